Background: an optimization exercise with open tools, aiming at small area. Do not read the settings as production practice.
At most, simulation tests tie the RTL to the original design; equivalence was not proved.
Runs are listed by start time; runs that overlapped did not see each other's results, and the first one shown may already differ from the original design.
Not every run is shown, and edits may drop behaviour that the tests do not exercise.
Only the layout flow was run in run 1; the RTL was not checked for function there.
Power figures rest on the tool's default switching activity, not on a simulated workload.

===== flow/config.mk =====
export PLATFORM = sky130hd
export DESIGN_NAME = fan_top
export DESIGN_NICKNAME = fan_top
export VERILOG_FILES = /design/flow/design.v
export SDC_FILE = /design/flow/constraint.sdc
export NUM_CORES = 8
export LEC_CHECK = 0
export CAP_MARGIN = 20
export CORE_MARGIN = 2
export CORE_UTILIZATION = 45
export PLACE_DENSITY = 0.6
export SLEW_MARGIN = 20

===== flow/constraint.sdc =====
create_clock -name core_clock -period 7.0 [get_ports {clk}]
set_input_delay 1.4000 -clock core_clock [delete_from_list [all_inputs] [get_ports {clk}]]
set_output_delay 1.4000 -clock core_clock [all_outputs]
set_load 0.01 [all_outputs]

===== flow/design.v =====
`timescale 100ps / 100ps
module adder32(clk, rst_n, A, B, O);
    input [31:0] A, B;
    input clk;
    input rst_n;
    output reg [31:0] O;
    always@(posedge clk or negedge rst_n)begin
        if(rst_n == 1'b0) begin
            O <= 'd0;
        end 
        else begin
            O <= A + B;
        end
    end
endmodule
`timescale 100ps / 100ps
module reduction_mux # (
	parameter W = 32, 
	parameter NUM_IN = 4,  
	parameter SEL_IN = 2,  
	parameter NUM_OUT = 2) (  
	i_data,
	i_sel,
	o_data
);
	parameter SEL_IN_LEFT_END = SEL_IN/2 -1;
	parameter SEL_IN_RIGHT_START = SEL_IN/2;
	input [(NUM_IN * W)-1:0] i_data;  
	input [SEL_IN-1:0] i_sel;  
	output reg [(NUM_OUT * W)-1:0] o_data;  
	wire [(NUM_IN/2 * W )-1:0] w_data_left;
	wire [(NUM_IN/2 * W )-1:0] w_data_right;
	wire [SEL_IN/2 -1:0] w_sel_in_left;
	wire [SEL_IN/2 -1:0] w_sel_in_right;
	assign w_data_left = i_data[NUM_IN/2 * W -1:0];
	assign w_data_right = i_data[NUM_IN * W - 1: NUM_IN/2 * W];
	assign w_sel_in_left = i_sel[SEL_IN_LEFT_END:0];
	assign w_sel_in_right = i_sel[SEL_IN-1:SEL_IN_RIGHT_START];
	always @ (*) begin
		if (w_sel_in_left <= NUM_IN/2) begin
			o_data[0*W+:W] <= w_data_left[w_sel_in_left*W +: W];
		end else begin
			o_data[0*W+:W] <= 'b0;
		end
	end
	always @ (*) begin
		if (w_sel_in_right <= NUM_IN/2) begin
			o_data[1*W+:W] <= w_data_right[w_sel_in_right*W +: W];
		end else begin
			o_data[1*W+:W] <= 'b0;
		end
	end
endmodule
`timescale 100ps / 100ps
module adder_switch # (
	parameter DATA_WIDTH = 32,
	parameter NUM_IN = 4,
	parameter SEL_IN = 2) (
	clk,
	rst_n,
	i_valid,  
	i_data_bus,  
	i_add_en,  
	i_cmd,  
	i_sel,  
	o_vn,  
	o_vn_valid,  
	o_adder  
);
	parameter NUM_OUT =2;
	input clk;
	input rst_n;
	input i_valid;  
	input [(DATA_WIDTH*NUM_IN)-1:0] i_data_bus;  
	input i_add_en;
	input [2:0] i_cmd;  
	input [SEL_IN-1:0] i_sel;  
	output reg [(2*DATA_WIDTH)-1:0] o_vn;  
	output reg [1:0] o_vn_valid;  
	output reg [(DATA_WIDTH*NUM_OUT)-1:0] o_adder;  
	wire [(2 * DATA_WIDTH)-1:0] w_sel_data;  
	wire [DATA_WIDTH-1:0] w_O;  
	reg [(DATA_WIDTH*NUM_OUT)-1:0] r_adder;
	reg r_add_en;
	reg [(2*DATA_WIDTH)-1:0] r_vn;
	reg [1:0] r_vn_valid; 
	reduction_mux # (
		.W(DATA_WIDTH),
		.NUM_IN(NUM_IN),
		.SEL_IN(SEL_IN),
		.NUM_OUT(NUM_OUT)) my_reduction_mux (
		.i_data(i_data_bus),
		.i_sel(i_sel),
		.o_data(w_sel_data)
	);
	always @ (posedge clk or negedge rst_n) begin
		if (rst_n == 1'b0) begin
			r_adder <= 'b0;
			r_vn <= 'b0;
			r_vn_valid <= 'b0;
		end else begin
			if (i_valid == 1'b1) begin
				case (i_cmd)
					3'b000 : begin
						r_vn_valid <= 2'b00;
					end
					3'b001 : begin
						r_adder <= w_sel_data;
						r_vn_valid <= 2'b00;
					end
					3'b010 : begin
						r_vn_valid <= 2'b00;
					end
					3'b011 : begin
						r_adder[2*DATA_WIDTH-1:DATA_WIDTH] <= w_sel_data[2*DATA_WIDTH-1:DATA_WIDTH];
						r_vn[DATA_WIDTH-1:0] <= i_data_bus[DATA_WIDTH-1:0];
						r_vn_valid <= 2'b01;
					end
					3'b100 : begin 
						r_adder[DATA_WIDTH-1:0] <= w_sel_data[DATA_WIDTH-1:0];
						r_vn[2*DATA_WIDTH-1:DATA_WIDTH] <= i_data_bus[(DATA_WIDTH*NUM_IN)-1:DATA_WIDTH*(NUM_IN-1)];
						r_vn_valid <= 2'b10;
					end
					3'b101: begin
						r_vn[2*DATA_WIDTH-1:DATA_WIDTH] <= i_data_bus[(DATA_WIDTH*NUM_IN)-1:DATA_WIDTH*(NUM_IN-1)];
						r_vn[DATA_WIDTH-1:0] <= i_data_bus[DATA_WIDTH-1:0];
						r_vn_valid <= 2'b11;					
					end
					default: begin
						r_vn_valid <= 2'b00;
					end
				endcase
			end
		end
	end
	always @ (posedge clk or negedge rst_n) begin
		if (rst_n == 1'b0) begin
			r_add_en <= 'b0;
		end else begin
			r_add_en <= i_add_en;
		end
	end
	always @ (*) begin
		if (rst_n == 1'b0) begin
			o_adder <= 'd0;
			o_vn <= 'd0;
			o_vn_valid <= 'd0;
		end else begin
			if (r_add_en == 1'b0) begin
				o_adder <= r_adder;
			end else begin
				o_adder <= {w_O,w_O};
			end
			o_vn <= r_vn;
			o_vn_valid <= r_vn_valid;
		end
	end
	adder32 my_adder (
		.clk(clk),
		.rst_n(rst_n),
		.A(w_sel_data[DATA_WIDTH+:DATA_WIDTH]),
		.B(w_sel_data[0+:DATA_WIDTH]),
		.O(w_O)
	);
endmodule
`timescale 100ps / 100ps
module edge_adder_switch # (
	parameter DATA_WIDTH = 32,
	parameter NUM_IN = 4,
	parameter SEL_IN = 2) (
	clk,
	rst_n,
	i_valid,  
	i_data_bus,  
	i_add_en,  
	i_cmd,  
	i_sel,  
	o_vn,  
	o_vn_valid,  
	o_adder  
);
	parameter NUM_OUT =1;
	input clk;
	input rst_n;
	input i_valid;  
	input [(DATA_WIDTH*NUM_IN)-1:0] i_data_bus;  
	input i_add_en;
	input [2:0] i_cmd;  
	input [SEL_IN-1:0] i_sel;  
	output reg [(2*DATA_WIDTH)-1:0] o_vn;  
	output reg [1:0] o_vn_valid;  
	output reg [DATA_WIDTH-1:0] o_adder;  
	wire [(2 * DATA_WIDTH)-1:0] w_sel_data;  
	wire [DATA_WIDTH-1:0] w_O;  
	reg [DATA_WIDTH-1:0] r_adder;
	reg r_add_en;
	reg [(2*DATA_WIDTH)-1:0] r_vn;
	reg [1:0] r_vn_valid;
	reduction_mux # (
		.W(DATA_WIDTH),
		.NUM_IN(NUM_IN),
		.SEL_IN(SEL_IN),
		.NUM_OUT(2)
	) my_reduction_mux (
		.i_data(i_data_bus),
		.i_sel(i_sel),
		.o_data(w_sel_data)
	);
	always @ (posedge clk or negedge rst_n) begin
		if (rst_n == 1'b0) begin
			r_adder <= 'b0;
			r_vn <= 'b0;
			r_vn_valid <= 'b0;
		end else begin
			if (i_valid == 1'b1) begin
				case (i_cmd)
					3'b000 : begin
						r_vn_valid <= 2'b00;
					end
					3'b001 : begin
						r_vn_valid <= 2'b00;
					end
					3'b010 : begin
						r_vn_valid <= 2'b00;
					end
					3'b011 : begin
						r_adder <= w_sel_data[2*DATA_WIDTH-1:DATA_WIDTH];
						r_vn[DATA_WIDTH-1:0] <= i_data_bus[DATA_WIDTH-1:0];
						r_vn_valid <= 2'b01;
					end
					3'b100 : begin 
						r_adder <= w_sel_data[DATA_WIDTH-1:0];
						r_vn[2*DATA_WIDTH-1:DATA_WIDTH] <= i_data_bus[(DATA_WIDTH*NUM_IN)-1:DATA_WIDTH*(NUM_IN-1)];
						r_vn_valid <= 2'b10;
					end
					3'b101: begin
						r_vn[2*DATA_WIDTH-1:DATA_WIDTH] <= i_data_bus[(DATA_WIDTH*NUM_IN)-1:DATA_WIDTH*(NUM_IN-1)];
						r_vn[DATA_WIDTH-1:0] <= i_data_bus[DATA_WIDTH-1:0];
						r_vn_valid <= 2'b11;					
					end
					default: begin
						r_vn_valid <= 2'b00;
					end
				endcase
			end
		end
	end
	always @ (posedge clk or negedge rst_n) begin
		if (rst_n == 1'b0) begin
			r_add_en <= 'b0;
		end else begin
			r_add_en <= i_add_en;
		end
	end
	always @ (*) begin
		if (rst_n == 1'b0) begin
			o_adder <= 'd0;
			o_vn <= 'd0;
			o_vn_valid <= 'd0;
		end else begin
			if (r_add_en == 1'b0) begin
				o_adder <= r_adder;
			end else begin
				o_adder <= w_O;
			end
			o_vn <= r_vn;
			o_vn_valid <= r_vn_valid;
		end
	end
	adder32 my_adder (
		.clk(clk),
		.rst_n(rst_n),
		.A(w_sel_data[DATA_WIDTH+:DATA_WIDTH]),
		.B(w_sel_data[0+:DATA_WIDTH]),
		.O(w_O)
	);
endmodule
`timescale 100ps / 100ps
module fan_network # (
	parameter DATA_WIDTH =  32 ,
	parameter NUM_PES =  32 ,
	parameter LOG2_PES =  5 ) (
	clk,
	rst_n,
	i_valid,
	i_data_bus,
	i_add_en_bus,
	i_cmd_bus,
	i_sel_bus,
	o_valid,
	o_valid_bus,
	o_data_bus
);
	input clk;
	input rst_n;
	input i_valid;  
	input [NUM_PES*DATA_WIDTH-1 : 0] i_data_bus;  
	input [(NUM_PES-1)-1 : 0] i_add_en_bus;  
	input [3*(NUM_PES-1)-1 : 0] i_cmd_bus;  
	input [19 : 0] i_sel_bus;  
	output reg o_valid;
	output reg [NUM_PES-1 : 0] o_valid_bus;  
	output reg [NUM_PES*DATA_WIDTH-1 : 0] o_data_bus;  
	wire [ 959  : 0] w_fan_lvl_0;
	wire [ 447  : 0] w_fan_lvl_1;
	wire [ 191  : 0] w_fan_lvl_2;
	wire [ 63  : 0] w_fan_lvl_3;
	wire [ 31  : 0] w_fan_lvl_4;
	reg [63 : 0] r_fan_ff_lvl_0_to_4;
	reg [191 : 0] r_fan_ff_lvl_0_to_3;
	reg [447 : 0] r_fan_ff_lvl_0_to_2;
	reg [63 : 0] r_fan_ff_lvl_1_to_4;
	reg [191 : 0] r_fan_ff_lvl_1_to_3;
	reg [63 : 0] r_fan_ff_lvl_2_to_4;
	wire [1023 : 0] w_vn_lvl_0;
	wire [31 : 0] w_vn_lvl_0_valid;
	wire [511 : 0] w_vn_lvl_1;
	wire [15 : 0] w_vn_lvl_1_valid;
	wire [255 : 0] w_vn_lvl_2;
	wire [7 : 0] w_vn_lvl_2_valid;
	wire [127 : 0] w_vn_lvl_3;
	wire [3 : 0] w_vn_lvl_3_valid;
	wire [63 : 0] w_vn_lvl_4;
	wire [1 : 0] w_vn_lvl_4_valid;
	reg [5119 : 0] r_lvl_output_ff;
	reg [159 : 0] r_lvl_output_ff_valid;
	reg [6 : 0] r_valid;
	reg [DATA_WIDTH-1:0] r_final_sum;
	reg r_final_add;
	reg r_final_add2;
	always @ (posedge clk or negedge rst_n) begin
		if (rst_n == 1'b0) begin
			r_fan_ff_lvl_0_to_4 <= 'd0;
			r_fan_ff_lvl_0_to_3 <= 'd0;
			r_fan_ff_lvl_0_to_2 <= 'd0;
			r_fan_ff_lvl_1_to_4 <= 'd0;
			r_fan_ff_lvl_1_to_3 <= 'd0;
			r_fan_ff_lvl_2_to_4 <= 'd0;
		end else begin
			r_fan_ff_lvl_0_to_4[31:0] <= r_fan_ff_lvl_0_to_3[95:64];
			r_fan_ff_lvl_0_to_4[63:32] <= r_fan_ff_lvl_0_to_3[127:96];
			r_fan_ff_lvl_0_to_3[31:0] <= r_fan_ff_lvl_0_to_2[95:64];
			r_fan_ff_lvl_0_to_3[63:32] <= r_fan_ff_lvl_0_to_2[127:96];
			r_fan_ff_lvl_0_to_3[95:64] <= r_fan_ff_lvl_0_to_2[223:192];
			r_fan_ff_lvl_0_to_3[127:96] <= r_fan_ff_lvl_0_to_2[255:224];
			r_fan_ff_lvl_0_to_3[159:128] <= r_fan_ff_lvl_0_to_2[351:320];
			r_fan_ff_lvl_0_to_3[191:160] <= r_fan_ff_lvl_0_to_2[383:352];
			r_fan_ff_lvl_0_to_2[31:0] <= w_fan_lvl_0[95:64];
			r_fan_ff_lvl_0_to_2[63:32] <= w_fan_lvl_0[127:96];
			r_fan_ff_lvl_0_to_2[95:64] <= w_fan_lvl_0[223:192];
			r_fan_ff_lvl_0_to_2[127:96] <= w_fan_lvl_0[255:224];
			r_fan_ff_lvl_0_to_2[159:128] <= w_fan_lvl_0[351:320];
			r_fan_ff_lvl_0_to_2[191:160] <= w_fan_lvl_0[383:352];
			r_fan_ff_lvl_0_to_2[223:192] <= w_fan_lvl_0[479:448];
			r_fan_ff_lvl_0_to_2[255:224] <= w_fan_lvl_0[511:480];
			r_fan_ff_lvl_0_to_2[287:256] <= w_fan_lvl_0[607:576];
			r_fan_ff_lvl_0_to_2[319:288] <= w_fan_lvl_0[639:608];
			r_fan_ff_lvl_0_to_2[351:320] <= w_fan_lvl_0[735:704];
			r_fan_ff_lvl_0_to_2[383:352] <= w_fan_lvl_0[767:736];
			r_fan_ff_lvl_0_to_2[415:384] <= w_fan_lvl_0[863:832];
			r_fan_ff_lvl_0_to_2[447:416] <= w_fan_lvl_0[895:864];
			r_fan_ff_lvl_1_to_4[31:0] <= r_fan_ff_lvl_1_to_3[95:64];
			r_fan_ff_lvl_1_to_4[63:32] <= r_fan_ff_lvl_1_to_3[127:96];
			r_fan_ff_lvl_1_to_3[31:0] <= w_fan_lvl_1[95:64];
			r_fan_ff_lvl_1_to_3[63:32] <= w_fan_lvl_1[127:96];
			r_fan_ff_lvl_1_to_3[95:64] <= w_fan_lvl_1[223:192];
			r_fan_ff_lvl_1_to_3[127:96] <= w_fan_lvl_1[255:224];
			r_fan_ff_lvl_1_to_3[159:128] <= w_fan_lvl_1[351:320];
			r_fan_ff_lvl_1_to_3[191:160] <= w_fan_lvl_1[383:352];
			r_fan_ff_lvl_2_to_4[31:0] <= w_fan_lvl_2[95:64];
			r_fan_ff_lvl_2_to_4[63:32] <= w_fan_lvl_2[127:96];
		end
	end
	always @ (posedge clk or negedge rst_n) begin
		if (rst_n == 1'b0) begin
			r_lvl_output_ff[1023:0] <= 'd0;
			r_lvl_output_ff_valid[31:0] <= 'd0;
		end else begin
			if (w_vn_lvl_0_valid[1:0] == 2'b11) begin  
				r_lvl_output_ff[63:0] <= w_vn_lvl_0[63:0];
				r_lvl_output_ff_valid[1:0] <= 2'b11;
			end else if (w_vn_lvl_0_valid[1:0] == 2'b10) begin  
				r_lvl_output_ff[63:32] <= w_vn_lvl_0[63:32];
				r_lvl_output_ff[31:0] <= 'd0;
				r_lvl_output_ff_valid[1:0] <= 2'b10;
			end else if (w_vn_lvl_0_valid[1:0] == 2'b01) begin  
				r_lvl_output_ff[63:0] <= 'd0;
				r_lvl_output_ff[31:0] <= w_vn_lvl_0[31:0];
				r_lvl_output_ff_valid[1:0] <= 2'b01;
			end else begin  
				r_lvl_output_ff[63:0] <= 'd0; 
				r_lvl_output_ff_valid[1:0] <= 2'b00;
			end
			if (w_vn_lvl_0_valid[3:2] == 2'b11) begin  
				r_lvl_output_ff[127:64] <= w_vn_lvl_0[127:64];
				r_lvl_output_ff_valid[3:2] <= 2'b11;
			end else if (w_vn_lvl_0_valid[3:2] == 2'b10) begin  
				r_lvl_output_ff[127:96] <= w_vn_lvl_0[127:96];
				r_lvl_output_ff[95:64] <= 'd0;
				r_lvl_output_ff_valid[3:2] <= 2'b10;
			end else if (w_vn_lvl_0_valid[3:2] == 2'b01) begin  
				r_lvl_output_ff[127:64] <= 'd0;
				r_lvl_output_ff[95:64] <= w_vn_lvl_0[95:64];
				r_lvl_output_ff_valid[3:2] <= 2'b01;
			end else begin  
				r_lvl_output_ff[127:64] <= 'd0; 
				r_lvl_output_ff_valid[3:2] <= 2'b00;
			end
			if (w_vn_lvl_0_valid[5:4] == 2'b11) begin  
				r_lvl_output_ff[191:128] <= w_vn_lvl_0[191:128];
				r_lvl_output_ff_valid[5:4] <= 2'b11;
			end else if (w_vn_lvl_0_valid[5:4] == 2'b10) begin  
				r_lvl_output_ff[191:160] <= w_vn_lvl_0[191:160];
				r_lvl_output_ff[159:128] <= 'd0;
				r_lvl_output_ff_valid[5:4] <= 2'b10;
			end else if (w_vn_lvl_0_valid[5:4] == 2'b01) begin  
				r_lvl_output_ff[191:128] <= 'd0;
				r_lvl_output_ff[159:128] <= w_vn_lvl_0[159:128];
				r_lvl_output_ff_valid[5:4] <= 2'b01;
			end else begin  
				r_lvl_output_ff[191:128] <= 'd0; 
				r_lvl_output_ff_valid[5:4] <= 2'b00;
			end
			if (w_vn_lvl_0_valid[7:6] == 2'b11) begin  
				r_lvl_output_ff[255:192] <= w_vn_lvl_0[255:192];
				r_lvl_output_ff_valid[7:6] <= 2'b11;
			end else if (w_vn_lvl_0_valid[7:6] == 2'b10) begin  
				r_lvl_output_ff[255:224] <= w_vn_lvl_0[255:224];
				r_lvl_output_ff[223:192] <= 'd0;
				r_lvl_output_ff_valid[7:6] <= 2'b10;
			end else if (w_vn_lvl_0_valid[7:6] == 2'b01) begin  
				r_lvl_output_ff[255:192] <= 'd0;
				r_lvl_output_ff[223:192] <= w_vn_lvl_0[223:192];
				r_lvl_output_ff_valid[7:6] <= 2'b01;
			end else begin  
				r_lvl_output_ff[255:192] <= 'd0; 
				r_lvl_output_ff_valid[7:6] <= 2'b00;
			end
			if (w_vn_lvl_0_valid[9:8] == 2'b11) begin  
				r_lvl_output_ff[319:256] <= w_vn_lvl_0[319:256];
				r_lvl_output_ff_valid[9:8] <= 2'b11;
			end else if (w_vn_lvl_0_valid[9:8] == 2'b10) begin  
				r_lvl_output_ff[319:288] <= w_vn_lvl_0[319:288];
				r_lvl_output_ff[287:256] <= 'd0;
				r_lvl_output_ff_valid[9:8] <= 2'b10;
			end else if (w_vn_lvl_0_valid[9:8] == 2'b01) begin  
				r_lvl_output_ff[319:256] <= 'd0;
				r_lvl_output_ff[287:256] <= w_vn_lvl_0[287:256];
				r_lvl_output_ff_valid[9:8] <= 2'b01;
			end else begin  
				r_lvl_output_ff[319:256] <= 'd0; 
				r_lvl_output_ff_valid[9:8] <= 2'b00;
			end
			if (w_vn_lvl_0_valid[11:10] == 2'b11) begin  
				r_lvl_output_ff[383:320] <= w_vn_lvl_0[383:320];
				r_lvl_output_ff_valid[11:10] <= 2'b11;
			end else if (w_vn_lvl_0_valid[11:10] == 2'b10) begin  
				r_lvl_output_ff[383:352] <= w_vn_lvl_0[383:352];
				r_lvl_output_ff[351:320] <= 'd0;
				r_lvl_output_ff_valid[11:10] <= 2'b10;
			end else if (w_vn_lvl_0_valid[11:10] == 2'b01) begin  
				r_lvl_output_ff[383:320] <= 'd0;
				r_lvl_output_ff[351:320] <= w_vn_lvl_0[351:320];
				r_lvl_output_ff_valid[11:10] <= 2'b01;
			end else begin  
				r_lvl_output_ff[383:320] <= 'd0; 
				r_lvl_output_ff_valid[11:10] <= 2'b00;
			end
			if (w_vn_lvl_0_valid[13:12] == 2'b11) begin  
				r_lvl_output_ff[447:384] <= w_vn_lvl_0[447:384];
				r_lvl_output_ff_valid[13:12] <= 2'b11;
			end else if (w_vn_lvl_0_valid[13:12] == 2'b10) begin  
				r_lvl_output_ff[447:416] <= w_vn_lvl_0[447:416];
				r_lvl_output_ff[415:384] <= 'd0;
				r_lvl_output_ff_valid[13:12] <= 2'b10;
			end else if (w_vn_lvl_0_valid[13:12] == 2'b01) begin  
				r_lvl_output_ff[447:384] <= 'd0;
				r_lvl_output_ff[415:384] <= w_vn_lvl_0[415:384];
				r_lvl_output_ff_valid[13:12] <= 2'b01;
			end else begin  
				r_lvl_output_ff[447:384] <= 'd0; 
				r_lvl_output_ff_valid[13:12] <= 2'b00;
			end
			if (w_vn_lvl_0_valid[15:14] == 2'b11) begin  
				r_lvl_output_ff[511:448] <= w_vn_lvl_0[511:448];
				r_lvl_output_ff_valid[15:14] <= 2'b11;
			end else if (w_vn_lvl_0_valid[15:14] == 2'b10) begin  
				r_lvl_output_ff[511:480] <= w_vn_lvl_0[511:480];
				r_lvl_output_ff[479:448] <= 'd0;
				r_lvl_output_ff_valid[15:14] <= 2'b10;
			end else if (w_vn_lvl_0_valid[15:14] == 2'b01) begin  
				r_lvl_output_ff[511:448] <= 'd0;
				r_lvl_output_ff[479:448] <= w_vn_lvl_0[479:448];
				r_lvl_output_ff_valid[15:14] <= 2'b01;
			end else begin  
				r_lvl_output_ff[511:448] <= 'd0; 
				r_lvl_output_ff_valid[15:14] <= 2'b00;
			end
			if (w_vn_lvl_0_valid[17:16] == 2'b11) begin  
				r_lvl_output_ff[575:512] <= w_vn_lvl_0[575:512];
				r_lvl_output_ff_valid[17:16] <= 2'b11;
			end else if (w_vn_lvl_0_valid[17:16] == 2'b10) begin  
				r_lvl_output_ff[575:544] <= w_vn_lvl_0[575:544];
				r_lvl_output_ff[543:512] <= 'd0;
				r_lvl_output_ff_valid[17:16] <= 2'b10;
			end else if (w_vn_lvl_0_valid[17:16] == 2'b01) begin  
				r_lvl_output_ff[575:512] <= 'd0;
				r_lvl_output_ff[543:512] <= w_vn_lvl_0[543:512];
				r_lvl_output_ff_valid[17:16] <= 2'b01;
			end else begin  
				r_lvl_output_ff[575:512] <= 'd0; 
				r_lvl_output_ff_valid[17:16] <= 2'b00;
			end
			if (w_vn_lvl_0_valid[19:18] == 2'b11) begin  
				r_lvl_output_ff[639:576] <= w_vn_lvl_0[639:576];
				r_lvl_output_ff_valid[19:18] <= 2'b11;
			end else if (w_vn_lvl_0_valid[19:18] == 2'b10) begin  
				r_lvl_output_ff[639:608] <= w_vn_lvl_0[639:608];
				r_lvl_output_ff[607:576] <= 'd0;
				r_lvl_output_ff_valid[19:18] <= 2'b10;
			end else if (w_vn_lvl_0_valid[19:18] == 2'b01) begin  
				r_lvl_output_ff[639:576] <= 'd0;
				r_lvl_output_ff[607:576] <= w_vn_lvl_0[607:576];
				r_lvl_output_ff_valid[19:18] <= 2'b01;
			end else begin  
				r_lvl_output_ff[639:576] <= 'd0; 
				r_lvl_output_ff_valid[19:18] <= 2'b00;
			end
			if (w_vn_lvl_0_valid[21:20] == 2'b11) begin  
				r_lvl_output_ff[703:640] <= w_vn_lvl_0[703:640];
				r_lvl_output_ff_valid[21:20] <= 2'b11;
			end else if (w_vn_lvl_0_valid[21:20] == 2'b10) begin  
				r_lvl_output_ff[703:672] <= w_vn_lvl_0[703:672];
				r_lvl_output_ff[671:640] <= 'd0;
				r_lvl_output_ff_valid[21:20] <= 2'b10;
			end else if (w_vn_lvl_0_valid[21:20] == 2'b01) begin  
				r_lvl_output_ff[703:640] <= 'd0;
				r_lvl_output_ff[671:640] <= w_vn_lvl_0[671:640];
				r_lvl_output_ff_valid[21:20] <= 2'b01;
			end else begin  
				r_lvl_output_ff[703:640] <= 'd0; 
				r_lvl_output_ff_valid[21:20] <= 2'b00;
			end
			if (w_vn_lvl_0_valid[23:22] == 2'b11) begin  
				r_lvl_output_ff[767:704] <= w_vn_lvl_0[767:704];
				r_lvl_output_ff_valid[23:22] <= 2'b11;
			end else if (w_vn_lvl_0_valid[23:22] == 2'b10) begin  
				r_lvl_output_ff[767:736] <= w_vn_lvl_0[767:736];
				r_lvl_output_ff[735:704] <= 'd0;
				r_lvl_output_ff_valid[23:22] <= 2'b10;
			end else if (w_vn_lvl_0_valid[23:22] == 2'b01) begin  
				r_lvl_output_ff[767:704] <= 'd0;
				r_lvl_output_ff[735:704] <= w_vn_lvl_0[735:704];
				r_lvl_output_ff_valid[23:22] <= 2'b01;
			end else begin  
				r_lvl_output_ff[767:704] <= 'd0; 
				r_lvl_output_ff_valid[23:22] <= 2'b00;
			end
			if (w_vn_lvl_0_valid[25:24] == 2'b11) begin  
				r_lvl_output_ff[831:768] <= w_vn_lvl_0[831:768];
				r_lvl_output_ff_valid[25:24] <= 2'b11;
			end else if (w_vn_lvl_0_valid[25:24] == 2'b10) begin  
				r_lvl_output_ff[831:800] <= w_vn_lvl_0[831:800];
				r_lvl_output_ff[799:768] <= 'd0;
				r_lvl_output_ff_valid[25:24] <= 2'b10;
			end else if (w_vn_lvl_0_valid[25:24] == 2'b01) begin  
				r_lvl_output_ff[831:768] <= 'd0;
				r_lvl_output_ff[799:768] <= w_vn_lvl_0[799:768];
				r_lvl_output_ff_valid[25:24] <= 2'b01;
			end else begin  
				r_lvl_output_ff[831:768] <= 'd0; 
				r_lvl_output_ff_valid[25:24] <= 2'b00;
			end
			if (w_vn_lvl_0_valid[27:26] == 2'b11) begin  
				r_lvl_output_ff[895:832] <= w_vn_lvl_0[895:832];
				r_lvl_output_ff_valid[27:26] <= 2'b11;
			end else if (w_vn_lvl_0_valid[27:26] == 2'b10) begin  
				r_lvl_output_ff[895:864] <= w_vn_lvl_0[895:864];
				r_lvl_output_ff[863:832] <= 'd0;
				r_lvl_output_ff_valid[27:26] <= 2'b10;
			end else if (w_vn_lvl_0_valid[27:26] == 2'b01) begin  
				r_lvl_output_ff[895:832] <= 'd0;
				r_lvl_output_ff[863:832] <= w_vn_lvl_0[863:832];
				r_lvl_output_ff_valid[27:26] <= 2'b01;
			end else begin  
				r_lvl_output_ff[895:832] <= 'd0; 
				r_lvl_output_ff_valid[27:26] <= 2'b00;
			end
			if (w_vn_lvl_0_valid[29:28] == 2'b11) begin  
				r_lvl_output_ff[959:896] <= w_vn_lvl_0[959:896];
				r_lvl_output_ff_valid[29:28] <= 2'b11;
			end else if (w_vn_lvl_0_valid[29:28] == 2'b10) begin  
				r_lvl_output_ff[959:928] <= w_vn_lvl_0[959:928];
				r_lvl_output_ff[927:896] <= 'd0;
				r_lvl_output_ff_valid[29:28] <= 2'b10;
			end else if (w_vn_lvl_0_valid[29:28] == 2'b01) begin  
				r_lvl_output_ff[959:896] <= 'd0;
				r_lvl_output_ff[927:896] <= w_vn_lvl_0[927:896];
				r_lvl_output_ff_valid[29:28] <= 2'b01;
			end else begin  
				r_lvl_output_ff[959:896] <= 'd0; 
				r_lvl_output_ff_valid[29:28] <= 2'b00;
			end
			if (w_vn_lvl_0_valid[31:30] == 2'b11) begin  
				r_lvl_output_ff[1023:960] <= w_vn_lvl_0[1023:960];
				r_lvl_output_ff_valid[31:30] <= 2'b11;
			end else if (w_vn_lvl_0_valid[31:30] == 2'b10) begin  
				r_lvl_output_ff[1023:992] <= w_vn_lvl_0[1023:992];
				r_lvl_output_ff[991:960] <= 'd0;
				r_lvl_output_ff_valid[31:30] <= 2'b10;
			end else if (w_vn_lvl_0_valid[31:30] == 2'b01) begin  
				r_lvl_output_ff[1023:960] <= 'd0;
				r_lvl_output_ff[991:960] <= w_vn_lvl_0[991:960];
				r_lvl_output_ff_valid[31:30] <= 2'b01;
			end else begin  
				r_lvl_output_ff[1023:960] <= 'd0; 
				r_lvl_output_ff_valid[31:30] <= 2'b00;
			end
		end
	end
	always @ (posedge clk) begin
		if (rst_n == 1'b0) begin
			r_lvl_output_ff[2047:1024] <= 'd0;
			r_lvl_output_ff_valid[63:32] <= 'd0;
		end else begin
			if (w_vn_lvl_1_valid[0] == 1'b1) begin
				r_lvl_output_ff[1055:1024] <= w_vn_lvl_1[31:0];
				r_lvl_output_ff_valid[32] <= 1'b1;
			end else begin
				r_lvl_output_ff[1055:1024] <= r_lvl_output_ff[31:0];
			    r_lvl_output_ff_valid[32] <= r_lvl_output_ff_valid[0];
			end
            r_lvl_output_ff[1087:1056] <= r_lvl_output_ff[63:32];
			r_lvl_output_ff_valid[33] <= r_lvl_output_ff_valid[1];
			if (w_vn_lvl_1_valid[1] == 1'b1) begin
				r_lvl_output_ff[1119:1088] <= w_vn_lvl_1[63:32];
				r_lvl_output_ff_valid[34] <= 1'b1;
			end else begin
				r_lvl_output_ff[1119:1088] <= r_lvl_output_ff[95:64];
				r_lvl_output_ff_valid[34] <= r_lvl_output_ff_valid[2];
			end
			r_lvl_output_ff[1151:1120] <= r_lvl_output_ff[127:96];
			r_lvl_output_ff_valid[35] <= r_lvl_output_ff_valid[3];
			if (w_vn_lvl_1_valid[2] == 1'b1) begin
				r_lvl_output_ff[1183:1152] <= w_vn_lvl_1[95:64];
				r_lvl_output_ff_valid[36] <= 1'b1;
			end else begin
				r_lvl_output_ff[1183:1152] <= r_lvl_output_ff[159:128];
			    r_lvl_output_ff_valid[36] <= r_lvl_output_ff_valid[4];
			end
            r_lvl_output_ff[1215:1184] <= r_lvl_output_ff[191:160];
			r_lvl_output_ff_valid[37] <= r_lvl_output_ff_valid[5];
			if (w_vn_lvl_1_valid[3] == 1'b1) begin
				r_lvl_output_ff[1247:1216] <= w_vn_lvl_1[127:96];
				r_lvl_output_ff_valid[38] <= 1'b1;
			end else begin
				r_lvl_output_ff[1247:1216] <= r_lvl_output_ff[223:192];
				r_lvl_output_ff_valid[38] <= r_lvl_output_ff_valid[6];
			end
			r_lvl_output_ff[1279:1248] <= r_lvl_output_ff[255:224];
			r_lvl_output_ff_valid[39] <= r_lvl_output_ff_valid[7];
			if (w_vn_lvl_1_valid[4] == 1'b1) begin
				r_lvl_output_ff[1311:1280] <= w_vn_lvl_1[159:128];
				r_lvl_output_ff_valid[40] <= 1'b1;
			end else begin
				r_lvl_output_ff[1311:1280] <= r_lvl_output_ff[287:256];
			    r_lvl_output_ff_valid[40] <= r_lvl_output_ff_valid[8];
			end
            r_lvl_output_ff[1343:1312] <= r_lvl_output_ff[319:288];
			r_lvl_output_ff_valid[41] <= r_lvl_output_ff_valid[9];
			if (w_vn_lvl_1_valid[5] == 1'b1) begin
				r_lvl_output_ff[1375:1344] <= w_vn_lvl_1[191:160];
				r_lvl_output_ff_valid[42] <= 1'b1;
			end else begin
				r_lvl_output_ff[1375:1344] <= r_lvl_output_ff[351:320];
				r_lvl_output_ff_valid[42] <= r_lvl_output_ff_valid[10];
			end
			r_lvl_output_ff[1407:1376] <= r_lvl_output_ff[383:352];
			r_lvl_output_ff_valid[43] <= r_lvl_output_ff_valid[11];
			if (w_vn_lvl_1_valid[6] == 1'b1) begin
				r_lvl_output_ff[1439:1408] <= w_vn_lvl_1[223:192];
				r_lvl_output_ff_valid[44] <= 1'b1;
			end else begin
				r_lvl_output_ff[1439:1408] <= r_lvl_output_ff[415:384];
			    r_lvl_output_ff_valid[44] <= r_lvl_output_ff_valid[12];
			end
            r_lvl_output_ff[1471:1440] <= r_lvl_output_ff[447:416];
	    	r_lvl_output_ff_valid[45] <= r_lvl_output_ff_valid[13];
			if (w_vn_lvl_1_valid[7] == 1'b1) begin
				r_lvl_output_ff[1503:1472] <= w_vn_lvl_1[255:224];
				r_lvl_output_ff_valid[46] <= 1'b1;
			end else begin
				r_lvl_output_ff[1503:1472] <= r_lvl_output_ff[479:448];
				r_lvl_output_ff_valid[46] <= r_lvl_output_ff_valid[14];
			end
			r_lvl_output_ff[1535:1504] <= r_lvl_output_ff[511:480];
			r_lvl_output_ff_valid[47] <= r_lvl_output_ff_valid[15];
			if (w_vn_lvl_1_valid[8] == 1'b1) begin
				r_lvl_output_ff[1567:1536] <= w_vn_lvl_1[287:256];
				r_lvl_output_ff_valid[48] <= 1'b1;
			end else begin
				r_lvl_output_ff[1567:1536] <= r_lvl_output_ff[543:512];
			    r_lvl_output_ff_valid[48] <= r_lvl_output_ff_valid[16];
			end
            r_lvl_output_ff[1599:1568] <= r_lvl_output_ff[575:544];
			r_lvl_output_ff_valid[49] <= r_lvl_output_ff_valid[17];
			if (w_vn_lvl_1_valid[9] == 1'b1) begin
				r_lvl_output_ff[1631:1600] <= w_vn_lvl_1[319:288];
				r_lvl_output_ff_valid[50] <= 1'b1;
			end else begin
				r_lvl_output_ff[1631:1600] <= r_lvl_output_ff[607:576];
				r_lvl_output_ff_valid[50] <= r_lvl_output_ff_valid[18];
			end
			r_lvl_output_ff[1663:1632] <= r_lvl_output_ff[639:608];
			r_lvl_output_ff_valid[51] <= r_lvl_output_ff_valid[19];
			if (w_vn_lvl_1_valid[10] == 1'b1) begin
				r_lvl_output_ff[1695:1664] <= w_vn_lvl_1[351:320];
				r_lvl_output_ff_valid[52] <= 1'b1;
			end else begin
				r_lvl_output_ff[1695:1664] <= r_lvl_output_ff[671:640];
			    r_lvl_output_ff_valid[52] <= r_lvl_output_ff_valid[20];
			end
            r_lvl_output_ff[1727:1696] <= r_lvl_output_ff[703:672];
			r_lvl_output_ff_valid[53] <= r_lvl_output_ff_valid[21];
			if (w_vn_lvl_1_valid[11] == 1'b1) begin
				r_lvl_output_ff[1759:1728] <= w_vn_lvl_1[383:352];
				r_lvl_output_ff_valid[54] <= 1'b1;
			end else begin
				r_lvl_output_ff[1759:1728] <= r_lvl_output_ff[735:704];
				r_lvl_output_ff_valid[54] <= r_lvl_output_ff_valid[22];
			end
			r_lvl_output_ff[1791:1760] <= r_lvl_output_ff[767:736];
			r_lvl_output_ff_valid[55] <= r_lvl_output_ff_valid[23];
			if (w_vn_lvl_1_valid[12] == 1'b1) begin
				r_lvl_output_ff[1823:1792] <= w_vn_lvl_1[415:384];
				r_lvl_output_ff_valid[56] <= 1'b1;
			end else begin
				r_lvl_output_ff[1823:1792] <= r_lvl_output_ff[799:768];
			    r_lvl_output_ff_valid[56] <= r_lvl_output_ff_valid[24];
			end
            r_lvl_output_ff[1855:1824] <= r_lvl_output_ff[831:800];
			r_lvl_output_ff_valid[57] <= r_lvl_output_ff_valid[25];
			if (w_vn_lvl_1_valid[13] == 1'b1) begin
				r_lvl_output_ff[1887:1856] <= w_vn_lvl_1[447:416];
				r_lvl_output_ff_valid[58] <= 1'b1;
			end else begin
				r_lvl_output_ff[1887:1856] <= r_lvl_output_ff[863:832];
				r_lvl_output_ff_valid[58] <= r_lvl_output_ff_valid[26];
			end
			r_lvl_output_ff[1919:1888] <= r_lvl_output_ff[895:864];
			r_lvl_output_ff_valid[59] <= r_lvl_output_ff_valid[27];
			if (w_vn_lvl_1_valid[14] == 1'b1) begin
				r_lvl_output_ff[1951:1920] <= w_vn_lvl_1[479:448];
				r_lvl_output_ff_valid[60] <= 1'b1;
			end else begin
				r_lvl_output_ff[1951:1920] <= r_lvl_output_ff[927:896];
			    r_lvl_output_ff_valid[60] <= r_lvl_output_ff_valid[28];
			end
            r_lvl_output_ff[1983:1952] <= r_lvl_output_ff[959:928];
			r_lvl_output_ff_valid[61] <= r_lvl_output_ff_valid[29];
			if (w_vn_lvl_1_valid[15] == 1'b1) begin
				r_lvl_output_ff[2015:1984] <= w_vn_lvl_1[511:480];
				r_lvl_output_ff_valid[62] <= 1'b1;
			end else begin
				r_lvl_output_ff[2015:1984] <= r_lvl_output_ff[991:960];
				r_lvl_output_ff_valid[62] <= r_lvl_output_ff_valid[30];
			end
			r_lvl_output_ff[2047:2016] <= r_lvl_output_ff[1023:992];
			r_lvl_output_ff_valid[63] <= r_lvl_output_ff_valid[31];
		end
	end
	always @ (posedge clk) begin
		if (rst_n == 1'b0) begin
			r_lvl_output_ff[3071:2048] <= 'd0;
			r_lvl_output_ff_valid[95:64] <= 'd0;
		end else begin
			r_lvl_output_ff[2079:2048] <= r_lvl_output_ff[1055:1024];
			r_lvl_output_ff_valid[64] <= r_lvl_output_ff_valid[32];
			if (w_vn_lvl_2_valid[0] == 1'b1) begin
				r_lvl_output_ff[2111:2080] <= w_vn_lvl_2[31:0];
				r_lvl_output_ff_valid[65] <= 1'b1;
			end else begin
				r_lvl_output_ff[2111:2080] <= r_lvl_output_ff[1087:1056];
			    r_lvl_output_ff_valid[65] <= r_lvl_output_ff_valid[33];
			end
			r_lvl_output_ff[2143:2112] <= r_lvl_output_ff[1119:1088];
			r_lvl_output_ff_valid[66] <= r_lvl_output_ff_valid[34];
            r_lvl_output_ff[2175:2144] <= r_lvl_output_ff[1151:1120];
			r_lvl_output_ff_valid[67] <= r_lvl_output_ff_valid[35];
            r_lvl_output_ff[2207:2176] <= r_lvl_output_ff[1183:1152];
			r_lvl_output_ff_valid[68] <= r_lvl_output_ff_valid[36];
            if (w_vn_lvl_2_valid[1] == 1'b1) begin
				r_lvl_output_ff[2239:2208] <= w_vn_lvl_2[63:32];
				r_lvl_output_ff_valid[69] <= 1'b1;
			end else begin
				r_lvl_output_ff[2239:2208] <= r_lvl_output_ff[1215:1184];
			    r_lvl_output_ff_valid[69] <= r_lvl_output_ff_valid[37];
			end
			r_lvl_output_ff[2271:2240] <= r_lvl_output_ff[1247:1216];
			r_lvl_output_ff_valid[70] <= r_lvl_output_ff_valid[38];
			r_lvl_output_ff[2303:2272] <= r_lvl_output_ff[1279:1248];
			r_lvl_output_ff_valid[71] <= r_lvl_output_ff_valid[39];
			r_lvl_output_ff[2335:2304] <= r_lvl_output_ff[1311:1280];
			r_lvl_output_ff_valid[72] <= r_lvl_output_ff_valid[40];
			if (w_vn_lvl_2_valid[2] == 1'b1) begin
				r_lvl_output_ff[2367:2336] <= w_vn_lvl_2[95:64];
				r_lvl_output_ff_valid[73] <= 1'b1;
			end else begin
				r_lvl_output_ff[2367:2336] <= r_lvl_output_ff[1343:1312];
			    r_lvl_output_ff_valid[73] <= r_lvl_output_ff_valid[41];
			end
			r_lvl_output_ff[2399:2368] <= r_lvl_output_ff[1375:1344];
			r_lvl_output_ff_valid[74] <= r_lvl_output_ff_valid[42];
            r_lvl_output_ff[2431:2400] <= r_lvl_output_ff[1407:1376];
			r_lvl_output_ff_valid[75] <= r_lvl_output_ff_valid[43];
            r_lvl_output_ff[2463:2432] <= r_lvl_output_ff[1439:1408];
			r_lvl_output_ff_valid[76] <= r_lvl_output_ff_valid[44];
			if (w_vn_lvl_2_valid[3] == 1'b1) begin
				r_lvl_output_ff[2495:2464] <= w_vn_lvl_2[127:96];
				r_lvl_output_ff_valid[77] <= 1'b1;
			end else begin
				r_lvl_output_ff[2495:2464] <= r_lvl_output_ff[1471:1440];
			    r_lvl_output_ff_valid[77] <= r_lvl_output_ff_valid[45];
			end
			r_lvl_output_ff[2527:2496] <= r_lvl_output_ff[1503:1472];
			r_lvl_output_ff_valid[78] <= r_lvl_output_ff_valid[46];
			r_lvl_output_ff[2559:2528] <= r_lvl_output_ff[1535:1504];
			r_lvl_output_ff_valid[79] <= r_lvl_output_ff_valid[47];
			r_lvl_output_ff[2591:2560] <= r_lvl_output_ff[1567:1536];
			r_lvl_output_ff_valid[80] <= r_lvl_output_ff_valid[48];
			if (w_vn_lvl_2_valid[4] == 1'b1) begin
				r_lvl_output_ff[2623:2592] <= w_vn_lvl_2[159:128];
				r_lvl_output_ff_valid[81] <= 1'b1;
			end else begin
				r_lvl_output_ff[2623:2592] <= r_lvl_output_ff[1599:1568];
			    r_lvl_output_ff_valid[81] <= r_lvl_output_ff_valid[49];
			end
			r_lvl_output_ff[2655:2624] <= r_lvl_output_ff[1631:1600];
			r_lvl_output_ff_valid[82] <= r_lvl_output_ff_valid[50];
            r_lvl_output_ff[2687:2656] <= r_lvl_output_ff[1663:1632];
			r_lvl_output_ff_valid[83] <= r_lvl_output_ff_valid[51];
            r_lvl_output_ff[2719:2688] <= r_lvl_output_ff[1695:1664];
			r_lvl_output_ff_valid[84] <= r_lvl_output_ff_valid[52];
			if (w_vn_lvl_2_valid[5] == 1'b1) begin
				r_lvl_output_ff[2751:2720] <= w_vn_lvl_2[191:160];
				r_lvl_output_ff_valid[85] <= 1'b1;
			end else begin
				r_lvl_output_ff[2751:2720] <= r_lvl_output_ff[1727:1696];
			    r_lvl_output_ff_valid[85] <= r_lvl_output_ff_valid[53];
			end
			r_lvl_output_ff[2783:2752] <= r_lvl_output_ff[1759:1728];
			r_lvl_output_ff_valid[86] <= r_lvl_output_ff_valid[54];
			r_lvl_output_ff[2815:2784] <= r_lvl_output_ff[1791:1760];
			r_lvl_output_ff_valid[87] <= r_lvl_output_ff_valid[55];
			r_lvl_output_ff[2847:2816] <= r_lvl_output_ff[1823:1792];
			r_lvl_output_ff_valid[88] <= r_lvl_output_ff_valid[56];
			if (w_vn_lvl_2_valid[6] == 1'b1) begin
				r_lvl_output_ff[2879:2848] <= w_vn_lvl_2[223:192];
				r_lvl_output_ff_valid[89] <= 1'b1;
			end else begin
				r_lvl_output_ff[2879:2848] <= r_lvl_output_ff[1855:1824];
			    r_lvl_output_ff_valid[89] <= r_lvl_output_ff_valid[57];
			end
			r_lvl_output_ff[2911:2880] <= r_lvl_output_ff[1887:1856];
			r_lvl_output_ff_valid[90] <= r_lvl_output_ff_valid[58];
            r_lvl_output_ff[2943:2912] <= r_lvl_output_ff[1919:1888];
			r_lvl_output_ff_valid[91] <= r_lvl_output_ff_valid[59];
            r_lvl_output_ff[2975:2944] <= r_lvl_output_ff[1951:1920];
			r_lvl_output_ff_valid[92] <= r_lvl_output_ff_valid[60];
			if (w_vn_lvl_2_valid[7] == 1'b1) begin
				r_lvl_output_ff[3007:2976] <= w_vn_lvl_2[255:224];
				r_lvl_output_ff_valid[93] <= 1'b1;
			end else begin
				r_lvl_output_ff[3007:2976] <= r_lvl_output_ff[1983:1952];
			    r_lvl_output_ff_valid[93] <= r_lvl_output_ff_valid[61];
			end
			r_lvl_output_ff[3039:3008] <= r_lvl_output_ff[2015:1984];
			r_lvl_output_ff_valid[94] <= r_lvl_output_ff_valid[62];
			r_lvl_output_ff[3071:3040] <= r_lvl_output_ff[2047:2016];
			r_lvl_output_ff_valid[95] <= r_lvl_output_ff_valid[63];
		end
	end
	always @ (posedge clk) begin
		if (rst_n == 1'b0) begin
			r_lvl_output_ff[4095:3072] <= 'd0;
			r_lvl_output_ff_valid[127:96] <= 'd0;
		end else begin
			r_lvl_output_ff[3103:3072] <= r_lvl_output_ff[2079:2048];
			r_lvl_output_ff_valid[96] <= r_lvl_output_ff_valid[64];
			r_lvl_output_ff[3135:3104] <= r_lvl_output_ff[2111:2080];
			r_lvl_output_ff_valid[97] <= r_lvl_output_ff_valid[65];
			r_lvl_output_ff[3167:3136] <= r_lvl_output_ff[2143:2112];
			r_lvl_output_ff_valid[98] <= r_lvl_output_ff_valid[66];
			if (w_vn_lvl_3_valid[0] == 1'b1) begin
				r_lvl_output_ff[3199:3168] <= w_vn_lvl_3[31:0];
				r_lvl_output_ff_valid[99] <= 1'b1;
			end else begin
				r_lvl_output_ff[3199:3168] <= r_lvl_output_ff[2175:2144];
			    r_lvl_output_ff_valid[99] <= r_lvl_output_ff_valid[67];
			end
			r_lvl_output_ff[3231:3200] <= r_lvl_output_ff[2207:2176];
			r_lvl_output_ff_valid[100] <= r_lvl_output_ff_valid[68];
			r_lvl_output_ff[3263:3232] <= r_lvl_output_ff[2239:2208];
			r_lvl_output_ff_valid[101] <= r_lvl_output_ff_valid[69];
			r_lvl_output_ff[3295:3264] <= r_lvl_output_ff[2271:2240];
			r_lvl_output_ff_valid[102] <= r_lvl_output_ff_valid[70];
            r_lvl_output_ff[3327:3296] <= r_lvl_output_ff[2303:2272];
			r_lvl_output_ff_valid[103] <= r_lvl_output_ff_valid[71];
            r_lvl_output_ff[3359:3328] <= r_lvl_output_ff[2335:2304];
			r_lvl_output_ff_valid[104] <= r_lvl_output_ff_valid[72];
			r_lvl_output_ff[3391:3360] <= r_lvl_output_ff[2367:2336];
			r_lvl_output_ff_valid[105] <= r_lvl_output_ff_valid[73];
			r_lvl_output_ff[3423:3392] <= r_lvl_output_ff[2399:2368];
			r_lvl_output_ff_valid[106] <= r_lvl_output_ff_valid[74];
			if (w_vn_lvl_3_valid[1] == 1'b1) begin
				r_lvl_output_ff[3455:3424] <= w_vn_lvl_3[63:32];
				r_lvl_output_ff_valid[107] <= 1'b1;
			end else begin
				r_lvl_output_ff[3455:3424] <= r_lvl_output_ff[2431:2400];
			    r_lvl_output_ff_valid[107] <= r_lvl_output_ff_valid[75];
			end
			r_lvl_output_ff[3487:3456] <= r_lvl_output_ff[2463:2432];
			r_lvl_output_ff_valid[108] <= r_lvl_output_ff_valid[76];
			r_lvl_output_ff[3519:3488] <= r_lvl_output_ff[2495:2464];
			r_lvl_output_ff_valid[109] <= r_lvl_output_ff_valid[77];
			r_lvl_output_ff[3551:3520] <= r_lvl_output_ff[2527:2496];
			r_lvl_output_ff_valid[110] <= r_lvl_output_ff_valid[78];
			r_lvl_output_ff[3583:3552] <= r_lvl_output_ff[2559:2528];
			r_lvl_output_ff_valid[111] <= r_lvl_output_ff_valid[79];
			r_lvl_output_ff[3615:3584] <= r_lvl_output_ff[2591:2560];
			r_lvl_output_ff_valid[112] <= r_lvl_output_ff_valid[80];
			r_lvl_output_ff[3647:3616] <= r_lvl_output_ff[2623:2592];
			r_lvl_output_ff_valid[113] <= r_lvl_output_ff_valid[81];
			r_lvl_output_ff[3679:3648] <= r_lvl_output_ff[2655:2624];
			r_lvl_output_ff_valid[114] <= r_lvl_output_ff_valid[82];
            if (w_vn_lvl_3_valid[2] == 1'b1) begin
				r_lvl_output_ff[3711:3680] <= w_vn_lvl_3[95:64];
				r_lvl_output_ff_valid[115] <= 1'b1;
			end else begin
				r_lvl_output_ff[3711:3680] <= r_lvl_output_ff[2687:2656];
			    r_lvl_output_ff_valid[115] <= r_lvl_output_ff_valid[83];
			end
			r_lvl_output_ff[3743:3712] <= r_lvl_output_ff[2719:2688];
			r_lvl_output_ff_valid[116] <= r_lvl_output_ff_valid[84];
			r_lvl_output_ff[3775:3744] <= r_lvl_output_ff[2751:2720];
			r_lvl_output_ff_valid[117] <= r_lvl_output_ff_valid[85];
			r_lvl_output_ff[3807:3776] <= r_lvl_output_ff[2783:2752];
			r_lvl_output_ff_valid[118] <= r_lvl_output_ff_valid[86];
            r_lvl_output_ff[3839:3808] <= r_lvl_output_ff[2815:2784];
			r_lvl_output_ff_valid[119] <= r_lvl_output_ff_valid[87];
            r_lvl_output_ff[3871:3840] <= r_lvl_output_ff[2847:2816];
			r_lvl_output_ff_valid[120] <= r_lvl_output_ff_valid[88];
			r_lvl_output_ff[3903:3872] <= r_lvl_output_ff[2879:2848];
			r_lvl_output_ff_valid[121] <= r_lvl_output_ff_valid[89];
			r_lvl_output_ff[3935:3904] <= r_lvl_output_ff[2911:2880];
			r_lvl_output_ff_valid[122] <= r_lvl_output_ff_valid[90];
            if (w_vn_lvl_3_valid[3] == 1'b1) begin
				r_lvl_output_ff[3967:3936] <= w_vn_lvl_3[127:96];
				r_lvl_output_ff_valid[123] <= 1'b1;
			end else begin
				r_lvl_output_ff[3967:3936] <= r_lvl_output_ff[2943:2912];
			    r_lvl_output_ff_valid[123] <= r_lvl_output_ff_valid[91];
			end
			r_lvl_output_ff[3999:3968] <= r_lvl_output_ff[2975:2944];
			r_lvl_output_ff_valid[124] <= r_lvl_output_ff_valid[92];
			r_lvl_output_ff[4031:4000] <= r_lvl_output_ff[3007:2976];
			r_lvl_output_ff_valid[125] <= r_lvl_output_ff_valid[93];
			r_lvl_output_ff[4063:4032] <= r_lvl_output_ff[3039:3008];
			r_lvl_output_ff_valid[126] <= r_lvl_output_ff_valid[94];
			r_lvl_output_ff[4095:4064] <= r_lvl_output_ff[3071:3040];
			r_lvl_output_ff_valid[127] <= r_lvl_output_ff_valid[95];
		end
	end
	always @ (posedge clk) begin
		if (rst_n == 1'b0) begin
			r_lvl_output_ff[5119:4096] <= 'd0;
			r_lvl_output_ff_valid[159:128] <= 'd0;
		end else begin
			r_lvl_output_ff[4127:4096] <= r_lvl_output_ff[3103:3072];
			r_lvl_output_ff_valid[128] <= r_lvl_output_ff_valid[96];
			r_lvl_output_ff[4159:4128] <= r_lvl_output_ff[3135:3104];
			r_lvl_output_ff_valid[129] <= r_lvl_output_ff_valid[97];
			r_lvl_output_ff[4191:4160] <= r_lvl_output_ff[3167:3136];
			r_lvl_output_ff_valid[130] <= r_lvl_output_ff_valid[98];
			r_lvl_output_ff[4223:4192] <= r_lvl_output_ff[3199:3168];
			r_lvl_output_ff_valid[131] <= r_lvl_output_ff_valid[99];
			r_lvl_output_ff[4255:4224] <= r_lvl_output_ff[3231:3200];
			r_lvl_output_ff_valid[132] <= r_lvl_output_ff_valid[100];
			r_lvl_output_ff[4287:4256] <= r_lvl_output_ff[3263:3232];
			r_lvl_output_ff_valid[133] <= r_lvl_output_ff_valid[101];
			r_lvl_output_ff[4319:4288] <= r_lvl_output_ff[3295:3264];
			r_lvl_output_ff_valid[134] <= r_lvl_output_ff_valid[102];
			if (w_vn_lvl_4_valid[0] == 1'b1) begin
				r_lvl_output_ff[4351:4320] <= w_vn_lvl_4[31:0];
				r_lvl_output_ff_valid[135] <= 1'b1;
			end else begin
				r_lvl_output_ff[4351:4320] <= r_lvl_output_ff[3327:3296];
			    r_lvl_output_ff_valid[135] <= r_lvl_output_ff_valid[103];
			end
			r_lvl_output_ff[4383:4352] <= r_lvl_output_ff[3359:3328];
			r_lvl_output_ff_valid[136] <= r_lvl_output_ff_valid[104];
			r_lvl_output_ff[4415:4384] <= r_lvl_output_ff[3391:3360];
			r_lvl_output_ff_valid[137] <= r_lvl_output_ff_valid[105];
			r_lvl_output_ff[4447:4416] <= r_lvl_output_ff[3423:3392];
			r_lvl_output_ff_valid[138] <= r_lvl_output_ff_valid[106];
			r_lvl_output_ff[4479:4448] <= r_lvl_output_ff[3455:3424];
			r_lvl_output_ff_valid[139] <= r_lvl_output_ff_valid[107];
			r_lvl_output_ff[4511:4480] <= r_lvl_output_ff[3487:3456];
			r_lvl_output_ff_valid[140] <= r_lvl_output_ff_valid[108];
			r_lvl_output_ff[4543:4512] <= r_lvl_output_ff[3519:3488];
			r_lvl_output_ff_valid[141] <= r_lvl_output_ff_valid[109];
			r_lvl_output_ff[4575:4544] <= r_lvl_output_ff[3551:3520];
			r_lvl_output_ff_valid[142] <= r_lvl_output_ff_valid[110];
            r_lvl_output_ff[4607:4576] <= r_lvl_output_ff[3583:3552];
			r_lvl_output_ff_valid[143] <= r_lvl_output_ff_valid[111];
            r_lvl_output_ff[4639:4608] <= r_lvl_output_ff[3615:3584];
			r_lvl_output_ff_valid[144] <= r_lvl_output_ff_valid[112];
			r_lvl_output_ff[4671:4640] <= r_lvl_output_ff[3647:3616];
			r_lvl_output_ff_valid[145] <= r_lvl_output_ff_valid[113];
			r_lvl_output_ff[4703:4672] <= r_lvl_output_ff[3679:3648];
			r_lvl_output_ff_valid[146] <= r_lvl_output_ff_valid[114];
			r_lvl_output_ff[4735:4704] <= r_lvl_output_ff[3711:3680];
			r_lvl_output_ff_valid[147] <= r_lvl_output_ff_valid[115];
			r_lvl_output_ff[4767:4736] <= r_lvl_output_ff[3743:3712];
			r_lvl_output_ff_valid[148] <= r_lvl_output_ff_valid[116];
			r_lvl_output_ff[4799:4768] <= r_lvl_output_ff[3775:3744];
			r_lvl_output_ff_valid[149] <= r_lvl_output_ff_valid[117];
			r_lvl_output_ff[4831:4800] <= r_lvl_output_ff[3807:3776];
			r_lvl_output_ff_valid[150] <= r_lvl_output_ff_valid[118];
            if (w_vn_lvl_4_valid[1] == 1'b1) begin
				r_lvl_output_ff[4863:4832] <= w_vn_lvl_4[63:32];
				r_lvl_output_ff_valid[151] <= 1'b1;
			end else begin
				r_lvl_output_ff[4863:4832] <= r_lvl_output_ff[3839:3808];
			    r_lvl_output_ff_valid[151] <= r_lvl_output_ff_valid[119];
			end
			r_lvl_output_ff[4895:4864] <= r_lvl_output_ff[3871:3840];
			r_lvl_output_ff_valid[152] <= r_lvl_output_ff_valid[120];
			r_lvl_output_ff[4927:4896] <= r_lvl_output_ff[3903:3872];
			r_lvl_output_ff_valid[153] <= r_lvl_output_ff_valid[121];
			r_lvl_output_ff[4959:4928] <= r_lvl_output_ff[3935:3904];
			r_lvl_output_ff_valid[154] <= r_lvl_output_ff_valid[122];
			r_lvl_output_ff[4991:4960] <= r_lvl_output_ff[3967:3936];
			r_lvl_output_ff_valid[155] <= r_lvl_output_ff_valid[123];
			r_lvl_output_ff[5023:4992] <= r_lvl_output_ff[3999:3968];
			r_lvl_output_ff_valid[156] <= r_lvl_output_ff_valid[124];
			r_lvl_output_ff[5055:5024] <= r_lvl_output_ff[4031:4000];
			r_lvl_output_ff_valid[157] <= r_lvl_output_ff_valid[125];
			r_lvl_output_ff[5087:5056] <= r_lvl_output_ff[4063:4032];
			r_lvl_output_ff_valid[158] <= r_lvl_output_ff_valid[126];
			r_lvl_output_ff[5119:5088] <= r_lvl_output_ff[4095:4064];
			r_lvl_output_ff_valid[159] <= r_lvl_output_ff_valid[127];
		end
	end
	always @ (*) begin
		if (i_valid == 1'b1) begin
			r_valid[0] <= 1'b1;
		end else begin
			r_valid[0] <= 1'b0;
		end
	end
	genvar i;
	generate
		for (i=0; i < 6; i=i+1) begin
			always @ (posedge clk or negedge rst_n) begin
				if (rst_n == 1'b0) begin
					r_valid[i+1] <= 1'b0;
				end else begin
					r_valid[i+1] <= r_valid[i];
				end
			end
		end
	endgenerate
	edge_adder_switch #(
		.DATA_WIDTH( 32 ),
		.NUM_IN( 2 ),
		.SEL_IN( 2 )) my_adder_0 (
		.clk(clk),
		.rst_n(rst_n),
		.i_valid(r_valid[0]),
		.i_data_bus(i_data_bus[63 : 0]),
		.i_add_en(i_add_en_bus[0]),
		.i_cmd(i_cmd_bus[2:0]),
		.i_sel(2'b00),
		.o_vn(w_vn_lvl_0[63 : 0]),
		.o_vn_valid(w_vn_lvl_0_valid[1 : 0]),
		.o_adder(w_fan_lvl_0[31 : 0])
	);
	edge_adder_switch #(
		.DATA_WIDTH( 32 ),
		.NUM_IN( 2 ),
		.SEL_IN( 2 )) my_adder_1 (
		.clk(clk),
		.rst_n(rst_n),
		.i_valid(r_valid[1]),
		.i_data_bus({ w_fan_lvl_0[63:32], w_fan_lvl_0[31:0]}),
		.i_add_en(i_add_en_bus[16]),
		.i_cmd(i_cmd_bus[50:48]),
		.i_sel(2'b00),
		.o_vn(w_vn_lvl_1[63 : 0]),
		.o_vn_valid(w_vn_lvl_1_valid[1 : 0]),
		.o_adder(w_fan_lvl_1[31 : 0])
	);
	adder_switch #(
		.DATA_WIDTH( 32 ),
		.NUM_IN( 2 ),
		.SEL_IN( 2 )) my_adder_2 (
		.clk(clk),
		.rst_n(rst_n),
		.i_valid(r_valid[0]),
		.i_data_bus(i_data_bus[127 : 64]),
		.i_add_en(i_add_en_bus[1]),
		.i_cmd(i_cmd_bus[5:3]),
		.i_sel(2'b00),
		.o_vn(w_vn_lvl_0[127 : 64]),
		.o_vn_valid(w_vn_lvl_0_valid[3 : 2]),
		.o_adder(w_fan_lvl_0[95 : 32])
	);
	edge_adder_switch #(
		.DATA_WIDTH( 32 ),
		.NUM_IN( 4 ),
		.SEL_IN( 2 )) my_adder_3 (
		.clk(clk),
		.rst_n(rst_n),
		.i_valid(r_valid[2]),
		.i_data_bus({ w_fan_lvl_1[63:32], r_fan_ff_lvl_0_to_2[63:32], r_fan_ff_lvl_0_to_2[31:0], w_fan_lvl_1[31:0]}),
		.i_add_en(i_add_en_bus[24]),
		.i_cmd(i_cmd_bus[74:72]),
		.i_sel(i_sel_bus[1:0]),
		.o_vn(w_vn_lvl_2[63 : 0]),
		.o_vn_valid(w_vn_lvl_2_valid[1 : 0]),
		.o_adder(w_fan_lvl_2[31 : 0])
	);
	adder_switch #(
		.DATA_WIDTH( 32 ),
		.NUM_IN( 2 ),
		.SEL_IN( 2 )) my_adder_4 (
		.clk(clk),
		.rst_n(rst_n),
		.i_valid(r_valid[0]),
		.i_data_bus(i_data_bus[191 : 128]),
		.i_add_en(i_add_en_bus[2]),
		.i_cmd(i_cmd_bus[8:6]),
		.i_sel(2'b00),
		.o_vn(w_vn_lvl_0[191 : 128]),
		.o_vn_valid(w_vn_lvl_0_valid[5 : 4]),
		.o_adder(w_fan_lvl_0[159 : 96])
	);
	adder_switch #(
		.DATA_WIDTH( 32 ),
		.NUM_IN( 2 ),
		.SEL_IN( 2 )) my_adder_5 (
		.clk(clk),
		.rst_n(rst_n),
		.i_valid(r_valid[1]),
		.i_data_bus({ w_fan_lvl_0[191:160], w_fan_lvl_0[159:128]}),
		.i_add_en(i_add_en_bus[17]),
		.i_cmd(i_cmd_bus[53:51]),
		.i_sel(2'b00),
		.o_vn(w_vn_lvl_1[127 : 64]),
		.o_vn_valid(w_vn_lvl_1_valid[3 : 2]),
		.o_adder(w_fan_lvl_1[95 : 32])
	);
	adder_switch #(
		.DATA_WIDTH( 32 ),
		.NUM_IN( 2 ),
		.SEL_IN( 2 )) my_adder_6 (
		.clk(clk),
		.rst_n(rst_n),
		.i_valid(r_valid[0]),
		.i_data_bus(i_data_bus[255 : 192]),
		.i_add_en(i_add_en_bus[3]),
		.i_cmd(i_cmd_bus[11:9]),
		.i_sel(2'b00),
		.o_vn(w_vn_lvl_0[255 : 192]),
		.o_vn_valid(w_vn_lvl_0_valid[7 : 6]),
		.o_adder(w_fan_lvl_0[223 : 160])
	);
	edge_adder_switch #(
		.DATA_WIDTH( 32 ),
		.NUM_IN( 6 ),
		.SEL_IN( 4 )) my_adder_7 (
		.clk(clk),
		.rst_n(rst_n),
		.i_valid(r_valid[3]),
		.i_data_bus({ w_fan_lvl_2[63:32], r_fan_ff_lvl_1_to_3[63:32], r_fan_ff_lvl_0_to_3[63:32], r_fan_ff_lvl_0_to_3[31:0], r_fan_ff_lvl_1_to_3[31:0], w_fan_lvl_2[31:0]}),
		.i_add_en(i_add_en_bus[28]),
		.i_cmd(i_cmd_bus[86:84]),
		.i_sel(i_sel_bus[11:8]),
		.o_vn(w_vn_lvl_3[63 : 0]),
		.o_vn_valid(w_vn_lvl_3_valid[1 : 0]),
		.o_adder(w_fan_lvl_3[31 : 0])
	);
	adder_switch #(
		.DATA_WIDTH( 32 ),
		.NUM_IN( 2 ),
		.SEL_IN( 2 )) my_adder_8 (
		.clk(clk),
		.rst_n(rst_n),
		.i_valid(r_valid[0]),
		.i_data_bus(i_data_bus[319 : 256]),
		.i_add_en(i_add_en_bus[4]),
		.i_cmd(i_cmd_bus[14:12]),
		.i_sel(2'b00),
		.o_vn(w_vn_lvl_0[319 : 256]),
		.o_vn_valid(w_vn_lvl_0_valid[9 : 8]),
		.o_adder(w_fan_lvl_0[287 : 224])
	);
	adder_switch #(
		.DATA_WIDTH( 32 ),
		.NUM_IN( 2 ),
		.SEL_IN( 2 )) my_adder_9 (
		.clk(clk),
		.rst_n(rst_n),
		.i_valid(r_valid[1]),
		.i_data_bus({ w_fan_lvl_0[319:288], w_fan_lvl_0[287:256]}),
		.i_add_en(i_add_en_bus[18]),
		.i_cmd(i_cmd_bus[56:54]),
		.i_sel(2'b00),
		.o_vn(w_vn_lvl_1[191 : 128]),
		.o_vn_valid(w_vn_lvl_1_valid[5 : 4]),
		.o_adder(w_fan_lvl_1[159 : 96])
	);
	adder_switch #(
		.DATA_WIDTH( 32 ),
		.NUM_IN( 2 ),
		.SEL_IN( 2 )) my_adder_10 (
		.clk(clk),
		.rst_n(rst_n),
		.i_valid(r_valid[0]),
		.i_data_bus(i_data_bus[383 : 320]),
		.i_add_en(i_add_en_bus[5]),
		.i_cmd(i_cmd_bus[17:15]),
		.i_sel(2'b00),
		.o_vn(w_vn_lvl_0[383 : 320]),
		.o_vn_valid(w_vn_lvl_0_valid[11 : 10]),
		.o_adder(w_fan_lvl_0[351 : 288])
	);
	adder_switch #(
		.DATA_WIDTH( 32 ),
		.NUM_IN( 4 ),
		.SEL_IN( 2 )) my_adder_11 (
		.clk(clk),
		.rst_n(rst_n),
		.i_valid(r_valid[2]),
		.i_data_bus({ w_fan_lvl_1[191:160], r_fan_ff_lvl_0_to_2[191:160], r_fan_ff_lvl_0_to_2[159:128], w_fan_lvl_1[159:128]}),
		.i_add_en(i_add_en_bus[25]),
		.i_cmd(i_cmd_bus[77:75]),
		.i_sel(i_sel_bus[3:2]),
		.o_vn(w_vn_lvl_2[127 : 64]),
		.o_vn_valid(w_vn_lvl_2_valid[3 : 2]),
		.o_adder(w_fan_lvl_2[95 : 32])
	);
	adder_switch #(
		.DATA_WIDTH( 32 ),
		.NUM_IN( 2 ),
		.SEL_IN( 2 )) my_adder_12 (
		.clk(clk),
		.rst_n(rst_n),
		.i_valid(r_valid[0]),
		.i_data_bus(i_data_bus[447 : 384]),
		.i_add_en(i_add_en_bus[6]),
		.i_cmd(i_cmd_bus[20:18]),
		.i_sel(2'b00),
		.o_vn(w_vn_lvl_0[447 : 384]),
		.o_vn_valid(w_vn_lvl_0_valid[13 : 12]),
		.o_adder(w_fan_lvl_0[415 : 352])
	);
	adder_switch #(
		.DATA_WIDTH( 32 ),
		.NUM_IN( 2 ),
		.SEL_IN( 2 )) my_adder_13 (
		.clk(clk),
		.rst_n(rst_n),
		.i_valid(r_valid[1]),
		.i_data_bus({ w_fan_lvl_0[447:416], w_fan_lvl_0[415:384]}),
		.i_add_en(i_add_en_bus[19]),
		.i_cmd(i_cmd_bus[59:57]),
		.i_sel(2'b00),
		.o_vn(w_vn_lvl_1[255 : 192]),
		.o_vn_valid(w_vn_lvl_1_valid[7 : 6]),
		.o_adder(w_fan_lvl_1[223 : 160])
	);
	adder_switch #(
		.DATA_WIDTH( 32 ),
		.NUM_IN( 2 ),
		.SEL_IN( 2 )) my_adder_14 (
		.clk(clk),
		.rst_n(rst_n),
		.i_valid(r_valid[0]),
		.i_data_bus(i_data_bus[511 : 448]),
		.i_add_en(i_add_en_bus[7]),
		.i_cmd(i_cmd_bus[23:21]),
		.i_sel(2'b00),
		.o_vn(w_vn_lvl_0[511 : 448]),
		.o_vn_valid(w_vn_lvl_0_valid[15 : 14]),
		.o_adder(w_fan_lvl_0[479 : 416])
	);
	edge_adder_switch #(
		.DATA_WIDTH( 32 ),
		.NUM_IN( 8 ),
		.SEL_IN( 4 )) my_adder_15 (
		.clk(clk),
		.rst_n(rst_n),
		.i_valid(r_valid[4]),
		.i_data_bus({ w_fan_lvl_3[63:32], r_fan_ff_lvl_2_to_4[63:32], r_fan_ff_lvl_1_to_4[63:32], r_fan_ff_lvl_0_to_4[63:32], r_fan_ff_lvl_0_to_4[31:0], r_fan_ff_lvl_1_to_4[31:0], r_fan_ff_lvl_2_to_4[31:0], w_fan_lvl_3[31:0]}),
		.i_add_en(i_add_en_bus[30]),
		.i_cmd(i_cmd_bus[92:90]),
		.i_sel(i_sel_bus[19:16]),
		.o_vn(w_vn_lvl_4[63 : 0]),
		.o_vn_valid(w_vn_lvl_4_valid[1 : 0]),
		.o_adder(w_fan_lvl_4[31 : 0])
	);
	adder_switch #(
		.DATA_WIDTH( 32 ),
		.NUM_IN( 2 ),
		.SEL_IN( 2 )) my_adder_16 (
		.clk(clk),
		.rst_n(rst_n),
		.i_valid(r_valid[0]),
		.i_data_bus(i_data_bus[575 : 512]),
		.i_add_en(i_add_en_bus[8]),
		.i_cmd(i_cmd_bus[26:24]),
		.i_sel(2'b00),
		.o_vn(w_vn_lvl_0[575 : 512]),
		.o_vn_valid(w_vn_lvl_0_valid[17 : 16]),
		.o_adder(w_fan_lvl_0[543 : 480])
	);
	adder_switch #(
		.DATA_WIDTH( 32 ),
		.NUM_IN( 2 ),
		.SEL_IN( 2 )) my_adder_17 (
		.clk(clk),
		.rst_n(rst_n),
		.i_valid(r_valid[1]),
		.i_data_bus({ w_fan_lvl_0[575:544], w_fan_lvl_0[543:512]}),
		.i_add_en(i_add_en_bus[20]),
		.i_cmd(i_cmd_bus[62:60]),
		.i_sel(2'b00),
		.o_vn(w_vn_lvl_1[319 : 256]),
		.o_vn_valid(w_vn_lvl_1_valid[9 : 8]),
		.o_adder(w_fan_lvl_1[287 : 224])
	);
	adder_switch #(
		.DATA_WIDTH( 32 ),
		.NUM_IN( 2 ),
		.SEL_IN( 2 )) my_adder_18 (
		.clk(clk),
		.rst_n(rst_n),
		.i_valid(r_valid[0]),
		.i_data_bus(i_data_bus[639 : 576]),
		.i_add_en(i_add_en_bus[9]),
		.i_cmd(i_cmd_bus[29:27]),
		.i_sel(2'b00),
		.o_vn(w_vn_lvl_0[639 : 576]),
		.o_vn_valid(w_vn_lvl_0_valid[19 : 18]),
		.o_adder(w_fan_lvl_0[607 : 544])
	);
	adder_switch #(
		.DATA_WIDTH( 32 ),
		.NUM_IN( 4 ),
		.SEL_IN( 2 )) my_adder_19 (
		.clk(clk),
		.rst_n(rst_n),
		.i_valid(r_valid[2]),
		.i_data_bus({ w_fan_lvl_1[319:288], r_fan_ff_lvl_0_to_2[319:288], r_fan_ff_lvl_0_to_2[287:256], w_fan_lvl_1[287:256]}),
		.i_add_en(i_add_en_bus[26]),
		.i_cmd(i_cmd_bus[80:78]),
		.i_sel(i_sel_bus[5:4]),
		.o_vn(w_vn_lvl_2[191 : 128]),
		.o_vn_valid(w_vn_lvl_2_valid[5 : 4]),
		.o_adder(w_fan_lvl_2[159 : 96])
	);
	adder_switch #(
		.DATA_WIDTH( 32 ),
		.NUM_IN( 2 ),
		.SEL_IN( 2 )) my_adder_20 (
		.clk(clk),
		.rst_n(rst_n),
		.i_valid(r_valid[0]),
		.i_data_bus(i_data_bus[703 : 640]),
		.i_add_en(i_add_en_bus[10]),
		.i_cmd(i_cmd_bus[32:30]),
		.i_sel(2'b00),
		.o_vn(w_vn_lvl_0[703 : 640]),
		.o_vn_valid(w_vn_lvl_0_valid[21 : 20]),
		.o_adder(w_fan_lvl_0[671 : 608])
	);
	adder_switch #(
		.DATA_WIDTH( 32 ),
		.NUM_IN( 2 ),
		.SEL_IN( 2 )) my_adder_21 (
		.clk(clk),
		.rst_n(rst_n),
		.i_valid(r_valid[1]),
		.i_data_bus({ w_fan_lvl_0[703:672], w_fan_lvl_0[671:640]}),
		.i_add_en(i_add_en_bus[21]),
		.i_cmd(i_cmd_bus[65:63]),
		.i_sel(2'b00),
		.o_vn(w_vn_lvl_1[383 : 320]),
		.o_vn_valid(w_vn_lvl_1_valid[11 : 10]),
		.o_adder(w_fan_lvl_1[351 : 288])
	);
	adder_switch #(
		.DATA_WIDTH( 32 ),
		.NUM_IN( 2 ),
		.SEL_IN( 2 )) my_adder_22 (
		.clk(clk),
		.rst_n(rst_n),
		.i_valid(r_valid[0]),
		.i_data_bus(i_data_bus[767 : 704]),
		.i_add_en(i_add_en_bus[11]),
		.i_cmd(i_cmd_bus[35:33]),
		.i_sel(2'b00),
		.o_vn(w_vn_lvl_0[767 : 704]),
		.o_vn_valid(w_vn_lvl_0_valid[23 : 22]),
		.o_adder(w_fan_lvl_0[735 : 672])
	);
	edge_adder_switch #(
		.DATA_WIDTH( 32 ),
		.NUM_IN( 6 ),
		.SEL_IN( 4 )) my_adder_23 (
		.clk(clk),
		.rst_n(rst_n),
		.i_valid(r_valid[3]),
		.i_data_bus({ w_fan_lvl_2[191:160], r_fan_ff_lvl_1_to_3[191:160], r_fan_ff_lvl_0_to_3[191:160], r_fan_ff_lvl_0_to_3[159:128], r_fan_ff_lvl_1_to_3[159:128], w_fan_lvl_2[159:128]}),
		.i_add_en(i_add_en_bus[29]),
		.i_cmd(i_cmd_bus[89:87]),
		.i_sel(i_sel_bus[15:12]),
		.o_vn(w_vn_lvl_3[127 : 64]),
		.o_vn_valid(w_vn_lvl_3_valid[3 : 2]),
		.o_adder(w_fan_lvl_3[63 : 32])
	);
	adder_switch #(
		.DATA_WIDTH( 32 ),
		.NUM_IN( 2 ),
		.SEL_IN( 2 )) my_adder_24 (
		.clk(clk),
		.rst_n(rst_n),
		.i_valid(r_valid[0]),
		.i_data_bus(i_data_bus[831 : 768]),
		.i_add_en(i_add_en_bus[12]),
		.i_cmd(i_cmd_bus[38:36]),
		.i_sel(2'b00),
		.o_vn(w_vn_lvl_0[831 : 768]),
		.o_vn_valid(w_vn_lvl_0_valid[25 : 24]),
		.o_adder(w_fan_lvl_0[799 : 736])
	);
	adder_switch #(
		.DATA_WIDTH( 32 ),
		.NUM_IN( 2 ),
		.SEL_IN( 2 )) my_adder_25 (
		.clk(clk),
		.rst_n(rst_n),
		.i_valid(r_valid[1]),
		.i_data_bus({ w_fan_lvl_0[831:800], w_fan_lvl_0[799:768]}),
		.i_add_en(i_add_en_bus[22]),
		.i_cmd(i_cmd_bus[68:66]),
		.i_sel(2'b00),
		.o_vn(w_vn_lvl_1[447 : 384]),
		.o_vn_valid(w_vn_lvl_1_valid[13 : 12]),
		.o_adder(w_fan_lvl_1[415 : 352])
	);
	adder_switch #(
		.DATA_WIDTH( 32 ),
		.NUM_IN( 2 ),
		.SEL_IN( 2 )) my_adder_26 (
		.clk(clk),
		.rst_n(rst_n),
		.i_valid(r_valid[0]),
		.i_data_bus(i_data_bus[895 : 832]),
		.i_add_en(i_add_en_bus[13]),
		.i_cmd(i_cmd_bus[41:39]),
		.i_sel(2'b00),
		.o_vn(w_vn_lvl_0[895 : 832]),
		.o_vn_valid(w_vn_lvl_0_valid[27 : 26]),
		.o_adder(w_fan_lvl_0[863 : 800])
	);
	edge_adder_switch #(
		.DATA_WIDTH( 32 ),
		.NUM_IN( 4 ),
		.SEL_IN( 2 )) my_adder_27 (
		.clk(clk),
		.rst_n(rst_n),
		.i_valid(r_valid[2]),
		.i_data_bus({ w_fan_lvl_1[447:416], r_fan_ff_lvl_0_to_2[447:416], r_fan_ff_lvl_0_to_2[415:384], w_fan_lvl_1[415:384]}),
		.i_add_en(i_add_en_bus[27]),
		.i_cmd(i_cmd_bus[83:81]),
		.i_sel(i_sel_bus[7:6]),
		.o_vn(w_vn_lvl_2[255 : 192]),
		.o_vn_valid(w_vn_lvl_2_valid[7 : 6]),
		.o_adder(w_fan_lvl_2[191 : 160])
	);
	adder_switch #(
		.DATA_WIDTH( 32 ),
		.NUM_IN( 2 ),
		.SEL_IN( 2 )) my_adder_28 (
		.clk(clk),
		.rst_n(rst_n),
		.i_valid(r_valid[0]),
		.i_data_bus(i_data_bus[959 : 896]),
		.i_add_en(i_add_en_bus[14]),
		.i_cmd(i_cmd_bus[44:42]),
		.i_sel(2'b00),
		.o_vn(w_vn_lvl_0[959 : 896]),
		.o_vn_valid(w_vn_lvl_0_valid[29 : 28]),
		.o_adder(w_fan_lvl_0[927 : 864])
	);
	edge_adder_switch #(
		.DATA_WIDTH( 32 ),
		.NUM_IN( 2 ),
		.SEL_IN( 2 )) my_adder_29 (
		.clk(clk),
		.rst_n(rst_n),
		.i_valid(r_valid[1]),
		.i_data_bus({ w_fan_lvl_0[959:928], w_fan_lvl_0[927:896]}),
		.i_add_en(i_add_en_bus[23]),
		.i_cmd(i_cmd_bus[71:69]),
		.i_sel(2'b00),
		.o_vn(w_vn_lvl_1[511 : 448]),
		.o_vn_valid(w_vn_lvl_1_valid[15 : 14]),
		.o_adder(w_fan_lvl_1[447 : 416])
	);
	edge_adder_switch #(
		.DATA_WIDTH( 32 ),
		.NUM_IN( 2 ),
		.SEL_IN( 2 )) my_adder_30 (
		.clk(clk),
		.rst_n(rst_n),
		.i_valid(r_valid[0]),
		.i_data_bus(i_data_bus[1023 : 960]),
		.i_add_en(i_add_en_bus[15]),
		.i_cmd(i_cmd_bus[47:45]),
		.i_sel(2'b00),
		.o_vn(w_vn_lvl_0[1023 : 960]),
		.o_vn_valid(w_vn_lvl_0_valid[31 : 30]),
		.o_adder(w_fan_lvl_0[959 : 928])
	);
	always @ (posedge clk or negedge rst_n) begin
		if (rst_n == 1'b0) begin
			r_final_add <= 'd0;
			r_final_add2 <= 'd0;
			r_final_sum <= 'd0;
		end else begin
			r_final_add <= i_add_en_bus[30];
			r_final_add2 <= r_final_add;
			r_final_sum <= w_fan_lvl_4;
			end
	end
	always @ (*) begin
		if (rst_n == 1'b0) begin
			o_data_bus <= 'd0;
		end else begin
			o_data_bus[479:0] <= r_lvl_output_ff[4575:4096];
			if (r_final_add2 == 1'b1) begin
				o_data_bus[511:480] <= r_final_sum;
			end else begin
				o_data_bus[511:480] <= r_lvl_output_ff[4607:4576];
			end
			o_data_bus[1023:512] <= r_lvl_output_ff[5119:4608];
		end
	end
	always @ (*) begin
		if (rst_n == 1'b0 || r_valid[6] == 1'b0) begin
			o_valid_bus <= 'd0;
			o_valid <= 1'b0;
		end else begin
			o_valid_bus[14:0] <= r_lvl_output_ff_valid[143:128];
			if (r_final_add2 == 1'b1) begin
				o_valid_bus[15] <= 1'b1 ;
			end else begin
				o_valid_bus[15] <= r_lvl_output_ff_valid[143];
			end
			o_valid_bus[31:16] <= r_lvl_output_ff_valid[159:144];
			o_valid <= 1'b1;
		end
	end
endmodule
`timescale 100ps / 100ps
module fan_ctrl # (
	parameter DATA_WIDTH =  32 ,
	parameter NUM_PES =  32 ,
	parameter LOG2_PES =  5 ) (
	clk,
	rst_n,
	i_vn,
	i_data_valid,
	o_reduction_add,
	o_reduction_cmd,
	o_reduction_sel,
	o_reduction_valid
);
	input clk;
	input rst_n;
	input [NUM_PES*LOG2_PES-1: 0] i_vn;  
	input i_data_valid;  
	output reg [(NUM_PES-1)-1:0] o_reduction_add;  
	output reg [3*(NUM_PES-1)-1:0] o_reduction_cmd;  
	output reg [19 : 0] o_reduction_sel;  
	output reg o_reduction_valid;  
	reg [(NUM_PES-1)-1:0] r_reduction_add;
	reg [3*(NUM_PES-1)-1:0] r_reduction_cmd;
	reg [19 : 0] r_reduction_sel;
	reg [15 : 0] r_add_lvl_0;
	reg [15 : 0] r_add_lvl_1;
	reg [11 : 0] r_add_lvl_2;
	reg [7 : 0] r_add_lvl_3;
	reg [4 : 0] r_add_lvl_4;
	reg [47 : 0] r_cmd_lvl_0;
	reg [47 : 0] r_cmd_lvl_1;
	reg [35 : 0] r_cmd_lvl_2;
	reg [23 : 0] r_cmd_lvl_3;
	reg [14 : 0] r_cmd_lvl_4;
	reg [23 : 0] r_sel_lvl_2;
	reg [31 : 0] r_sel_lvl_3;
	reg [19 : 0] r_sel_lvl_4;
	reg [2*NUM_PES*LOG2_PES-1:0] r_vn;
	reg [NUM_PES*LOG2_PES-1:0] w_vn;
	reg [4 : 0 ] r_valid;
	genvar i, x;
	always @(*) begin
		w_vn <= i_vn;  
	end
	generate
		for (x=0; x < 16; x=x+1) begin: adders_lvl_0
			if (x == 0) begin: l_edge_case
				always @ (*) begin
					if (rst_n == 1'b0) begin
						r_reduction_add[0+x] = 'd0;
						r_reduction_cmd[3*0+3*x+:3] = 'd0;
					end else begin
						if (r_valid[0] == 1'b1) begin
							if (w_vn[(2*x+0)*LOG2_PES+:LOG2_PES] == w_vn[(2*x+1)*LOG2_PES+:LOG2_PES]) begin
								r_reduction_add[0+x] = 1'b1;  
							end else begin
								r_reduction_add[0+x] = 1'b0;
							end
							if (w_vn[(2*x+1)*LOG2_PES+:LOG2_PES] != w_vn[(2*x+2)*LOG2_PES+:LOG2_PES] && w_vn[(2*x+0)*LOG2_PES+:LOG2_PES] != w_vn[(2*x+1)*LOG2_PES+:LOG2_PES]) begin
								r_reduction_cmd[3*0+3*x+:3] = 3'b101;  
							end else if (w_vn[(2*x+1)*LOG2_PES+:LOG2_PES] == w_vn[(2*x+2)*LOG2_PES+:LOG2_PES] && w_vn[(2*x+0)*LOG2_PES+:LOG2_PES] != w_vn[(2*x+1)*LOG2_PES+:LOG2_PES]) begin
								r_reduction_cmd[3*0+3*x+:3] = 3'b011;  
							end else begin
								r_reduction_cmd[3*0+3*x+:3] = 3'b000;  
							end
						end else begin
							r_reduction_add[0+x] = 1'b0;
							r_reduction_cmd[3*0+3*x+:3] = 3'b000;  
						end
					end
				end
			end else if (x == 15) begin: r_edge_case
				always @ (*) begin
					if (rst_n == 1'b0) begin
						r_reduction_add[0+x] = 'd0;
						r_reduction_cmd[3*0+3*x+:3] = 'd0;
					end else begin
						if (r_valid[0] == 1'b1) begin
							if (w_vn[(2*x+0)*LOG2_PES+:LOG2_PES] == w_vn[(2*x+1)*LOG2_PES+:LOG2_PES]) begin
								r_reduction_add[0+x] = 1'b1;  
							end else begin
								r_reduction_add[0+x] = 1'b0;
							end
							if (w_vn[(2*x+0)*LOG2_PES+:LOG2_PES] != w_vn[(2*x+-1)*LOG2_PES+:LOG2_PES] && w_vn[(2*x+0)*LOG2_PES+:LOG2_PES] != w_vn[(2*x+1)*LOG2_PES+:LOG2_PES]) begin
								r_reduction_cmd[3*0+3*x+:3] = 3'b101;  
							end else if (w_vn[(2*x+0)*LOG2_PES+:LOG2_PES] == w_vn[(2*x+-1)*LOG2_PES+:LOG2_PES] && w_vn[(2*x+0)*LOG2_PES+:LOG2_PES] != w_vn[(2*x+1)*LOG2_PES+:LOG2_PES]) begin
								r_reduction_cmd[3*0+3*x+:3] = 3'b100;  
							end else begin
								r_reduction_cmd[3*0+3*x+:3] = 3'b000;  
							end
						end else begin
							r_reduction_add[0+x] = 1'b0;
							r_reduction_cmd[3*0+3*x+:3] = 3'b000;  
						end
					end
				end
			end else begin: normal
				always @ (*) begin
					if (rst_n == 1'b0) begin
						r_reduction_add[0+x] = 'd0;
						r_reduction_cmd[3*0+3*x+:3] = 'd0;
					end else begin
						if (r_valid[0] == 1'b1) begin
							if (w_vn[(2*x+0)*LOG2_PES+:LOG2_PES] == w_vn[(2*x+1)*LOG2_PES+:LOG2_PES]) begin
								r_reduction_add[0+x] = 1'b1;  
							end else begin
								r_reduction_add[0+x] = 1'b0;
							end
							if ((w_vn[(2*x+0)*LOG2_PES+:LOG2_PES] != w_vn[(2*x+-1)*LOG2_PES+:LOG2_PES]) && (w_vn[(2*x+1)*LOG2_PES+:LOG2_PES] != w_vn[(2*x+2)*LOG2_PES+:LOG2_PES]) && w_vn[(2*x+0)*LOG2_PES+:LOG2_PES] != w_vn[(2*x+1)*LOG2_PES+:LOG2_PES]) begin
								r_reduction_cmd[3*0+3*x+:3] = 3'b101;  
							end else if ((w_vn[(2*x+0)*LOG2_PES+:LOG2_PES] == w_vn[(2*x+-1)*LOG2_PES+:LOG2_PES]) && (w_vn[(2*x+1)*LOG2_PES+:LOG2_PES] != w_vn[(2*x+2)*LOG2_PES+:LOG2_PES]) && w_vn[(2*x+0)*LOG2_PES+:LOG2_PES] != w_vn[(2*x+1)*LOG2_PES+:LOG2_PES]) begin
								r_reduction_cmd[3*0+3*x+:3] = 3'b100;  
							end else if ((w_vn[(2*x+0)*LOG2_PES+:LOG2_PES] != w_vn[(2*x+-1)*LOG2_PES+:LOG2_PES]) && (w_vn[(2*x+1)*LOG2_PES+:LOG2_PES] == w_vn[(2*x+2)*LOG2_PES+:LOG2_PES]) && w_vn[(2*x+0)*LOG2_PES+:LOG2_PES] != w_vn[(2*x+1)*LOG2_PES+:LOG2_PES]) begin
								r_reduction_cmd[3*0+3*x+:3] = 3'b011;  
							end else begin
								r_reduction_cmd[3*0+3*x+:3] = 3'b001;  
							end
						end else begin
							r_reduction_add[0+x] = 1'b0;
					r_reduction_cmd[3*0+3*x+:3] = 3'b000;  
						end
					end
				end
			end
		end
	endgenerate
	generate
		for (x=0; x < 8; x=x+1) begin: adders_lvl_1
			if (x == 0) begin: l_edge_case
				always @ (*) begin
					if (rst_n == 1'b0) begin
						r_reduction_add[16+x] = 'd0;
						r_reduction_cmd[3*16+3*x+:3] = 'd0;
					end else begin
						if (r_valid[0] == 1'b1) begin
							if (w_vn[(4*x+1)*LOG2_PES+:LOG2_PES] == w_vn[(4*x+2)*LOG2_PES+:LOG2_PES]) begin
								r_reduction_add[16+x] = 1'b1;  
							end else begin
								r_reduction_add[16+x] = 1'b0;
							end
							if ((w_vn[(4*x+0)*LOG2_PES+:LOG2_PES] == w_vn[(4*x+1)*LOG2_PES+:LOG2_PES]) && (w_vn[(4*x+2)*LOG2_PES+:LOG2_PES] == w_vn[(4*x+3)*LOG2_PES+:LOG2_PES]) && (w_vn[(4*x+4)*LOG2_PES+:LOG2_PES] != w_vn[(4*x+3)*LOG2_PES+:LOG2_PES]) && w_vn[(4*x+1)*LOG2_PES+:LOG2_PES] != w_vn[(4*x+2)*LOG2_PES+:LOG2_PES]) begin
								r_reduction_cmd[3*16+3*x+:3] = 3'b101;  
							end else if ((w_vn[(4*x+2)*LOG2_PES+:LOG2_PES] == w_vn[(4*x+3)*LOG2_PES+:LOG2_PES]) && (w_vn[(4*x+4)*LOG2_PES+:LOG2_PES] != w_vn[(4*x+3)*LOG2_PES+:LOG2_PES]) && w_vn[(4*x+1)*LOG2_PES+:LOG2_PES] != w_vn[(4*x+2)*LOG2_PES+:LOG2_PES]) begin
								r_reduction_cmd[3*16+3*x+:3] = 3'b100;  
							end else if ((w_vn[(4*x+0)*LOG2_PES+:LOG2_PES] == w_vn[(4*x+1)*LOG2_PES+:LOG2_PES]) && w_vn[(4*x+1)*LOG2_PES+:LOG2_PES] != w_vn[(4*x+2)*LOG2_PES+:LOG2_PES]) begin
								r_reduction_cmd[3*16+3*x+:3] = 3'b011;  
							end else begin
								r_reduction_cmd[3*16+3*x+:3] = 3'b000;  
							end
						end else begin
							r_reduction_add[16+x] = 1'b0;
							r_reduction_cmd[3*16+3*x+:3] = 3'b000;  
						end
					end
				end
			end else if (x == 7) begin: r_edge_case
				always @ (*) begin
					if (rst_n == 1'b0) begin
						r_reduction_add[16+x] = 'd0;
						r_reduction_cmd[3*16+3*x+:3] = 'd0;
					end else begin
						if (r_valid[0] == 1'b1) begin
							if (w_vn[(4*x+1)*LOG2_PES+:LOG2_PES] == w_vn[(4*x+2)*LOG2_PES+:LOG2_PES]) begin
								r_reduction_add[16+x] = 1'b1;  
							end else begin
								r_reduction_add[16+x] = 1'b0;
							end
							if ((w_vn[(4*x+0)*LOG2_PES+:LOG2_PES] == w_vn[(4*x+1)*LOG2_PES+:LOG2_PES]) && (w_vn[(4*x+2)*LOG2_PES+:LOG2_PES] == w_vn[(4*x+3)*LOG2_PES+:LOG2_PES]) && (w_vn[(4*x+0)*LOG2_PES+:LOG2_PES] != w_vn[(4*x+-1)*LOG2_PES+:LOG2_PES]) && w_vn[(4*x+1)*LOG2_PES+:LOG2_PES] != w_vn[(4*x+2)*LOG2_PES+:LOG2_PES]) begin
								r_reduction_cmd[3*16+3*x+:3] = 3'b101;  
							end else if ((w_vn[(4*x+0)*LOG2_PES+:LOG2_PES] == w_vn[(4*x+1)*LOG2_PES+:LOG2_PES]) && (w_vn[(4*x+0)*LOG2_PES+:LOG2_PES] != w_vn[(4*x+-1)*LOG2_PES+:LOG2_PES]) && w_vn[(4*x+1)*LOG2_PES+:LOG2_PES] != w_vn[(4*x+2)*LOG2_PES+:LOG2_PES]) begin
								r_reduction_cmd[3*16+3*x+:3] = 3'b011;  
							end else if ((w_vn[(4*x+2)*LOG2_PES+:LOG2_PES] == w_vn[(4*x+3)*LOG2_PES+:LOG2_PES]) && w_vn[(4*x+1)*LOG2_PES+:LOG2_PES] != w_vn[(4*x+2)*LOG2_PES+:LOG2_PES]) begin
								r_reduction_cmd[3*16+3*x+:3] = 3'b100;  
							end else begin
								r_reduction_cmd[3*16+3*x+:3] = 3'b000;  
							end
						end else begin
							r_reduction_add[16+x] = 1'b0;
							r_reduction_cmd[3*16+3*x+:3] = 3'b000;  
						end
					end
				end
			end else begin: normal
				always @ (*) begin
					if (rst_n == 1'b0) begin
						r_reduction_add[16+x] = 'd0;
						r_reduction_cmd[3*16+3*x+:3] = 'd0;
					end else begin
						if (r_valid[0] == 1'b1) begin
							if (w_vn[(4*x+1)*LOG2_PES+:LOG2_PES] == w_vn[(4*x+2)*LOG2_PES+:LOG2_PES]) begin
								r_reduction_add[16+x] = 1'b1;  
							end else begin
								r_reduction_add[16+x] = 1'b0;
							end
							if ((w_vn[(4*x+0)*LOG2_PES+:LOG2_PES] == w_vn[(4*x+1)*LOG2_PES+:LOG2_PES]) && (w_vn[(4*x+2)*LOG2_PES+:LOG2_PES] == w_vn[(4*x+3)*LOG2_PES+:LOG2_PES]) && (w_vn[(4*x+0)*LOG2_PES+:LOG2_PES] != w_vn[(4*x+-1)*LOG2_PES+:LOG2_PES]) && (w_vn[(4*x+4)*LOG2_PES+:LOG2_PES] != w_vn[(4*x+3)*LOG2_PES+:LOG2_PES]) && w_vn[(4*x+1)*LOG2_PES+:LOG2_PES] != w_vn[(4*x+2)*LOG2_PES+:LOG2_PES]) begin
								r_reduction_cmd[3*16+3*x+:3] = 3'b101;  
							end else if ((w_vn[(4*x+2)*LOG2_PES+:LOG2_PES] == w_vn[(4*x+3)*LOG2_PES+:LOG2_PES]) && (w_vn[(4*x+4)*LOG2_PES+:LOG2_PES] != w_vn[(4*x+3)*LOG2_PES+:LOG2_PES]) && w_vn[(4*x+1)*LOG2_PES+:LOG2_PES] != w_vn[(4*x+2)*LOG2_PES+:LOG2_PES]) begin
								r_reduction_cmd[3*16+3*x+:3] = 3'b100;  
							end else if ((w_vn[(4*x+0)*LOG2_PES+:LOG2_PES] == w_vn[(4*x+1)*LOG2_PES+:LOG2_PES]) && (w_vn[(4*x+0)*LOG2_PES+:LOG2_PES] != w_vn[(4*x+-1)*LOG2_PES+:LOG2_PES]) && w_vn[(4*x+1)*LOG2_PES+:LOG2_PES] != w_vn[(4*x+2)*LOG2_PES+:LOG2_PES]) begin
								r_reduction_cmd[3*16+3*x+:3] = 3'b011;  
							end else begin
								r_reduction_cmd[3*16+3*x+:3] = 3'b000;  
							end
						end else begin
							r_reduction_add[16+x] = 1'b0;
					r_reduction_cmd[3*16+3*x+:3] = 3'b000;  
						end
					end
				end
			end
		end
	endgenerate
	generate
		for (x=0; x < 4; x=x+1) begin: adders_lvl_2
			if (x == 0) begin: l_edge_case
				always @ (*) begin
					if (rst_n == 1'b0) begin
						r_reduction_add[24+x] = 'd0;
						r_reduction_cmd[3*24+3*x+:3] = 'd0;
						r_reduction_sel[(x*2)+0+:2] = 'd0;
					end else begin
						if (r_valid[0] == 1'b1) begin
							if (w_vn[(8*x+3)*LOG2_PES+:LOG2_PES] == w_vn[(8*x+4)*LOG2_PES+:LOG2_PES]) begin
								r_reduction_add[24+x] = 1'b1;  
							end else begin
								r_reduction_add[24+x] = 1'b0;
							end
							if ((w_vn[(8*x+1)*LOG2_PES+:LOG2_PES] == w_vn[(8*x+2)*LOG2_PES+:LOG2_PES]) && (w_vn[(8*x+5)*LOG2_PES+:LOG2_PES] == w_vn[(8*x+6)*LOG2_PES+:LOG2_PES]) && (w_vn[(8*x+8)*LOG2_PES+:LOG2_PES] != w_vn[(8*x+6)*LOG2_PES+:LOG2_PES]) && (w_vn[(8*x+2)*LOG2_PES+:LOG2_PES] != w_vn[(8*x+4)*LOG2_PES+:LOG2_PES]) && (w_vn[(8*x+5)*LOG2_PES+:LOG2_PES] != w_vn[(8*x+3)*LOG2_PES+:LOG2_PES])) begin
								r_reduction_cmd[3*24+3*x+:3] = 3'b101;  
							end else if ((w_vn[(8*x+5)*LOG2_PES+:LOG2_PES] == w_vn[(8*x+6)*LOG2_PES+:LOG2_PES]) && (w_vn[(8*x+8)*LOG2_PES+:LOG2_PES] != w_vn[(8*x+6)*LOG2_PES+:LOG2_PES])  && (w_vn[(8*x+5)*LOG2_PES+:LOG2_PES] != w_vn[(8*x+3)*LOG2_PES+:LOG2_PES])) begin
								r_reduction_cmd[3*24+3*x+:3] = 3'b100;  
							end else if ((w_vn[(8*x+1)*LOG2_PES+:LOG2_PES] == w_vn[(8*x+2)*LOG2_PES+:LOG2_PES]) && (w_vn[(8*x+2)*LOG2_PES+:LOG2_PES] != w_vn[(8*x+4)*LOG2_PES+:LOG2_PES])) begin
								r_reduction_cmd[3*24+3*x+:3] = 3'b011;  
							end else begin
								r_reduction_cmd[3*24+3*x+:3] = 3'b000;  
							end
						end else begin
							r_reduction_add[24+x] = 1'b0;
							r_reduction_cmd[3*24+3*x+:3] = 3'b000;  
						end
						if (r_valid[0] == 1'b1) begin
							if (w_vn[(8*x+3)*LOG2_PES+:LOG2_PES] == w_vn[(8*x+1)*LOG2_PES+:LOG2_PES]) begin
								r_reduction_sel[(x*2)+0+:1] = 'd0;
							end else begin
								r_reduction_sel[(x*2)+0+:1] = 'd1;
							end
						end else begin
							r_reduction_sel[(x*2)+0+:2] = 'd0;
						end
						if (r_valid[0] == 1'b1) begin
							if (w_vn[(8*x+4)*LOG2_PES+:LOG2_PES] == w_vn[(8*x+6)*LOG2_PES+:LOG2_PES]) begin
								r_reduction_sel[(x*2)+1+:1] = 'd1;
							end else begin
								r_reduction_sel[(x*2)+1+:1] = 'd0;
							end
						end else begin
							r_reduction_sel[(x*2)+0+:2] = 'd0;
						end
					end
				end
			end else if (x == 3) begin: r_edge_case
				always @ (*) begin
					if (rst_n == 1'b0) begin
						r_reduction_add[24+x] = 'd0;
						r_reduction_cmd[3*24+3*x+:3] = 'd0;
						r_reduction_sel[(x*2)+0+:2] = 'd0;
					end else begin
						if (r_valid[0] == 1'b1) begin
							if (w_vn[(8*x+3)*LOG2_PES+:LOG2_PES] == w_vn[(8*x+4)*LOG2_PES+:LOG2_PES]) begin
								r_reduction_add[24+x] = 1'b1;  
							end else begin
								r_reduction_add[24+x] = 1'b0;
							end
							if ((w_vn[(8*x+1)*LOG2_PES+:LOG2_PES] == w_vn[(8*x+2)*LOG2_PES+:LOG2_PES]) && (w_vn[(8*x+5)*LOG2_PES+:LOG2_PES] == w_vn[(8*x+6)*LOG2_PES+:LOG2_PES]) && (w_vn[(8*x+1)*LOG2_PES+:LOG2_PES] != w_vn[(8*x+-1)*LOG2_PES+:LOG2_PES]) && (w_vn[(8*x+2)*LOG2_PES+:LOG2_PES] != w_vn[(8*x+4)*LOG2_PES+:LOG2_PES]) && (w_vn[(8*x+5)*LOG2_PES+:LOG2_PES] != w_vn[(8*x+3)*LOG2_PES+:LOG2_PES])) begin
								r_reduction_cmd[3*24+3*x+:3] = 3'b101;  
							end else if ((w_vn[(8*x+1)*LOG2_PES+:LOG2_PES] == w_vn[(8*x+2)*LOG2_PES+:LOG2_PES]) && (w_vn[(8*x+1)*LOG2_PES+:LOG2_PES] != w_vn[(8*x+-1)*LOG2_PES+:LOG2_PES]) && (w_vn[(8*x+4)*LOG2_PES+:LOG2_PES] != w_vn[(8*x+2)*LOG2_PES+:LOG2_PES])) begin
								r_reduction_cmd[3*24+3*x+:3] = 3'b011;  
							end else if ((w_vn[(8*x+5)*LOG2_PES+:LOG2_PES] == w_vn[(8*x+6)*LOG2_PES+:LOG2_PES]) && (w_vn[(8*x+5)*LOG2_PES+:LOG2_PES] != w_vn[(8*x+3)*LOG2_PES+:LOG2_PES])) begin
								r_reduction_cmd[3*24+3*x+:3] = 3'b100;  
							end else begin
								r_reduction_cmd[3*24+3*x+:3] = 3'b000;  
							end
						end else begin
							r_reduction_add[24+x] = 1'b0;
							r_reduction_cmd[3*24+3*x+:3] = 3'b000;  
						end
						if (r_valid[0] == 1'b1) begin
							if (w_vn[(8*x+3)*LOG2_PES+:LOG2_PES] == w_vn[(8*x+1)*LOG2_PES+:LOG2_PES]) begin
								r_reduction_sel[(x*2)+0+:1] = 'd0;
							end else begin
								r_reduction_sel[(x*2)+0+:1] = 'd1;
							end
						end else begin
							r_reduction_sel[(x*2)+0+:2] = 'd0;
						end
						if (r_valid[0] == 1'b1) begin
							if (w_vn[(8*x+4)*LOG2_PES+:LOG2_PES] == w_vn[(8*x+6)*LOG2_PES+:LOG2_PES]) begin
								r_reduction_sel[(x*2)+1+:1] = 'd1;
							end else begin
								r_reduction_sel[(x*2)+1+:1] = 'd0;
							end
						end else begin
							r_reduction_sel[(x*2)+0+:2] = 'd0;
						end
					end
				end
			end else begin: normal
				always @ (*) begin
					if (rst_n == 1'b0) begin
						r_reduction_add[24+x] = 'd0;
						r_reduction_cmd[3*24+3*x+:3] = 'd0;
						r_reduction_sel[(x*2)+0+:2] = 'd0;
					end else begin
						if (r_valid[0] == 1'b1) begin
							if (w_vn[(8*x+3)*LOG2_PES+:LOG2_PES] == w_vn[(8*x+4)*LOG2_PES+:LOG2_PES]) begin
								r_reduction_add[24+x] = 1'b1;  
							end else begin
								r_reduction_add[24+x] = 1'b0;
							end
							if ((w_vn[(8*x+1)*LOG2_PES+:LOG2_PES] == w_vn[(8*x+2)*LOG2_PES+:LOG2_PES]) && (w_vn[(8*x+5)*LOG2_PES+:LOG2_PES] == w_vn[(8*x+6)*LOG2_PES+:LOG2_PES]) && (w_vn[(8*x+1)*LOG2_PES+:LOG2_PES] != w_vn[(8*x+-1)*LOG2_PES+:LOG2_PES]) && (w_vn[(8*x+8)*LOG2_PES+:LOG2_PES] != w_vn[(8*x+6)*LOG2_PES+:LOG2_PES])  && (w_vn[(8*x+2)*LOG2_PES+:LOG2_PES] != w_vn[(8*x+4)*LOG2_PES+:LOG2_PES]) && (w_vn[(8*x+5)*LOG2_PES+:LOG2_PES] != w_vn[(8*x+3)*LOG2_PES+:LOG2_PES])) begin
								r_reduction_cmd[3*24+3*x+:3] = 3'b101;  
							end else if ((w_vn[(8*x+5)*LOG2_PES+:LOG2_PES] == w_vn[(8*x+6)*LOG2_PES+:LOG2_PES]) && (w_vn[(8*x+8)*LOG2_PES+:LOG2_PES] != w_vn[(8*x+6)*LOG2_PES+:LOG2_PES])  && (w_vn[(8*x+5)*LOG2_PES+:LOG2_PES] != w_vn[(8*x+3)*LOG2_PES+:LOG2_PES])) begin
								r_reduction_cmd[3*24+3*x+:3] = 3'b100;  
							end else if ((w_vn[(8*x+1)*LOG2_PES+:LOG2_PES] == w_vn[(8*x+2)*LOG2_PES+:LOG2_PES]) && (w_vn[(8*x+1)*LOG2_PES+:LOG2_PES] != w_vn[(8*x+-1)*LOG2_PES+:LOG2_PES]) && (w_vn[(8*x+4)*LOG2_PES+:LOG2_PES] != w_vn[(8*x+2)*LOG2_PES+:LOG2_PES])) begin
								r_reduction_cmd[3*24+3*x+:3] = 3'b011;  
							end else begin
								r_reduction_cmd[3*24+3*x+:3] = 3'b000;  
							end
						end else begin
							r_reduction_add[24+x] = 1'b0;
					r_reduction_cmd[3*24+3*x+:3] = 3'b000;  
						end
						if (r_valid[0] == 1'b1) begin
							if (w_vn[(8*x+3)*LOG2_PES+:LOG2_PES] == w_vn[(8*x+1)*LOG2_PES+:LOG2_PES]) begin
								r_reduction_sel[(x*2)+0+:1] = 'd0;
							end else begin
								r_reduction_sel[(x*2)+0+:1] = 'd1;
							end
						end else begin
							r_reduction_sel[(x*2)+0+:2] = 'd0;
						end
						if (r_valid[0] == 1'b1) begin
							if (w_vn[(8*x+4)*LOG2_PES+:LOG2_PES] == w_vn[(8*x+6)*LOG2_PES+:LOG2_PES]) begin
								r_reduction_sel[(x*2)+1+:1] = 'd1;
							end else begin
								r_reduction_sel[(x*2)+1+:1] = 'd0;
							end
						end else begin
							r_reduction_sel[(x*2)+0+:2] = 'd0;
						end
					end
				end
			end
		end
	endgenerate
	generate
		for (x=0; x < 2; x=x+1) begin: adders_lvl_3
			if (x == 0) begin: l_edge_case
				always @ (*) begin
					if (rst_n == 1'b0) begin
						r_reduction_add[28+x] = 'd0;
						r_reduction_cmd[3*28+3*x+:3] = 'd0;
						r_reduction_sel[(x*4)+8+:4] = 'd0;
					end else begin
						if (r_valid[0] == 1'b1) begin
							if (w_vn[(16*x+7)*LOG2_PES+:LOG2_PES] == w_vn[(16*x+8)*LOG2_PES+:LOG2_PES]) begin
								r_reduction_add[28+x] = 1'b1;  
							end else begin
								r_reduction_add[28+x] = 1'b0;
							end
							if ((w_vn[(16*x+3)*LOG2_PES+:LOG2_PES] == w_vn[(16*x+4)*LOG2_PES+:LOG2_PES]) && (w_vn[(16*x+11)*LOG2_PES+:LOG2_PES] == w_vn[(16*x+12)*LOG2_PES+:LOG2_PES]) && (w_vn[(16*x+16)*LOG2_PES+:LOG2_PES] != w_vn[(16*x+12)*LOG2_PES+:LOG2_PES]) && (w_vn[(16*x+4)*LOG2_PES+:LOG2_PES] != w_vn[(16*x+8)*LOG2_PES+:LOG2_PES]) && (w_vn[(16*x+11)*LOG2_PES+:LOG2_PES] != w_vn[(16*x+7)*LOG2_PES+:LOG2_PES])) begin
								r_reduction_cmd[3*28+3*x+:3] = 3'b101;  
							end else if ((w_vn[(16*x+11)*LOG2_PES+:LOG2_PES] == w_vn[(16*x+12)*LOG2_PES+:LOG2_PES]) && (w_vn[(16*x+16)*LOG2_PES+:LOG2_PES] != w_vn[(16*x+12)*LOG2_PES+:LOG2_PES])  && (w_vn[(16*x+11)*LOG2_PES+:LOG2_PES] != w_vn[(16*x+7)*LOG2_PES+:LOG2_PES])) begin
								r_reduction_cmd[3*28+3*x+:3] = 3'b100;  
							end else if ((w_vn[(16*x+3)*LOG2_PES+:LOG2_PES] == w_vn[(16*x+4)*LOG2_PES+:LOG2_PES]) && (w_vn[(16*x+4)*LOG2_PES+:LOG2_PES] != w_vn[(16*x+8)*LOG2_PES+:LOG2_PES])) begin
								r_reduction_cmd[3*28+3*x+:3] = 3'b011;  
							end else begin
								r_reduction_cmd[3*28+3*x+:3] = 3'b000;  
							end
						end else begin
							r_reduction_add[28+x] = 1'b0;
							r_reduction_cmd[3*28+3*x+:3] = 3'b000;  
						end
						if (r_valid[0] == 1'b1) begin
							if (w_vn[(16*x+7)*LOG2_PES+:LOG2_PES] == w_vn[(16*x+3)*LOG2_PES+:LOG2_PES]) begin
								r_reduction_sel[(x*4)+8+:2] = 'd0;
							end else if (w_vn[(16*x+7)*LOG2_PES+:LOG2_PES] == w_vn[(16*x+5)*LOG2_PES+:LOG2_PES]) begin
								r_reduction_sel[(x*4)+8+:2] = 'd1;
							end else begin
								r_reduction_sel[(x*4)+8+:2] = 'd2;
							end
						end else begin
							r_reduction_sel[(x*4)+8+:4] = 'd0;
						end
						if (r_valid[0] == 1'b1) begin
							if (w_vn[(16*x+8)*LOG2_PES+:LOG2_PES] == w_vn[(16*x+12)*LOG2_PES+:LOG2_PES]) begin
								r_reduction_sel[(x*4)+10+:2] = 'd2;
							end else if (w_vn[(16*x+8)*LOG2_PES+:LOG2_PES] == w_vn[(16*x+10)*LOG2_PES+:LOG2_PES]) begin
								r_reduction_sel[(x*4)+10+:2] = 'd1;
							end else begin
								r_reduction_sel[(x*4)+10+:2] = 'd0;
							end
						end else begin
							r_reduction_sel[(x*4)+8+:4] = 'd0;
						end
					end
				end
			end else if (x == 1) begin: r_edge_case
				always @ (*) begin
					if (rst_n == 1'b0) begin
						r_reduction_add[28+x] = 'd0;
						r_reduction_cmd[3*28+3*x+:3] = 'd0;
						r_reduction_sel[(x*4)+8+:4] = 'd0;
					end else begin
						if (r_valid[0] == 1'b1) begin
							if (w_vn[(16*x+7)*LOG2_PES+:LOG2_PES] == w_vn[(16*x+8)*LOG2_PES+:LOG2_PES]) begin
								r_reduction_add[28+x] = 1'b1;  
							end else begin
								r_reduction_add[28+x] = 1'b0;
							end
							if ((w_vn[(16*x+3)*LOG2_PES+:LOG2_PES] == w_vn[(16*x+4)*LOG2_PES+:LOG2_PES]) && (w_vn[(16*x+11)*LOG2_PES+:LOG2_PES] == w_vn[(16*x+12)*LOG2_PES+:LOG2_PES]) && (w_vn[(16*x+3)*LOG2_PES+:LOG2_PES] != w_vn[(16*x+-1)*LOG2_PES+:LOG2_PES]) && (w_vn[(16*x+4)*LOG2_PES+:LOG2_PES] != w_vn[(16*x+8)*LOG2_PES+:LOG2_PES]) && (w_vn[(16*x+11)*LOG2_PES+:LOG2_PES] != w_vn[(16*x+7)*LOG2_PES+:LOG2_PES])) begin
								r_reduction_cmd[3*28+3*x+:3] = 3'b101;  
							end else if ((w_vn[(16*x+3)*LOG2_PES+:LOG2_PES] == w_vn[(16*x+4)*LOG2_PES+:LOG2_PES]) && (w_vn[(16*x+3)*LOG2_PES+:LOG2_PES] != w_vn[(16*x+-1)*LOG2_PES+:LOG2_PES]) && (w_vn[(16*x+8)*LOG2_PES+:LOG2_PES] != w_vn[(16*x+4)*LOG2_PES+:LOG2_PES])) begin
								r_reduction_cmd[3*28+3*x+:3] = 3'b011;  
							end else if ((w_vn[(16*x+11)*LOG2_PES+:LOG2_PES] == w_vn[(16*x+12)*LOG2_PES+:LOG2_PES]) && (w_vn[(16*x+11)*LOG2_PES+:LOG2_PES] != w_vn[(16*x+7)*LOG2_PES+:LOG2_PES])) begin
								r_reduction_cmd[3*28+3*x+:3] = 3'b100;  
							end else begin
								r_reduction_cmd[3*28+3*x+:3] = 3'b000;  
							end
						end else begin
							r_reduction_add[28+x] = 1'b0;
							r_reduction_cmd[3*28+3*x+:3] = 3'b000;  
						end
						if (r_valid[0] == 1'b1) begin
							if (w_vn[(16*x+7)*LOG2_PES+:LOG2_PES] == w_vn[(16*x+3)*LOG2_PES+:LOG2_PES]) begin
								r_reduction_sel[(x*4)+8+:2] = 'd0;
							end else if (w_vn[(16*x+7)*LOG2_PES+:LOG2_PES] == w_vn[(16*x+5)*LOG2_PES+:LOG2_PES]) begin
								r_reduction_sel[(x*4)+8+:2] = 'd1;
							end else begin
								r_reduction_sel[(x*4)+8+:2] = 'd2;
							end
						end else begin
							r_reduction_sel[(x*4)+8+:4] = 'd0;
						end
						if (r_valid[0] == 1'b1) begin
							if (w_vn[(16*x+8)*LOG2_PES+:LOG2_PES] == w_vn[(16*x+12)*LOG2_PES+:LOG2_PES]) begin
								r_reduction_sel[(x*4)+10+:2] = 'd2;
							end else if (w_vn[(16*x+8)*LOG2_PES+:LOG2_PES] == w_vn[(16*x+10)*LOG2_PES+:LOG2_PES]) begin
								r_reduction_sel[(x*4)+10+:2] = 'd1;
							end else begin
								r_reduction_sel[(x*4)+10+:2] = 'd0;
							end
						end else begin
							r_reduction_sel[(x*4)+8+:4] = 'd0;
						end
					end
				end
			end else begin: normal
				always @ (*) begin
					if (rst_n == 1'b0) begin
						r_reduction_add[28+x] = 'd0;
						r_reduction_cmd[3*28+3*x+:3] = 'd0;
						r_reduction_sel[(x*4)+8+:4] = 'd0;
					end else begin
						if (r_valid[0] == 1'b1) begin
							if (w_vn[(16*x+7)*LOG2_PES+:LOG2_PES] == w_vn[(16*x+8)*LOG2_PES+:LOG2_PES]) begin
								r_reduction_add[28+x] = 1'b1;  
							end else begin
								r_reduction_add[28+x] = 1'b0;
							end
							if ((w_vn[(16*x+3)*LOG2_PES+:LOG2_PES] == w_vn[(16*x+4)*LOG2_PES+:LOG2_PES]) && (w_vn[(16*x+11)*LOG2_PES+:LOG2_PES] == w_vn[(16*x+12)*LOG2_PES+:LOG2_PES]) && (w_vn[(16*x+3)*LOG2_PES+:LOG2_PES] != w_vn[(16*x+-1)*LOG2_PES+:LOG2_PES]) && (w_vn[(16*x+16)*LOG2_PES+:LOG2_PES] != w_vn[(16*x+12)*LOG2_PES+:LOG2_PES])  && (w_vn[(16*x+4)*LOG2_PES+:LOG2_PES] != w_vn[(16*x+8)*LOG2_PES+:LOG2_PES]) && (w_vn[(16*x+11)*LOG2_PES+:LOG2_PES] != w_vn[(16*x+7)*LOG2_PES+:LOG2_PES])) begin
								r_reduction_cmd[3*28+3*x+:3] = 3'b101;  
							end else if ((w_vn[(16*x+11)*LOG2_PES+:LOG2_PES] == w_vn[(16*x+12)*LOG2_PES+:LOG2_PES]) && (w_vn[(16*x+16)*LOG2_PES+:LOG2_PES] != w_vn[(16*x+12)*LOG2_PES+:LOG2_PES])  && (w_vn[(16*x+11)*LOG2_PES+:LOG2_PES] != w_vn[(16*x+7)*LOG2_PES+:LOG2_PES])) begin
								r_reduction_cmd[3*28+3*x+:3] = 3'b100;  
							end else if ((w_vn[(16*x+3)*LOG2_PES+:LOG2_PES] == w_vn[(16*x+4)*LOG2_PES+:LOG2_PES]) && (w_vn[(16*x+3)*LOG2_PES+:LOG2_PES] != w_vn[(16*x+-1)*LOG2_PES+:LOG2_PES]) && (w_vn[(16*x+8)*LOG2_PES+:LOG2_PES] != w_vn[(16*x+4)*LOG2_PES+:LOG2_PES])) begin
								r_reduction_cmd[3*28+3*x+:3] = 3'b011;  
							end else begin
								r_reduction_cmd[3*28+3*x+:3] = 3'b000;  
							end
						end else begin
							r_reduction_add[28+x] = 1'b0;
					r_reduction_cmd[3*28+3*x+:3] = 3'b000;  
						end
						if (r_valid[0] == 1'b1) begin
							if (w_vn[(16*x+7)*LOG2_PES+:LOG2_PES] == w_vn[(16*x+3)*LOG2_PES+:LOG2_PES]) begin
								r_reduction_sel[(x*4)+8+:2] = 'd0;
							end else if (w_vn[(16*x+7)*LOG2_PES+:LOG2_PES] == w_vn[(16*x+5)*LOG2_PES+:LOG2_PES]) begin
								r_reduction_sel[(x*4)+8+:2] = 'd1;
							end else begin
								r_reduction_sel[(x*4)+8+:2] = 'd2;
							end
						end else begin
							r_reduction_sel[(x*4)+8+:4] = 'd0;
						end
						if (r_valid[0] == 1'b1) begin
							if (w_vn[(16*x+8)*LOG2_PES+:LOG2_PES] == w_vn[(16*x+12)*LOG2_PES+:LOG2_PES]) begin
								r_reduction_sel[(x*4)+10+:2] = 'd2;
							end else if (w_vn[(16*x+8)*LOG2_PES+:LOG2_PES] == w_vn[(16*x+10)*LOG2_PES+:LOG2_PES]) begin
								r_reduction_sel[(x*4)+10+:2] = 'd1;
							end else begin
								r_reduction_sel[(x*4)+10+:2] = 'd0;
							end
						end else begin
							r_reduction_sel[(x*4)+8+:4] = 'd0;
						end
					end
				end
			end
		end
	endgenerate
	generate
		for (x=0; x < 1; x=x+1) begin: adders_lvl_4
			if (x == 0) begin: middle_case
				always @ (*) begin
					if (rst_n == 1'b0) begin
						r_reduction_add[30+x] = 'd0;
						r_reduction_cmd[3*30+3*x+:3] = 'd0;
						r_reduction_sel[(x*4)+16+:4] = 'd0;
					end else begin
						if (r_valid[0] == 1'b1) begin
							if (w_vn[(32*x+15)*LOG2_PES+:LOG2_PES] == w_vn[(32*x+16)*LOG2_PES+:LOG2_PES]) begin
								r_reduction_add[30+x] = 1'b1;  
							end else begin
								r_reduction_add[30+x] = 1'b0;
							end
							if ((w_vn[(32*x+7)*LOG2_PES+:LOG2_PES] == w_vn[(32*x+8)*LOG2_PES+:LOG2_PES]) && (w_vn[(32*x+23)*LOG2_PES+:LOG2_PES] == w_vn[(32*x+24)*LOG2_PES+:LOG2_PES]) && (w_vn[(32*x+8)*LOG2_PES+:LOG2_PES] != w_vn[(32*x+16)*LOG2_PES+:LOG2_PES]) && (w_vn[(32*x+23)*LOG2_PES+:LOG2_PES] != w_vn[(32*x+15)*LOG2_PES+:LOG2_PES])) begin
								r_reduction_cmd[3*30+3*x+:3] = 3'b101;  
							end else if ((w_vn[(32*x+23)*LOG2_PES+:LOG2_PES] == w_vn[(32*x+24)*LOG2_PES+:LOG2_PES]) && (w_vn[(32*x+23)*LOG2_PES+:LOG2_PES] != w_vn[(32*x+15)*LOG2_PES+:LOG2_PES])) begin
								r_reduction_cmd[3*30+3*x+:3] = 3'b100;  
							end else if ((w_vn[(32*x+7)*LOG2_PES+:LOG2_PES] == w_vn[(32*x+8)*LOG2_PES+:LOG2_PES]) && (w_vn[(32*x+16)*LOG2_PES+:LOG2_PES] != w_vn[(32*x+8)*LOG2_PES+:LOG2_PES])) begin
								r_reduction_cmd[3*30+3*x+:3] = 3'b011;  
							end else begin
								r_reduction_cmd[3*30+3*x+:3] = 3'b000;  
							end
						end else begin
							r_reduction_add[30+x] = 1'b0;
							r_reduction_cmd[3*30+3*x+:3] = 3'b000;  
						end
						if (r_valid[0] == 1'b1) begin
							if (w_vn[(32*x+15)*LOG2_PES+:LOG2_PES] == w_vn[(32*x+7)*LOG2_PES+:LOG2_PES]) begin
								r_reduction_sel[(x*4)+16+:2] = 'd0;
							end else if (w_vn[(32*x+15)*LOG2_PES+:LOG2_PES] == w_vn[(32*x+11)*LOG2_PES+:LOG2_PES]) begin
								r_reduction_sel[(x*4)+16+:2] = 'd1;
							end else if (w_vn[(32*x+15)*LOG2_PES+:LOG2_PES] == w_vn[(32*x+13)*LOG2_PES+:LOG2_PES]) begin
								r_reduction_sel[(x*4)+16+:2] = 'd2;
							end else begin
								r_reduction_sel[(x*4)+16+:2] = 'd3;
							end
						end else begin
							r_reduction_sel[(x*4)+16+:4] = 'd0;
						end
						if (r_valid[0] == 1'b1) begin
							if (w_vn[(32*x+16)*LOG2_PES+:LOG2_PES] == w_vn[(32*x+24)*LOG2_PES+:LOG2_PES]) begin
								r_reduction_sel[(x*4)+18+:2] = 'd3;
							end else if (w_vn[(32*x+16)*LOG2_PES+:LOG2_PES] == w_vn[(32*x+20)*LOG2_PES+:LOG2_PES]) begin
								r_reduction_sel[(x*4)+18+:2] = 'd2;
							end else if (w_vn[(32*x+16)*LOG2_PES+:LOG2_PES] == w_vn[(32*x+18)*LOG2_PES+:LOG2_PES]) begin
								r_reduction_sel[(x*4)+18+:2] = 'd1;
							end else begin
								r_reduction_sel[(x*4)+18+:2] = 'd0;
							end
						end else begin
							r_reduction_sel[(x*4)+16+:4] = 'd0;
						end
					end
				end
			end
		end
	endgenerate
	always @ (posedge clk or negedge rst_n) begin
		if (rst_n == 1'b0) begin
			r_add_lvl_0 <= 'd0;
			r_add_lvl_1 <= 'd0;
			r_add_lvl_2 <= 'd0;
			r_add_lvl_3 <= 'd0;
			r_add_lvl_4 <= 'd0;
			r_cmd_lvl_0 <= 'd0;
			r_cmd_lvl_1 <= 'd0;
			r_cmd_lvl_2 <= 'd0;
			r_cmd_lvl_3 <= 'd0;
			r_cmd_lvl_4 <= 'd0;
			r_sel_lvl_2 <= 'd0;
			r_sel_lvl_3 <= 'd0;
			r_sel_lvl_4 <= 'd0;
		end else begin
			r_add_lvl_0[15:0] <= r_reduction_add[15:0];
			r_add_lvl_1[7:0] <= r_reduction_add[23:16];
			r_add_lvl_1[15:8] <= r_add_lvl_1[7:0];
			r_add_lvl_2[3:0] <= r_reduction_add[27:24];
			r_add_lvl_2[7:4] <= r_add_lvl_2[3:0];
			r_add_lvl_2[11:8] <= r_add_lvl_2[7:4];
			r_add_lvl_3[1:0] <= r_reduction_add[29:28];
			r_add_lvl_3[3:2] <= r_add_lvl_3[1:0];
			r_add_lvl_3[5:4] <= r_add_lvl_3[3:2];
			r_add_lvl_3[7:6] <= r_add_lvl_3[5:4];
			r_add_lvl_4[0:0] <= r_reduction_add[30:30];
			r_add_lvl_4[1:1] <= r_add_lvl_4[0:0];
			r_add_lvl_4[2:2] <= r_add_lvl_4[1:1];
			r_add_lvl_4[3:3] <= r_add_lvl_4[2:2];
			r_add_lvl_4[4:4] <= r_add_lvl_4[3:3];
			r_cmd_lvl_0[47:0] <= r_reduction_cmd[47:0];
			r_cmd_lvl_1[23:0] <= r_reduction_cmd[71:48];
			r_cmd_lvl_1[47:24] <= r_cmd_lvl_1[23:0];
			r_cmd_lvl_2[11:0] <= r_reduction_cmd[83:72];
			r_cmd_lvl_2[23:12] <= r_cmd_lvl_2[11:0];
			r_cmd_lvl_2[35:24] <= r_cmd_lvl_2[23:12];
			r_cmd_lvl_3[5:0] <= r_reduction_cmd[89:84];
			r_cmd_lvl_3[11:6] <= r_cmd_lvl_3[5:0];
			r_cmd_lvl_3[17:12] <= r_cmd_lvl_3[11:6];
			r_cmd_lvl_3[23:18] <= r_cmd_lvl_3[17:12];
			r_cmd_lvl_4[2:0] <= r_reduction_cmd[92:90];
			r_cmd_lvl_4[5:3] <= r_cmd_lvl_4[2:0];
			r_cmd_lvl_4[8:6] <= r_cmd_lvl_4[5:3];
			r_cmd_lvl_4[11:9] <= r_cmd_lvl_4[8:6];
			r_cmd_lvl_4[14:12] <= r_cmd_lvl_4[11:9];
			r_sel_lvl_2[7:0] <= r_reduction_sel[7:0];
			r_sel_lvl_2[15:8] <= r_sel_lvl_2[7:0];
			r_sel_lvl_2[23:16] <= r_sel_lvl_2[15:8];
			r_sel_lvl_3[7:0] <= r_reduction_sel[15:8];
			r_sel_lvl_3[15:8] <= r_sel_lvl_3[7:0];
			r_sel_lvl_3[23:16] <= r_sel_lvl_3[15:8];
			r_sel_lvl_3[31:24] <= r_sel_lvl_3[23:16];
			r_sel_lvl_4[3:0] <= r_reduction_sel[19:16];
			r_sel_lvl_4[7:4] <= r_sel_lvl_4[3:0];
			r_sel_lvl_4[11:8] <= r_sel_lvl_4[7:4];
			r_sel_lvl_4[15:12] <= r_sel_lvl_4[11:8];
			r_sel_lvl_4[19:16] <= r_sel_lvl_4[15:12];
		end
	end
	always @ (*) begin
		r_valid[0] <= i_data_valid;
	end
	generate
		for (i=0; i < 4; i=i+1) begin
			always @ (posedge clk or negedge rst_n) begin
				if (rst_n == 1'b0) begin
					r_valid[i+1] <= 1'b0;
				end else begin
					r_valid[i+1] <= r_valid[i];
				end
			end
		end
	endgenerate
	always @ (*) begin
		if (rst_n == 1'b0) begin
			o_reduction_valid <= 1'b0;
		end else begin
			o_reduction_valid <= r_valid[2];
		end
	end
	always @ (posedge clk or negedge rst_n) begin
		if (rst_n == 1'b0) begin
			o_reduction_add <= 'd0;
			o_reduction_cmd <= 'd0;
			o_reduction_sel <= 'd0;
		end else begin
			o_reduction_add <= {r_add_lvl_4[4:4],r_add_lvl_3[7:6],r_add_lvl_2[11:8],r_add_lvl_1[15:8],r_add_lvl_0[15:0]};
			o_reduction_cmd <= {r_cmd_lvl_4[14:12],r_cmd_lvl_3[23:18],r_cmd_lvl_2[35:24],r_cmd_lvl_1[47:24],r_cmd_lvl_0[47:0]};
			o_reduction_sel <= {r_sel_lvl_4[19:16],r_sel_lvl_3[31:24],r_sel_lvl_2[23:16]};
		end
	end
endmodule
`timescale 100ps / 100ps
module fan_top (
    input clk,
    input rst_n,
    input i_valid,
    input [127:0] i_vn,
    input [1023:0] i_data,
    output o_valid,
    output [31:0] o_valid_bus,
    output [1023:0] o_data
);
    wire [30:0] w_add;
    wire [92:0] w_cmd;
    wire [19:0] w_sel;
    wire w_rvalid;
    fan_ctrl #(.DATA_WIDTH(32), .NUM_PES(32), .LOG2_PES(4)) u_fan_ctrl (
        .clk(clk), .rst_n(rst_n), .i_vn(i_vn), .i_data_valid(i_valid),
        .o_reduction_add(w_add), .o_reduction_cmd(w_cmd),
        .o_reduction_sel(w_sel), .o_reduction_valid(w_rvalid));
    fan_network #(.DATA_WIDTH(32), .NUM_PES(32), .LOG2_PES(5)) u_fan_network (
        .clk(clk), .rst_n(rst_n), .i_valid(w_rvalid), .i_data_bus(i_data),
        .i_add_en_bus(w_add), .i_cmd_bus(w_cmd), .i_sel_bus(w_sel),
        .o_valid(o_valid), .o_valid_bus(o_valid_bus), .o_data_bus(o_data));
endmodule

===== flow/run.sh =====
#!/bin/bash
# synth_recipe.tcl (not shown) runs the flow's synth.tcl, then flattens the netlist and writes it again
# the make line also repeats each setting of config.mk as NAME=value (left out here)
make -C /OpenROAD-flow-scripts/flow DESIGN_CONFIG=/design/flow/config.mk WORK_HOME=/design/flow/orfs CLKGATE_MAP_FILE= SYNTH_SCRIPT=/design/flow/synth_recipe.tcl finish

==> results of run 1 <==
[area by class of cell]
type,instances,area [µm²]
sequential,11560,268200
multi-input combinational,24030,170800
fill,86400,464600
timing repair buffer,3183,30260
clock buffer,1860,36760
tap,13280,16620
clock inverter,429,5839
antenna,471,1179
inverter,932,3506
[synth_stat cells (all sizes together) (31+ instances only)]
master,number
xnor2,819
dfrtp,7332
nand2,2950
or3,41
o21a,203
fa,31
nand3b,45
xor2,402
nand3,164
o31ai,33
buf,87
nor3,131
mux2,2713
a21boi,1064
inv,932
and3,1165
a211oi,76
o21bai,118
nor2,616
ha,960
clkbuf,2045
o211ai,56
nor2b,1388
o31a,31
mux2i,1458
and2,4304
dfxtp,4224
a21o,443
mux4,56
a31oi,127
o21ai,2128
nor4,58
a21oi,830
nand2b,1155
nand4,71
[report_power, final]
| part | internal [µW] | switching (µW) | total [µW] |
|---|---|---|---|
| sequential | 73900 | 3830 | 77700 |
| combinational | 8990 | 13400 | 22400 |
| clock | 39800 | 28200 | 68000 |
| total | 123000 | 45400 | 168000 |
[per-stage QoR]
stage          setup slack [ns]  cells  instance area [µm²]
6_report                 0.7393  55740               533200
3_3_place_gp             0.5120  52970               489200
4_1_cts                  0.7962  55270               532000
3_5_place_dp             0.5683  52980               489400
2_1_floorplan             1.238  38650               450000
5_1_grt                  0.5957  55610               532900
[path summary, 6_finish.rpt]
path	slack, ns	startpoint	to	cells past startpoint
max	0.74	rst_n	o_data[542]	7
min	0.32	u_fan_network.r_fan_ff_lvl_0_to_2[69]	u_fan_network.r_fan_ff_lvl_0_to_3[5]	0
max reg2reg	1.51	u_fan_network.my_adder_9.r_add_en	u_fan_network.my_adder_11.my_adder.O[30]	17
min reg2reg	0.32	u_fan_network.r_fan_ff_lvl_0_to_2[69]	u_fan_network.r_fan_ff_lvl_0_to_3[5]	0
max in group asynchronous	3.45	rst_n	u_fan_network.my_adder_0.r_adder[15]	7
min in group asynchronous	0.36	rst_n	u_fan_network.my_adder_19.r_adder[18]	1
[routing by layer]
metal  GRT usage (%)  vias up  routed length (µm)
met4           16.97      126               97400
met1           41.31   149900              679900
li1                -   134000                   -
met2           49.62     8840              745000
met5               0        -                 849
met3           5.590     2557               94540
[sequential cells by signal (all words and copies together), names as in the netlist, 92 cells and up]
signal,cells
u_fan_network.r_fan_ff_lvl_0_to_2,448
u_fan_network.r_fan_ff_lvl_0_to_3,192
u_fan_network.r_fan_ff_lvl_1_to_3,192
u_fan_ctrl.o_reduction_cmd,92
u_fan_network.r_lvl_output_ff,5120
u_fan_network.r_lvl_output_ff_valid,160
[cells by family (layout without fill, tap and decap cells)]
logic type / Yosys count / after routing
DFF: 11560 / 11560
xor gates and xnor gates: 1221 / 1221
buffers and inverters: 3064 / 6404
adders and majority gates: 991 / 991
muxes: 4227 / 4227
other: 0 / 471
and+or+nand+nor: 12200 / 12200
AOI/OAI and AO/OA: 5386 / 5386
[critical path: stages]
cell	delay, ns
buf_16	0.20
buf_12	0.31
buf_4	0.39
buf_12	0.49
buf_4	0.69
and2_1	0.23
clkdlybuf4s50_1	0.54
[layout by cell type (no fill, tap or decap), types with 118 or more instances in the layout]
cell type and count:
buf_4 896, and2_1 4303, o21a_1 203, nor2_1 615
o21bai_1 118, clkdlybuf4s50_1 2194, mux2i_1 1457, xor2_1 402
nand2b_1 1155, xnor2_1 818, a21boi_0 1050, inv_1 930
dfxtp_1 4224, dfrtp_1 7250, and3_1 1154, nand3_1 158
a31oi_1 127, nor2b_1 1384, a21o_1 441, ha_1 960
clkinv_2 172, diode_2 471, mux2_2 2709, clkbuf_8 251
a21oi_1 829, nand2_1 2947, o21ai_0 2074, clkbuf_1 327
clkbuf_16 1282
==> qor.txt, run 1 <==
Final #Nets = 43.08k
max-cap viol count = 0
initial core utilization = 45.10%
#FFs+latches synth = 11.56k
hold_ws = 0.3156 ns
Post-DP HPWL = 1,239,000 µm
CP Launch Type = input pin
Clk Latency, worst-skew pair = 1.17 ns
Post-synth EDFFs = 0
CTS tree = done
period utilization = 89.44%
Synth Net Count = 40.79k
status = finished clean
largest net degree at the start of global routing = 255
worst endpoint required time = 5.60 ns
synthesized area = 450,000 µm²
Netlist cell types = 97
critical path arrival = 4.86 ns
Synth Area in Simple Gates = 14.95%
most used flip-flop cell after synthesis = dfrtp_1
Routed WL = 1,618,000 µm
Iter 0 DRT Violations = 24.40k
Chip Width = 1004 µm
combinational family with the most area after synthesis = simple AND/OR/NAND/NOR gates
Hold Buf Count CTS = 0
ys async rst share = 63.45%
Synth-to-Final Area Change = 18.49%
htree depth = 7
Slew Limit Fails = 0
ANT nets after route = 0
DR DRC count = 0
Syn Inst Count = 38.65k
CP max FO = 161
clk buf depth = 5
Hold Path Class = reg -> reg
FMAX = 159.7 MHz
Core Footprint = 997,800 µm²
worst vdd ir = 0.0002122 V
static leakage = 0.2400 µW
CTS Buf Count = 1,235
GRT Util Overall = 31.40%
# clock sinks = 11.56k
Tot Pwr = 168,100 µW
Setup crit end kind = output pin
die height = 1004 µm
power per cell area = 315.3 nW/µm²
Setup TNS Final = 0 ns
complex-gate fraction of the synthesized area = 7.422%
post-synthesis xor/xnor area fraction = 2.378%
min cycle time layout = 6.261 ns
Setup Fix Bufs, Post-CTS = 0
worst rel slew slack = 9.003%
Vias = 295.4k
CTS root buffer = clkbuf_16
Setup violations, final = 0
Clock Pin Slew Worst Setup and Hold Paths = 0.06 ns
share of cells above drive strength 1 = 14.15%
cts repair resizes = 0
initial antenna violation count = 467
Layout Utilization = 53.43%
I/O Pins = 2,212
Synth Area in Adders = 2.807%
top cell type's share of synthesized area = 40.77%
register area share after synthesis = 59.57%
First-pass DRT Iterations = 6
Final Skew = 0.08881 ns
global-route wire length before repair = 2,251,000 µm
Synth area leaders = dfrtp_1 41%, dfxtp_1 19%, mux2_2 6.8%, and2_1 6.0%, mux2i_1 3.2%
average wire per standard cell = 29.02 µm
Hold Fails Final Rpt = 0
syn_area_per_cell = 11.64 µm²
routability cong. = 0.9612
DR vias/cell = 5.300
# port buffers = 2,211
Worst Tran Pin Value = 1.353 ns
leading area contributor after synthesis = dfrtp_1
RSZ-0062 raised after global routing = no
vias in the first global route = 293.0k
post-synthesis mux area share = 10.31%
Synth warnings = 13
die area = 1,008,000 µm²
critical path class = in -> out
Row Count = 367
total gr overflow = 0
--- run 2: outline of the changes from run 1 ---
flow/design.v: 2265 -> 1736 lines; modules unchanged: 0
  fan_top: edited, 23 -> 1735 lines, shown in part
  removed: adder32, reduction_mux, adder_switch, edge_adder_switch, fan_network, fan_ctrl
  code outside the modules changed too, not shown
==> module fan_top, changes in run 2, first 35 of 1741 lines <==
@@ -8,16 +8,1728 @@
     output [31:0] o_valid_bus,
     output [1023:0] o_data
 );
-    wire [30:0] w_add;
-    wire [92:0] w_cmd;
-    wire [19:0] w_sel;
-    wire w_rvalid;
-    fan_ctrl #(.DATA_WIDTH(32), .NUM_PES(32), .LOG2_PES(4)) u_fan_ctrl (
-        .clk(clk), .rst_n(rst_n), .i_vn(i_vn), .i_data_valid(i_valid),
-        .o_reduction_add(w_add), .o_reduction_cmd(w_cmd),
-        .o_reduction_sel(w_sel), .o_reduction_valid(w_rvalid));
-    fan_network #(.DATA_WIDTH(32), .NUM_PES(32), .LOG2_PES(5)) u_fan_network (
-        .clk(clk), .rst_n(rst_n), .i_valid(w_rvalid), .i_data_bus(i_data),
-        .i_add_en_bus(w_add), .i_cmd_bus(w_cmd), .i_sel_bus(w_sel),
-        .o_valid(o_valid), .o_valid_bus(o_valid_bus), .o_data_bus(o_data));
+    wire [30:0] w_eq;
+    assign w_eq[0] = (i_vn[0 +: 4] == i_vn[4 +: 4]);
+    assign w_eq[1] = (i_vn[4 +: 4] == i_vn[8 +: 4]);
+    assign w_eq[2] = (i_vn[8 +: 4] == i_vn[12 +: 4]);
+    assign w_eq[3] = (i_vn[12 +: 4] == i_vn[16 +: 4]);
+    assign w_eq[4] = (i_vn[16 +: 4] == i_vn[20 +: 4]);
+    assign w_eq[5] = (i_vn[20 +: 4] == i_vn[24 +: 4]);
+    assign w_eq[6] = (i_vn[24 +: 4] == i_vn[28 +: 4]);
+    assign w_eq[7] = (i_vn[28 +: 4] == i_vn[32 +: 4]);
+    assign w_eq[8] = (i_vn[32 +: 4] == i_vn[36 +: 4]);
+    assign w_eq[9] = (i_vn[36 +: 4] == i_vn[40 +: 4]);
+    assign w_eq[10] = (i_vn[40 +: 4] == i_vn[44 +: 4]);
+    assign w_eq[11] = (i_vn[44 +: 4] == i_vn[48 +: 4]);
+    assign w_eq[12] = (i_vn[48 +: 4] == i_vn[52 +: 4]);
+    assign w_eq[13] = (i_vn[52 +: 4] == i_vn[56 +: 4]);
+    assign w_eq[14] = (i_vn[56 +: 4] == i_vn[60 +: 4]);
+    assign w_eq[15] = (i_vn[60 +: 4] == i_vn[64 +: 4]);
+    assign w_eq[16] = (i_vn[64 +: 4] == i_vn[68 +: 4]);
+    assign w_eq[17] = (i_vn[68 +: 4] == i_vn[72 +: 4]);
==> qor.txt, run 2 <==
status = finished clean
top cell type's share of synthesized area = 75.57%
min cycle time layout = 6.529 ns
total gr overflow = 0
htree depth = 6
hold_ws = 0.2749 ns
worst endpoint required time = 7.87 ns
CTS root buffer = clkbuf_16
Hold Path Class = reg -> reg
Worst Tran Pin Value = 1.166 ns
# port buffers = 2,211
CP Cell Sequence = and2_1, nand2_1, nand2_1, nand2_1, fa_1, fa_1, o21ai_0, a221oi_1, fa_1, fa_1, fa_1, fa_1, fa_1, fa_1, fa_1, inv_1, fa_1
register area share after synthesis = 75.68%
initial antenna violation count = 290
FMAX = 153.2 MHz
Chip Width = 621.1 µm
RR Endpoint = r4_23[13]
syn_area_per_cell = 14.85 µm²
most used flip-flop cell after synthesis = dfxtp_1
Worst R2R Path Depth = 17
WP buf/inv = 1
Synth area leaders = dfxtp_1 76%, fa_1 11%, inv_1 2.5%, nand2_1 1.7%, mux2i_1 1.3%
Setup Fix Bufs, Post-CTS = 0
Routed WL = 644,000 µm
critical path's largest stage delay = 0.53 ns
initial core utilization = 45.22%
CP Launch Type = flip-flop
Synth warnings = 1
period utilization = 93.27%
critical path class = reg -> reg
Final Skew = 0.06161 ns
critical path arrival = 7.40 ns
ys async rst share = 0.1235%
CTS Buf Count = 622
power per cell area = 380.5 nW/µm²
vias in the first global route = 96.54k
share of cells above drive strength 1 = 9.229%
Final #Nets = 16.39k
leading area contributor after synthesis = dfxtp_1
Syn Inst Count = 11.54k
max-cap viol count = 0
ANT nets after route = 0
Cell Area, Placed = 200,000 µm²
average wire per standard cell = 32.32 µm
Worst path top cell family by delay = adder cells
die area = 385,700 µm²
Synth-to-Final Area Change = 29.51%
DR DRC count = 0
DR vias/cell = 4.657
Layout Utilization = 58.56%
most frequent CP cell = fa_1
Hold Buf Count CTS = 0
Slew Limit Fails = 0
Vias = 92.80k
count leader, synth = dfxtp_1
Core Footprint = 378,900 µm²
most frequent cells in the layout = 6,468 x dfxtp_1, 2,211 x clkdlybuf4s50_1, 1,151 x inv_1, 930 x fa_1, 780 x nand2_1
CP max-delay cell = fa_1
Synth Net Count = 13.66k
cts repair resizes = 0
Setup TNS Final = 0 ns
commonest non-fill, non-tap cell in the layout = dfxtp_1
routability cong. = 0.9821
synthesized area = 171,300 µm²
largest net degree at the start of global routing = 33
I/O Pins = 2,212
static leakage = 0.09362 µW
Post-synth top cells = 6,468 x dfxtp_1, 1,152 x inv_1, 930 x fa_1
# clock sinks = 6,476
worst rel slew slack = 21.44%
Post-synth EDFFs = 0
Hold EP = r5_22[4]
Hold Path Cell Cnt = 0
#FFs+latches synth = 6,476
CTS tree = done
Reg area = 129,700 µm²
Setup violations, final = 0
RSZ-0062 raised after global routing = no
fillcell total = 29.87k
Row Count = 226
Clock Pin Slew Worst Setup and Hold Paths = 0.06 ns
RR Startpoint = q3[20]
die height = 621.1 µm
Netlist cell types = 52
Setup crit end kind = flip-flop
Hold Path Origin = r4_22[4]
worst vdd ir = 0.0002469 V
global-route wire length before repair = 849,400 µm
Clk Latency, worst-skew pair = 1.04 ns
multi-input logic area = 36,400 µm²
First-pass DRT Iterations = 13
design area = 221,900 µm²
Iter 0 DRT Violations = 7,607
clk buf depth = 4
Hold Fails Final Rpt = 0
R2R Setup Slk = 0.47 ns
Post-DP HPWL = 542,000 µm
CP max FO = 10
GRT Util Overall = 32.95%
worst setup path start = q3[20]
run 2: changes by cell type after synthesis, sizes merged, moves of 899 or more:
cell,previous run,this run
o21ai,2128,132
nand2,2950,780
fa,31,930
ha,960,31
nand2b,1155,15
mux2,2713,188
dfxtp,4224,6468
and3,1165,26
and2,4304,318
nor2b,1388,93
a21boi,1064,57
mux2i,1458,230
dfrtp,7332,8
clkbuf,2045,231
run 2: cell families (layout without fill, tap and decap cells):
family,after synthesis,count (layout),share of synthesized area (%)
and+or+nand+nor,1456,1456,3.970
muxes,418,418,2.579
AOI/OAI and AO/OA,638,638,2.622
DFF,6476,6476,75.68
other,0,131,0
adders and majority gates,961,961,11.09
xor gates and xnor gates,181,181,0.9661
buffers and inverters,1409,4650,3.087
run 2: worst max path at each step:
stage / cells after the start / end / slack, ns
6_report: 17 / r4_23[13] / 0.47
2_1_floorplan: 19 / r5_23[24] / 0.71
3_3_place_gp: 15 / r5_15[21] / 0.20
3_5_place_dp: 15 / r5_15[21] / 0.28
4_1_cts: 15 / r5_15[21] / 0.24
5_1_grt: 17 / r4_23[13] / 0.16
run 2: area by class of cell:
| class | instances | area share, % |
|---|---|---|
| well taps | 5016 | 2.828 |
| diodes | 131 | 0.1477 |
| multi-input cells | 3654 | 16.41 |
| inverters | 1152 | 1.949 |
| clock buffers | 869 | 8.025 |
| repair buffers | 2370 | 10.51 |
| flip-flops and latches | 6476 | 58.44 |
| clock inverters | 259 | 1.698 |
run 2: through the flow:
step | setup slack, ns | power (µW) | std cells
detailed placement | 0.2806 | 50430 | 18670
global route | 0.1619 | 86810 | 19880
CTS | 0.2448 | 84830 | 19790
floorplan | 0.7095 | 44390 | 11540
global placement | 0.1996 | 50420 | 18660
finish | 0.4712 | 84450 | 19930
run 2: layer usage:
metal / routed length (µm) / global-route usage, % / up-vias
met3: 43360 / 7.605 / 1096
li1: - / - / 41500
met5: 452 / 0 / -
met1: 256900 / 40.61 / 46360
met4: 36120 / 17.50 / 72
met2: 307200 / 53.86 / 3773
run 2: power breakdown:
part	internal, µW	total (µW)	switching, µW
clock network	20200	34700	14500
registers	40700	43500	2740
logic	2890	6260	3370
## Run 3: large edit since run 2, in outline
flow/design.v: 1736 -> 2609 lines; modules unchanged: 0
  fan_top: edited, 1735 -> 2589 lines, shown in part
  hadd: new, 9 lines
  fadd: new, 10 lines
==> module fan_top, changes in run 3, first 31 of 2078 lines <==
@@ -322,9 +322,18 @@
     wire sr2_0_0 = q2[0];
     wire [10:0] m2_0 = ({11{sr2_0_0}} & r2_1[10:0]);
     wire [11:0] y2_0;
-    assign y2_0[0] = 1'b0;
-    wire [10:0] n2_0 = l2_0 ^ m2_0 ^ y2_0[10:0];
-    assign y2_0[11:1] = (l2_0 & m2_0) | (l2_0 & y2_0[10:0]) | (m2_0 & y2_0[10:0]);
+    wire [10:0] n2_0;
+    hadd u_ha2_0_0 (.a(l2_0[0]), .b(m2_0[0]), .s(n2_0[0]), .co(y2_0[1]));
+    fadd u_fa2_0_1 (.a(l2_0[1]), .b(m2_0[1]), .ci(y2_0[1]), .s(n2_0[1]), .co(y2_0[2]));
+    fadd u_fa2_0_2 (.a(l2_0[2]), .b(m2_0[2]), .ci(y2_0[2]), .s(n2_0[2]), .co(y2_0[3]));
+    fadd u_fa2_0_3 (.a(l2_0[3]), .b(m2_0[3]), .ci(y2_0[3]), .s(n2_0[3]), .co(y2_0[4]));
+    fadd u_fa2_0_4 (.a(l2_0[4]), .b(m2_0[4]), .ci(y2_0[4]), .s(n2_0[4]), .co(y2_0[5]));
+    fadd u_fa2_0_5 (.a(l2_0[5]), .b(m2_0[5]), .ci(y2_0[5]), .s(n2_0[5]), .co(y2_0[6]));
+    fadd u_fa2_0_6 (.a(l2_0[6]), .b(m2_0[6]), .ci(y2_0[6]), .s(n2_0[6]), .co(y2_0[7]));
+    fadd u_fa2_0_7 (.a(l2_0[7]), .b(m2_0[7]), .ci(y2_0[7]), .s(n2_0[7]), .co(y2_0[8]));
+    fadd u_fa2_0_8 (.a(l2_0[8]), .b(m2_0[8]), .ci(y2_0[8]), .s(n2_0[8]), .co(y2_0[9]));
+    fadd u_fa2_0_9 (.a(l2_0[9]), .b(m2_0[9]), .ci(y2_0[9]), .s(n2_0[9]), .co(y2_0[10]));
+    fadd u_fa2_0_10 (.a(l2_0[10]), .b(m2_0[10]), .ci(y2_0[10]), .s(n2_0[10]), .co(y2_0[11]));
     reg k3_0;
     always @(posedge clk) k3_0 <= y2_0[11];
     wire sl2_1_0 = ~q2[0];
@@ -333,18 +342,33 @@
     wire sr2_1_0 = q2[1];
     wire [7:0] m2_1 = ({8{sr2_1_0}} & c2_2[7:0]);
     wire [8:0] y2_1;
-    assign y2_1[0] = 1'b0;
-    wire [7:0] n2_1 = l2_1 ^ m2_1 ^ y2_1[7:0];
-    assign y2_1[8:1] = (l2_1 & m2_1) | (l2_1 & y2_1[7:0]) | (m2_1 & y2_1[7:0]);
+    wire [7:0] n2_1;
+    hadd u_ha2_1_0 (.a(l2_1[0]), .b(m2_1[0]), .s(n2_1[0]), .co(y2_1[1]));
==> module hadd as of run 3 <==
module hadd (
    input a,
    input b,
    output s,
    output co
);
    assign s = a ^ b;
    assign co = a & b;
endmodule
==> module fadd as of run 3 <==
module fadd (
    input a,
    input b,
    input ci,
    output s,
    output co
);
    assign s = a ^ b ^ ci;
    assign co = (a & b) | (a & ci) | (b & ci);
endmodule
removed: flow/run.sh
==> flow/flow/run.sh (new file) <==
#!/bin/bash
# The standard layout (standard.sh: standard synthesis, floorplan, power grid,
# placement, CTS, routing), with two settings changed:
#  - each port gets a buf_1 as its port buffer (BUFFER_PORTS_ARGS);
#  - clock tree: clkbuf_16 buffers, sinks clustered up to 30 within 60 um,
#    no dummy loads (CTS_ARGS).
# The make output goes to standard.log; each step's own log is in orfs/logs.
set -euo pipefail
bash standard.sh \
  "BUFFER_PORTS_ARGS=-buffer_cell sky130_fd_sc_hd__buf_1" \
  "CTS_ARGS=-sink_clustering_enable -repair_clock_nets -dont_use_dummy_load -sink_clustering_size 30 -sink_clustering_max_diameter 60 -buf_list sky130_fd_sc_hd__clkbuf_16" \
  finish > standard.log 2>&1
==> flow/standard.sh (new file) <==
#!/bin/bash
# synth_recipe.tcl (not shown) runs the flow's synth.tcl, then flattens the netlist and writes it again
# the make line also repeats each setting of config.mk as NAME=value (left out here)
make -C /OpenROAD-flow-scripts/flow DESIGN_CONFIG=/design/flow/config.mk WORK_HOME=/design/flow/orfs CLKGATE_MAP_FILE= SYNTH_SCRIPT=/design/flow/synth_recipe.tcl "${@:-finish}"
--- a/flow/config.mk
+++ b/flow/config.mk
@@ -10,3 +10,4 @@
 export CORE_UTILIZATION = 45
 export PLACE_DENSITY = 0.6
 export SLEW_MARGIN = 20
+export SYNTH_HIERARCHICAL = 1
==> qor.txt, run 3 <==
status = finished clean
Hold Fails Final Rpt = 0
initial antenna violation count = 258
DR DRC count = 0
largest net degree at the start of global routing = 34
placed instance count = 17.59k
CP Cell Sequence = buf_4, and2_1, nand2_1, a21boi_0, fa_1, a221o_1, fa_1, fa_1, fa_1, fa_1, fa_1, fa_1, fa_1, fa_1, fa_1
Iter 0 DRT Violations = 6,816
CTS Buf Count = 404
Setup violations, final = 0
RSZ-0062 raised after global routing = no
Hold Path Cell Cnt = 0
share of cells above drive strength 1 = 5.979%
RR Endpoint = r5_23[24]
htree depth = 5
leading area contributor after synthesis = dfxtp_1
CP max-delay cell = fa_1
critical path class = reg -> reg
Post-DP HPWL = 513,200 µm
worst endpoint required time = 7.84 ns
Vias = 86.32k
Setup crit end kind = flip-flop
Clk Latency, worst-skew pair = 1.00 ns
period utilization = 91.20%
Synth area leaders = dfxtp_1 76%, fa_1 11%, and2_1 3.1%, mux2_2 1.7%, mux2i_1 1.0%
Hold Buf Count CTS = 0
RR Startpoint = q4[29]
static leakage = 0.08006 µW
Synth Net Count = 12.69k
Hold Path Class = reg -> reg
GRT Util Overall = 31.13%
critical path arrival = 7.23 ns
CTS root buffer = clkbuf_16
CTS tree = done
Synth warnings = 7
initial core utilization = 45.14%
I/O Pins = 2,212
max-cap viol count = 0
Row Count = 225
top cell type's share of synthesized area = 76.43%
Setup TNS Final = 0 ns
Worst Tran Pin Value = 1.141 ns
DR vias/cell = 4.768
cts repair resizes = 0
total gr overflow = 0
count leader, synth = dfxtp_1
Clock Pin Slew Worst Setup and Hold Paths = 0.09 ns
average wire per standard cell = 33.35 µm
min cycle time layout = 6.384 ns
Netlist cell types = 42
vias in the first global route = 89.53k
First-pass DRT Iterations = 5
Cell Area, Placed = 183,500 µm²
multi-input logic area = 38,370 µm²
Core Footprint = 375,300 µm²
Synth-to-Final Area Change = 14.48%
die area = 381,400 µm²
worst vdd ir = 0.0002325 V
Setup Fix Bufs, Post-CTS = 0
Hold Path Origin = r5_18[22]
Final Non-Filler Cells = 18.10k
# clock sinks = 6,476
fillcell total = 31.74k
Slew Limit Fails = 0
R2R Setup Slk = 0.62 ns
Chip Width = 617.6 µm
die height = 617.6 µm
critical path's largest stage delay = 0.54 ns
worst setup path start = q4[29]
CP Launch Type = flip-flop
FMAX = 156.7 MHz
worst rel slew slack = 23.75%
Syn Inst Count = 10.54k
synthesized area = 169,400 µm²
clk buf depth = 4
most frequent cells in the layout = 6,467 x dfxtp_1, 2,207 x buf_1, 961 x fa_1, 831 x and2_1, 404 x clkbuf_16
commonest non-fill, non-tap cell in the layout = dfxtp_1
ANT nets after route = 0
register area share after synthesis = 76.55%
syn_area_per_cell = 16.07 µm²
# port buffers = 2,211
most used flip-flop cell after synthesis = dfxtp_1
routability cong. = 0.9879
power per cell area = 359.7 nW/µm²
most frequent CP cell = fa_1
design area = 193,900 µm²
Worst R2R Path Depth = 15
Reg area = 129,700 µm²
Final #Nets = 15.14k
Post-synth top cells = 6,468 x dfxtp_1, 961 x fa_1, 831 x and2_1
#FFs+latches synth = 6,476
Routed WL = 603,700 µm
Final Skew = 0.1413 ns
CP max FO = 13
Hold EP = r6_18[22]
Post-synth EDFFs = 0
global-route wire length before repair = 788,100 µm
ys async rst share = 0.1235%
==> run 3: cell count changes in the layout (fill, tap and decap cells not counted), moves of 97 or more <==
cell	previous run	this run
a221o_1	21	122
a222oi_1	97	0
and2_1	318	831
buf_1	0	2207
clkbuf_1	120	0
clkbuf_16	626	404
clkbuf_8	123	0
clkdlybuf4s50_1	2211	0
clkinv_2	105	0
inv_1	1151	42
nand2_1	780	308
o21ai_0	131	14
==> run 3: cells by family after synthesis <==
| kind of cell | Yosys count | share of synthesized area (%) |
|---|---|---|
| buf+inv | 304 | 0.8110 |
| mux | 433 | 2.747 |
| fa+ha+maj | 992 | 11.59 |
| xor+xnor | 124 | 0.6411 |
| compound gates | 616 | 2.581 |
| simple gates | 1595 | 5.082 |
| flops | 6476 | 76.55 |
==> run 3: worst max-delay path by stage <==
| stage | end | slack [ns] | cells after the start |
|---|---|---|---|
| after CTS | r5_23[24] | 0.64 | 15 |
| after global routing | r5_23[24] | 0.45 | 15 |
| after global placement | r5_15[21] | 0.64 | 15 |
| final | r5_23[24] | 0.62 | 15 |
| after detailed placement | r5_23[24] | 0.60 | 15 |
| after floorplan | r5_3[27] | 1.40 | 15 |
==> run 3: through the flow <==
step / power (µW) / util [%] / hold slack [ns] / setup slack [ns]
3_3_place_gp: 48830 / 48.90 / 0.3096 / 0.6415
3_5_place_dp: 48830 / 48.91 / 0.3121 / 0.5978
6_report: 69760 / 51.68 / 0.2376 / 0.6163
4_1_cts: 70090 / 51.60 / 0.2302 / 0.6359
2_1_floorplan: 44280 / - / 0.3096 / 1.398
5_1_grt: 71840 / 51.64 / 0.2357 / 0.4496
==> run 3: routing by layer <==
metal,part of all wire (%),track usage (%),vias up
met1,41,39.70,43530
li1,-,-,38320
met4,6.5,17.67,20
met2,46,49.87,3428
met3,6.2,5.871,1018
met5,0.023,0,-
==> run 3: modules after synthesis, one instance, submodules excluded <==
module	area [µm²]	flip-flops and latches	cells
hadd	12.51	0	1
fadd	20.02	0	1
fan_top	149800	6476	9548
==> run 3: worst max-delay path: cells and delay by family, from the launching register on <==
family                   cells  cell delay [ns]
adder cells (fa/ha/maj)     10             4.27
AO/OA/AOI/OAI                2             0.98
AND/OR/NAND/NOR              2             0.52
flip-flops                   1             0.33
buffers and inverters        1             0.18
==> run 3: report_power, final <==
part	switching (µW)	internal, µW	total (µW)
clock	11500	10200	21700
sequential	2970	40700	43700
combinational	2960	1450	4410
==> run 3: area by class of cell <==
type	count	area share (%)
Timing Repair Buffer	2313	4.679
Inverter	42	0.08129
Tap cell	4994	3.222
Clock buffer	404	5.213
Multi-Input combinational cell	3760	19.79
Sequential cell	6476	66.87
Antenna cell	114	0.1471
==> run 4: changes to the inputs <==
==> flow/flow/run.sh (replaced) <==
#!/bin/bash
# The standard layout (standard.sh: standard synthesis, floorplan, power grid,
# placement, CTS, routing), with two settings changed:
#  - each port gets a buf_1 as its port buffer (BUFFER_PORTS_ARGS);
#  - clock tree: clkbuf_8 buffers, sinks clustered up to 16 within 60 um,
#    no dummy loads (CTS_ARGS).
# The make output goes to standard.log; each step's own log is in orfs/logs.
set -euo pipefail
bash standard.sh \
  "BUFFER_PORTS_ARGS=-buffer_cell sky130_fd_sc_hd__buf_1" \
  "CTS_ARGS=-sink_clustering_enable -repair_clock_nets -dont_use_dummy_load -sink_clustering_size 16 -sink_clustering_max_diameter 60 -buf_list sky130_fd_sc_hd__clkbuf_8" \
  finish > standard.log 2>&1
==> qor.txt, run 4 <==
GRT Util Overall = 31.18%
CTS Buf Count = 478
Iter 0 DRT Violations = 6,514
cts repair resizes = 0
Chip Width = 617.6 µm
# port buffers = 2,211
Row Count = 225
#FFs+latches synth = 6,476
global-route wire length before repair = 790,200 µm
combinational share of power = 6.8%
Tot Pwr = 65,190 µW
power per cell area = 342.4 nW/µm²
Setup Fix Bufs, Post-CTS = 0
average wire per standard cell = 33.27 µm
count leader, synth = dfxtp_1
initial antenna violation count = 258
Synth area leaders = dfxtp_1 76%, fa_1 11%, and2_1 3.1%, mux2_2 1.7%, mux2i_1 1.0%
status = finished clean
top cell type's share of synthesized area = 76.43%
Synth warnings = 7
largest net degree at the start of global routing = 34
die height = 617.6 µm
Post-synth EDFFs = 0
period utilization = 92.99%
setup ws final = 0.4910 ns
Setup violations, final = 0
critical path arrival = 7.50 ns
static leakage = 0.07852 µW
syn_area_per_cell = 16.07 µm²
Routed WL = 604,700 µm
Synth Net Count = 12.69k
max-cap viol count = 0
Clk Latency, worst-skew pair = 1.17 ns
Clock Pin Slew Worst Setup and Hold Paths = 0.10 ns
P_sw = 16,980 µW
initial core utilization = 45.14%
Worst R2R Path Depth = 15
FMAX = 153.6 MHz
worst rel slew slack = 21.88%
DR vias/cell = 4.767
Setup crit end kind = flip-flop
clock group share of total power = 26.3%
htree depth = 5
CP max FO = 13
Hold Fails Final Rpt = 0
Final Non-Filler Cells = 18.18k
ys async rst share = 0.1235%
clk buf depth = 4
commonest non-fill, non-tap cell in the layout = dfxtp_1
Hold Buf Count CTS = 0
RR Endpoint = r5_23[24]
Final #Nets = 15.22k
leading area contributor after synthesis = dfxtp_1
Syn Inst Count = 10.54k
worst vdd ir = 0.0002449 V
worst endpoint required time = 7.99 ns
worst setup path start = q4[29]
register area share after synthesis = 76.55%
Post-synth top cells = 6,468 x dfxtp_1, 961 x fa_1, 831 x and2_1
total gr overflow = 0
fillcell total = 32.16k
Reg power frac = 67.0%
Worst Tran Pin Value = 1.169 ns
CP endpoint = r5_23[24]
pre-CTS WS = 0.5978 ns
Core Footprint = 375,300 µm²
I/O Pins = 2,212
Post-DP HPWL = 513,200 µm
Vias = 86.66k
DR DRC count = 0
ANT nets after route = 0
most used flip-flop cell after synthesis = dfxtp_1
Synth-to-Final Area Change = 12.39%
critical path class = reg -> reg
min cycle time layout = 6.509 ns
die area = 381,400 µm²
Final Skew = 0.1576 ns
P_int = 48,210 µW
CTS tree = done
Netlist cell types = 42
# clock sinks = 6,476
CTS root buffer = clkbuf_8
RR Startpoint = q4[29]
routability cong. = 0.9879
placed instance count = 17.59k
most frequent cells in the layout = 6,467 x dfxtp_1, 2,207 x buf_1, 961 x fa_1, 831 x and2_1, 478 x clkbuf_8
sw frac = 26.04%
R2R Setup Slk = 0.49 ns
Setup TNS Final = 0 ns
vias in the first global route = 90.19k
RSZ-0062 raised after global routing = no
synthesized area = 169,400 µm²
First-pass DRT Iterations = 7
CP Launch Type = flip-flop
share of cells above drive strength 1 = 6.512%
Slew Limit Fails = 0
Hold Path Class = in -> async
## run 4: per-stage QoR
step | hold WS, ns | instance area, µm² | util, %
floorplan | 0.3096 | 169400 | -
global placement | 0.3096 | 183500 | 48.90
detailed placement | 0.3121 | 183500 | 48.91
CTS | 0.04400 | 190100 | 50.66
global route | 0.1501 | 190300 | 50.70
finish | 0.1964 | 190400 | 50.74
## run 4: cell families (layout without fill, tap and decap cells)
kind of cell | count (synthesis) | in the layout | synth area share, %
DFF | 6476 | 6476 | 76.55
and+or+nand+nor | 1595 | 1595 | 5.082
adders and majority gates | 992 | 992 | 11.59
AOI/OAI and AO/OA | 616 | 616 | 2.581
muxes | 433 | 433 | 2.747
buffers and inverters | 304 | 2833 | 0.8110
xor gates and xnor gates | 124 | 124 | 0.6411
other | 0 | 115 | 0
## run 4: critical path, cell delays in order, from the launching register on
cell	delay [ns]
dfxtp_1	0.34
buf_4	0.18
and2_1	0.41
nand2_1	0.11
a21boi_0	0.49
fa_1	0.54
a221o_1	0.48
fa_1	0.47
fa_1	0.39
fa_1	0.41
fa_1	0.41
fa_1	0.41
fa_1	0.40
fa_1	0.41
fa_1	0.41
fa_1	0.44
## run 4: cell type report
cell class              count  area, µm²  share of cell area [%]
well taps                4994       6248                   3.282
flip-flops and latches   6476     129700                   68.11
repair buffers           2313       9075                   4.766
inverters                  42      157.7                 0.08280
clock buffers             478       6579                   3.455
diodes                    115      287.8                  0.1511
multi-input cells        3760      38370                   20.15
## run 4: Yosys stat by module (local to each module, per instance)
module | area [µm²] | times used | flip-flops and latches | cells inside
fan_top | 149800 | 1 | 6476 | 9548
fadd | 20.02 | 961 | 0 | 1
hadd | 12.51 | 31 | 0 | 1
## run 4: layer usage
metal	track usage, %	up-vias	part of all wire, %
met1	39.62	43700	41
met2	49.97	3454	46
met3	5.776	1108	6.1
li1	-	38370	-
met4	18.25	26	6.8
met5	0	-	0.027
## run 4: worst min-delay path by stage
stage             start  slack, ns       end  cells after the start
6_report          rst_n       0.20    r_v[7]                      1
4_1_cts           rst_n       0.04    r_v[0]                      1
3_5_place_dp   r3_6[25]       0.31  r4_6[25]                      0
2_1_floorplan     q0[0]       0.31     q1[0]                      0
3_3_place_gp   r5_31[8]       0.31  r6_31[8]                      0
5_1_grt           rst_n       0.15    r_v[7]                      1
## run 4: power by group through the flow
stage,Clock (µW),Sequential [µW],Combinational (µW)
final,17100,43700,4400
after detailed placement,0,44400,4410
after floorplan,0,42700,1560
after global placement,0,44500,4370
after global routing,18700,43800,4700
after CTS,17400,43600,4440
## Run 5: large edit since run 4, in outline
flow/design.v: 2609 -> 2673 lines; modules unchanged: 2
  fan_top: edited, 2589 -> 2653 lines, shown in part
==> module fan_top as of run 5, first 39 of 2653 lines <==
module fan_top (
    input clk,
    input rst_n,
    input i_valid,
    input [127:0] i_vn,
    input [1023:0] i_data,
    output o_valid,
    output [31:0] o_valid_bus,
    output [1023:0] o_data
);
    wire [30:0] w_eq;
    assign w_eq[0] = (i_vn[0 +: 4] == i_vn[4 +: 4]);
    assign w_eq[1] = (i_vn[4 +: 4] == i_vn[8 +: 4]);
    assign w_eq[2] = (i_vn[8 +: 4] == i_vn[12 +: 4]);
    assign w_eq[3] = (i_vn[12 +: 4] == i_vn[16 +: 4]);
    assign w_eq[4] = (i_vn[16 +: 4] == i_vn[20 +: 4]);
    assign w_eq[5] = (i_vn[20 +: 4] == i_vn[24 +: 4]);
    assign w_eq[6] = (i_vn[24 +: 4] == i_vn[28 +: 4]);
    assign w_eq[7] = (i_vn[28 +: 4] == i_vn[32 +: 4]);
    assign w_eq[8] = (i_vn[32 +: 4] == i_vn[36 +: 4]);
    assign w_eq[9] = (i_vn[36 +: 4] == i_vn[40 +: 4]);
    assign w_eq[10] = (i_vn[40 +: 4] == i_vn[44 +: 4]);
    assign w_eq[11] = (i_vn[44 +: 4] == i_vn[48 +: 4]);
    assign w_eq[12] = (i_vn[48 +: 4] == i_vn[52 +: 4]);
    assign w_eq[13] = (i_vn[52 +: 4] == i_vn[56 +: 4]);
    assign w_eq[14] = (i_vn[56 +: 4] == i_vn[60 +: 4]);
    assign w_eq[15] = (i_vn[60 +: 4] == i_vn[64 +: 4]);
    assign w_eq[16] = (i_vn[64 +: 4] == i_vn[68 +: 4]);
    assign w_eq[17] = (i_vn[68 +: 4] == i_vn[72 +: 4]);
    assign w_eq[18] = (i_vn[72 +: 4] == i_vn[76 +: 4]);
    assign w_eq[19] = (i_vn[76 +: 4] == i_vn[80 +: 4]);
    assign w_eq[20] = (i_vn[80 +: 4] == i_vn[84 +: 4]);
    assign w_eq[21] = (i_vn[84 +: 4] == i_vn[88 +: 4]);
    assign w_eq[22] = (i_vn[88 +: 4] == i_vn[92 +: 4]);
    assign w_eq[23] = (i_vn[92 +: 4] == i_vn[96 +: 4]);
    assign w_eq[24] = (i_vn[96 +: 4] == i_vn[100 +: 4]);
    assign w_eq[25] = (i_vn[100 +: 4] == i_vn[104 +: 4]);
    assign w_eq[26] = (i_vn[104 +: 4] == i_vn[108 +: 4]);
    assign w_eq[27] = (i_vn[108 +: 4] == i_vn[112 +: 4]);
==> qor.txt, run 5 <==
CP Launch Type = flip-flop
Post-DP HPWL = 523,900 µm
critical path class = reg -> reg
FMAX = 161.6 MHz
routability cong. = 1.029
Chip Width = 616.4 µm
initial core utilization = 45.28%
die area = 380,000 µm²
synthesized area = 168,800 µm²
max-cap viol count = 0
Slew Limit Fails = 0
Clock Pin Slew Worst Setup and Hold Paths = 0.10 ns
Worst path top cell family by delay = adder cells
# clock sinks = 6,480
power per cell area = 342.4 nW/µm²
average wire per standard cell = 33.95 µm
Synth-to-Final Area Change = 12.57%
CTS root buffer = clkbuf_8
critical path's largest stage delay = 1.00 ns
DR vias/cell = 4.854
WP buf/inv = 4
cts repair resizes = 0
Final Skew = 0.1405 ns
min cycle time layout = 6.189 ns
count leader, synth = dfxtp_1
most frequent CP cell = fa_1
CP max-delay cell = a222oi_1
Hold Path Class = in -> async
static leakage = 0.07832 µW
status = finished clean
# port buffers = 2,211
share of cells above drive strength 1 = 6.473%
Clk Latency, worst-skew pair = 1.15 ns
Routed WL = 617,900 µm
Setup TNS Final = 0 ns
largest net degree at the start of global routing = 34
Setup violations, final = 0
First-pass DRT Iterations = 8
Hold Buf Count CTS = 0
initial antenna violation count = 233
commonest non-fill, non-tap cell in the layout = dfxtp_1
worst vdd ir = 0.0002177 V
clk buf depth = 4
Hold Fails Final Rpt = 0
register area share after synthesis = 76.89%
most used flip-flop cell after synthesis = dfxtp_1
CTS tree = done
Core Footprint = 372,800 µm²
Post-synth top cells = 6,472 x dfxtp_1, 930 x fa_1, 755 x and2_1
period utilization = 88.41%
Setup crit end kind = flip-flop
RSZ-0062 raised after global routing = no
fillcell total = 31.71k
global-route wire length before repair = 805,100 µm
Synth Net Count = 12.68k
Syn Inst Count = 10.57k
Final #Nets = 15.23k
Iter 0 DRT Violations = 8,584
Row Count = 224
critical path arrival = 7.15 ns
Post-synth EDFFs = 0
I/O Pins = 2,212
Synth warnings = 7
worst endpoint required time = 7.96 ns
worst rel slew slack = 19.04%
DR DRC count = 0
CTS Buf Count = 473
vias in the first global route = 90.87k
#FFs+latches synth = 6,480
Setup Fix Bufs, Post-CTS = 0
placed instance count = 17.62k
CP max FO = 25
total gr overflow = 0
Netlist cell types = 54
Synth area leaders = dfxtp_1 77%, fa_1 11%, and2_1 2.8%, mux2_2 1.7%, mux2i_1 1.0%
syn_area_per_cell = 15.97 µm²
Final Non-Filler Cells = 18.20k
leading area contributor after synthesis = dfxtp_1
htree depth = 5
CP Cell Sequence = buf_4, mux2_2, fa_1, nand3_1, a21boi_0, fa_1, a222oi_1, buf_4, inv_1, fa_1, fa_1, mux2i_1, o21ai_0, buf_4, fa_1
top cell type's share of synthesized area = 76.77%
ANT nets after route = 0
most frequent cells in the layout = 6,472 x dfxtp_1, 2,199 x buf_1, 930 x fa_1, 755 x and2_1, 473 x clkbuf_8
Vias = 88.35k
die height = 616.4 µm
Worst Tran Pin Value = 1.214 ns
ys async rst share = 0.1235%
GRT Util Overall = 31.85%
==> run 5: per-stage QoR <==
| stage | area [µm²] | setup WS (ns) | hold slack [ns] | utilization, % | total power (µW) |
|---|---|---|---|---|---|
| global placement | 183200 | 0.9678 | 0.3100 | 49.14 | 48750 |
| CTS | 189700 | 0.8791 | 0.03355 | 50.89 | 65290 |
| finish | 190000 | 0.8113 | 0.1626 | 50.97 | 65050 |
| floorplan | 168800 | 1.425 | 0.3096 | - | 44240 |
| detailed placement | 183200 | 0.9598 | 0.3121 | 49.15 | 48790 |
| global route | 189800 | 0.6696 | 0.1109 | 50.93 | 67090 |
==> run 5: power breakdown <==
part           switching (µW)  internal [µW]  total [µW]
Combinational            2940           1430        4360
Sequential               2980          40700       43700
Clock                   11000           6010       17000
Total                   16900          48100       65000
==> run 5: layout make-up <==
class	count	area [µm²]	share of cell area [%]
diodes	113	282.8	0.1488
clock buffers	473	6510	3.426
inverters	139	521.8	0.2746
multi-input cells	3720	37630	19.81
flip-flops and latches	6480	129800	68.30
well taps	4972	6221	3.274
repair buffers	2304	9062	4.770
==> run 5: cells by family (layout without fill, tap and decap cells) <==
group           after synthesis  in the layout  synth area share (%)
buf+inv                     366           2916                0.8281
fa+ha+maj                   961            961                 11.26
mux                         423            423                 2.696
flops                      6480           6480                 76.89
other cells                   0            113                     0
xor+xnor                    185            185                0.9645
compound gates              717            717                 2.855
simple gates               1434           1434                 4.509
==> run 5: worst reg2reg max path, delay by kind of cell (launching register included) <==
| kind | cells | cell delay, ns |
|---|---|---|
| adder cells (fa/ha/maj) | 5 | 2.56 |
| AND/OR/NAND/NOR | 1 | 0.08 |
| flip-flops | 1 | 0.38 |
| multiplexers | 2 | 0.55 |
| buffers and inverters | 4 | 0.84 |
| AO/OA/AOI/OAI | 3 | 1.64 |
==> run 5: metal layers <==
metal | part of all wire (%) | vias up | GRT usage, %
met5 | 0.044 | - | 0
met4 | 6.2 | 44 | 17.81
met3 | 7.2 | 1115 | 7.151
met2 | 45 | 4103 | 49.48
met1 | 41 | 44500 | 41.29
li1 | - | 38600 | -
==> run 5: final timing paths <==
| check | start | to | slack [ns] | depth (start not counted) |
|---|---|---|---|---|
| worst min register to register | r6_23[19] | r7_23[19] | 0.23 | 0 |
| max in group asynchronous | rst_n | r_v[7] | 6.50 | 1 |
| worst max register to register | q4[28] | r5_15[19] | 0.81 | 15 |
| worst min-delay path | rst_n | r_v[3] | 0.16 | 1 |
| worst max-delay path | q4[28] | r5_15[19] | 0.81 | 15 |
| min in group core_clock | r6_23[19] | r7_23[19] | 0.23 | 0 |
==> run 5: per-module statistics from Yosys (local to each module, per instance) <==
module   cells  copies in the design  flip-flops and latches  cell area, µm²
hadd         1                    31                       0           12.51
fadd         1                   930                       0           20.02
fan_top   9605                     1                    6480          149800
--- run 6: outline of the changes from run 5 ---
flow/design.v: 2673 -> 2555 lines; modules unchanged: 2
  fan_top: edited, 2653 -> 2535 lines, shown in part
==> module fan_top, changes in run 6, first 36 of 1718 lines <==
@@ -289,35 +289,35 @@
         r2_31 <= i_data[992 +: 32];
     end
     wire [31:0] c2_0 = {r2_0[31:12], n2_0[11:0]};
-    wire [31:0] c2_1 = {r2_1[31:9], n2_1[8:0]};
+    wire [31:0] c2_1 = {r2_1[31:10], n2_1[9:0]};
     wire [31:0] c2_2 = {r2_2[31:12], n2_2[11:0]};
     wire [31:0] c2_3 = {r2_3[31:7], n2_3[6:0]};
     wire [31:0] c2_4 = {r2_4[31:12], n2_4[11:0]};
-    wire [31:0] c2_5 = {r2_5[31:9], n2_5[8:0]};
+    wire [31:0] c2_5 = {r2_5[31:10], n2_5[9:0]};
     wire [31:0] c2_6 = {r2_6[31:12], n2_6[11:0]};
-    wire [31:0] c2_7 = {r2_7[31:4], n2_7[3:0]};
+    wire [31:0] c2_7 = {r2_7[31:5], n2_7[4:0]};
     wire [31:0] c2_8 = {r2_8[31:12], n2_8[11:0]};
-    wire [31:0] c2_9 = {r2_9[31:9], n2_9[8:0]};
+    wire [31:0] c2_9 = {r2_9[31:10], n2_9[9:0]};
     wire [31:0] c2_10 = {r2_10[31:12], n2_10[11:0]};
     wire [31:0] c2_11 = {r2_11[31:7], n2_11[6:0]};
     wire [31:0] c2_12 = {r2_12[31:12], n2_12[11:0]};
-    wire [31:0] c2_13 = {r2_13[31:9], n2_13[8:0]};
+    wire [31:0] c2_13 = {r2_13[31:10], n2_13[9:0]};
     wire [31:0] c2_14 = {r2_14[31:12], n2_14[11:0]};
     wire [31:0] c2_15 = {r2_15[31:2], n2_15[1:0]};
     wire [31:0] c2_16 = {r2_16[31:12], n2_16[11:0]};
-    wire [31:0] c2_17 = {r2_17[31:9], n2_17[8:0]};
+    wire [31:0] c2_17 = {r2_17[31:10], n2_17[9:0]};
     wire [31:0] c2_18 = {r2_18[31:12], n2_18[11:0]};
     wire [31:0] c2_19 = {r2_19[31:7], n2_19[6:0]};
     wire [31:0] c2_20 = {r2_20[31:12], n2_20[11:0]};
-    wire [31:0] c2_21 = {r2_21[31:9], n2_21[8:0]};
+    wire [31:0] c2_21 = {r2_21[31:10], n2_21[9:0]};
     wire [31:0] c2_22 = {r2_22[31:12], n2_22[11:0]};
-    wire [31:0] c2_23 = {r2_23[31:4], n2_23[3:0]};
+    wire [31:0] c2_23 = {r2_23[31:5], n2_23[4:0]};
     wire [31:0] c2_24 = {r2_24[31:12], n2_24[11:0]};
==> qor.txt, run 6 <==
cts repair resizes = 0
CP Launch Type = flip-flop
ANT nets after route = 0
syn_area_per_cell = 15.99 µm²
Hold Buf Count CTS = 0
Synth warnings = 7
multi-input logic area = 37,400 µm²
top cell type's share of synthesized area = 76.82%
# clock sinks = 6,470
sw frac = 26.01%
Post-synth top cells = 6,462 x dfxtp_1, 930 x fa_1, 754 x and2_1
DR DRC count = 0
Reg power frac = 67.0%
Iter 0 DRT Violations = 7,685
I/O Pins = 2,212
share of cells above drive strength 1 = 6.590%
initial antenna violation count = 295
P_int = 48,220 µW
vias in the first global route = 90.79k
Worst Tran Pin Value = 1.342 ns
Setup TNS Final = 0 ns
die area = 379,100 µm²
initial core utilization = 45.21%
global-route wire length before repair = 797,800 µm
Netlist cell types = 51
Synth-to-Final Area Change = 12.81%
Syn Inst Count = 10.54k
synthesized area = 168,400 µm²
RR Endpoint = r5_23[22]
R2R Setup Slk = 0.40 ns
leading area contributor after synthesis = dfxtp_1
GRT Util Overall = 31.67%
htree depth = 5
Final Skew = 0.1589 ns
worst vdd ir = 0.0002159 V
commonest non-fill, non-tap cell in the layout = dfxtp_1
Setup violations, final = 0
critical path arrival = 7.61 ns
status = finished clean
Worst R2R Path Depth = 13
pre-CTS WS = 0.6519 ns
period utilization = 94.23%
most used flip-flop cell after synthesis = dfxtp_1
#FFs+latches synth = 6,470
Synth Net Count = 12.65k
RSZ-0062 raised after global routing = no
Hold Path Class = in -> async
clk buf depth = 4
Post-synth EDFFs = 0
routability cong. = 0.9960
CTS Buf Count = 480
Clock Pin Slew Worst Setup and Hold Paths = 0.10 ns
max-cap viol count = 0
Row Count = 224
P_sw = 16,950 µW
design area = 190,000 µm²
die height = 615.7 µm
Setup crit end kind = flip-flop
Slew Limit Fails = 0
min cycle time layout = 6.596 ns
CP max FO = 13
ys async rst share = 0.1236%
hold_ws = 0.1700 ns
register area share after synthesis = 76.94%
Reg area = 129,600 µm²
Hold Fails Final Rpt = 0
Core Footprint = 372,500 µm²
average wire per standard cell = 33.50 µm
FMAX = 151.6 MHz
Layout Utilization = 51.01%
fillcell total = 31.85k
# port buffers = 2,211
clock group share of total power = 26.4%
Setup Fix Bufs, Post-CTS = 0
CTS root buffer = clkbuf_8
Cell Area, Placed = 182,900 µm²
Synth area leaders = dfxtp_1 77%, fa_1 11%, and2_1 2.8%, mux2_2 1.7%, mux2i_1 0.87%
largest net degree at the start of global routing = 34
setup ws final = 0.4038 ns
power per cell area = 343.0 nW/µm²
Final #Nets = 15.21k
combinational share of power = 6.6%
total gr overflow = 0
worst endpoint required time = 8.01 ns
Vias = 87.82k
CTS tree = done
First-pass DRT Iterations = 9
Routed WL = 612,000 µm
count leader, synth = dfxtp_1
RR Startpoint = q4[27]
Post-DP HPWL = 518,900 µm
static leakage = 0.07835 µW
most frequent cells in the layout = 6,461 x dfxtp_1, 2,183 x buf_1, 930 x fa_1, 754 x and2_1, 480 x clkbuf_8
DR vias/cell = 4.808
critical path class = reg -> reg
Chip Width = 615.7 µm
worst rel slew slack = 10.37%
Clk Latency, worst-skew pair = 1.16 ns
## run 6: changes by cell type in the layout (fill, tap and decap cells not counted), sizes merged, moves of 14 or more
cell	previous run	this run
mux2i	171	148
inv	138	164
nand2	362	378
nand3	91	58
a222oi	88	119
a22oi	118	82
clkbuf	473	487
diode	113	199
## run 6: routing by layer
layer | track usage, % | up-vias | share of wire, %
li1 | - | 38590 | -
met1 | 38.86 | 44110 | 39
met2 | 52.17 | 3892 | 47
met3 | 5.626 | 1180 | 6.2
met4 | 19.29 | 46 | 7.4
met5 | 0 | - | 0.051
## run 6: power by group through the flow
stage / clock, µW / sequential [µW] / combinational, µW
floorplan: 0 / 42800 / 1490
global placement: 0 / 44500 / 4270
detailed placement: 0 / 44500 / 4310
CTS: 17400 / 43700 / 4330
global route: 18800 / 43900 / 4560
finish: 17200 / 43700 / 4300
## run 6: logic make-up (layout without fill, tap and decap cells)
logic type      Yosys count  in the layout  share of synthesized area (%)
flops                  6470           6470                          76.94
other cells               0            199                              0
compound gates          712            712                          2.855
fa+ha+maj               961            961                          11.29
simple gates           1416           1416                          4.434
mux                     400            400                          2.569
xor+xnor                191            191                          1.054
buf+inv                 385           2945                         0.8656
## run 6: worst max-delay path, stage by stage, from the launching register on
cell and delay, ns:
dfxtp_1 0.73, a21oi_1 0.45, a222oi_1 1.07, buf_4 0.28, inv_1 0.07, fa_1 0.41
fa_1 0.39, fa_1 0.40, fa_1 0.40, fa_1 0.40, fa_1 0.57, fa_1 0.45
fa_1 0.38, fa_1 0.45
## run 6: worst max path at each step
stage	from	end	slack, ns	cells past startpoint
final	q4[27]	r5_23[22]	0.40	13
after global routing	q4[27]	r5_23[22]	0.46	13
after CTS	q4[27]	r5_23[22]	0.58	13
after detailed placement	q4[27]	r5_23[22]	0.65	13
after global placement	q4[27]	r5_23[22]	0.70	13
after floorplan	q3[20]	r4_20[23]	1.39	15
## run 6: final cells by class
| class | instances | share of cell area [%] |
|---|---|---|
| multi-input cells | 3680 | 19.69 |
| inverters | 165 | 0.3260 |
| clock buffers | 480 | 3.477 |
| repair buffers | 2300 | 4.773 |
| well taps | 4972 | 3.275 |
| flip-flops and latches | 6470 | 68.20 |
| diodes | 199 | 0.2621 |
## run 6: metrics by stage
step           std cells  power [µW]
2_1_floorplan      10540       44250
3_3_place_gp       17590       48750
3_5_place_dp       17590       48760
4_1_cts            18070       65430
5_1_grt            18210       67200
6_report           18270       65170
## run 6: modules after synthesis, one instance, submodules excluded
module   flops+latches  cells  cell area (µm²)
fadd                 0      1            20.02
fan_top           6470   9574           149400
hadd                 0      1            12.51
==> run 7: changes to the inputs <==
--- a/flow/design.v
+++ b/flow/design.v
@@ -341,7 +341,8 @@
     always @(posedge clk) k3_0 <= y2_0[12];
     wire sl2_1_0 = ~q2[0];
     wire sl2_1_1 = (&q2[0:0]);
-    wire [9:0] l2_1 = ({10{sl2_1_0}} & r2_1[9:0]) | ({10{sl2_1_1}} & c2_0[9:0]);
+    wire [9:0] l2_1;
+    sel_or #(.N(10), .M(2)) u_sell2_1 (.d({c2_0[9:0], r2_1[9:0]}), .s({sl2_1_1, sl2_1_0}), .y(l2_1));
     wire sr2_1_0 = q2[1];
     wire [9:0] m2_1 = ({10{sr2_1_0}} & c2_2[9:0]);
     wire [10:0] y2_1;
@@ -380,10 +381,12 @@
     wire sl2_3_0 = ~q2[2];
     wire sl2_3_1 = (&q2[2:2]) & ~(&q2[2:1]);
     wire sl2_3_2 = (&q2[2:1]);
-    wire [6:0] l2_3 = ({7{sl2_3_0}} & r2_3[6:0]) | ({7{sl2_3_1}} & c2_2[6:0]) | ({7{sl2_3_2}} & c2_1[6:0]);
+    wire [6:0] l2_3;
+    sel_or #(.N(7), .M(3)) u_sell2_3 (.d({c2_1[6:0], c2_2[6:0], r2_3[6:0]}), .s({sl2_3_2, sl2_3_1, sl2_3_0}), .y(l2_3));
     wire sr2_3_0 = q2[3] & ~(&q2[5:4]);
     wire sr2_3_1 = q2[3] & (&q2[5:4]);
-    wire [6:0] m2_3 = ({7{sr2_3_0}} & c2_4[6:0]) | ({7{sr2_3_1}} & c2_5[6:0]);
+    wire [6:0] m2_3;
+    sel_or #(.N(7), .M(2)) u_selr2_3 (.d({c2_5[6:0], c2_4[6:0]}), .s({sr2_3_1, sr2_3_0}), .y(m2_3));
     wire [7:0] y2_3;
     wire [6:0] n2_3;
     hadd u_ha2_3_0 (.a(l2_3[0]), .b(m2_3[0]), .s(n2_3[0]), .co(y2_3[1]));
@@ -416,7 +419,8 @@
     always @(posedge clk) k3_4 <= y2_4[12];
     wire sl2_5_0 = ~q2[4];
     wire sl2_5_1 = (&q2[4:4]);
-    wire [9:0] l2_5 = ({10{sl2_5_0}} & r2_5[9:0]) | ({10{sl2_5_1}} & c2_4[9:0]);
+    wire [9:0] l2_5;
+    sel_or #(.N(10), .M(2)) u_sell2_5 (.d({c2_4[9:0], r2_5[9:0]}), .s({sl2_5_1, sl2_5_0}), .y(l2_5));
     wire sr2_5_0 = q2[5];
     wire [9:0] m2_5 = ({10{sr2_5_0}} & c2_6[9:0]);
     wire [10:0] y2_5;
@@ -456,11 +460,13 @@
     wire sl2_7_1 = (&q2[6:6]) & ~(&q2[6:5]);
     wire sl2_7_2 = (&q2[6:5]) & ~(&q2[6:3]);
     wire sl2_7_3 = (&q2[6:3]);
-    wire [4:0] l2_7 = ({5{sl2_7_0}} & r2_7[4:0]) | ({5{sl2_7_1}} & c2_6[4:0]) | ({5{sl2_7_2}} & c2_5[4:0]) | ({5{sl2_7_3}} & c2_3[4:0]);
+    wire [4:0] l2_7;
+    sel_or #(.N(5), .M(4)) u_sell2_7 (.d({c2_3[4:0], c2_5[4:0], c2_6[4:0], r2_7[4:0]}), .s({sl2_7_3, sl2_7_2, sl2_7_1, sl2_7_0}), .y(l2_7));
     wire sr2_7_0 = q2[7] & ~(&q2[9:8]);
     wire sr2_7_1 = q2[7] & (&q2[9:8]) & ~(&q2[11:8]);
     wire sr2_7_2 = q2[7] & (&q2[11:8]);
-    wire [4:0] m2_7 = ({5{sr2_7_0}} & c2_8[4:0]) | ({5{sr2_7_1}} & c2_9[4:0]) | ({5{sr2_7_2}} & c2_11[4:0]);
+    wire [4:0] m2_7;
+    sel_or #(.N(5), .M(3)) u_selr2_7 (.d({c2_11[4:0], c2_9[4:0], c2_8[4:0]}), .s({sr2_7_2, sr2_7_1, sr2_7_0}), .y(m2_7));
     wire [5:0] y2_7;
     wire [4:0] n2_7;
     hadd u_ha2_7_0 (.a(l2_7[0]), .b(m2_7[0]), .s(n2_7[0]), .co(y2_7[1]));
@@ -491,7 +497,8 @@
     always @(posedge clk) k3_8 <= y2_8[12];
     wire sl2_9_0 = ~q2[8];
     wire sl2_9_1 = (&q2[8:8]);
-    wire [9:0] l2_9 = ({10{sl2_9_0}} & r2_9[9:0]) | ({10{sl2_9_1}} & c2_8[9:0]);
+    wire [9:0] l2_9;
+    sel_or #(.N(10), .M(2)) u_sell2_9 (.d({c2_8[9:0], r2_9[9:0]}), .s({sl2_9_1, sl2_9_0}), .y(l2_9));
     wire sr2_9_0 = q2[9];
     wire [9:0] m2_9 = ({10{sr2_9_0}} & c2_10[9:0]);
     wire [10:0] y2_9;
@@ -530,10 +537,12 @@
     wire sl2_11_0 = ~q2[10];
     wire sl2_11_1 = (&q2[10:10]) & ~(&q2[10:9]);
     wire sl2_11_2 = (&q2[10:9]);
-    wire [6:0] l2_11 = ({7{sl2_11_0}} & r2_11[6:0]) | ({7{sl2_11_1}} & c2_10[6:0]) | ({7{sl2_11_2}} & c2_9[6:0]);
+    wire [6:0] l2_11;
+    sel_or #(.N(7), .M(3)) u_sell2_11 (.d({c2_9[6:0], c2_10[6:0], r2_11[6:0]}), .s({sl2_11_2, sl2_11_1, sl2_11_0}), .y(l2_11));
     wire sr2_11_0 = q2[11] & ~(&q2[13:12]);
     wire sr2_11_1 = q2[11] & (&q2[13:12]);
-    wire [6:0] m2_11 = ({7{sr2_11_0}} & c2_12[6:0]) | ({7{sr2_11_1}} & c2_13[6:0]);
+    wire [6:0] m2_11;
+    sel_or #(.N(7), .M(2)) u_selr2_11 (.d({c2_13[6:0], c2_12[6:0]}), .s({sr2_11_1, sr2_11_0}), .y(m2_11));
     wire [7:0] y2_11;
     wire [6:0] n2_11;
     hadd u_ha2_11_0 (.a(l2_11[0]), .b(m2_11[0]), .s(n2_11[0]), .co(y2_11[1]));
@@ -566,7 +575,8 @@
     always @(posedge clk) k3_12 <= y2_12[12];
     wire sl2_13_0 = ~q2[12];
     wire sl2_13_1 = (&q2[12:12]);
-    wire [9:0] l2_13 = ({10{sl2_13_0}} & r2_13[9:0]) | ({10{sl2_13_1}} & c2_12[9:0]);
+    wire [9:0] l2_13;
+    sel_or #(.N(10), .M(2)) u_sell2_13 (.d({c2_12[9:0], r2_13[9:0]}), .s({sl2_13_1, sl2_13_0}), .y(l2_13));
     wire sr2_13_0 = q2[13];
     wire [9:0] m2_13 = ({10{sr2_13_0}} & c2_14[9:0]);
     wire [10:0] y2_13;
@@ -607,12 +617,14 @@
     wire sl2_15_2 = (&q2[14:13]) & ~(&q2[14:11]);
     wire sl2_15_3 = (&q2[14:11]) & ~(&q2[14:7]);
     wire sl2_15_4 = (&q2[14:7]);
-    wire [1:0] l2_15 = ({2{sl2_15_0}} & r2_15[1:0]) | ({2{sl2_15_1}} & c2_14[1:0]) | ({2{sl2_15_2}} & c2_13[1:0]) | ({2{sl2_15_3}} & c2_11[1:0]) | ({2{sl2_15_4}} & c2_7[1:0]);
+    wire [1:0] l2_15;
+    sel_or #(.N(2), .M(5)) u_sell2_15 (.d({c2_7[1:0], c2_11[1:0], c2_13[1:0], c2_14[1:0], r2_15[1:0]}), .s({sl2_15_4, sl2_15_3, sl2_15_2, sl2_15_1, sl2_15_0}), .y(l2_15));
     wire sr2_15_0 = q2[15] & ~(&q2[17:16]);
     wire sr2_15_1 = q2[15] & (&q2[17:16]) & ~(&q2[19:16]);
     wire sr2_15_2 = q2[15] & (&q2[19:16]) & ~(&q2[23:16]);
     wire sr2_15_3 = q2[15] & (&q2[23:16]);
-    wire [1:0] m2_15 = ({2{sr2_15_0}} & c2_16[1:0]) | ({2{sr2_15_1}} & c2_17[1:0]) | ({2{sr2_15_2}} & c2_19[1:0]) | ({2{sr2_15_3}} & c2_23[1:0]);
+    wire [1:0] m2_15;
+    sel_or #(.N(2), .M(4)) u_selr2_15 (.d({c2_23[1:0], c2_19[1:0], c2_17[1:0], c2_16[1:0]}), .s({sr2_15_3, sr2_15_2, sr2_15_1, sr2_15_0}), .y(m2_15));
     wire [2:0] y2_15;
     wire [1:0] n2_15;
     hadd u_ha2_15_0 (.a(l2_15[0]), .b(m2_15[0]), .s(n2_15[0]), .co(y2_15[1]));
@@ -640,7 +652,8 @@
     always @(posedge clk) k3_16 <= y2_16[12];
     wire sl2_17_0 = ~q2[16];
     wire sl2_17_1 = (&q2[16:16]);
-    wire [9:0] l2_17 = ({10{sl2_17_0}} & r2_17[9:0]) | ({10{sl2_17_1}} & c2_16[9:0]);
+    wire [9:0] l2_17;
+    sel_or #(.N(10), .M(2)) u_sell2_17 (.d({c2_16[9:0], r2_17[9:0]}), .s({sl2_17_1, sl2_17_0}), .y(l2_17));
     wire sr2_17_0 = q2[17];
     wire [9:0] m2_17 = ({10{sr2_17_0}} & c2_18[9:0]);
     wire [10:0] y2_17;
@@ -679,10 +692,12 @@
     wire sl2_19_0 = ~q2[18];
     wire sl2_19_1 = (&q2[18:18]) & ~(&q2[18:17]);
     wire sl2_19_2 = (&q2[18:17]);
-    wire [6:0] l2_19 = ({7{sl2_19_0}} & r2_19[6:0]) | ({7{sl2_19_1}} & c2_18[6:0]) | ({7{sl2_19_2}} & c2_17[6:0]);
+    wire [6:0] l2_19;
+    sel_or #(.N(7), .M(3)) u_sell2_19 (.d({c2_17[6:0], c2_18[6:0], r2_19[6:0]}), .s({sl2_19_2, sl2_19_1, sl2_19_0}), .y(l2_19));
     wire sr2_19_0 = q2[19] & ~(&q2[21:20]);
     wire sr2_19_1 = q2[19] & (&q2[21:20]);
-    wire [6:0] m2_19 = ({7{sr2_19_0}} & c2_20[6:0]) | ({7{sr2_19_1}} & c2_21[6:0]);
+    wire [6:0] m2_19;
+    sel_or #(.N(7), .M(2)) u_selr2_19 (.d({c2_21[6:0], c2_20[6:0]}), .s({sr2_19_1, sr2_19_0}), .y(m2_19));
     wire [7:0] y2_19;
     wire [6:0] n2_19;
     hadd u_ha2_19_0 (.a(l2_19[0]), .b(m2_19[0]), .s(n2_19[0]), .co(y2_19[1]));
@@ -715,7 +730,8 @@
     always @(posedge clk) k3_20 <= y2_20[12];
     wire sl2_21_0 = ~q2[20];
     wire sl2_21_1 = (&q2[20:20]);
-    wire [9:0] l2_21 = ({10{sl2_21_0}} & r2_21[9:0]) | ({10{sl2_21_1}} & c2_20[9:0]);
+    wire [9:0] l2_21;
+    sel_or #(.N(10), .M(2)) u_sell2_21 (.d({c2_20[9:0], r2_21[9:0]}), .s({sl2_21_1, sl2_21_0}), .y(l2_21));
     wire sr2_21_0 = q2[21];
     wire [9:0] m2_21 = ({10{sr2_21_0}} & c2_22[9:0]);
     wire [10:0] y2_21;
@@ -755,11 +771,13 @@
     wire sl2_23_1 = (&q2[22:22]) & ~(&q2[22:21]);
     wire sl2_23_2 = (&q2[22:21]) & ~(&q2[22:19]);
     wire sl2_23_3 = (&q2[22:19]);
-    wire [4:0] l2_23 = ({5{sl2_23_0}} & r2_23[4:0]) | ({5{sl2_23_1}} & c2_22[4:0]) | ({5{sl2_23_2}} & c2_21[4:0]) | ({5{sl2_23_3}} & c2_19[4:0]);
+    wire [4:0] l2_23;
+    sel_or #(.N(5), .M(4)) u_sell2_23 (.d({c2_19[4:0], c2_21[4:0], c2_22[4:0], r2_23[4:0]}), .s({sl2_23_3, sl2_23_2, sl2_23_1, sl2_23_0}), .y(l2_23));
     wire sr2_23_0 = q2[23] & ~(&q2[25:24]);
     wire sr2_23_1 = q2[23] & (&q2[25:24]) & ~(&q2[27:24]);
     wire sr2_23_2 = q2[23] & (&q2[27:24]);
-    wire [4:0] m2_23 = ({5{sr2_23_0}} & c2_24[4:0]) | ({5{sr2_23_1}} & c2_25[4:0]) | ({5{sr2_23_2}} & c2_27[4:0]);
+    wire [4:0] m2_23;
+    sel_or #(.N(5), .M(3)) u_selr2_23 (.d({c2_27[4:0], c2_25[4:0], c2_24[4:0]}), .s({sr2_23_2, sr2_23_1, sr2_23_0}), .y(m2_23));
     wire [5:0] y2_23;
     wire [4:0] n2_23;
     hadd u_ha2_23_0 (.a(l2_23[0]), .b(m2_23[0]), .s(n2_23[0]), .co(y2_23[1]));
@@ -790,7 +808,8 @@
     always @(posedge clk) k3_24 <= y2_24[12];
     wire sl2_25_0 = ~q2[24];
     wire sl2_25_1 = (&q2[24:24]);
-    wire [9:0] l2_25 = ({10{sl2_25_0}} & r2_25[9:0]) | ({10{sl2_25_1}} & c2_24[9:0]);
+    wire [9:0] l2_25;
+    sel_or #(.N(10), .M(2)) u_sell2_25 (.d({c2_24[9:0], r2_25[9:0]}), .s({sl2_25_1, sl2_25_0}), .y(l2_25));
     wire sr2_25_0 = q2[25];
     wire [9:0] m2_25 = ({10{sr2_25_0}} & c2_26[9:0]);
     wire [10:0] y2_25;
@@ -829,10 +848,12 @@
     wire sl2_27_0 = ~q2[26];
     wire sl2_27_1 = (&q2[26:26]) & ~(&q2[26:25]);
     wire sl2_27_2 = (&q2[26:25]);
-    wire [6:0] l2_27 = ({7{sl2_27_0}} & r2_27[6:0]) | ({7{sl2_27_1}} & c2_26[6:0]) | ({7{sl2_27_2}} & c2_25[6:0]);
+    wire [6:0] l2_27;
+    sel_or #(.N(7), .M(3)) u_sell2_27 (.d({c2_25[6:0], c2_26[6:0], r2_27[6:0]}), .s({sl2_27_2, sl2_27_1, sl2_27_0}), .y(l2_27));
     wire sr2_27_0 = q2[27] & ~(&q2[29:28]);
     wire sr2_27_1 = q2[27] & (&q2[29:28]);
-    wire [6:0] m2_27 = ({7{sr2_27_0}} & c2_28[6:0]) | ({7{sr2_27_1}} & c2_29[6:0]);
+    wire [6:0] m2_27;
+    sel_or #(.N(7), .M(2)) u_selr2_27 (.d({c2_29[6:0], c2_28[6:0]}), .s({sr2_27_1, sr2_27_0}), .y(m2_27));
     wire [7:0] y2_27;
     wire [6:0] n2_27;
     hadd u_ha2_27_0 (.a(l2_27[0]), .b(m2_27[0]), .s(n2_27[0]), .co(y2_27[1]));
@@ -865,7 +886,8 @@
     always @(posedge clk) k3_28 <= y2_28[12];
     wire sl2_29_0 = ~q2[28];
     wire sl2_29_1 = (&q2[28:28]);
-    wire [9:0] l2_29 = ({10{sl2_29_0}} & r2_29[9:0]) | ({10{sl2_29_1}} & c2_28[9:0]);
+    wire [9:0] l2_29;
+    sel_or #(.N(10), .M(2)) u_sell2_29 (.d({c2_28[9:0], r2_29[9:0]}), .s({sl2_29_1, sl2_29_0}), .y(l2_29));
     wire sr2_29_0 = q2[29];
     wire [9:0] m2_29 = ({10{sr2_29_0}} & c2_30[9:0]);
     wire [10:0] y2_29;
@@ -988,7 +1010,8 @@
     always @(posedge clk) k4_0 <= y3_0[24];
     wire sl3_1_0 = ~q3[0];
     wire sl3_1_1 = (&q3[0:0]);
-    wire [20:10] l3_1 = ({11{sl3_1_0}} & r3_1[20:10]) | ({11{sl3_1_1}} & c3_0[20:10]);
+    wire [20:10] l3_1;
+    sel_or #(.N(11), .M(2)) u_sell3_1 (.d({c3_0[20:10], r3_1[20:10]}), .s({sl3_1_1, sl3_1_0}), .y(l3_1));
     wire sr3_1_0 = q3[1];
     wire [20:10] m3_1 = ({11{sr3_1_0}} & c3_2[20:10]);
     wire [21:10] y3_1;
@@ -1030,10 +1053,12 @@
     wire sl3_3_0 = ~q3[2];
     wire sl3_3_1 = (&q3[2:2]) & ~(&q3[2:1]);
     wire sl3_3_2 = (&q3[2:1]);
-    wire [16:7] l3_3 = ({10{sl3_3_0}} & r3_3[16:7]) | ({10{sl3_3_1}} & c3_2[16:7]) | ({10{sl3_3_2}} & c3_1[16:7]);
+    wire [16:7] l3_3;
+    sel_or #(.N(10), .M(3)) u_sell3_3 (.d({c3_1[16:7], c3_2[16:7], r3_3[16:7]}), .s({sl3_3_2, sl3_3_1, sl3_3_0}), .y(l3_3));
     wire sr3_3_0 = q3[3] & ~(&q3[5:4]);
     wire sr3_3_1 = q3[3] & (&q3[5:4]);
-    wire [16:7] m3_3 = ({10{sr3_3_0}} & c3_4[16:7]) | ({10{sr3_3_1}} & c3_5[16:7]);
+    wire [16:7] m3_3;
+    sel_or #(.N(10), .M(2)) u_selr3_3 (.d({c3_5[16:7], c3_4[16:7]}), .s({sr3_3_1, sr3_3_0}), .y(m3_3));
     wire [17:7] y3_3;
     assign y3_3[7] = k3_3;
     wire [16:7] n3_3;
@@ -1071,7 +1096,8 @@
     always @(posedge clk) k4_4 <= y3_4[24];
     wire sl3_5_0 = ~q3[4];
     wire sl3_5_1 = (&q3[4:4]);
-    wire [20:10] l3_5 = ({11{sl3_5_0}} & r3_5[20:10]) | ({11{sl3_5_1}} & c3_4[20:10]);
+    wire [20:10] l3_5;
+    sel_or #(.N(11), .M(2)) u_sell3_5 (.d({c3_4[20:10], r3_5[20:10]}), .s({sl3_5_1, sl3_5_0}), .y(l3_5));
     wire sr3_5_0 = q3[5];
     wire [20:10] m3_5 = ({11{sr3_5_0}} & c3_6[20:10]);
     wire [21:10] y3_5;
@@ -1114,11 +1140,13 @@
     wire sl3_7_1 = (&q3[6:6]) & ~(&q3[6:5]);
     wire sl3_7_2 = (&q3[6:5]) & ~(&q3[6:3]);
     wire sl3_7_3 = (&q3[6:3]);
-    wire [13:5] l3_7 = ({9{sl3_7_0}} & r3_7[13:5]) | ({9{sl3_7_1}} & c3_6[13:5]) | ({9{sl3_7_2}} & c3_5[13:5]) | ({9{sl3_7_3}} & c3_3[13:5]);
+    wire [13:5] l3_7;
+    sel_or #(.N(9), .M(4)) u_sell3_7 (.d({c3_3[13:5], c3_5[13:5], c3_6[13:5], r3_7[13:5]}), .s({sl3_7_3, sl3_7_2, sl3_7_1, sl3_7_0}), .y(l3_7));
     wire sr3_7_0 = q3[7] & ~(&q3[9:8]);
     wire sr3_7_1 = q3[7] & (&q3[9:8]) & ~(&q3[11:8]);
     wire sr3_7_2 = q3[7] & (&q3[11:8]);
-    wire [13:5] m3_7 = ({9{sr3_7_0}} & c3_8[13:5]) | ({9{sr3_7_1}} & c3_9[13:5]) | ({9{sr3_7_2}} & c3_11[13:5]);
+    wire [13:5] m3_7;
+    sel_or #(.N(9), .M(3)) u_selr3_7 (.d({c3_11[13:5], c3_9[13:5], c3_8[13:5]}), .s({sr3_7_2, sr3_7_1, sr3_7_0}), .y(m3_7));
     wire [14:5] y3_7;
     assign y3_7[5] = k3_7;
     wire [13:5] n3_7;
@@ -1155,7 +1183,8 @@
     always @(posedge clk) k4_8 <= y3_8[24];
     wire sl3_9_0 = ~q3[8];
     wire sl3_9_1 = (&q3[8:8]);
-    wire [20:10] l3_9 = ({11{sl3_9_0}} & r3_9[20:10]) | ({11{sl3_9_1}} & c3_8[20:10]);
+    wire [20:10] l3_9;
+    sel_or #(.N(11), .M(2)) u_sell3_9 (.d({c3_8[20:10], r3_9[20:10]}), .s({sl3_9_1, sl3_9_0}), .y(l3_9));
     wire sr3_9_0 = q3[9];
     wire [20:10] m3_9 = ({11{sr3_9_0}} & c3_10[20:10]);
     wire [21:10] y3_9;
@@ -1197,10 +1226,12 @@
     wire sl3_11_0 = ~q3[10];
     wire sl3_11_1 = (&q3[10:10]) & ~(&q3[10:9]);
     wire sl3_11_2 = (&q3[10:9]);
-    wire [16:7] l3_11 = ({10{sl3_11_0}} & r3_11[16:7]) | ({10{sl3_11_1}} & c3_10[16:7]) | ({10{sl3_11_2}} & c3_9[16:7]);
+    wire [16:7] l3_11;
+    sel_or #(.N(10), .M(3)) u_sell3_11 (.d({c3_9[16:7], c3_10[16:7], r3_11[16:7]}), .s({sl3_11_2, sl3_11_1, sl3_11_0}), .y(l3_11));
     wire sr3_11_0 = q3[11] & ~(&q3[13:12]);
     wire sr3_11_1 = q3[11] & (&q3[13:12]);
-    wire [16:7] m3_11 = ({10{sr3_11_0}} & c3_12[16:7]) | ({10{sr3_11_1}} & c3_13[16:7]);
+    wire [16:7] m3_11;
+    sel_or #(.N(10), .M(2)) u_selr3_11 (.d({c3_13[16:7], c3_12[16:7]}), .s({sr3_11_1, sr3_11_0}), .y(m3_11));
     wire [17:7] y3_11;
     assign y3_11[7] = k3_11;
     wire [16:7] n3_11;
@@ -1238,7 +1269,8 @@
     always @(posedge clk) k4_12 <= y3_12[24];
     wire sl3_13_0 = ~q3[12];
     wire sl3_13_1 = (&q3[12:12]);
-    wire [20:10] l3_13 = ({11{sl3_13_0}} & r3_13[20:10]) | ({11{sl3_13_1}} & c3_12[20:10]);
+    wire [20:10] l3_13;
+    sel_or #(.N(11), .M(2)) u_sell3_13 (.d({c3_12[20:10], r3_13[20:10]}), .s({sl3_13_1, sl3_13_0}), .y(l3_13));
     wire sr3_13_0 = q3[13];
     wire [20:10] m3_13 = ({11{sr3_13_0}} & c3_14[20:10]);
     wire [21:10] y3_13;
@@ -1282,12 +1314,14 @@
     wire sl3_15_2 = (&q3[14:13]) & ~(&q3[14:11]);
     wire sl3_15_3 = (&q3[14:11]) & ~(&q3[14:7]);
     wire sl3_15_4 = (&q3[14:7]);
-    wire [10:2] l3_15 = ({9{sl3_15_0}} & r3_15[10:2]) | ({9{sl3_15_1}} & c3_14[10:2]) | ({9{sl3_15_2}} & c3_13[10:2]) | ({9{sl3_15_3}} & c3_11[10:2]) | ({9{sl3_15_4}} & c3_7[10:2]);
+    wire [10:2] l3_15;
+    sel_or #(.N(9), .M(5)) u_sell3_15 (.d({c3_7[10:2], c3_11[10:2], c3_13[10:2], c3_14[10:2], r3_15[10:2]}), .s({sl3_15_4, sl3_15_3, sl3_15_2, sl3_15_1, sl3_15_0}), .y(l3_15));
     wire sr3_15_0 = q3[15] & ~(&q3[17:16]);
     wire sr3_15_1 = q3[15] & (&q3[17:16]) & ~(&q3[19:16]);
     wire sr3_15_2 = q3[15] & (&q3[19:16]) & ~(&q3[23:16]);
     wire sr3_15_3 = q3[15] & (&q3[23:16]);
-    wire [10:2] m3_15 = ({9{sr3_15_0}} & c3_16[10:2]) | ({9{sr3_15_1}} & c3_17[10:2]) | ({9{sr3_15_2}} & c3_19[10:2]) | ({9{sr3_15_3}} & c3_23[10:2]);
+    wire [10:2] m3_15;
+    sel_or #(.N(9), .M(4)) u_selr3_15 (.d({c3_23[10:2], c3_19[10:2], c3_17[10:2], c3_16[10:2]}), .s({sr3_15_3, sr3_15_2, sr3_15_1, sr3_15_0}), .y(m3_15));
     wire [11:2] y3_15;
     assign y3_15[2] = k3_15;
     wire [10:2] n3_15;
@@ -1324,7 +1358,8 @@
     always @(posedge clk) k4_16 <= y3_16[24];
     wire sl3_17_0 = ~q3[16];
     wire sl3_17_1 = (&q3[16:16]);
-    wire [20:10] l3_17 = ({11{sl3_17_0}} & r3_17[20:10]) | ({11{sl3_17_1}} & c3_16[20:10]);
+    wire [20:10] l3_17;
+    sel_or #(.N(11), .M(2)) u_sell3_17 (.d({c3_16[20:10], r3_17[20:10]}), .s({sl3_17_1, sl3_17_0}), .y(l3_17));
     wire sr3_17_0 = q3[17];
     wire [20:10] m3_17 = ({11{sr3_17_0}} & c3_18[20:10]);
     wire [21:10] y3_17;
@@ -1366,10 +1401,12 @@
     wire sl3_19_0 = ~q3[18];
     wire sl3_19_1 = (&q3[18:18]) & ~(&q3[18:17]);
     wire sl3_19_2 = (&q3[18:17]);
-    wire [16:7] l3_19 = ({10{sl3_19_0}} & r3_19[16:7]) | ({10{sl3_19_1}} & c3_18[16:7]) | ({10{sl3_19_2}} & c3_17[16:7]);
+    wire [16:7] l3_19;
+    sel_or #(.N(10), .M(3)) u_sell3_19 (.d({c3_17[16:7], c3_18[16:7], r3_19[16:7]}), .s({sl3_19_2, sl3_19_1, sl3_19_0}), .y(l3_19));
     wire sr3_19_0 = q3[19] & ~(&q3[21:20]);
     wire sr3_19_1 = q3[19] & (&q3[21:20]);
-    wire [16:7] m3_19 = ({10{sr3_19_0}} & c3_20[16:7]) | ({10{sr3_19_1}} & c3_21[16:7]);
+    wire [16:7] m3_19;
+    sel_or #(.N(10), .M(2)) u_selr3_19 (.d({c3_21[16:7], c3_20[16:7]}), .s({sr3_19_1, sr3_19_0}), .y(m3_19));
     wire [17:7] y3_19;
     assign y3_19[7] = k3_19;
     wire [16:7] n3_19;
@@ -1407,7 +1444,8 @@
     always @(posedge clk) k4_20 <= y3_20[24];
     wire sl3_21_0 = ~q3[20];
     wire sl3_21_1 = (&q3[20:20]);
-    wire [20:10] l3_21 = ({11{sl3_21_0}} & r3_21[20:10]) | ({11{sl3_21_1}} & c3_20[20:10]);
+    wire [20:10] l3_21;
+    sel_or #(.N(11), .M(2)) u_sell3_21 (.d({c3_20[20:10], r3_21[20:10]}), .s({sl3_21_1, sl3_21_0}), .y(l3_21));
     wire sr3_21_0 = q3[21];
     wire [20:10] m3_21 = ({11{sr3_21_0}} & c3_22[20:10]);
     wire [21:10] y3_21;
@@ -1450,11 +1488,13 @@
     wire sl3_23_1 = (&q3[22:22]) & ~(&q3[22:21]);
     wire sl3_23_2 = (&q3[22:21]) & ~(&q3[22:19]);
     wire sl3_23_3 = (&q3[22:19]);
-    wire [13:5] l3_23 = ({9{sl3_23_0}} & r3_23[13:5]) | ({9{sl3_23_1}} & c3_22[13:5]) | ({9{sl3_23_2}} & c3_21[13:5]) | ({9{sl3_23_3}} & c3_19[13:5]);
+    wire [13:5] l3_23;
+    sel_or #(.N(9), .M(4)) u_sell3_23 (.d({c3_19[13:5], c3_21[13:5], c3_22[13:5], r3_23[13:5]}), .s({sl3_23_3, sl3_23_2, sl3_23_1, sl3_23_0}), .y(l3_23));
     wire sr3_23_0 = q3[23] & ~(&q3[25:24]);
     wire sr3_23_1 = q3[23] & (&q3[25:24]) & ~(&q3[27:24]);
     wire sr3_23_2 = q3[23] & (&q3[27:24]);
-    wire [13:5] m3_23 = ({9{sr3_23_0}} & c3_24[13:5]) | ({9{sr3_23_1}} & c3_25[13:5]) | ({9{sr3_23_2}} & c3_27[13:5]);
+    wire [13:5] m3_23;
+    sel_or #(.N(9), .M(3)) u_selr3_23 (.d({c3_27[13:5], c3_25[13:5], c3_24[13:5]}), .s({sr3_23_2, sr3_23_1, sr3_23_0}), .y(m3_23));
     wire [14:5] y3_23;
     assign y3_23[5] = k3_23;
     wire [13:5] n3_23;
@@ -1491,7 +1531,8 @@
     always @(posedge clk) k4_24 <= y3_24[24];
     wire sl3_25_0 = ~q3[24];
     wire sl3_25_1 = (&q3[24:24]);
-    wire [20:10] l3_25 = ({11{sl3_25_0}} & r3_25[20:10]) | ({11{sl3_25_1}} & c3_24[20:10]);
+    wire [20:10] l3_25;
+    sel_or #(.N(11), .M(2)) u_sell3_25 (.d({c3_24[20:10], r3_25[20:10]}), .s({sl3_25_1, sl3_25_0}), .y(l3_25));
     wire sr3_25_0 = q3[25];
     wire [20:10] m3_25 = ({11{sr3_25_0}} & c3_26[20:10]);
     wire [21:10] y3_25;
@@ -1533,10 +1574,12 @@
     wire sl3_27_0 = ~q3[26];
     wire sl3_27_1 = (&q3[26:26]) & ~(&q3[26:25]);
     wire sl3_27_2 = (&q3[26:25]);
-    wire [16:7] l3_27 = ({10{sl3_27_0}} & r3_27[16:7]) | ({10{sl3_27_1}} & c3_26[16:7]) | ({10{sl3_27_2}} & c3_25[16:7]);
+    wire [16:7] l3_27;
+    sel_or #(.N(10), .M(3)) u_sell3_27 (.d({c3_25[16:7], c3_26[16:7], r3_27[16:7]}), .s({sl3_27_2, sl3_27_1, sl3_27_0}), .y(l3_27));
     wire sr3_27_0 = q3[27] & ~(&q3[29:28]);
     wire sr3_27_1 = q3[27] & (&q3[29:28]);
-    wire [16:7] m3_27 = ({10{sr3_27_0}} & c3_28[16:7]) | ({10{sr3_27_1}} & c3_29[16:7]);
+    wire [16:7] m3_27;
+    sel_or #(.N(10), .M(2)) u_selr3_27 (.d({c3_29[16:7], c3_28[16:7]}), .s({sr3_27_1, sr3_27_0}), .y(m3_27));
     wire [17:7] y3_27;
     assign y3_27[7] = k3_27;
     wire [16:7] n3_27;
@@ -1574,7 +1617,8 @@
     always @(posedge clk) k4_28 <= y3_28[24];
     wire sl3_29_0 = ~q3[28];
     wire sl3_29_1 = (&q3[28:28]);
-    wire [20:10] l3_29 = ({11{sl3_29_0}} & r3_29[20:10]) | ({11{sl3_29_1}} & c3_28[20:10]);
+    wire [20:10] l3_29;
+    sel_or #(.N(11), .M(2)) u_sell3_29 (.d({c3_28[20:10], r3_29[20:10]}), .s({sl3_29_1, sl3_29_0}), .y(l3_29));
     wire sr3_29_0 = q3[29];
     wire [20:10] m3_29 = ({11{sr3_29_0}} & c3_30[20:10]);
     wire [21:10] y3_29;
@@ -1694,7 +1738,8 @@
     assign n4_0[31] = l4_0[31] ^ m4_0[31] ^ y4_0[31];
     wire sl4_1_0 = ~q4[0];
     wire sl4_1_1 = (&q4[0:0]);
-    wire [31:21] l4_1 = ({11{sl4_1_0}} & r4_1[31:21]) | ({11{sl4_1_1}} & c4_0[31:21]);
+    wire [31:21] l4_1;
+    sel_or #(.N(11), .M(2)) u_sell4_1 (.d({c4_0[31:21], r4_1[31:21]}), .s({sl4_1_1, sl4_1_0}), .y(l4_1));
     wire sr4_1_0 = q4[1];
     wire [31:21] m4_1 = ({11{sr4_1_0}} & c4_2[31:21]);
     wire [31:21] y4_1;
@@ -1728,10 +1773,12 @@
     wire sl4_3_0 = ~q4[2];
     wire sl4_3_1 = (&q4[2:2]) & ~(&q4[2:1]);
     wire sl4_3_2 = (&q4[2:1]);
-    wire [26:17] l4_3 = ({10{sl4_3_0}} & r4_3[26:17]) | ({10{sl4_3_1}} & c4_2[26:17]) | ({10{sl4_3_2}} & c4_1[26:17]);
+    wire [26:17] l4_3;
+    sel_or #(.N(10), .M(3)) u_sell4_3 (.d({c4_1[26:17], c4_2[26:17], r4_3[26:17]}), .s({sl4_3_2, sl4_3_1, sl4_3_0}), .y(l4_3));
     wire sr4_3_0 = q4[3] & ~(&q4[5:4]);
     wire sr4_3_1 = q4[3] & (&q4[5:4]);
-    wire [26:17] m4_3 = ({10{sr4_3_0}} & c4_4[26:17]) | ({10{sr4_3_1}} & c4_5[26:17]);
+    wire [26:17] m4_3;
+    sel_or #(.N(10), .M(2)) u_selr4_3 (.d({c4_5[26:17], c4_4[26:17]}), .s({sr4_3_1, sr4_3_0}), .y(m4_3));
     wire [27:17] y4_3;
     assign y4_3[17] = k4_3;
     wire [26:17] n4_3;
@@ -1763,7 +1810,8 @@
     assign n4_4[31] = l4_4[31] ^ m4_4[31] ^ y4_4[31];
     wire sl4_5_0 = ~q4[4];
     wire sl4_5_1 = (&q4[4:4]);
-    wire [31:21] l4_5 = ({11{sl4_5_0}} & r4_5[31:21]) | ({11{sl4_5_1}} & c4_4[31:21]);
+    wire [31:21] l4_5;
+    sel_or #(.N(11), .M(2)) u_sell4_5 (.d({c4_4[31:21], r4_5[31:21]}), .s({sl4_5_1, sl4_5_0}), .y(l4_5));
     wire sr4_5_0 = q4[5];
     wire [31:21] m4_5 = ({11{sr4_5_0}} & c4_6[31:21]);
     wire [31:21] y4_5;
@@ -1798,11 +1846,13 @@
     wire sl4_7_1 = (&q4[6:6]) & ~(&q4[6:5]);
     wire sl4_7_2 = (&q4[6:5]) & ~(&q4[6:3]);
     wire sl4_7_3 = (&q4[6:3]);
-    wire [22:14] l4_7 = ({9{sl4_7_0}} & r4_7[22:14]) | ({9{sl4_7_1}} & c4_6[22:14]) | ({9{sl4_7_2}} & c4_5[22:14]) | ({9{sl4_7_3}} & c4_3[22:14]);
+    wire [22:14] l4_7;
+    sel_or #(.N(9), .M(4)) u_sell4_7 (.d({c4_3[22:14], c4_5[22:14], c4_6[22:14], r4_7[22:14]}), .s({sl4_7_3, sl4_7_2, sl4_7_1, sl4_7_0}), .y(l4_7));
     wire sr4_7_0 = q4[7] & ~(&q4[9:8]);
     wire sr4_7_1 = q4[7] & (&q4[9:8]) & ~(&q4[11:8]);
     wire sr4_7_2 = q4[7] & (&q4[11:8]);
-    wire [22:14] m4_7 = ({9{sr4_7_0}} & c4_8[22:14]) | ({9{sr4_7_1}} & c4_9[22:14]) | ({9{sr4_7_2}} & c4_11[22:14]);
+    wire [22:14] m4_7;
+    sel_or #(.N(9), .M(3)) u_selr4_7 (.d({c4_11[22:14], c4_9[22:14], c4_8[22:14]}), .s({sr4_7_2, sr4_7_1, sr4_7_0}), .y(m4_7));
     wire [23:14] y4_7;
     assign y4_7[14] = k4_7;
     wire [22:14] n4_7;
@@ -1833,7 +1883,8 @@
     assign n4_8[31] = l4_8[31] ^ m4_8[31] ^ y4_8[31];
     wire sl4_9_0 = ~q4[8];
     wire sl4_9_1 = (&q4[8:8]);
-    wire [31:21] l4_9 = ({11{sl4_9_0}} & r4_9[31:21]) | ({11{sl4_9_1}} & c4_8[31:21]);
+    wire [31:21] l4_9;
+    sel_or #(.N(11), .M(2)) u_sell4_9 (.d({c4_8[31:21], r4_9[31:21]}), .s({sl4_9_1, sl4_9_0}), .y(l4_9));
     wire sr4_9_0 = q4[9];
     wire [31:21] m4_9 = ({11{sr4_9_0}} & c4_10[31:21]);
     wire [31:21] y4_9;
@@ -1867,10 +1918,12 @@
     wire sl4_11_0 = ~q4[10];
     wire sl4_11_1 = (&q4[10:10]) & ~(&q4[10:9]);
     wire sl4_11_2 = (&q4[10:9]);
-    wire [26:17] l4_11 = ({10{sl4_11_0}} & r4_11[26:17]) | ({10{sl4_11_1}} & c4_10[26:17]) | ({10{sl4_11_2}} & c4_9[26:17]);
+    wire [26:17] l4_11;
+    sel_or #(.N(10), .M(3)) u_sell4_11 (.d({c4_9[26:17], c4_10[26:17], r4_11[26:17]}), .s({sl4_11_2, sl4_11_1, sl4_11_0}), .y(l4_11));
     wire sr4_11_0 = q4[11] & ~(&q4[13:12]);
     wire sr4_11_1 = q4[11] & (&q4[13:12]);
-    wire [26:17] m4_11 = ({10{sr4_11_0}} & c4_12[26:17]) | ({10{sr4_11_1}} & c4_13[26:17]);
+    wire [26:17] m4_11;
+    sel_or #(.N(10), .M(2)) u_selr4_11 (.d({c4_13[26:17], c4_12[26:17]}), .s({sr4_11_1, sr4_11_0}), .y(m4_11));
     wire [27:17] y4_11;
     assign y4_11[17] = k4_11;
     wire [26:17] n4_11;
@@ -1902,7 +1955,8 @@
     assign n4_12[31] = l4_12[31] ^ m4_12[31] ^ y4_12[31];
     wire sl4_13_0 = ~q4[12];
     wire sl4_13_1 = (&q4[12:12]);
-    wire [31:21] l4_13 = ({11{sl4_13_0}} & r4_13[31:21]) | ({11{sl4_13_1}} & c4_12[31:21]);
+    wire [31:21] l4_13;
+    sel_or #(.N(11), .M(2)) u_sell4_13 (.d({c4_12[31:21], r4_13[31:21]}), .s({sl4_13_1, sl4_13_0}), .y(l4_13));
     wire sr4_13_0 = q4[13];
     wire [31:21] m4_13 = ({11{sr4_13_0}} & c4_14[31:21]);
     wire [31:21] y4_13;
@@ -1938,12 +1992,14 @@
     wire sl4_15_2 = (&q4[14:13]) & ~(&q4[14:11]);
     wire sl4_15_3 = (&q4[14:11]) & ~(&q4[14:7]);
     wire sl4_15_4 = (&q4[14:7]);
-    wire [19:11] l4_15 = ({9{sl4_15_0}} & r4_15[19:11]) | ({9{sl4_15_1}} & c4_14[19:11]) | ({9{sl4_15_2}} & c4_13[19:11]) | ({9{sl4_15_3}} & c4_11[19:11]) | ({9{sl4_15_4}} & c4_7[19:11]);
+    wire [19:11] l4_15;
+    sel_or #(.N(9), .M(5)) u_sell4_15 (.d({c4_7[19:11], c4_11[19:11], c4_13[19:11], c4_14[19:11], r4_15[19:11]}), .s({sl4_15_4, sl4_15_3, sl4_15_2, sl4_15_1, sl4_15_0}), .y(l4_15));
     wire sr4_15_0 = q4[15] & ~(&q4[17:16]);
     wire sr4_15_1 = q4[15] & (&q4[17:16]) & ~(&q4[19:16]);
     wire sr4_15_2 = q4[15] & (&q4[19:16]) & ~(&q4[23:16]);
     wire sr4_15_3 = q4[15] & (&q4[23:16]);
-    wire [19:11] m4_15 = ({9{sr4_15_0}} & c4_16[19:11]) | ({9{sr4_15_1}} & c4_17[19:11]) | ({9{sr4_15_2}} & c4_19[19:11]) | ({9{sr4_15_3}} & c4_23[19:11]);
+    wire [19:11] m4_15;
+    sel_or #(.N(9), .M(4)) u_selr4_15 (.d({c4_23[19:11], c4_19[19:11], c4_17[19:11], c4_16[19:11]}), .s({sr4_15_3, sr4_15_2, sr4_15_1, sr4_15_0}), .y(m4_15));
     wire [20:11] y4_15;
     assign y4_15[11] = k4_15;
     wire [19:11] n4_15;
@@ -1974,7 +2030,8 @@
     assign n4_16[31] = l4_16[31] ^ m4_16[31] ^ y4_16[31];
     wire sl4_17_0 = ~q4[16];
     wire sl4_17_1 = (&q4[16:16]);
-    wire [31:21] l4_17 = ({11{sl4_17_0}} & r4_17[31:21]) | ({11{sl4_17_1}} & c4_16[31:21]);
+    wire [31:21] l4_17;
+    sel_or #(.N(11), .M(2)) u_sell4_17 (.d({c4_16[31:21], r4_17[31:21]}), .s({sl4_17_1, sl4_17_0}), .y(l4_17));
     wire sr4_17_0 = q4[17];
     wire [31:21] m4_17 = ({11{sr4_17_0}} & c4_18[31:21]);
     wire [31:21] y4_17;
@@ -2008,10 +2065,12 @@
     wire sl4_19_0 = ~q4[18];
     wire sl4_19_1 = (&q4[18:18]) & ~(&q4[18:17]);
     wire sl4_19_2 = (&q4[18:17]);
-    wire [26:17] l4_19 = ({10{sl4_19_0}} & r4_19[26:17]) | ({10{sl4_19_1}} & c4_18[26:17]) | ({10{sl4_19_2}} & c4_17[26:17]);
+    wire [26:17] l4_19;
+    sel_or #(.N(10), .M(3)) u_sell4_19 (.d({c4_17[26:17], c4_18[26:17], r4_19[26:17]}), .s({sl4_19_2, sl4_19_1, sl4_19_0}), .y(l4_19));
     wire sr4_19_0 = q4[19] & ~(&q4[21:20]);
     wire sr4_19_1 = q4[19] & (&q4[21:20]);
-    wire [26:17] m4_19 = ({10{sr4_19_0}} & c4_20[26:17]) | ({10{sr4_19_1}} & c4_21[26:17]);
+    wire [26:17] m4_19;
+    sel_or #(.N(10), .M(2)) u_selr4_19 (.d({c4_21[26:17], c4_20[26:17]}), .s({sr4_19_1, sr4_19_0}), .y(m4_19));
     wire [27:17] y4_19;
     assign y4_19[17] = k4_19;
     wire [26:17] n4_19;
@@ -2043,7 +2102,8 @@
     assign n4_20[31] = l4_20[31] ^ m4_20[31] ^ y4_20[31];
     wire sl4_21_0 = ~q4[20];
     wire sl4_21_1 = (&q4[20:20]);
-    wire [31:21] l4_21 = ({11{sl4_21_0}} & r4_21[31:21]) | ({11{sl4_21_1}} & c4_20[31:21]);
+    wire [31:21] l4_21;
+    sel_or #(.N(11), .M(2)) u_sell4_21 (.d({c4_20[31:21], r4_21[31:21]}), .s({sl4_21_1, sl4_21_0}), .y(l4_21));
     wire sr4_21_0 = q4[21];
     wire [31:21] m4_21 = ({11{sr4_21_0}} & c4_22[31:21]);
     wire [31:21] y4_21;
@@ -2078,11 +2138,13 @@
     wire sl4_23_1 = (&q4[22:22]) & ~(&q4[22:21]);
     wire sl4_23_2 = (&q4[22:21]) & ~(&q4[22:19]);
     wire sl4_23_3 = (&q4[22:19]);
-    wire [22:14] l4_23 = ({9{sl4_23_0}} & r4_23[22:14]) | ({9{sl4_23_1}} & c4_22[22:14]) | ({9{sl4_23_2}} & c4_21[22:14]) | ({9{sl4_23_3}} & c4_19[22:14]);
+    wire [22:14] l4_23;
+    sel_or #(.N(9), .M(4)) u_sell4_23 (.d({c4_19[22:14], c4_21[22:14], c4_22[22:14], r4_23[22:14]}), .s({sl4_23_3, sl4_23_2, sl4_23_1, sl4_23_0}), .y(l4_23));
     wire sr4_23_0 = q4[23] & ~(&q4[25:24]);
     wire sr4_23_1 = q4[23] & (&q4[25:24]) & ~(&q4[27:24]);
     wire sr4_23_2 = q4[23] & (&q4[27:24]);
-    wire [22:14] m4_23 = ({9{sr4_23_0}} & c4_24[22:14]) | ({9{sr4_23_1}} & c4_25[22:14]) | ({9{sr4_23_2}} & c4_27[22:14]);
+    wire [22:14] m4_23;
+    sel_or #(.N(9), .M(3)) u_selr4_23 (.d({c4_27[22:14], c4_25[22:14], c4_24[22:14]}), .s({sr4_23_2, sr4_23_1, sr4_23_0}), .y(m4_23));
     wire [23:14] y4_23;
     assign y4_23[14] = k4_23;
     wire [22:14] n4_23;
@@ -2113,7 +2175,8 @@
     assign n4_24[31] = l4_24[31] ^ m4_24[31] ^ y4_24[31];
     wire sl4_25_0 = ~q4[24];
     wire sl4_25_1 = (&q4[24:24]);
-    wire [31:21] l4_25 = ({11{sl4_25_0}} & r4_25[31:21]) | ({11{sl4_25_1}} & c4_24[31:21]);
+    wire [31:21] l4_25;
+    sel_or #(.N(11), .M(2)) u_sell4_25 (.d({c4_24[31:21], r4_25[31:21]}), .s({sl4_25_1, sl4_25_0}), .y(l4_25));
     wire sr4_25_0 = q4[25];
     wire [31:21] m4_25 = ({11{sr4_25_0}} & c4_26[31:21]);
     wire [31:21] y4_25;
@@ -2147,10 +2210,12 @@
     wire sl4_27_0 = ~q4[26];
     wire sl4_27_1 = (&q4[26:26]) & ~(&q4[26:25]);
     wire sl4_27_2 = (&q4[26:25]);
-    wire [26:17] l4_27 = ({10{sl4_27_0}} & r4_27[26:17]) | ({10{sl4_27_1}} & c4_26[26:17]) | ({10{sl4_27_2}} & c4_25[26:17]);
+    wire [26:17] l4_27;
+    sel_or #(.N(10), .M(3)) u_sell4_27 (.d({c4_25[26:17], c4_26[26:17], r4_27[26:17]}), .s({sl4_27_2, sl4_27_1, sl4_27_0}), .y(l4_27));
     wire sr4_27_0 = q4[27] & ~(&q4[29:28]);
     wire sr4_27_1 = q4[27] & (&q4[29:28]);
-    wire [26:17] m4_27 = ({10{sr4_27_0}} & c4_28[26:17]) | ({10{sr4_27_1}} & c4_29[26:17]);
+    wire [26:17] m4_27;
+    sel_or #(.N(10), .M(2)) u_selr4_27 (.d({c4_29[26:17], c4_28[26:17]}), .s({sr4_27_1, sr4_27_0}), .y(m4_27));
     wire [27:17] y4_27;
     assign y4_27[17] = k4_27;
     wire [26:17] n4_27;
@@ -2182,7 +2247,8 @@
     assign n4_28[31] = l4_28[31] ^ m4_28[31] ^ y4_28[31];
     wire sl4_29_0 = ~q4[28];
     wire sl4_29_1 = (&q4[28:28]);
-    wire [31:21] l4_29 = ({11{sl4_29_0}} & r4_29[31:21]) | ({11{sl4_29_1}} & c4_28[31:21]);
+    wire [31:21] l4_29;
+    sel_or #(.N(11), .M(2)) u_sell4_29 (.d({c4_28[31:21], r4_29[31:21]}), .s({sl4_29_1, sl4_29_0}), .y(l4_29));
     wire sr4_29_0 = q4[29];
     wire [31:21] m4_29 = ({11{sr4_29_0}} & c4_30[31:21]);
     wire [31:21] y4_29;
@@ -2257,10 +2323,12 @@
     wire sl5_3_0 = ~q5[2];
     wire sl5_3_1 = (&q5[2:2]) & ~(&q5[2:1]);
     wire sl5_3_2 = (&q5[2:1]);
-    wire [31:27] l5_3 = ({5{sl5_3_0}} & r5_3[31:27]) | ({5{sl5_3_1}} & r5_2[31:27]) | ({5{sl5_3_2}} & r5_1[31:27]);
+    wire [31:27] l5_3;
+    sel_or #(.N(5), .M(3)) u_sell5_3 (.d({r5_1[31:27], r5_2[31:27], r5_3[31:27]}), .s({sl5_3_2, sl5_3_1, sl5_3_0}), .y(l5_3));
     wire sr5_3_0 = q5[3] & ~(&q5[5:4]);
     wire sr5_3_1 = q5[3] & (&q5[5:4]);
-    wire [31:27] m5_3 = ({5{sr5_3_0}} & r5_4[31:27]) | ({5{sr5_3_1}} & r5_5[31:27]);
+    wire [31:27] m5_3;
+    sel_or #(.N(5), .M(2)) u_selr5_3 (.d({r5_5[31:27], r5_4[31:27]}), .s({sr5_3_1, sr5_3_0}), .y(m5_3));
     wire [31:27] y5_3;
     assign y5_3[27] = k5_3;
     wire [31:27] n5_3;
@@ -2273,11 +2341,13 @@
     wire sl5_7_1 = (&q5[6:6]) & ~(&q5[6:5]);
     wire sl5_7_2 = (&q5[6:5]) & ~(&q5[6:3]);
     wire sl5_7_3 = (&q5[6:3]);
-    wire [31:23] l5_7 = ({9{sl5_7_0}} & r5_7[31:23]) | ({9{sl5_7_1}} & r5_6[31:23]) | ({9{sl5_7_2}} & r5_5[31:23]) | ({9{sl5_7_3}} & c5_3[31:23]);
+    wire [31:23] l5_7;
+    sel_or #(.N(9), .M(4)) u_sell5_7 (.d({c5_3[31:23], r5_5[31:23], r5_6[31:23], r5_7[31:23]}), .s({sl5_7_3, sl5_7_2, sl5_7_1, sl5_7_0}), .y(l5_7));
     wire sr5_7_0 = q5[7] & ~(&q5[9:8]);
     wire sr5_7_1 = q5[7] & (&q5[9:8]) & ~(&q5[11:8]);
     wire sr5_7_2 = q5[7] & (&q5[11:8]);
-    wire [31:23] m5_7 = ({9{sr5_7_0}} & r5_8[31:23]) | ({9{sr5_7_1}} & r5_9[31:23]) | ({9{sr5_7_2}} & c5_11[31:23]);
+    wire [31:23] m5_7;
+    sel_or #(.N(9), .M(3)) u_selr5_7 (.d({c5_11[31:23], r5_9[31:23], r5_8[31:23]}), .s({sr5_7_2, sr5_7_1, sr5_7_0}), .y(m5_7));
     wire [31:23] y5_7;
     assign y5_7[23] = k5_7;
     wire [31:23] n5_7;
@@ -2293,10 +2363,12 @@
     wire sl5_11_0 = ~q5[10];
     wire sl5_11_1 = (&q5[10:10]) & ~(&q5[10:9]);
     wire sl5_11_2 = (&q5[10:9]);
-    wire [31:27] l5_11 = ({5{sl5_11_0}} & r5_11[31:27]) | ({5{sl5_11_1}} & r5_10[31:27]) | ({5{sl5_11_2}} & r5_9[31:27]);
+    wire [31:27] l5_11;
+    sel_or #(.N(5), .M(3)) u_sell5_11 (.d({r5_9[31:27], r5_10[31:27], r5_11[31:27]}), .s({sl5_11_2, sl5_11_1, sl5_11_0}), .y(l5_11));
     wire sr5_11_0 = q5[11] & ~(&q5[13:12]);
     wire sr5_11_1 = q5[11] & (&q5[13:12]);
-    wire [31:27] m5_11 = ({5{sr5_11_0}} & r5_12[31:27]) | ({5{sr5_11_1}} & r5_13[31:27]);
+    wire [31:27] m5_11;
+    sel_or #(.N(5), .M(2)) u_selr5_11 (.d({r5_13[31:27], r5_12[31:27]}), .s({sr5_11_1, sr5_11_0}), .y(m5_11));
     wire [31:27] y5_11;
     assign y5_11[27] = k5_11;
     wire [31:27] n5_11;
@@ -2310,12 +2382,14 @@
     wire sl5_15_2 = (&q5[14:13]) & ~(&q5[14:11]);
     wire sl5_15_3 = (&q5[14:11]) & ~(&q5[14:7]);
     wire sl5_15_4 = (&q5[14:7]);
-    wire [28:20] l5_15 = ({9{sl5_15_0}} & r5_15[28:20]) | ({9{sl5_15_1}} & r5_14[28:20]) | ({9{sl5_15_2}} & r5_13[28:20]) | ({9{sl5_15_3}} & c5_11[28:20]) | ({9{sl5_15_4}} & c5_7[28:20]);
+    wire [28:20] l5_15;
+    sel_or #(.N(9), .M(5)) u_sell5_15 (.d({c5_7[28:20], c5_11[28:20], r5_13[28:20], r5_14[28:20], r5_15[28:20]}), .s({sl5_15_4, sl5_15_3, sl5_15_2, sl5_15_1, sl5_15_0}), .y(l5_15));
     wire sr5_15_0 = q5[15] & ~(&q5[17:16]);
     wire sr5_15_1 = q5[15] & (&q5[17:16]) & ~(&q5[19:16]);
     wire sr5_15_2 = q5[15] & (&q5[19:16]) & ~(&q5[23:16]);
     wire sr5_15_3 = q5[15] & (&q5[23:16]);
-    wire [28:20] m5_15 = ({9{sr5_15_0}} & r5_16[28:20]) | ({9{sr5_15_1}} & r5_17[28:20]) | ({9{sr5_15_2}} & c5_19[28:20]) | ({9{sr5_15_3}} & c5_23[28:20]);
+    wire [28:20] m5_15;
+    sel_or #(.N(9), .M(4)) u_selr5_15 (.d({c5_23[28:20], c5_19[28:20], r5_17[28:20], r5_16[28:20]}), .s({sr5_15_3, sr5_15_2, sr5_15_1, sr5_15_0}), .y(m5_15));
     wire [29:20] y5_15;
     assign y5_15[20] = k5_15;
     wire [28:20] n5_15;
@@ -2333,10 +2407,12 @@
     wire sl5_19_0 = ~q5[18];
     wire sl5_19_1 = (&q5[18:18]) & ~(&q5[18:17]);
     wire sl5_19_2 = (&q5[18:17]);
-    wire [31:27] l5_19 = ({5{sl5_19_0}} & r5_19[31:27]) | ({5{sl5_19_1}} & r5_18[31:27]) | ({5{sl5_19_2}} & r5_17[31:27]);
+    wire [31:27] l5_19;
+    sel_or #(.N(5), .M(3)) u_sell5_19 (.d({r5_17[31:27], r5_18[31:27], r5_19[31:27]}), .s({sl5_19_2, sl5_19_1, sl5_19_0}), .y(l5_19));
     wire sr5_19_0 = q5[19] & ~(&q5[21:20]);
     wire sr5_19_1 = q5[19] & (&q5[21:20]);
-    wire [31:27] m5_19 = ({5{sr5_19_0}} & r5_20[31:27]) | ({5{sr5_19_1}} & r5_21[31:27]);
+    wire [31:27] m5_19;
+    sel_or #(.N(5), .M(2)) u_selr5_19 (.d({r5_21[31:27], r5_20[31:27]}), .s({sr5_19_1, sr5_19_0}), .y(m5_19));
     wire [31:27] y5_19;
     assign y5_19[27] = k5_19;
     wire [31:27] n5_19;
@@ -2349,11 +2425,13 @@
     wire sl5_23_1 = (&q5[22:22]) & ~(&q5[22:21]);
     wire sl5_23_2 = (&q5[22:21]) & ~(&q5[22:19]);
     wire sl5_23_3 = (&q5[22:19]);
-    wire [31:23] l5_23 = ({9{sl5_23_0}} & r5_23[31:23]) | ({9{sl5_23_1}} & r5_22[31:23]) | ({9{sl5_23_2}} & r5_21[31:23]) | ({9{sl5_23_3}} & c5_19[31:23]);
+    wire [31:23] l5_23;
+    sel_or #(.N(9), .M(4)) u_sell5_23 (.d({c5_19[31:23], r5_21[31:23], r5_22[31:23], r5_23[31:23]}), .s({sl5_23_3, sl5_23_2, sl5_23_1, sl5_23_0}), .y(l5_23));
     wire sr5_23_0 = q5[23] & ~(&q5[25:24]);
     wire sr5_23_1 = q5[23] & (&q5[25:24]) & ~(&q5[27:24]);
     wire sr5_23_2 = q5[23] & (&q5[27:24]);
-    wire [31:23] m5_23 = ({9{sr5_23_0}} & r5_24[31:23]) | ({9{sr5_23_1}} & r5_25[31:23]) | ({9{sr5_23_2}} & c5_27[31:23]);
+    wire [31:23] m5_23;
+    sel_or #(.N(9), .M(3)) u_selr5_23 (.d({c5_27[31:23], r5_25[31:23], r5_24[31:23]}), .s({sr5_23_2, sr5_23_1, sr5_23_0}), .y(m5_23));
     wire [31:23] y5_23;
     assign y5_23[23] = k5_23;
     wire [31:23] n5_23;
@@ -2369,10 +2447,12 @@
     wire sl5_27_0 = ~q5[26];
     wire sl5_27_1 = (&q5[26:26]) & ~(&q5[26:25]);
     wire sl5_27_2 = (&q5[26:25]);
-    wire [31:27] l5_27 = ({5{sl5_27_0}} & r5_27[31:27]) | ({5{sl5_27_1}} & r5_26[31:27]) | ({5{sl5_27_2}} & r5_25[31:27]);
+    wire [31:27] l5_27;
+    sel_or #(.N(5), .M(3)) u_sell5_27 (.d({r5_25[31:27], r5_26[31:27], r5_27[31:27]}), .s({sl5_27_2, sl5_27_1, sl5_27_0}), .y(l5_27));
     wire sr5_27_0 = q5[27] & ~(&q5[29:28]);
     wire sr5_27_1 = q5[27] & (&q5[29:28]);
-    wire [31:27] m5_27 = ({5{sr5_27_0}} & r5_28[31:27]) | ({5{sr5_27_1}} & r5_29[31:27]);
+    wire [31:27] m5_27;
+    sel_or #(.N(5), .M(2)) u_selr5_27 (.d({r5_29[31:27], r5_28[31:27]}), .s({sr5_27_1, sr5_27_0}), .y(m5_27));
     wire [31:27] y5_27;
     assign y5_27[27] = k5_27;
     wire [31:27] n5_27;
@@ -2421,12 +2501,14 @@
     wire sl6_15_2 = (&q6[14:13]) & ~(&q6[14:11]);
     wire sl6_15_3 = (&q6[14:11]) & ~(&q6[14:7]);
     wire sl6_15_4 = (&q6[14:7]);
-    wire [31:29] l6_15 = ({3{sl6_15_0}} & r6_15[31:29]) | ({3{sl6_15_1}} & r6_14[31:29]) | ({3{sl6_15_2}} & r6_13[31:29]) | ({3{sl6_15_3}} & r6_11[31:29]) | ({3{sl6_15_4}} & r6_7[31:29]);
+    wire [31:29] l6_15;
+    sel_or #(.N(3), .M(5)) u_sell6_15 (.d({r6_7[31:29], r6_11[31:29], r6_13[31:29], r6_14[31:29], r6_15[31:29]}), .s({sl6_15_4, sl6_15_3, sl6_15_2, sl6_15_1, sl6_15_0}), .y(l6_15));
     wire sr6_15_0 = q6[15] & ~(&q6[17:16]);
     wire sr6_15_1 = q6[15] & (&q6[17:16]) & ~(&q6[19:16]);
     wire sr6_15_2 = q6[15] & (&q6[19:16]) & ~(&q6[23:16]);
     wire sr6_15_3 = q6[15] & (&q6[23:16]);
-    wire [31:29] m6_15 = ({3{sr6_15_0}} & r6_16[31:29]) | ({3{sr6_15_1}} & r6_17[31:29]) | ({3{sr6_15_2}} & r6_19[31:29]) | ({3{sr6_15_3}} & r6_23[31:29]);
+    wire [31:29] m6_15;
+    sel_or #(.N(3), .M(4)) u_selr6_15 (.d({r6_23[31:29], r6_19[31:29], r6_17[31:29], r6_16[31:29]}), .s({sr6_15_3, sr6_15_2, sr6_15_1, sr6_15_0}), .y(m6_15));
     wire [31:29] y6_15;
     assign y6_15[29] = k6_15;
     wire [31:29] n6_15;
@@ -2534,6 +2616,18 @@
     assign o_data[960 +: 32] = r7_30;
     assign o_data[992 +: 32] = r7_31;
 endmodule
+module sel_or #(parameter N = 1, parameter M = 2) (
+    input [N*M-1:0] d,
+    input [M-1:0] s,
+    output reg [N-1:0] y
+);
+    integer i;
+    always @(*) begin
+        y = {N{1'b0}};
+        for (i = 0; i < M; i = i + 1)
+            y = y | (d[i*N +: N] & {N{s[i]}});
+    end
+endmodule
 module hadd (
     input a,
     input b,
==> qor.txt, run 7 <==
die height = 614.0 µm
Synth warnings = 22
fillcell total = 31.55k
syn_area_per_cell = 16.49 µm²
GRT Util Overall = 31.04%
ANT nets after route = 0
CTS Buf Count = 477
Clock Pin Slew Worst Setup and Hold Paths = 0.10 ns
top cell type's share of synthesized area = 77.27%
most frequent cells in the layout = 6,462 x dfxtp_1, 2,197 x buf_1, 930 x fa_1, 767 x and2_1, 477 x clkbuf_8
Vias = 86.96k
die area = 376,900 µm²
most used flip-flop cell after synthesis = dfxtp_1
Tot Pwr = 64,930 µW
Setup TNS Final = 0 ns
max-cap viol count = 0
critical path class = reg -> reg
Row Count = 223
routability cong. = 0.9889
htree depth = 5
Core Footprint = 369,700 µm²
Setup Fix Bufs, Post-CTS = 0
Hold Fails Final Rpt = 0
Synth-to-Final Area Change = 12.11%
Final #Nets = 14.82k
worst rel slew slack = 22.51%
Syn Inst Count = 10.15k
DR DRC count = 0
CTS root buffer = clkbuf_8
DR vias/cell = 4.889
share of cells above drive strength 1 = 5.000%
Slew Limit Fails = 0
Post-synth top cells = 6,462 x dfxtp_1, 930 x fa_1, 767 x and2_1
Synth Net Count = 12.27k
CP max FO = 17
CP Cell Sequence = inv_1, nor2_1, a222oi_1, inv_1, fa_1, a222oi_1, inv_1, fa_1, fa_1, fa_1, fa_1, fa_1, fa_1, fa_1
Final Skew = 0.1457 ns
initial antenna violation count = 291
# clock sinks = 6,470
Iter 0 DRT Violations = 8,722
RSZ-0062 raised after global routing = no
ys async rst share = 0.1236%
worst endpoint required time = 7.94 ns
commonest non-fill, non-tap cell in the layout = dfxtp_1
min cycle time layout = 6.166 ns
count leader, synth = dfxtp_1
initial core utilization = 45.29%
Worst path top cell family by delay = adder cells
static leakage = 0.07799 µW
total gr overflow = 0
#FFs+latches synth = 6,470
Clk Latency, worst-skew pair = 1.14 ns
Post-synth EDFFs = 0
register area share after synthesis = 77.39%
Hold Buf Count CTS = 0
critical path arrival = 7.11 ns
power per cell area = 345.9 nW/µm²
critical path's largest stage delay = 0.75 ns
average wire per standard cell = 33.76 µm
# port buffers = 2,211
I/O Pins = 2,212
period utilization = 88.09%
status = finished clean
most frequent CP cell = fa_1
global-route wire length before repair = 775,000 µm
hold_ws = 0.2151 ns
cts repair resizes = 0
worst vdd ir = 0.0002110 V
clk buf depth = 4
Routed WL = 600,500 µm
Worst Tran Pin Value = 1.152 ns
Hold Path Class = in -> async
Setup crit end kind = flip-flop
Layout Utilization = 50.77%
largest net degree at the start of global routing = 30
Post-DP HPWL = 506,200 µm
synthesized area = 167,400 µm²
Synth area leaders = dfxtp_1 77%, fa_1 11%, and2_1 2.9%, a22o_1 1.8%, a222oi_1 1.3%
Chip Width = 614.0 µm
First-pass DRT Iterations = 10
FMAX = 162.2 MHz
CTS tree = done
WP buf/inv = 3
CP Launch Type = flip-flop
CP max-delay cell = dfxtp_1
Setup violations, final = 0
leading area contributor after synthesis = dfxtp_1
Netlist cell types = 41
vias in the first global route = 88.90k
==> run 7: per-layer routing <==
metal,track usage (%),vias up,part of all wire [%]
met5,0,-,0.012
met1,41.81,44070,42
met4,15.84,12,5.4
met2,48.19,4006,46
li1,-,37830,-
met3,5.506,1046,6.7
==> run 7: metrics by stage <==
step	instance area [µm²]	setup slack, ns	instances
2_1_floorplan	167400	1.478	10150
3_3_place_gp	180800	1.006	17170
3_5_place_dp	180800	0.9263	17170
4_1_cts	187400	0.9269	17650
5_1_grt	187600	0.5169	17730
6_report	187700	0.8336	17790
==> run 7: worst paths after layout <==
| kind | start | end | slack (ns) | cells past startpoint |
|---|---|---|---|---|
| max in group asynchronous | rst_n | r_v[6] | 6.48 | 1 |
| setup / recovery | q3[26] | r4_23[13] | 0.83 | 14 |
| setup reg to reg | q3[26] | r4_23[13] | 0.83 | 14 |
| hold reg to reg | r2_8[17] | r3_8[17] | 0.23 | 0 |
| min in group core_clock | r2_8[17] | r3_8[17] | 0.23 | 0 |
| hold / removal | rst_n | r_v[3] | 0.22 | 1 |
==> run 7: logic make-up after synthesis <==
group,Yosys count,share of synthesized area (%)
and+or+nand+nor,1111,3.778
muxes,8,0.04783
DFF,6470,77.39
AOI/OAI and AO/OA,931,4.774
buffers and inverters,483,1.687
xor gates and xnor gates,186,0.9730
adders and majority gates,961,11.35
==> run 7: cell type report <==
| class | count | area [µm²] | area share [%] |
|---|---|---|---|
| well taps | 4950 | 6193 | 3.300 |
| flip-flops and latches | 6470 | 129600 | 69.03 |
| repair buffers | 2302 | 9015 | 4.803 |
| diodes | 137 | 342.8 | 0.1827 |
| inverters | 253 | 949.7 | 0.5060 |
| clock buffers | 477 | 6565 | 3.498 |
| multi-input cells | 3197 | 35070 | 18.68 |
==> run 7: Yosys stat by module (local to each module, per instance), excerpt <==
module / cells / times used / flip-flops and latches / area (µm²)
fan_top: 7880 / 1 / 6470 / 138300
fadd: 1 / 930 / 0 / 20.02
hadd: 1 / 31 / 0 / 12.51
==> run 7: power breakdown <==
part | switching, µW | leakage (µW) | internal [µW]
registers | 3070 | 0.0545 | 40700
logic | 2640 | 0.0200 | 1380
clock network | 11100 | 0.00343 | 6060
total | 16800 | 0.0780 | 48200
==> run 8: changes to the inputs <==
==> flow/flow/run.sh (replaced) <==
#!/bin/bash
# The standard layout (standard.sh: standard synthesis, floorplan, power grid,
# placement, CTS, routing), with two settings changed:
#  - each port gets a buf_1 as its port buffer (BUFFER_PORTS_ARGS);
#  - clock tree: clkbuf_8 buffers, sinks clustered up to 16 within 70 um,
#    no dummy loads (CTS_ARGS).
# The make output goes to standard.log; each step's own log is in orfs/logs.
set -euo pipefail
bash standard.sh \
  "BUFFER_PORTS_ARGS=-buffer_cell sky130_fd_sc_hd__buf_1" \
  "CTS_ARGS=-sink_clustering_enable -repair_clock_nets -dont_use_dummy_load -sink_clustering_size 16 -sink_clustering_max_diameter 70 -buf_list sky130_fd_sc_hd__clkbuf_8" \
  finish > standard.log 2>&1
==> qor.txt, run 8 <==
status = finished clean
max-cap viol count = 0
Setup violations, final = 0
worst rel slew slack = 20.02%
die height = 614.0 µm
average wire per standard cell = 33.85 µm
CTS tree = done
syn_area_per_cell = 16.49 µm²
combinational share of power = 6.2%
GRT Util Overall = 31.04%
Core Footprint = 369,700 µm²
critical path arrival = 7.06 ns
min cycle time layout = 6.156 ns
DR DRC count = 0
share of cells above drive strength 1 = 4.805%
Clock Pin Slew Worst Setup and Hold Paths = 0.09 ns
worst vdd ir = 0.0002032 V
Worst path top cell family by delay = adder cells
I/O Pins = 2,212
RR Startpoint = q3[26]
Routed WL = 600,200 µm
#FFs+latches synth = 6,470
Final #Nets = 14.79k
Post-synth EDFFs = 0
# clock sinks = 6,470
Setup Fix Bufs, Post-CTS = 0
Layout Utilization = 50.65%
P_sw = 16,680 µW
Slew Limit Fails = 0
Row Count = 223
Netlist cell types = 41
P_int = 47,850 µW
# port buffers = 2,211
RSZ-0062 raised after global routing = no
RR Endpoint = r4_23[13]
Syn Inst Count = 10.15k
most used flip-flop cell after synthesis = dfxtp_1
routability cong. = 0.9889
First-pass DRT Iterations = 11
clk buf depth = 4
Post-DP HPWL = 506,200 µm
leading area contributor after synthesis = dfxtp_1
Reg power frac = 67.9%
WP buf/inv = 3
DR vias/cell = 4.880
ys async rst share = 0.1236%
largest net degree at the start of global routing = 30
clock group share of total power = 25.9%
worst endpoint required time = 7.91 ns
vias in the first global route = 88.85k
worst setup path start = q3[26]
initial core utilization = 45.29%
Hold Path Class = in -> async
most frequent cells in the layout = 6,462 x dfxtp_1, 2,197 x buf_1, 930 x fa_1, 767 x and2_1, 451 x clkbuf_8
Clk Latency, worst-skew pair = 1.12 ns
CP max-delay cell = dfxtp_1
Synth area leaders = dfxtp_1 77%, fa_1 11%, and2_1 2.9%, a22o_1 1.8%, a222oi_1 1.3%
top cell type's share of synthesized area = 77.27%
die area = 376,900 µm²
global-route wire length before repair = 774,500 µm
htree depth = 5
CP max FO = 17
cts repair resizes = 0
Synth Net Count = 12.27k
power per cell area = 344.6 nW/µm²
critical path's largest stage delay = 0.76 ns
register area share after synthesis = 77.39%
static leakage = 0.07780 µW
Worst Tran Pin Value = 1.189 ns
Synth warnings = 22
Hold Buf Count CTS = 0
Iter 0 DRT Violations = 8,695
Setup TNS Final = 0 ns
count leader, synth = dfxtp_1
CTS root buffer = clkbuf_8
total gr overflow = 0
period utilization = 87.94%
sw frac = 25.84%
commonest non-fill, non-tap cell in the layout = dfxtp_1
Hold Fails Final Rpt = 0
CP Cell Sequence = inv_1, nor2_1, a222oi_1, inv_1, fa_1, a222oi_1, inv_1, fa_1, fa_1, fa_1, fa_1, fa_1, fa_1, fa_1
most frequent CP cell = fa_1
critical path class = reg -> reg
initial antenna violation count = 285
FMAX = 162.5 MHz
ANT nets after route = 0
Post-synth top cells = 6,462 x dfxtp_1, 930 x fa_1, 767 x and2_1
Worst R2R Path Depth = 14
Crit path depth = 14
Setup crit end kind = flip-flop
synthesized area = 167,400 µm²
CP Launch Type = flip-flop
Synth-to-Final Area Change = 11.85%
R2R Setup Slk = 0.84 ns
Chip Width = 614.0 µm
CTS Buf Count = 451
Vias = 86.54k
Final Skew = 0.1264 ns
==> run 8: cell types whose count changed in the layout (fill, tap and decap cells not counted), sizes merged <==
cell    previous run  this run
clkbuf           485       459
diode            137       109
==> run 8: metrics by stage <==
stage	hold WS, ns	std cells	power, µW	instance area (µm²)	setup slack, ns
global placement	0.3101	17170	48550	180800	1.006
floorplan	0.3096	10150	44280	167400	1.478
detailed placement	0.3121	17170	48550	180800	0.9263
finish	0.2419	17730	64530	187300	0.8443
CTS	0.08344	17620	64820	187000	0.9153
global route	0.1720	17680	66600	187100	0.5157
==> run 8: per-module statistics from Yosys, one instance, submodules excluded, excerpt <==
module   flip-flops and latches  area [µm²]  copies in the design
hadd                          0       12.51                    31
fadd                          0       20.02                   930
fan_top                    6470      138300                     1
==> run 8: cells by family after synthesis <==
group                    Yosys count  synth area share, %
AND/OR/NAND/NOR                 1111                3.778
XOR/XNOR                         186               0.9730
AO/OA/AOI/OAI                    931                4.774
flip-flops                      6470                77.39
adder cells (fa/ha/maj)          961                11.35
multiplexers                       8              0.04783
buffers and inverters            483                1.687
==> run 8: routing by layer <==
layer  track usage [%]  wire, µm  vias up
met5                 0       107        -
met4             16.31     34630       18
met3             5.276     41310     1013
met2             47.95    271100     3986
met1             41.97    253100    43770
li1                  -         -    37750
==> run 8: cell type report <==
type / instances / area, µm²
antenna: 109 / 272.8
sequential: 6470 / 129600
timing repair buffer: 2302 / 9015
multi-input combinational: 3197 / 35070
inverter: 253 / 949.7
fill: 31550 / 182400
clock buffer: 451 / 6207
tap: 4950 / 6193
==> run 8: worst max path at each step <==
stage / end
5_1_grt: r4_23[13]
4_1_cts: r4_23[13]
3_5_place_dp: r4_19[16]
6_report: r4_23[13]
3_3_place_gp: r4_19[16]
2_1_floorplan: r4_21[20]
==> run 8: worst reg2reg max path: cells and delay by family (launching register included) <==
family | cells | cell delay [ns]
adders and majority gates | 8 | 3.29
DFF | 1 | 0.76
and+or+nand+nor | 1 | 0.73
buffers and inverters | 3 | 0.68
AOI/OAI and AO/OA | 2 | 0.51
==> run 8: power groups by stage <==
stage | registers, µW | logic, µW | clock network, µW
after CTS | 43700 | 4050 | 17000
after floorplan | 42800 | 1470 | 0
after global placement | 44600 | 3980 | 0
after detailed placement | 44500 | 4020 | 0
final | 43800 | 4020 | 16700
after global routing | 44000 | 4310 | 18300

## port drivers added, routing unchanged
How much do the figures lean on ideal ports? The routed layouts below were timed once more, with nothing changed but the port constraints. Step 1 (the two cells are an assumption about what drives the block):
set clk [get_ports {clk}]
set_driving_cell -lib_cell sky130_fd_sc_hd__clkbuf_16 $clk
set_driving_cell -lib_cell sky130_fd_sc_hd__buf_2 [delete_from_list [all_inputs] $clk]
Step 2 adds t to the input delays and takes it off the output delays; t is the mean of the earliest and latest rising clock arrival at the registers after step 1. Input paths then give back, and output paths get back, about the clock's delay inside the block. a / b / c = no drivers / after step 1 / after step 2; a / b = the first two.
| run | t, ns | setup slack, ns | worst data-port slew with drivers (ns) |
|---|---|---|---|
| run 1 | 1.301 | 0.739 / 0.632 / 0.102 | 0.47 |
| run 2 | 1.139 | 0.471 / 0.471 / 0.471 | 0.32 |
| run 3 | 1.052 | 0.616 / 0.616 / 0.616 | 0.29 |
| run 4 | 1.219 | 0.491 / 0.491 / 0.491 | 0.29 |
| run 5 | 1.175 | 0.811 / 0.811 / 0.811 | 0.29 |
| run 6 | 1.200 | 0.404 / 0.404 / 0.404 | 0.32 |
| run 7 | 1.196 | 0.834 / 0.834 / 0.834 | 0.28 |
| run 8 | 1.167 | 0.844 / 0.844 / 0.844 | 0.31 |
After both steps setup and hold are still met in every run listed. The setup slack of run 1, which loses most, moves by -0.107 ns with the drivers and by -0.637 ns with both steps.
